This design comes from an exercise in tuning for a short achievable clock period and few clock cycles on the open sky130 flow, not from production work.
Where RTL was checked, it was by simulation tests only, not by an equivalence proof against the original.
Runs are listed by start time; runs that overlapped did not see each other's results, and the first one shown may already differ from the original design.
Not every run is shown, and edits may drop behaviour that the tests do not exercise.
For runs 4, 5, 7, 8, 10 and 12, only the layout was checked, not whether the RTL still works.
Power figures rest on the tool's default switching activity, not on a simulated workload.

`design/flow/design.v`:
```
module cpu
(
   input  wire       rst,
   input  wire       clk,
   input  wire [7:0] imem_data,
   output wire [7:0] imem_addr,
   output wire       dmem_port_write,
   output wire [7:0] dmem_port_wdata,
   input  wire [7:0] dmem_port_rdata,
   output wire [7:0] dmem_port_addr
);
reg  [7:0] fa;         
reg        ph;         
reg  [7:0] op;         
reg  [7:0] acc;        
reg  [7:0] zr;         
reg        cf;         
reg        pend_ld;    
reg        pend_alu;   
reg  [7:0] daddr;
reg  [7:0] wdata;
reg        we;
assign imem_addr       = fa;
assign dmem_port_addr  = daddr;
assign dmem_port_wdata = wdata;
assign dmem_port_write = we;
wire zf = ~|zr;
wire nf = zr[7];
wire o_ls    = (op[7:2] == 6'b000000);
wire o_alu   = (op[7:6] == 2'b01 || op[7:6] == 2'b10) && (op[5:3] == 3'b000);
wire o_jmp   = (op[7:2] == 6'b110000);
wire o_load  = o_ls & (op[1:0] == 2'd0);
wire o_loadi = o_ls & (op[1:0] == 2'd1);
wire o_store = o_ls & (op[1:0] == 2'd2);
wire o_stori = o_ls & (op[1:0] == 2'd3);
wire o_imm   = op[2];
function cond;
   input [1:0] j;
   input z, c, n;
   begin
      case (j)
      2'd0: cond = 1'b1;
      2'd1: cond = z;
      2'd2: cond = c;
      default: cond = n;
      endcase
   end
endfunction
wire [7:0] bop = ph ? imem_data : dmem_port_rdata;
wire       sub = op[0];
wire       cin = sub ? ~(op[1] & cf) : (op[1] & cf);
wire [8:0] sum = {1'b0, acc} + {1'b0, sub ? ~bop : bop} + {8'd0, cin};
reg  [7:0] lres;
always @(*) begin
   case (op[1:0])
   2'd0: lres = ~(acc & bop);
   2'd1: lres = ~(acc | bop);
   2'd2: lres = acc ^ bop;
   default: lres = ~(acc ^ bop);
   endcase
end
wire [7:0] ares = op[7] ? lres : sum[7:0];
wire       acar = ~op[7] & ~sub & sum[8];
wire [7:0] ni = imem_data;
wire n_used = (ni[7:2] == 6'b000000) ||
              (((ni[7:6] == 2'b01) || (ni[7:6] == 2'b10)) && (ni[5:3] == 3'b000)) ||
              (ni[7:2] == 6'b110000);
wire n_jc   = (ni[7:2] == 6'b110000) && (ni[1:0] != 2'd0);
wire skip   = ~n_used | (n_jc & ~pend_alu & ~cond(ni[1:0], zf, cf, nf));
wire taken  = o_jmp & cond(op[1:0], zf, cf, nf);
always @(posedge clk or posedge rst) begin
   if (rst) begin
      fa       <= 8'd0;
      ph       <= 1'b0;
      op       <= 8'd0;
      acc      <= 8'd0;
      zr       <= 8'd1;
      cf       <= 1'b0;
      pend_ld  <= 1'b0;
      pend_alu <= 1'b0;
      daddr    <= 8'd0;
      wdata    <= 8'd0;
      we       <= 1'b0;
   end
   else if (!ph) begin
      op       <= imem_data;
      pend_ld  <= 1'b0;
      pend_alu <= 1'b0;
      we       <= 1'b0;
      if (pend_ld)
         acc <= dmem_port_rdata;
      if (pend_alu) begin
         acc <= ares;
         zr  <= ares;
         cf  <= acar;
      end
      if (skip) begin
         fa <= fa + 8'd2;
      end
      else begin
         fa <= fa + 8'd1;
         ph <= 1'b1;
      end
   end
   else begin
      ph <= 1'b0;
      fa <= taken ? fa + imem_data : fa + 8'd1;
      if (o_loadi)
         acc <= imem_data;
      if (o_alu & o_imm) begin
         acc <= ares;
         zr  <= ares;
         cf  <= acar;
      end
      if (o_load | (o_alu & ~o_imm)) begin
         daddr    <= imem_data;
         pend_ld  <= o_load;
         pend_alu <= o_alu;
      end
      if (o_store) begin
         daddr <= imem_data;
         wdata <= acc;
         we    <= 1'b1;
      end
      if (o_stori) begin
         daddr <= acc;
         wdata <= imem_data;
         we    <= 1'b1;
      end
   end
end
endmodule
```
`design/flow/run.sh`:
```
#!/bin/bash
# synth_recipe.tcl (not shown) runs the flow's synth.tcl, then flattens the netlist and writes it again
# the make line also repeats each setting of config.mk as NAME=value (left out here)
make -C /OpenROAD-flow-scripts/flow DESIGN_CONFIG=/design/flow/config.mk WORK_HOME=/design/flow/orfs CLKGATE_MAP_FILE= SYNTH_SCRIPT=/design/flow/synth_recipe.tcl finish
```
`design/flow/config.mk`:
```
export PLATFORM = sky130hd
export DESIGN_NAME = cpu
export DESIGN_NICKNAME = cpu
export VERILOG_FILES = /design/flow/design.v
export SDC_FILE = /design/flow/constraint.sdc
export NUM_CORES = 4
export LEC_CHECK = 0
export CAP_MARGIN = 20
export CORE_MARGIN = 2
export CORE_UTILIZATION = 40
export SLEW_MARGIN = 20
```
`design/flow/constraint.sdc`:
```
create_clock -name core_clock -period 7.0 [get_ports {clk}]
set_input_delay 1.4000 -clock core_clock [delete_from_list [all_inputs] [get_ports {clk}]]
set_output_delay 1.4000 -clock core_clock [all_outputs]
set_load 0.01 [all_outputs]
```
==> impl_metrics.csv, run 1 <==
group,metric,value,unit
global_route,grtUsageTotal,20.1,%
drt,firstDrtPassIters,4,
setup_path,cp-startpoint,"imem_data[0]",
job,cap_violations,0,
drt,routed_wl,10.7,mm
setup_path,slowest_delay,570,ps
clock_network,ctsResizeCount,0,
synth,synth.area.top_cells,"dfrtp_1 32%, ha_1 11%, mux2i_1 5.9%, a21oi_1 4.7%, nand2_1 4.3%",
synth,synthDistinctLibCells,60,
setup_path,crit_end,"acc[6]$_DFFE_PP0P_",
clock_network,cts.path.max_buffers,2,
clock_network,clk_latency,320,ps
setup_path,rr_startpoint,"op[0]$_DFFE_PP0N_",
clock_network,path_clk_slew,110,ps
floorplan,boundaryPins,43,
setup_path,crit_chain,"clkdlybuf4s50_1 > mux2i_1 > xnor2_1 > fa_1 > fa_1 > a21o_1 > a21o_1 > a211o_1 > o311a_1 > a21o_1 > a31oi_1",
sta,grt_setup_unrepaired,"false",
worst_hold_path,hold_path_class,"reg2reg",
floorplan,core,9820,sq um
clock_network,numCtsBuffers,5,
setup_path,worstReg2RegEnd,"acc[6]$_DFFE_PP0P_",
cells_and_area,antenna_cells,0,
setup_path,slowest_stage,"clkdlybuf4s50_1",
cells_and_area,final_nets,558,
floorplan,die_w,105,microns
synth,yosysWarnings,1,
setup_path,cp_max_fo,7,
sta,max_slew_margin,44.9,%
cells_and_area,final.fill_count,995,
drt,ant_nets,0,
synth,syn_avg_cell_area,8.66,sq um
setup_path,r2r_slack,3690,ps
sta,setup_tns,0,ps
synth,netlist_area,4070,sq um
setup_path,reg2reg_depth,10,
setup_path,arrival,4460,ps
global_route,grt_pass1_wl,18.0,mm
synth,synth_top_area_share,32.0,%
sta,hold_violations,0,
sta,final.min_clock_period,4210,ps
floorplan,rows,36,
cells_and_area,layout-drive-gt1-share,6.39,%
drt,wl_per_cell,16.8,microns
setup_path,cp-end-kind,"flip-flop",
place,dp_hpwl,7.55,mm
global_route,first_global_vias,3664,
power_and_ir_drop,ir_drop,0.174,mV
clock_network,htreeDepth,2,
sta,drv_slew,0,
synth,synth.largest_area_cell,"dfrtp_1",
cells_and_area,final_cell_mix,"52 x dfrtp_1, 47 x nand2_1, 45 x nor2_1",
drt,drc_errors,0,
outcome,outcome,"timing/DRC/antenna clean",
sta,fin_crit_sh,60.2,%
power_and_ir_drop,power_density,285,nW/um^2
cells_and_area,area_growth,16.3,%
setup_path,critical_path_class,"in2reg",
synth,synthArstFlopShare,100,%
synth,synth_cells,470,
sta,worstMarginPinSlew,827,ps
global_route,antenna_found_initial,0,
place,globalplace.congestion,0.921,
global_route,overflow,0,
clock_network,cts_tree,"done",
place,portBuffers,42,
synth,synth_edf_count,0,
synth,ys_seq_area_share,32.6,%
synth,ys_ff_latch,53,
global_route,grt_max_degree,54,
cells_and_area,register_area,1330,sq um
drt,drt-initial-drc-count,186,
power_and_ir_drop,power.leakage,2.04,nW
clock_network,cts_root_buf,"clkbuf_8",
sta,setup_viol,0,
setup_path,cp.required,7250,ps
cells_and_area,final_core_util,48.2,%
drt,vias,3540,
clock_network,hold_buffers,0,
floorplan,start_util,41.5,%
clock_network,clock-sinks,53,
floorplan,fp.dieH,105,microns
setup_path,worstSetupStartpointType,"input pin",
setup_path,crit_top_cell,"a21o_1",
drt,viasPerCell,5.58,
sta,fin_worst_skew,12.8,ps
synth,syn-num-nets,528,
floorplan,die_area,11000,sq um
cells_and_area,layout_commonest_cell,"dfrtp_1",
clock_network,postCtsSetupRepairBufs,0,
cells_and_area,multiInputGateArea,2530,sq um
synth,yosys_most_used_dff,"dfrtp_1",
sta,max_freq,237,MHz
[flip-flops by register name, indices dropped and copies added, names as in the netlist]
name,flops
pend_alu,1
wdata,8
ph,1
we,1
fa,8
cf,1
acc,8
zr,8
pend_ld,1
daddr,8
op,8
[worst min path at each step]
stage                             end  slack (ps)  cells after the start               from
floorplan           zr[6]$_DFFE_PP0P_         470                      2  zr[6]$_DFFE_PP0P_
global placement      fa[7]$_DFF_PP0_         460                      1    fa[7]$_DFF_PP0_
detailed placement    fa[7]$_DFF_PP0_         470                      1    fa[7]$_DFF_PP0_
CTS                   fa[7]$_DFF_PP0_         480                      1    fa[7]$_DFF_PP0_
global route          fa[7]$_DFF_PP0_         490                      1    fa[7]$_DFF_PP0_
finish                fa[7]$_DFF_PP0_         490                      1    fa[7]$_DFF_PP0_
[cell usage after synthesis, types with 3 or more instances]
library cell,n
xnor2_1,17
a221oi_1,4
nor2b_1,10
nand3_1,8
and2_1,3
nor3_1,10
mux2_2,4
clkbuf_1,20
o22ai_1,8
a31oi_1,6
ha_1,37
o21ai_0,25
a211oi_1,5
a22oi_1,4
xor2_1,8
nor4_2,3
nor2_1,45
o21ai_1,4
o211ai_1,6
nand2_1,47
a21o_1,8
inv_1,29
fa_1,3
a21oi_1,38
dfrtp_1,52
mux2i_1,24
[where the power goes]
part,internal (W),switching [W],leakage [nW]
logic,0.000300,0.000316,1.39
clock network,0.000142,0.000111,0.0681
registers,0.000376,0.000107,0.587
total,0.000818,0.000535,2.04
[layout make-up]
class                   count  area share [%]
clock buffers               5            1.45
clock inverters             3            1.37
inverters                  30            2.38
multi-input cells         362            53.4
flip-flops and latches     53            28.0
well taps                 133            3.51
repair buffers             48            9.83
[cell families (layout without fill, tap and decap cells)]
| logic type | count (synthesis) | count (layout) | synth area share [%] |
|---|---|---|---|
| AO/OA/AOI/OAI | 125 | 125 | 19.8 |
| XOR/XNOR | 25 | 25 | 5.38 |
| adder cells (fa/ha/maj) | 40 | 40 | 12.8 |
| buffers and inverters | 55 | 86 | 5.32 |
| flip-flops | 53 | 53 | 32.6 |
| multiplexers | 30 | 30 | 7.65 |
| AND/OR/NAND/NOR | 142 | 142 | 16.4 |
[through the flow]
| stage | setup slack [ps] | instance area, sq um | hold WS, ps | std cells | power, W |
|---|---|---|---|---|---|
| final | 2790 | 4740 | 485 | 634 | 0.00135 |
| after global routing | 2630 | 4740 | 495 | 634 | 0.00147 |
| after detailed placement | 2500 | 4600 | 468 | 626 | 0.00110 |
| after CTS | 2820 | 4730 | 482 | 634 | 0.00136 |
| after floorplan | 3310 | 4070 | 467 | 470 | 0.000912 |
| after global placement | 2580 | 4600 | 461 | 626 | 0.00108 |
[worst max-delay path, delay by kind of cell]
kind,cells,cell delay (ps)
XOR/XNOR,1,140
multiplexers,1,350
adder cells (fa/ha/maj),2,880
buffers and inverters,1,570
AO/OA/AOI/OAI,6,1120
[routing by layer]
| metal | up-vias | global-route usage [%] | wire [microns] |
|---|---|---|---|
| li1 | 1713 | - | - |
| met1 | 1728 | 26.5 | 4990 |
| met2 | 81 | 33.7 | 5040 |
| met3 | 18 | 3.68 | 427 |
| met4 | 0 | 6.10 | 211 |
| met5 | - | 0 | 0 |
Testbench counts, summed over its fixed seeds: cycles 125,497.
==> run 2: changes to the inputs <==
--- a/design/flow/config.mk
+++ b/design/flow/config.mk
@@ -9,3 +9,4 @@
 export CORE_MARGIN = 2
 export CORE_UTILIZATION = 40
+export SETUP_SLACK_MARGIN = 4.2
 export SLEW_MARGIN = 20
==> run 2 against run 1 <==
  * Critical path depth increased by 4
  * Sequential share of layout area down 3.3 points
  * Clock-buffer cell count stayed put
  * Cell area rose by 14%
  * Fmax is 26% higher
  * Global-route usage is 1.1 points higher
  * Critical path type unchanged
==> impl_metrics.csv, run 2 <==
group,metric,value,unit
floorplan,start_util,41.5,%
sta,setup_viol,0,
cells_and_area,area_growth,32.9,%
setup_path,cp.required,7260,ps
power_and_ir_drop,ir_drop,0.208,mV
job,cap_violations,0,
synth,ys_seq_area_share,32.6,%
synth,synth_common_cells,"52 x dfrtp_1, 47 x nand2_1, 45 x nor2_1",
power_and_ir_drop,p_seq_share,31.8,%
cells_and_area,final.fill_count,936,
floorplan,die_area,11000,sq um
setup_path,critical_path_class,"in2reg",
synth,syn-num-nets,528,
place,place_inst,626,
power_and_ir_drop,power.leakage,2.31,nW
place,dp_hpwl,7.69,mm
drt,wl_per_cell,17.1,microns
global_route,overflow,0,
global_route,antenna_found_initial,0,
sta,hold_violations,0,
power_and_ir_drop,power_switching,0.000631,W
sta,max_slew_margin,48.5,%
drt,vias,3716,
synth,synth.largest_area_cell,"dfrtp_1",
setup_path,crit_top_cell,"buf_6",
sta,fin_worst_skew,8.87,ps
floorplan,fp.dieH,105,microns
drt,firstDrtPassIters,5,
floorplan,boundaryPins,43,
cells_and_area,final_core_util,55.1,%
sta,fin_crit_sh,47.9,%
synth,synth.area.top_cells,"dfrtp_1 32%, ha_1 11%, mux2i_1 5.9%, a21oi_1 4.7%, nand2_1 4.3%",
clock_network,cts_tree,"done",
clock_network,clock-sinks,53,
synth,synth_cells,470,
synth,synthArstFlopShare,100,%
synth,netlist_area,4070,sq um
cells_and_area,layout-drive-gt1-share,25.8,%
floorplan,core,9820,sq um
clock_network,path_clk_slew,110,ps
synth,yosysWarnings,1,
power_and_ir_drop,netSwitchingFraction,41.4,%
global_route,first_global_vias,3811,
synth,syn_avg_cell_area,8.66,sq um
drt,viasPerCell,5.53,
setup_path,cp_max_fo,3,
worst_hold_path,hold_path_class,"reg2reg",
clock_network,cts.path.max_buffers,2,
setup_path,cp-end-kind,"flip-flop",
cells_and_area,layout_commonest_cell,"nand2_1",
clock_network,hold_buffers,0,
clock_network,htreeDepth,2,
power_and_ir_drop,clkPwrFrac,12.5,%
power_and_ir_drop,internal_power,0.000892,W
setup_path,slowest_delay,380,ps
floorplan,rows,36,
sta,worstMarginPinSlew,773,ps
setup_path,crit_chain,"buf_8 > mux2i_4 > xnor2_2 > fa_2 > buf_4 > buf_6 > buf_6 > buf_6 > buf_6 > nand3_4 > a21oi_4 > mux2i_2 > a2111oi_4 > buf_4 > a21o_1",
setup_path,arrival,3620,ps
global_route,grt_pass1_wl,19.0,mm
synth,yosysMostFrequentCell,"dfrtp_1",
global_route,grt_max_degree,54,
sta,drv_slew,0,
clock_network,numCtsBuffers,5,
clock_network,cts_root_buf,"clkbuf_8",
drt,routed_wl,11.5,mm
cells_and_area,final_cells,672,
global_route,grtUsageTotal,21.2,%
cells_and_area,fin_area,5410,sq um
cells_and_area,antenna_cells,0,
sta,max_freq,298,MHz
place,portBuffers,42,
drt,ant_nets,0,
place,placed_area,4710,sq um
sta,grt_setup_unrepaired,"true",
synth,synth_top_area_share,32.0,%
sta,setup_tns,0,ps
clock_network,clk_latency,320,ps
cells_and_area,final_nets,596,
drt,drc_errors,0,
floorplan,die_w,105,microns
setup_path,worstSetupStartpointType,"input pin",
setup_path,slowest_stage,"fa_2",
cells_and_area,final_cell_mix,"45 x nand2_1, 43 x nor2_1, 43 x dfrtp_1",
drt,drt-initial-drc-count,160,
synth,yosys_most_used_dff,"dfrtp_1",
power_and_ir_drop,power_density,282,nW/um^2
power_and_ir_drop,p_comb_share,55.7,%
power_and_ir_drop,p_total,0.00152,W
outcome,outcome,"timing/DRC/antenna clean",
place,globalplace.congestion,0.846,
synth,synthDistinctLibCells,60,
synth,synth_edf_count,0,
synth,ys_ff_latch,53,
sta,final.min_clock_period,3360,ps
==> run 2: critical path: cells and delay by family <==
kind	cells	cell delay, ps
compound gates	3	480
xor+xnor	1	80
fa+ha+maj	1	380
buf+inv	7	840
mux	2	340
simple gates	1	80
==> run 2: power by group through the flow <==
stage / Clock, W / Sequential [W] / Combinational [W]
2_1_floorplan: 0 / 0.000458 / 0.000477
3_3_place_gp: 0 / 0.000489 / 0.000621
3_5_place_dp: 0 / 0.000491 / 0.000634
4_1_cts: 0.000195 / 0.000482 / 0.000750
5_1_grt: 0.000206 / 0.000498 / 0.000938
6_report: 0.000190 / 0.000485 / 0.000849
==> run 2: cells by family (layout without fill, tap and decap cells) <==
logic type,after synthesis,count (layout),synth area share [%]
compound gates,125,125,19.8
simple gates,142,142,16.4
flops,53,53,32.6
xor+xnor,25,25,5.38
mux,30,30,7.65
buf+inv,55,124,5.32
fa+ha+maj,40,40,12.8
==> run 2: metrics by stage <==
stage                     hold slack, ps  worst slack (ps)
final                                472              3640
after global routing                 526              3570
after floorplan                      459              3530
after detailed placement             472              2690
after CTS                            490              3590
after global placement               464              2740
==> run 2: worst paths after layout <==
path | startpoint | endpoint | slack (ps) | depth (start not counted)
setup reg to reg | ph$_DFF_PP0_ | zr[5]$_DFFE_PP0P_ | 3750 | 15
min in group asynchronous | rst | we$_DFFE_PP0P_ | 1610 | 3
max in group asynchronous | rst | op[7]$_DFFE_PP0N_ | 4870 | 3
hold reg to reg | fa[7]$_DFF_PP0_ | fa[7]$_DFF_PP0_ | 470 | 1
setup / recovery | dmem_port_rdata[0] | zr[5]$_DFFE_PP0P_ | 3640 | 15
hold / removal | fa[7]$_DFF_PP0_ | fa[7]$_DFF_PP0_ | 470 | 1
==> run 2: area by class of cell <==
class	instances	area [sq um]	area share, %
multi-input cells	362	2900	53.6
flip-flops and latches	53	1340	24.7
repair buffers	86	797	14.7
well taps	133	166	3.08
inverters	30	113	2.08
clock buffers	5	68.8	1.27
clock inverters	3	26.3	0.486
==> run 2: repair_timing <==
item / CTS / global route
gates resized for setup: 113 / 26
setup endpoints to repair: 30 / 42
buffers inserted: 30 / 8
pin swaps: 34 / 14
==> run 2: metal layers <==
layer  up-vias  wire length, microns  track usage [%]
met5         -                     0                0
met4         0                   111             4.19
met3        15                   440             2.62
met2        80                  5920             37.8
met1      1821                  5000             27.6
li1       1800                     -                -
==> run 3: changes to the inputs <==
--- a/design/flow/config.mk
+++ b/design/flow/config.mk
@@ -6,7 +6,8 @@
 export NUM_CORES = 4
 export LEC_CHECK = 0
+export ABC_CLOCK_PERIOD_IN_PS = 2300
 export CAP_MARGIN = 20
 export CORE_MARGIN = 2
 export CORE_UTILIZATION = 40
-export SETUP_SLACK_MARGIN = 4.2
+export SETUP_SLACK_MARGIN = 4.7
 export SLEW_MARGIN = 20
==> run 3 against run 2 <==
  * Still clean on timing, DRC and antenna
  * Synthesized area is the same
  * Fmax is 0.53% lower
  * Wire length rose by 7.3%
  * Die area stayed put
  * Largest cell class unchanged
==> impl_metrics.csv, run 3 <==
group,metric,value,unit
power_and_ir_drop,power_density,279,nW/um^2
floorplan,core,9820,sq um
cells_and_area,register_area,1350,sq um
synth,yosysMostFrequentCell,"dfrtp_1",
synth,ys_seq_area_share,32.6,%
sta,max_freq,296,MHz
drt,routed_wl,12.3,mm
clock_network,numCtsBuffers,5,
setup_path,crit_top_cell,"a21o_1",
synth,synthArstFlopShare,100,%
cells_and_area,area_growth,39.4,%
floorplan,die_w,105,microns
setup_path,worstReg2RegEnd,"acc[6]$_DFFE_PP0P_",
synth,yosysWarnings,1,
setup_path,slowest_stage,"fa_2",
setup_path,critical_path_class,"in2reg",
drt,ant_nets,0,
place,portBuffers,42,
drt,drc_errors,0,
setup_path,crit_end,"acc[6]$_DFFE_PP0P_",
clock_network,cts_tree,"done",
clock_network,clk_latency,320,ps
sta,fin_worst_skew,16.8,ps
cells_and_area,layout-drive-gt1-share,36.7,%
drt,viasPerCell,5.53,
place,dp_hpwl,7.95,mm
synth,synth_edf_count,0,
drt,wl_per_cell,17.8,microns
setup_path,worstSetupStartpointType,"input pin",
setup_path,rr_startpoint,"ph$_DFF_PP0_",
synth,synthDistinctLibCells,60,
drt,firstDrtPassIters,4,
clock_network,path_clk_slew,120,ps
cells_and_area,final_cell_mix,"52 x buf_4, 44 x nand2_1, 42 x dfrtp_1",
synth,syn-num-nets,528,
clock_network,clock-sinks,53,
clock_network,htreeDepth,2,
synth,synth_common_cells,"52 x dfrtp_1, 47 x nand2_1, 45 x nor2_1",
floorplan,die_area,11000,sq um
job,cap_violations,0,
global_route,overflow,0,
drt,drt-initial-drc-count,173,
floorplan,rows,36,
global_route,first_global_vias,3779,
synth,synth_top_area_share,32.0,%
cells_and_area,layout_commonest_cell,"buf_4",
sta,fin_crit_sh,48.2,%
synth,synth.largest_area_cell,"dfrtp_1",
cells_and_area,final_nets,615,
cells_and_area,antenna_cells,0,
synth,ys_ff_latch,53,
global_route,antenna_found_initial,0,
sta,setup_viol,0,
setup_path,cp-end-kind,"flip-flop",
sta,drv_slew,0,
drt,vias,3822,
synth,synth_cells,470,
global_route,grtUsageTotal,22.5,%
global_route,grt_pass1_wl,19.7,mm
setup_path,cp-startpoint,"dmem_port_rdata[0]",
floorplan,boundaryPins,43,
setup_path,cp_top_family,"compound AO/OA/AOI/OAI gates",
global_route,grt_max_degree,54,
setup_path,slowest_delay,380,ps
synth,synth.area.top_cells,"dfrtp_1 32%, ha_1 11%, mux2i_1 5.9%, a21oi_1 4.7%, nand2_1 4.3%",
synth,syn_avg_cell_area,8.66,sq um
power_and_ir_drop,ir_drop,0.175,mV
cells_and_area,final.fill_count,923,
sta,hold_violations,0,
setup_path,cp.depth,11,
clock_network,cts.path.max_buffers,2,
sta,final.min_clock_period,3370,ps
power_and_ir_drop,power.leakage,2.40,nW
sta,setup_tns,0,ps
sta,whs,490,ps
place,globalplace.congestion,0.828,
floorplan,start_util,41.5,%
setup_path,path_buf_inv,1,
synth,yosys_most_used_dff,"dfrtp_1",
floorplan,fp.dieH,105,microns
sta,grt_setup_unrepaired,"true",
clock_network,cts_root_buf,"clkbuf_8",
setup_path,cp.required,7250,ps
cells_and_area,final_core_util,57.8,%
outcome,outcome,"timing/DRC/antenna clean",
setup_path,r2r_slack,3940,ps
setup_path,crit_chain,"buf_8 > mux2i_4 > xnor2_2 > fa_2 > fa_2 > a21o_1 > a21o_1 > a211o_1 > o311a_1 > a21o_1 > a31oi_1",
setup_path,cp_max_fo,3,
setup_path,reg2reg_depth,11,
cells_and_area,multiInputGateArea,3100,sq um
sta,max_slew_margin,34.8,%
sta,worstMarginPinSlew,974,ps
worst_hold_path,hold_path_class,"reg2reg",
setup_path,arrival,3630,ps
synth,netlist_area,4070,sq um
-- run 3: cells by family after synthesis --
group | after synthesis | share of synthesized area [%]
AOI/OAI and AO/OA | 125 | 19.8
muxes | 30 | 7.65
and+or+nand+nor | 142 | 16.4
adders and majority gates | 40 | 12.8
DFF | 53 | 32.6
buffers and inverters | 55 | 5.32
xor gates and xnor gates | 25 | 5.38
-- run 3: repair_timing --
action / in CTS / in global routing
setup endpoints to repair: 68 / 58
buffers inserted: 44 / 14
resized for setup: 233 / 49
hold buffers: 0 / 0
pin swaps: 42 / 17
-- run 3: per-layer routing --
metal  vias to the layer above  global-route usage (%)  wire length, microns
met2                        95                    38.0                  6030
met1                      1874                    29.8                  5480
met3                        24                    2.81                   465
met5                         -                       0                     0
li1                       1829                       -                     -
met4                         0                    7.24                   328
-- run 3: area by class of cell --
| class | instances | area share (%) |
|---|---|---|
| Clock buffer | 5 | 1.21 |
| Tap cell | 133 | 2.93 |
| Inverter | 30 | 2.14 |
| Timing Repair Buffer | 105 | 15.0 |
| Sequential cell | 53 | 23.7 |
| Clock inverter | 3 | 0.397 |
| Multi-Input combinational cell | 362 | 54.6 |
-- run 3: power breakdown --
part           internal, W  total (W)  switching (W)  leakage (nW)
combinational     0.000464   0.000931       0.000466          1.79
clock            0.0000706   0.000187       0.000116        0.0364
sequential        0.000380   0.000465      0.0000849         0.575
-- run 3: tightest hold or removal path, stage by stage (launching register included) --
cell     delay [ps]
dfrtp_1         360
nand2_1          40
o21ai_0          60
-- run 3: per-stage QoR --
stage	total power (W)	setup slack, ps	cell area, sq um	instances
after detailed placement	0.00117	2710	4780	625
after CTS	0.00147	3580	5310	677
final	0.00158	3630	5670	691
after global placement	0.00115	2750	4780	625
after floorplan	0.000961	3530	4260	470
after global routing	0.00169	3530	5670	691
-- run 3: how the worst min path moves through the flow --
| stage | from | cells past startpoint | end | slack, ps |
|---|---|---|---|---|
| after floorplan | zr[6]$_DFFE_PP0P_ | 2 | zr[6]$_DFFE_PP0P_ | 460 |
| after global placement | fa[7]$_DFF_PP0_ | 1 | fa[7]$_DFF_PP0_ | 460 |
| after detailed placement | fa[7]$_DFF_PP0_ | 1 | fa[7]$_DFF_PP0_ | 460 |
| after CTS | wdata[6]$_DFFE_PP0P_ | 2 | wdata[6]$_DFFE_PP0P_ | 490 |
| after global routing | zr[1]$_DFFE_PP0P_ | 1 | zr[1]$_DFFE_PP0P_ | 530 |
| final | wdata[6]$_DFFE_PP0P_ | 2 | wdata[6]$_DFFE_PP0P_ | 490 |
==> run 4: changes to the inputs <==
==> design/flow/design.v (replaced) <==
module cpu
(
   input  wire       rst,
   input  wire       clk,
   input  wire [7:0] imem_data,
   output wire [7:0] imem_addr,
   output wire       dmem_port_write,
   output wire [7:0] dmem_port_wdata,
   input  wire [7:0] dmem_port_rdata,
   output wire [7:0] dmem_port_addr
);
localparam IB  = 6;                
localparam N   = 1 << IB;          
localparam TB  = 8 - IB;           
localparam WIN = 8'd32;            
reg  [7:0]    fa;                  
reg  [7:0]    pf;                  
reg  [7:0]    pc;                  
reg  [7:0]    pc1, pc2, pc3;       
reg  [7:0]    tg1;                 
reg           q_jmp, q_cj, q_alu, q_ls, q_used;    
reg  [7:0]    ir_op;
reg           ir_opv;
reg  [7:0]    ir_arg;
reg           ir_argv;
reg  [7:0]    tgt;                 
reg  [7:0]    cd [0:N-1];          
reg  [TB-1:0] ct [0:N-1];          
reg  [N-1:0]  cv;                  
reg  [7:0]    acc;
reg  [7:0]    zr;                  
reg           cf;
reg           ex_ld;               
reg           ex_li;               
reg           ex_alu;              
reg           ex_imm;              
reg  [2:0]    ex_op;               
reg  [7:0]    ex_b;
reg  [7:0]    daddr;
reg  [7:0]    wdata;
reg           we;
assign imem_addr       = fa;
assign dmem_port_addr  = daddr;
assign dmem_port_wdata = wdata;
assign dmem_port_write = we;
function [8:0] ks_add;
   input [7:0] a;
   input [7:0] b;
   input       ci;
   reg   [7:0] g, p, g1, p1, g2, p2, g3;
   integer i;
   begin
      g = a & b;
      p = a ^ b;
      g[0] = g[0] | (p[0] & ci);
      for (i = 0; i < 8; i = i + 1) begin
         g1[i] = (i >= 1) ? (g[i] | (p[i] & g[i-1])) : g[i];
         p1[i] = (i >= 1) ? (p[i] & p[i-1]) : p[i];
      end
      for (i = 0; i < 8; i = i + 1) begin
         g2[i] = (i >= 2) ? (g1[i] | (p1[i] & g1[i-2])) : g1[i];
         p2[i] = (i >= 2) ? (p1[i] & p1[i-2]) : p1[i];
      end
      for (i = 0; i < 8; i = i + 1) begin
         g3[i] = (i >= 4) ? (g2[i] | (p2[i] & g2[i-4])) : g2[i];
      end
      ks_add = {g3[7], p ^ {g3[6:0], ci}};
   end
endfunction
function [7:0] ks_tgt;
   input [7:0] a;
   input [7:0] b;
   reg   [8:0] r;
   begin
      r      = ks_add(a, b, 1'b0);
      ks_tgt = r[7:0];
   end
endfunction
wire [7:0] bop = ex_imm ? ex_b : dmem_port_rdata;
wire       sub = ex_op[0];
wire [8:0] sum = ks_add(sub ? ~acc : acc, bop, ex_op[1] & cf);
reg  [7:0] lres;
always @(*) begin
   case (ex_op[1:0])
   2'd0: lres = ~(acc & bop);
   2'd1: lres = ~(acc | bop);
   2'd2: lres = acc ^ bop;
   default: lres = ~(acc ^ bop);
   endcase
end
wire [7:0] ares = ex_op[2] ? lres : sub ? ~sum[7:0] : sum[7:0];
wire       acar = ~ex_op[2] & ~sub & sum[8];
wire [7:0] acc_fwd = ex_alu ? ares : ex_ld ? dmem_port_rdata : ex_li ? ex_b : acc;
wire h2  = cv[pc2[IB-1:0]] && (ct[pc2[IB-1:0]] == pc2[7:IB]);
wire h3  = cv[pc3[IB-1:0]] && (ct[pc3[IB-1:0]] == pc3[7:IB]);
wire ht  = cv[tgt[IB-1:0]] && (ct[tgt[IB-1:0]] == tgt[7:IB]);
wire ht1 = cv[tg1[IB-1:0]] && (ct[tg1[IB-1:0]] == tg1[7:IB]);
wire p0  = (fa == pc);
wire p1  = (fa == pc1);
wire p2  = (fa == pc2);
wire p3  = (fa == pc3);
wire pt  = (fa == tgt);
wire pt1 = (fa == tg1);
wire a2  = h2  | p2;
wire a3  = h3  | p3;
wire at  = ht  | pt;
wire at1 = ht1 | pt1;
wire [7:0] c3  = cd[pc3[IB-1:0]];
wire [7:0] ct1 = cd[tg1[IB-1:0]];
wire [7:0] b2  = p2  ? imem_data : cd[pc2[IB-1:0]];
wire [7:0] b3  = p3  ? imem_data : c3;
wire [7:0] bt  = pt  ? imem_data : cd[tgt[IB-1:0]];
wire [7:0] bt1 = pt1 ? imem_data : ct1;
function [4:0] predecode;             
   input [7:0] o;
   reg ls, alu, jmp;
   begin
      ls  = (o[7:2] == 6'b000000);
      alu = (o[7:6] == 2'b01 || o[7:6] == 2'b10) && (o[5:3] == 3'b000);
      jmp = (o[7:2] == 6'b110000);
      predecode = {jmp, jmp & (o[1:0] != 2'd0), alu, ls, ls | alu | jmp};
   end
endfunction
wire zf = ~|zr;
wire nf = zr[7];
wire d_load  = q_ls & (ir_op[1:0] == 2'd0);
wire d_loadi = q_ls & (ir_op[1:0] == 2'd1);
wire d_store = q_ls & (ir_op[1:0] == 2'd2);
wire d_stori = q_ls & (ir_op[1:0] == 2'd3);
reg cnd;
always @(*) begin
   case (ir_op[1:0])
   2'd0: cnd = 1'b1;
   2'd1: cnd = zf;
   2'd2: cnd = cf;
   default: cnd = nf;
   endcase
end
wire hz      = q_cj & ex_alu;
wire needarg = q_used & ~(q_jmp & ~cnd);
wire issue   = ir_opv & (ir_argv | ~needarg) & ~hz;
wire tk      = q_jmp & cnd;           
wire iseq    = issue & ~tk;
wire itk     = issue & tk;
wire m_op  = ~(ir_opv | p0);
wire m_arg = ~(ir_argv | p1);
function [8:0] pf_at;                 
   input [7:0] p, base, npc;
   reg   [7:0] d, q, w;
   begin
      d = p - base;
      q = d[7] ? base : p;
      w = q - npc;
      pf_at = {(w < WIN), q};
   end
endfunction
wire [8:0] pfs = pf_at(pf, pc3, pc);
wire [8:0] pfq = pf_at(pf, pc + 8'd5, pc2);
wire [8:0] pft = pf_at(pf, tgt + 8'd3, tgt);
wire [8:0] pfx = itk ? pft : iseq ? pfq : pfs;
wire [7:0] pfx1 = itk ? pft[7:0] + 8'd1 : iseq ? pfq[7:0] + 8'd1 : pfs[7:0] + 8'd1;
wire [7:0] npc = itk ? tgt : iseq ? pc2 : pc;
reg  [7:0] dem;
reg        dem_v;
always @(*) begin
   dem_v = 1'b1;
   if (itk) begin
      if (!at)        dem = tgt;
      else if (!at1)  dem = tg1;
      else begin      dem = tgt; dem_v = 1'b0; end
   end
   else if (!issue && m_op)  dem = pc;
   else if (!issue && m_arg) dem = pc1;
   else if (!a2)             dem = pc2;
   else if (!a3)             dem = pc3;
   else begin                dem = pc2; dem_v = 1'b0; end
end
always @(posedge clk) begin
   cd[fa[IB-1:0]] <= imem_data;
   ct[fa[IB-1:0]] <= fa[7:IB];
end
always @(posedge clk or posedge rst) begin
   if (rst) begin
      cv <= {N{1'b0}};
   end
   else begin
      cv[fa[IB-1:0]] <= 1'b1;
   end
end
always @(posedge clk or posedge rst) begin
   if (rst) begin
      fa      <= 8'd0;
      pf      <= 8'd3;
      pc      <= 8'd0;
      pc1     <= 8'd1;
      pc2     <= 8'd2;
      pc3     <= 8'd3;
      ir_op   <= 8'd0;
      ir_opv  <= 1'b0;
      ir_arg  <= 8'd0;
      ir_argv <= 1'b0;
      tgt     <= 8'd0;
      tg1     <= 8'd1;
      q_jmp   <= 1'b0;
      q_cj    <= 1'b0;
      q_alu   <= 1'b0;
      q_ls    <= 1'b0;
      q_used  <= 1'b0;
   end
   else begin
      if (dem_v) begin
         fa <= dem;
         pf <= pfx[7:0];
      end
      else if (pfx[8]) begin
         fa <= pfx[7:0];
         pf <= pfx1;
      end
      else begin
         fa <= npc;
         pf <= pfx[7:0];
      end
      if (itk) begin
         pc      <= tgt;
         pc1     <= tg1;
         pc2     <= tgt + 8'd2;
         pc3     <= tgt + 8'd3;
         ir_opv  <= at;
         ir_op   <= bt;
         {q_jmp, q_cj, q_alu, q_ls, q_used} <= predecode(bt);
         ir_argv <= at1;
         ir_arg  <= bt1;
         tgt     <= pt1 ? ks_tgt(fa, imem_data) : ks_tgt(tg1, ct1);
         tg1     <= pt1 ? ks_tgt(tgt + 8'd2, imem_data) : ks_tgt(tgt + 8'd2, ct1);
      end
      else if (iseq) begin
         pc      <= pc2;
         pc1     <= pc3;
         pc2     <= pc + 8'd4;
         pc3     <= pc + 8'd5;
         ir_opv  <= a2;
         ir_op   <= b2;
         {q_jmp, q_cj, q_alu, q_ls, q_used} <= predecode(b2);
         ir_argv <= a3;
         ir_arg  <= b3;
         tgt     <= p3 ? ks_tgt(fa, imem_data) : ks_tgt(pc3, c3);
         tg1     <= p3 ? ks_tgt(pc + 8'd4, imem_data) : ks_tgt(pc + 8'd4, c3);
      end
      else begin
         if (!ir_opv && p0) begin
            ir_opv <= 1'b1;
            ir_op  <= imem_data;
            {q_jmp, q_cj, q_alu, q_ls, q_used} <= predecode(imem_data);
         end
         if (!ir_argv && p1) begin
            ir_argv <= 1'b1;
            ir_arg  <= imem_data;
            tgt     <= ks_tgt(pc1, imem_data);
            tg1     <= ks_tgt(pc2, imem_data);
         end
      end
   end
end
always @(posedge clk or posedge rst) begin
   if (rst) begin
      acc    <= 8'd0;
      zr     <= 8'd1;
      cf     <= 1'b0;
      ex_ld  <= 1'b0;
      ex_li  <= 1'b0;
      ex_alu <= 1'b0;
      ex_imm <= 1'b0;
      ex_op  <= 3'd0;
      ex_b   <= 8'd0;
      daddr  <= 8'd0;
      wdata  <= 8'd0;
      we     <= 1'b0;
   end
   else begin
      acc <= acc_fwd;
      if (ex_alu) begin
         zr <= ares;
         cf <= acar;
      end
      ex_ld  <= issue & d_load;
      ex_li  <= issue & d_loadi;
      ex_alu <= issue & q_alu;
      we     <= issue & (d_store | d_stori);
      if (issue) begin
         ex_imm <= ir_op[2];
         ex_op  <= {ir_op[7], ir_op[1:0]};
         ex_b   <= ir_arg;
         if (d_load | q_alu | d_store)
            daddr <= ir_arg;
         if (d_stori)
            daddr <= acc_fwd;
         if (d_store)
            wdata <= acc_fwd;
         if (d_stori)
            wdata <= ir_arg;
      end
   end
end
endmodule
--- a/design/flow/config.mk
+++ b/design/flow/config.mk
@@ -6,8 +6,7 @@
 export NUM_CORES = 4
 export LEC_CHECK = 0
-export ABC_CLOCK_PERIOD_IN_PS = 2300
 export CAP_MARGIN = 20
 export CORE_MARGIN = 2
 export CORE_UTILIZATION = 40
-export SETUP_SLACK_MARGIN = 4.7
+export SETUP_SLACK_MARGIN = 4.5
 export SLEW_MARGIN = 20
==> run 4 against run 3 <==
  * Highest routed layer is now met5
  * Still clean on timing, DRC and antenna
  * Critical path type is now reg2reg
  * Sequential share of layout area increased by 10 points
  * Clock skew up 64 ps
  * Sequential cell count grew 783
  * Largest cell class unchanged
  * Setup slack worse by 1600 ps
  * Clock-buffer cell count increased by 119
  * Synthesized area grew to 14 times the previous value
  * Wire length rose to 19 times the previous value
  * Cell area grew to 13 times the previous value
  * Die area grew to 13 times the previous value
  * Global-route usage rose by 8.9 points
  * Core utilization fell by 7.3 points
  * Synthesized cell count rose to 8.8 times the previous value
==> impl_metrics.csv, run 4 <==
group,metric,value,unit
global_route,grtUsageTotal,31.3,%
setup_path,cp_max_fo,6,
synth,synth_common_cells,"702 x mux4_2, 640 x edfxtp_1, 266 x nand2_1",
clock_network,htreeDepth,3,
setup_path,arrival,5650,ps
drt,dr_wl_met2,101,mm
floorplan,boundaryPins,43,
cells_and_area,layout-drive-gt1-share,41.3,%
sta,final.min_clock_period,5000,ps
setup_path,cp-startpoint,"tg1[0]$_DFFE_PP1P_",
synth,yosysWarnings,1,
sta,grt_setup_unrepaired,"true",
setup_path,cp-end-kind,"flip-flop",
floorplan,die_w,380,microns
global_route,antenna_found_initial,12,
setup_path,cp_top_family,"multiplexers",
sta,fin_worst_skew,81.1,ps
sta,hold_violations,0,
global_route,overflow,0,
drt,wl_per_cell,36.1,microns
worst_hold_path,hold_path_class,"reg2reg",
drt,drc_errors,0,
drt,drt-initial-drc-count,7062,
worst_hold_path,hold_start,"ir_op[2]$_DFFE_PP0P_",
setup_path,path_buf_inv,4,
cells_and_area,final_core_util,50.5,%
synth,yosys_most_used_dff,"edfxtp_1",
synth,synth_cells,4136,
synth,synth_top_area_share,33.9,%
clock_network,path_clk_slew,60,ps
floorplan,die_area,145000,sq um
global_route,first_global_vias,43300,
clock_network,numCtsBuffers,96,
drt,ant_nets,0,
synth,synth_edf_count,640,
setup_path,critical_path_class,"reg2reg",
global_route,grt_max_degree,127,
job,cap_violations,0,
cells_and_area,layout_commonest_cell,"mux4_2",
floorplan,core,141000,sq um
clock_network,clk_latency,780,ps
place,globalplace.congestion,0.953,
sta,worstMarginPinSlew,1190,ps
drt,wirelength_met1,80.0,mm
cells_and_area,area_growth,25.8,%
sta,drv_slew,0,
setup_path,worstSetupStartpointType,"flip-flop",
clock_network,clock-sinks,836,
drt,viasPerCell,6.95,
synth,synthDistinctLibCells,95,
synth,ys_ff_latch,836,
drt,routed_wl,234,mm
place,post-place-ws,1100,ps
clock_network,hold_buffers,0,
synth,yosysMostFrequentCell,"mux4_2",
setup_path,cp.required,7650,ps
synth,syn_avg_cell_area,13.7,sq um
sta,fin_crit_sh,71.5,%
floorplan,rows,138,
synth,synth.area.top_cells,"edfxtp_1 34%, mux4_2 28%, dfrtp_1 8.3%, mux2i_1 3.7%, ha_1 3.0%",
sta,max_slew_margin,20.6,%
floorplan,fp.dieH,380,microns
setup_path,rr_startpoint,"tg1[0]$_DFFE_PP1P_",
setup_path,slowest_delay,740,ps
clock_network,cts_root_buf,"clkbuf_16",
sta,whs,463,ps
synth,syn-num-nets,4299,
cells_and_area,final_nets,4674,
drt,vias,45100,
setup_path,slowest_stage,"dfstp_4",
place,portBuffers,42,
sta,setup_tns,0,ps
global_route,grt_pass1_wl,325,mm
cells_and_area,final_cell_mix,"703 x mux4_2, 640 x edfxtp_1, 319 x buf_4",
synth,synth.largest_area_cell,"edfxtp_1",
synth,synthArstFlopShare,23.4,%
clock_network,cts.path.max_buffers,3,
place,dp_hpwl,138,mm
drt,dr.max_layer_used,"met5",
sta,max_freq,200,MHz
drt,wl_met3,35.7,mm
sta,setup_viol,0,
synth,netlist_area,56700,sq um
drt,firstDrtPassIters,8,
outcome,outcome,"timing/DRC/antenna clean",
synth,ys_seq_area_share,42.6,%
setup_path,crit_chain,"buf_12 > buf_12 > buf_12 > mux4_2 > mux4_2 > mux4_2 > ha_1 > inv_1 > o21bai_4 > a21oi_2 > o21bai_1 > a21oi_2 > xnor2_1 > xnor2_1 > a211o_1 > o311ai_1 > a22o_1",
cells_and_area,largest_reg_flops,512,
setup_path,r2r_slack,2000,ps
floorplan,start_util,40.2,%
clock_network,cts_tree,"done",
sta,fin_ws,2000,ps
cells_and_area,final.fill_count,11600,
run 4: changes by cell type after synthesis, sizes merged, moves of 130 or more:
cell    change
a21oi     +167
buf       +149
clkbuf    +153
dfrtp     +136
edfxtp    +640
mux2i     +188
mux4      +706
nand2     +219
nor2      +181
o21ai     +130
run 4: layer usage:
| layer | track usage, % | vias to the layer above |
|---|---|---|
| met5 | 0.529 | - |
| met4 | 18.2 | 12 |
| met3 | 12.0 | 1040 |
| met2 | 46.0 | 3828 |
| met1 | 39.4 | 22700 |
| li1 | - | 17500 |
run 4: cell families (layout without fill, tap and decap cells):
logic type,count (synthesis),after routing,synth area share [%]
mux,947,947,32.4
flops,836,836,42.6
simple gates,782,786,6.23
compound gates,776,778,9.00
buf+inv,466,917,3.51
xor+xnor,183,183,2.91
fa+ha+maj,146,146,3.36
other cells,0,8,0
run 4: what timing repair did:
action | CTS | global route
resized for setup | 606 | 187
pin swaps | 138 | 119
buffers inserted | 274 | 105
endpoints found under the setup margin | 685 | 514
gates cloned | 43 | 12
run 4: cell type report:
| cell class | instances | area, sq um | share of cell area [%] |
|---|---|---|---|
| multi-input combinational | 2840 | 33200 | 46.6 |
| timing repair buffer | 598 | 7610 | 10.7 |
| clock buffer | 124 | 2600 | 3.65 |
| tap | 1890 | 2360 | 3.32 |
| sequential | 836 | 24200 | 34.0 |
| antenna | 8 | 20.0 | 0.0281 |
| inverter | 139 | 566 | 0.793 |
| clock inverter | 56 | 726 | 1.02 |
run 4: tightest hold or removal path: cells and delay by family, from the launching register on:
family	cells	cell delay, ps
flip-flops	1	340
AND/OR/NAND/NOR	2	100
run 4: path summary, 6_finish.rpt:
check                                endpoint  depth (start not counted)
max                        tgt[7]$_DFFE_PP0P_                         17
min                        ex_imm$_DFFE_PP0P_                          2
max reg2reg                tgt[7]$_DFFE_PP0P_                         17
min reg2reg                ex_imm$_DFFE_PP0P_                          2
max in group asynchronous    cv[48]$_DFF_PP0_                          3
min in group asynchronous  pc3[7]$_DFFE_PP0P_                          2
run 4: stage by stage:
step | std cells | instance area (sq um)
after global routing | 6484 | 71300
after global placement | 5869 | 59700
final | 6491 | 71300
after detailed placement | 5869 | 59700
after CTS | 6366 | 69200
after floorplan | 4136 | 57900
Power of run 4 is not shown: the default activity estimate is doubtful for this run.
==> run 5: changes to the inputs <==
==> design/flow/design.v (replaced) <==
module cpu
(
   input  wire       rst,
   input  wire       clk,
   input  wire [7:0] imem_data,
   output wire [7:0] imem_addr,
   output wire       dmem_port_write,
   output wire [7:0] dmem_port_wdata,
   input  wire [7:0] dmem_port_rdata,
   output wire [7:0] dmem_port_addr
);
reg  [7:0] fa;         
reg        ph;         
reg  [7:0] op;         
reg  [7:0] acc;        
reg  [7:0] zr;         
reg        cf;         
reg        pend_ld;    
reg        pend_alu;   
reg  [7:0] daddr;
reg  [7:0] wdata;
reg        we;
assign imem_addr       = fa;
assign dmem_port_addr  = daddr;
assign dmem_port_wdata = wdata;
assign dmem_port_write = we;
wire zf = ~|zr;
wire nf = zr[7];
wire o_ls    = (op[7:2] == 6'b000000);
wire o_alu   = (op[7:6] == 2'b01 || op[7:6] == 2'b10) && (op[5:3] == 3'b000);
wire o_jmp   = (op[7:2] == 6'b110000);
wire o_load  = o_ls & (op[1:0] == 2'd0);
wire o_loadi = o_ls & (op[1:0] == 2'd1);
wire o_store = o_ls & (op[1:0] == 2'd2);
wire o_stori = o_ls & (op[1:0] == 2'd3);
wire o_imm   = op[2];
function cond;
   input [1:0] j;
   input z, c, n;
   begin
      case (j)
      2'd0: cond = 1'b1;
      2'd1: cond = z;
      2'd2: cond = c;
      default: cond = n;
      endcase
   end
endfunction
function [8:0] ks_add;
   input [7:0] a;
   input [7:0] b;
   input       ci;
   reg   [7:0] g, p, g1, p1, g2, p2, g3;
   integer i;
   begin
      g = a & b;
      p = a ^ b;
      g[0] = g[0] | (p[0] & ci);
      for (i = 0; i < 8; i = i + 1) begin
         g1[i] = (i >= 1) ? (g[i] | (p[i] & g[i-1])) : g[i];
         p1[i] = (i >= 1) ? (p[i] & p[i-1]) : p[i];
      end
      for (i = 0; i < 8; i = i + 1) begin
         g2[i] = (i >= 2) ? (g1[i] | (p1[i] & g1[i-2])) : g1[i];
         p2[i] = (i >= 2) ? (p1[i] & p1[i-2]) : p1[i];
      end
      for (i = 0; i < 8; i = i + 1) begin
         g3[i] = (i >= 4) ? (g2[i] | (p2[i] & g2[i-4])) : g2[i];
      end
      ks_add = {g3[7], p ^ {g3[6:0], ci}};
   end
endfunction
function [7:0] ks_tgt;
   input [7:0] a;
   input [7:0] b;
   reg   [8:0] r;
   begin
      r      = ks_add(a, b, 1'b0);
      ks_tgt = r[7:0];
   end
endfunction
wire [7:0] bop = ph ? imem_data : dmem_port_rdata;
wire       sub = op[0];
wire [8:0] sum = ks_add(sub ? ~acc : acc, bop, op[1] & cf);
reg  [7:0] lres;
always @(*) begin
   case (op[1:0])
   2'd0: lres = ~(acc & bop);
   2'd1: lres = ~(acc | bop);
   2'd2: lres = acc ^ bop;
   default: lres = ~(acc ^ bop);
   endcase
end
wire [7:0] ares = op[7] ? lres : sub ? ~sum[7:0] : sum[7:0];
wire       acar = ~op[7] & ~sub & sum[8];
wire [7:0] ni = imem_data;
wire n_used = (ni[7:2] == 6'b000000) ||
              (((ni[7:6] == 2'b01) || (ni[7:6] == 2'b10)) && (ni[5:3] == 3'b000)) ||
              (ni[7:2] == 6'b110000);
wire n_jc   = (ni[7:2] == 6'b110000) && (ni[1:0] != 2'd0);
wire skip   = ~n_used | (n_jc & ~pend_alu & ~cond(ni[1:0], zf, cf, nf));
wire taken  = o_jmp & cond(op[1:0], zf, cf, nf);
always @(posedge clk or posedge rst) begin
   if (rst) begin
      fa       <= 8'd0;
      ph       <= 1'b0;
      op       <= 8'd0;
      acc      <= 8'd0;
      zr       <= 8'd1;
      cf       <= 1'b0;
      pend_ld  <= 1'b0;
      pend_alu <= 1'b0;
      daddr    <= 8'd0;
      wdata    <= 8'd0;
      we       <= 1'b0;
   end
   else if (!ph) begin
      op       <= imem_data;
      pend_ld  <= 1'b0;
      pend_alu <= 1'b0;
      we       <= 1'b0;
      if (pend_ld)
         acc <= dmem_port_rdata;
      if (pend_alu) begin
         acc <= ares;
         zr  <= ares;
         cf  <= acar;
      end
      if (skip) begin
         fa <= fa + 8'd2;
      end
      else begin
         fa <= fa + 8'd1;
         ph <= 1'b1;
      end
   end
   else begin
      ph <= 1'b0;
      fa <= taken ? ks_tgt(fa, imem_data) : fa + 8'd1;
      if (o_loadi)
         acc <= imem_data;
      if (o_alu & o_imm) begin
         acc <= ares;
         zr  <= ares;
         cf  <= acar;
      end
      if (o_load | (o_alu & ~o_imm)) begin
         daddr    <= imem_data;
         pend_ld  <= o_load;
         pend_alu <= o_alu;
      end
      if (o_store) begin
         daddr <= imem_data;
         wdata <= acc;
         we    <= 1'b1;
      end
      if (o_stori) begin
         daddr <= acc;
         wdata <= imem_data;
         we    <= 1'b1;
      end
   end
end
endmodule
==> run 5 against run 4 <==
  * First-iteration DRC count is 97% lower
  * Highest routed layer is now met4
  * Setup slack improved by 1800 ps
  * Global-route usage fell by 9.0 points
  * Sequential cell count down 783
  * Core utilization grew 5.3 points
  * Cell count down 89%
  * Synthesized area down 93%
==> impl_metrics.csv, run 5 <==
group,metric,value,unit
drt,wl_per_cell,17.1,microns
drt,firstDrtPassIters,4,
cells_and_area,final_core_util,55.8,%
setup_path,critical_path_class,"in2reg",
synth,synth_common_cells,"55 x nand2_1, 55 x nor2_1, 52 x dfrtp_1",
synth,synthDistinctLibCells,58,
clock_network,clk_latency,330,ps
synth,ys_ff_latch,53,
setup_path,crit_top_cell,"fa_2",
place,post-place-ws,2620,ps
drt,drc_errors,0,
sta,final.min_clock_period,3230,ps
setup_path,rr_startpoint,"op[0]$_DFFE_PP0N_",
synth,synth.area.top_cells,"dfrtp_1 31%, ha_1 11%, nand2_1 4.9%, nor2_1 4.9%, xor2_1 4.0%",
place,placed_area,4880,sq um
clock_network,path_clk_slew,110,ps
sta,fin_ws,3770,ps
synth,synth_top_area_share,31.1,%
cells_and_area,layout_commonest_cell,"nand2_1",
setup_path,slowest_delay,510,ps
floorplan,die_w,106,microns
worst_hold_path,hold_path_class,"reg2reg",
setup_path,crit_chain,"buf_8 > mux2i_4 > fa_2 > fa_2 > nor2b_2 > o21a_1 > o21ai_2 > mux2i_1 > or4_4 > a31oi_1",
floorplan,boundaryPins,43,
cells_and_area,final_cell_mix,"55 x nand2_1, 53 x nor2_1, 45 x dfrtp_1",
sta,setup_viol,0,
sta,worstMarginPinSlew,954,ps
global_route,grt_max_degree,54,
power_and_ir_drop,ir_drop,0.123,mV
cells_and_area,layout-drive-gt1-share,28.1,%
cells_and_area,final_cells,709,
floorplan,fp.dieH,106,microns
synth,netlist_area,4190,sq um
sta,max_slew_margin,36.2,%
global_route,grt_pass1_wl,19.8,mm
synth,yosysWarnings,1,
setup_path,cp.depth,10,
floorplan,rows,37,
floorplan,die_area,11300,sq um
sta,fin_crit_sh,46.1,%
synth,synthArstFlopShare,100,%
sta,hold_violations,0,
clock_network,hold_buffers,0,
setup_path,cp-end-kind,"flip-flop",
drt,vias,3903,
setup_path,path_buf_inv,1,
power_and_ir_drop,power_density,273,nW/um^2
drt,drt-initial-drc-count,195,
clock_network,htreeDepth,2,
place,dp_hpwl,7.87,mm
setup_path,r2r_slack,3910,ps
clock_network,cts.path.max_buffers,2,
place,place_inst,650,
global_route,antenna_found_initial,0,
synth,synth_edf_count,0,
setup_path,cp_max_fo,2,
cells_and_area,fin_area,5710,sq um
drt,ant_nets,0,
cells_and_area,area_growth,36.4,%
global_route,grtUsageTotal,22.4,%
global_route,overflow,0,
synth,synth_cells,488,
global_route,first_global_vias,3809,
place,globalplace.congestion,0.833,
sta,drv_slew,0,
setup_path,worstReg2RegEnd,"acc[6]$_DFFE_PP0P_",
place,portBuffers,42,
synth,syn-num-nets,545,
floorplan,start_util,40.9,%
clock_network,clock-sinks,53,
sta,fin_worst_skew,9.88,ps
setup_path,slowest_stage,"or4_4",
clock_network,numCtsBuffers,5,
floorplan,core,10200,sq um
outcome,outcome,"timing/DRC/antenna clean",
setup_path,worstSetupStartpointType,"input pin",
job,cap_violations,0,
synth,ys_seq_area_share,31.7,%
sta,grt_setup_unrepaired,"true",
synth,syn_avg_cell_area,8.58,sq um
cells_and_area,final_nets,629,
setup_path,reg2reg_depth,10,
sta,max_freq,310,MHz
clock_network,cts_tree,"done",
drt,routed_wl,12.1,mm
setup_path,cp.required,7260,ps
sta,setup_tns,0,ps
synth,yosys_most_used_dff,"dfrtp_1",
cells_and_area,antenna_cells,0,
setup_path,crit_end,"acc[6]$_DFFE_PP0P_",
synth,synth.largest_area_cell,"dfrtp_1",
setup_path,arrival,3490,ps
setup_path,cp_top_family,"adder cells",
drt,viasPerCell,5.50,
power_and_ir_drop,power.leakage,2.43,nW
clock_network,cts_root_buf,"clkbuf_8",
setup_path,cp-startpoint,"dmem_port_rdata[0]",
==> run 5: cell types whose count changed after synthesis, sizes merged, moves of 87 or more <==
| cell | delta |
|---|---|
| nand2 | -211 |
| buf | -142 |
| nor2 | -172 |
| xnor2 | -98 |
| mux4 | -706 |
| o21ai | -124 |
| mux2i | -196 |
| dfrtp | -136 |
| a21oi | -188 |
| o21bai | -87 |
| inv | -105 |
| edfxtp | -640 |
| clkbuf | -163 |
| ha | -98 |
==> run 5: power breakdown <==
part | total (W) | leakage [nW] | internal, W | switching, W
clock | 0.000231 | 0.0574 | 0.000116 | 0.000115
sequential | 0.000451 | 0.575 | 0.000378 | 0.0000726
combinational | 0.000875 | 1.79 | 0.000434 | 0.000442
total | 0.00156 | 2.43 | 0.000929 | 0.000629
==> run 5: kinds of logic (layout without fill, tap and decap cells) <==
family | Yosys count | count (layout) | share of synthesized area [%]
AND/OR/NAND/NOR | 159 | 159 | 17.8
multiplexers | 21 | 21 | 5.17
flip-flops | 53 | 53 | 31.7
adder cells (fa/ha/maj) | 39 | 39 | 12.2
AO/OA/AOI/OAI | 130 | 130 | 21.2
buffers and inverters | 54 | 139 | 5.26
XOR/XNOR | 32 | 32 | 6.70
==> run 5: layer usage <==
layer,part of all wire (%),up-vias,GRT usage [%]
met5,0,-,0
met4,1.3,0,6.77
met3,3.4,11,2.94
met2,48,77,36.3
met1,47,1919,31.1
li1,-,1896,-
==> run 5: timing repair <==
action	in CTS	in global routing
buffers inserted	41	10
endpoints found under the setup margin	63	38
pin swaps	38	27
gates resized for setup	147	22
==> run 5: metrics by stage <==
stage                     hold slack, ps  power (W)
after floorplan                      440   0.000961
after CTS                            477    0.00152
after global placement               455    0.00114
final                                474    0.00156
after detailed placement             460    0.00116
after global routing                 489    0.00168
==> run 5: worst min-delay path by stage <==
stage | from | end | depth (start not counted)
3_3_place_gp | fa[7]$_DFF_PP0_ | fa[7]$_DFF_PP0_ | 1
4_1_cts | fa[7]$_DFF_PP0_ | fa[7]$_DFF_PP0_ | 1
6_report | fa[7]$_DFF_PP0_ | fa[7]$_DFF_PP0_ | 1
3_5_place_dp | fa[7]$_DFF_PP0_ | fa[7]$_DFF_PP0_ | 1
5_1_grt | fa[7]$_DFF_PP0_ | fa[7]$_DFF_PP0_ | 1
2_1_floorplan | zr[6]$_DFFE_PP0P_ | zr[6]$_DFFE_PP0P_ | 2
==> run 5: worst register-to-register path, delay by kind of cell, from the launching register on <==
| kind | cells | cell delay (ps) |
|---|---|---|
| adders and majority gates | 2 | 850 |
| and+or+nand+nor | 2 | 630 |
| buffers and inverters | 1 | 460 |
| AOI/OAI and AO/OA | 3 | 400 |
| DFF | 1 | 340 |
| xor gates and xnor gates | 1 | 220 |
| muxes | 1 | 120 |
==> run 5: area by class of cell <==
cell class	instances	area, sq um
clock inverters	2	37.5
fillers	913	4520
inverters	32	144
multi-input cells	381	3040
well taps	136	170
clock buffers	6	82.6
repair buffers	99	902
flip-flops and latches	53	1340
==> run 6: changes to the inputs <==
==> design/flow/design.v (replaced) <==
module cpu
(
   input  wire       rst,
   input  wire       clk,
   input  wire [7:0] imem_data,
   output wire [7:0] imem_addr,
   output wire       dmem_port_write,
   output wire [7:0] dmem_port_wdata,
   input  wire [7:0] dmem_port_rdata,
   output wire [7:0] dmem_port_addr
);
reg  [7:0] fa;         
reg        ph;         
reg  [7:0] op;         
reg  [7:0] acc;
reg  [7:0] zr;         
reg        cf;
reg        m_ld, m_li, m_alu, m_imm;
reg  [2:0] m_op;       
reg  [7:0] m_b;
reg  [7:0] daddr;
reg  [7:0] wdata;
reg        we;
reg        e_ld, e_li, e_alu;
reg  [2:0] e_op;
reg  [7:0] e_b;
assign imem_addr       = fa;
assign dmem_port_addr  = daddr;
assign dmem_port_wdata = wdata;
assign dmem_port_write = we;
function [8:0] ks_add;
   input [7:0] a;
   input [7:0] b;
   input       ci;
   reg   [7:0] g, p, g1, p1, g2, p2, g3;
   integer i;
   begin
      g = a & b;
      p = a ^ b;
      g[0] = g[0] | (p[0] & ci);
      for (i = 0; i < 8; i = i + 1) begin
         g1[i] = (i >= 1) ? (g[i] | (p[i] & g[i-1])) : g[i];
         p1[i] = (i >= 1) ? (p[i] & p[i-1]) : p[i];
      end
      for (i = 0; i < 8; i = i + 1) begin
         g2[i] = (i >= 2) ? (g1[i] | (p1[i] & g1[i-2])) : g1[i];
         p2[i] = (i >= 2) ? (p1[i] & p1[i-2]) : p1[i];
      end
      for (i = 0; i < 8; i = i + 1) begin
         g3[i] = (i >= 4) ? (g2[i] | (p2[i] & g2[i-4])) : g2[i];
      end
      ks_add = {g3[7], p ^ {g3[6:0], ci}};
   end
endfunction
function [7:0] ks_tgt;
   input [7:0] a;
   input [7:0] b;
   reg   [8:0] r;
   begin
      r      = ks_add(a, b, 1'b0);
      ks_tgt = r[7:0];
   end
endfunction
wire       sub = e_op[0];
wire [8:0] sum = ks_add(sub ? ~acc : acc, e_b, e_op[1] & cf);
reg  [7:0] lres;
always @(*) begin
   case (e_op[1:0])
   2'd0: lres = ~(acc & e_b);
   2'd1: lres = ~(acc | e_b);
   2'd2: lres = acc ^ e_b;
   default: lres = ~(acc ^ e_b);
   endcase
end
wire [7:0] ares    = e_op[2] ? lres : sub ? ~sum[7:0] : sum[7:0];
wire       acar    = ~e_op[2] & ~sub & sum[8];
wire [7:0] acc_fwd = e_alu ? ares : (e_ld | e_li) ? e_b : acc;
wire zf = ~|zr;
wire nf = zr[7];
function cond;
   input [1:0] j;
   input z, c, n;
   begin
      case (j)
      2'd0: cond = 1'b1;
      2'd1: cond = z;
      2'd2: cond = c;
      default: cond = n;
      endcase
   end
endfunction
wire [7:0] ni     = imem_data;
wire       n_used = (ni[7:2] == 6'b000000) ||
                    (((ni[7:6] == 2'b01) || (ni[7:6] == 2'b10)) && (ni[5:3] == 3'b000)) ||
                    (ni[7:2] == 6'b110000);
wire       n_jc   = (ni[7:2] == 6'b110000) && (ni[1:0] != 2'd0);
wire       fbusy  = m_alu | e_alu;
wire       skip   = ~n_used | (n_jc & ~fbusy & ~cond(ni[1:0], zf, cf, nf));
wire o_ls    = (op[7:2] == 6'b000000);
wire o_alu   = (op[7:6] == 2'b01 || op[7:6] == 2'b10) && (op[5:3] == 3'b000);
wire o_jmp   = (op[7:2] == 6'b110000);
wire o_load  = o_ls & (op[1:0] == 2'd0);
wire o_loadi = o_ls & (op[1:0] == 2'd1);
wire o_store = o_ls & (op[1:0] == 2'd2);
wire o_stori = o_ls & (op[1:0] == 2'd3);
wire o_wait  = o_jmp & (op[1:0] != 2'd0) & e_alu;
wire taken   = o_jmp & cond(op[1:0], zf, cf, nf);
always @(posedge clk or posedge rst) begin
   if (rst) begin
      fa    <= 8'd0;
      ph    <= 1'b0;
      op    <= 8'd0;
      acc   <= 8'd0;
      zr    <= 8'd1;
      cf    <= 1'b0;
      m_ld  <= 1'b0;
      m_li  <= 1'b0;
      m_alu <= 1'b0;
      m_imm <= 1'b0;
      m_op  <= 3'd0;
      m_b   <= 8'd0;
      daddr <= 8'd0;
      wdata <= 8'd0;
      we    <= 1'b0;
      e_ld  <= 1'b0;
      e_li  <= 1'b0;
      e_alu <= 1'b0;
      e_op  <= 3'd0;
      e_b   <= 8'd0;
   end
   else begin
      acc <= acc_fwd;
      if (e_alu) begin
         zr <= ares;
         cf <= acar;
      end
      e_ld  <= m_ld;
      e_li  <= m_li;
      e_alu <= m_alu;
      e_op  <= m_op;
      e_b   <= (m_imm | m_li) ? m_b : dmem_port_rdata;
      m_ld  <= 1'b0;
      m_li  <= 1'b0;
      m_alu <= 1'b0;
      we    <= 1'b0;
      if (!ph) begin
         op <= imem_data;
         if (skip) begin
            fa <= fa + 8'd2;
         end
         else begin
            fa <= fa + 8'd1;
            ph <= 1'b1;
         end
      end
      else if (!o_wait) begin
         ph    <= 1'b0;
         fa    <= taken ? ks_tgt(fa, imem_data) : fa + 8'd1;
         m_ld  <= o_load;
         m_li  <= o_loadi;
         m_alu <= o_alu;
         m_imm <= op[2];
         m_op  <= {op[7], op[1:0]};
         m_b   <= imem_data;
         we    <= o_store | o_stori;
         if (o_load | o_store | (o_alu & ~op[2]))
            daddr <= imem_data;
         if (o_stori)
            daddr <= acc_fwd;
         if (o_store)
            wdata <= acc_fwd;
         if (o_stori)
            wdata <= imem_data;
      end
   end
end
endmodule
==> run 6 against run 5 <==
  * Still clean on timing, DRC and antenna
  * Cell area is 21% higher
  * Sequential share of layout area increased by 5.9 points
  * Worst hold slack lost 130 ps
  * Register-to-register slack improved by 490 ps
  * Non-clock buffer count fell by 19
  * Critical endpoint is now fa[6]$_DFFE_PP0P_
  * Largest power group unchanged
==> impl_metrics.csv, run 6 <==
group,metric,value,unit
clock_network,path_clk_slew,60,ps
power_and_ir_drop,ir_drop,0.182,mV
cells_and_area,fin_area,6890,sq um
cells_and_area,layout_commonest_cell,"dfrtp_1",
drt,viasPerCell,5.50,
floorplan,die_w,118,microns
cells_and_area,antenna_cells,0,
floorplan,rows,41,
clock_network,cts.path.max_buffers,2,
job,cap_violations,0,
drt,drc_errors,0,
global_route,grt_max_degree,61,
sta,max_slew_margin,43.0,%
sta,setup_tns,0,ps
global_route,antenna_found_initial,0,
setup_path,slowest_delay,400,ps
worst_hold_path,min_path_cells,0,
setup_path,cp.depth,9,
clock_network,cts_tree,"done",
cells_and_area,final.fill_count,1150,
drt,ant_nets,0,
place,placed_area,5900,sq um
drt,drt-initial-drc-count,261,
setup_path,cp.required,7260,ps
synth,synth_cells,553,
synth,netlist_area,5180,sq um
synth,synth_top_area_share,38.1,%
global_route,grtUsageTotal,21.4,%
synth,synth_common_cells,"79 x dfrtp_1, 44 x inv_1, 44 x nand2_1",
synth,synthArstFlopShare,100,%
setup_path,cp-end-kind,"flip-flop",
sta,setup_viol,0,
setup_path,reg2reg_depth,10,
global_route,overflow,0,
setup_path,cp_top_family,"simple AND/OR/NAND/NOR gates",
sta,grt_setup_unrepaired,"true",
synth,syn-num-nets,610,
clock_network,numCtsBuffers,9,
sta,drv_slew,0,
sta,fin_worst_skew,6.49,ps
drt,routed_wl,14.7,mm
place,globalplace.congestion,0.848,
synth,synth_edf_count,0,
sta,hold_violations,0,
setup_path,arrival,2940,ps
power_and_ir_drop,power.leakage,2.94,nW
setup_path,slowest_stage,"a2111oi_4",
cells_and_area,final_core_util,54.6,%
place,post-place-ws,3210,ps
floorplan,boundaryPins,43,
global_route,first_global_vias,4407,
cells_and_area,area_growth,32.8,%
cells_and_area,final_nets,677,
outcome,outcome,"timing/DRC/antenna clean",
power_and_ir_drop,power_density,350,nW/um^2
place,portBuffers,42,
synth,yosys_most_used_dff,"dfrtp_1",
floorplan,start_util,41.1,%
synth,synth.largest_area_cell,"dfrtp_1",
sta,fin_crit_sh,38.3,%
sta,final.min_clock_period,2680,ps
synth,synthDistinctLibCells,66,
synth,ys_seq_area_share,38.6,%
worst_hold_path,hold_path_class,"reg2reg",
synth,ys_ff_latch,80,
setup_path,path_buf_inv,2,
place,dp_hpwl,9.58,mm
floorplan,fp.dieH,118,microns
setup_path,cp_max_fo,6,
synth,yosysMostFrequentCell,"dfrtp_1",
clock_network,hold_buffers,0,
drt,firstDrtPassIters,4,
drt,wl_per_cell,18.5,microns
synth,synth.area.top_cells,"dfrtp_1 38%, ha_1 8.7%, xnor2_1 3.2%, a21oi_1 3.2%, inv_1 3.2%",
clock_network,cts_root_buf,"clkbuf_16",
sta,worstMarginPinSlew,853,ps
floorplan,core,12600,sq um
synth,yosysWarnings,1,
sta,max_freq,373,MHz
clock_network,clock-sinks,80,
cells_and_area,final_cell_mix,"69 x dfrtp_1, 41 x nand2_1, 38 x inv_1",
clock_network,clk_latency,350,ps
clock_network,htreeDepth,3,
cells_and_area,layout-drive-gt1-share,26.9,%
drt,vias,4379,
setup_path,critical_path_class,"in2reg",
global_route,grt_pass1_wl,23.4,mm
setup_path,crit_chain,"buf_12 > inv_12 > ha_4 > o21bai_4 > a2111oi_4 > nand3_4 > mux2i_2 > and3b_1 > nor3_2",
floorplan,die_area,13900,sq um
synth,syn_avg_cell_area,9.38,sq um
sta,fin_ws,4320,ps
setup_path,worstSetupStartpointType,"input pin",
## run 6: changes by cell type in the layout (fill, tap and decap cells not counted), moves of 7 or more
cell             delta
a21oi_2             +8
a31oi_1             -8
and3_1              +7
buf_4              -10
buf_6              -12
clkbuf_16          +10
clkdlybuf4s50_1     +7
dfrtp_1            +24
inv_1              +14
mux2_2              +8
nand2_1            -14
nor2_1             -31
nor2b_1            +10
o21ai_1            +20
## run 6: final timing paths
kind	startpoint	slack, ps	to
worst min-delay path	m_ld$_DFF_PP0_	350	e_ld$_DFF_PP0_
worst max-delay path	imem_data[6]	4320	fa[6]$_DFFE_PP0P_
min in group asynchronous	rst	1450	zr[3]$_DFFE_PP0P_
worst max register to register	e_op[0]$_DFF_PP0_	4400	daddr[1]$_DFFE_PP0P_
worst min register to register	m_ld$_DFF_PP0_	350	e_ld$_DFF_PP0_
max in group asynchronous	rst	4720	fa[3]$_DFFE_PP0P_
## run 6: kinds of logic after synthesis
logic type,Yosys count,synth area share [%]
mux,32,6.64
compound gates,148,18.5
fa+ha+maj,39,9.85
simple gates,151,15.3
buf+inv,70,5.48
xor+xnor,33,5.57
flops,80,38.6
## run 6: layout make-up
type                            instances  area [sq um]  area share (%)
Tap cell                              172           215            3.12
Clock buffer                           10           239            3.47
Multi-Input combinational cell        403          3350            48.6
Timing Repair Buffer                   80           803            11.7
Inverter                               46           204            2.96
Clock inverter                          5          57.6           0.836
Sequential cell                        80          2020            29.3
## run 6: report_power, final
part	switching (W)	internal, W
sequential	0.0000952	0.000566
combinational	0.000661	0.000609
clock	0.000196	0.000283
total	0.000952	0.00146
## run 6: repair_timing
action | 4_1_cts | 5_1_grt
pin swaps | 23 | 33
buffers inserted | 20 | 11
endpoints found under the setup margin | 136 | 91
resized for setup | 122 | 50
cloned | 1 | 1
## run 6: metal layers
metal / wire, microns / track usage, % / vias up
met2: 7290 / 35.8 / 79
li1: - / - / 2093
met5: 0 / 0 / -
met3: 611 / 4.31 / 17
met4: 244 / 6.33 / 0
met1: 6560 / 28.0 / 2190
## run 6: per-stage QoR
step / hold WS (ps) / total power (W) / std cells
CTS: 352 / 0.00227 / 784
detailed placement: 343 / 0.00165 / 748
finish: 349 / 0.00241 / 796
global route: 365 / 0.00257 / 796
global placement: 335 / 0.00163 / 748
floorplan: 331 / 0.00141 / 553
Testbench counts for the RTL of run 6, summed over its fixed seeds: cycles 128,148.
==> run 7: changes to the inputs <==
--- a/design/flow/design.v
+++ b/design/flow/design.v
@@ -17,4 +17,5 @@
 reg        cf;
 reg        m_ld, m_li, m_alu, m_imm;
+reg        m_st, m_sti;    
 reg  [2:0] m_op;       
 reg  [7:0] m_b;
@@ -75,5 +76,5 @@
 wire [7:0] ares    = e_op[2] ? lres : sub ? ~sum[7:0] : sum[7:0];
 wire       acar    = ~e_op[2] & ~sub & sum[8];
-wire [7:0] acc_fwd = e_alu ? ares : (e_ld | e_li) ? e_b : acc;
+wire [7:0] acc_nxt = e_alu ? ares : (e_ld | e_li) ? e_b : acc;
 wire zf = ~|zr;
 wire nf = zr[7];
@@ -118,4 +119,6 @@
       m_alu <= 1'b0;
       m_imm <= 1'b0;
+      m_st  <= 1'b0;
+      m_sti <= 1'b0;
       m_op  <= 3'd0;
       m_b   <= 8'd0;
@@ -130,5 +133,5 @@
    end
    else begin
-      acc <= acc_fwd;
+      acc <= acc_nxt;
       if (e_alu) begin
          zr <= ares;
@@ -143,5 +146,15 @@
       m_li  <= 1'b0;
       m_alu <= 1'b0;
-      we    <= 1'b0;
+      m_st  <= 1'b0;
+      m_sti <= 1'b0;
+      we    <= m_st | m_sti;
+      if (m_st) begin
+         daddr <= m_b;
+         wdata <= acc;
+      end
+      if (m_sti) begin
+         daddr <= acc;
+         wdata <= m_b;
+      end
       if (!ph) begin
          op <= imem_data;
@@ -163,13 +176,8 @@
          m_op  <= {op[7], op[1:0]};
          m_b   <= imem_data;
-         we    <= o_store | o_stori;
-         if (o_load | o_store | (o_alu & ~op[2]))
+         m_st  <= o_store;
+         m_sti <= o_stori;
+         if (o_load | (o_alu & ~op[2]))
             daddr <= imem_data;
-         if (o_stori)
-            daddr <= acc_fwd;
-         if (o_store)
-            wdata <= acc_fwd;
-         if (o_stori)
-            wdata <= imem_data;
       end
    end
--- a/design/flow/config.mk
+++ b/design/flow/config.mk
@@ -9,4 +9,4 @@
 export CORE_MARGIN = 2
 export CORE_UTILIZATION = 40
-export SETUP_SLACK_MARGIN = 4.5
+export SETUP_SLACK_MARGIN = 4.8
 export SLEW_MARGIN = 20
==> run 7 against run 6 <==
  * Synthesized area increased by 0.14%
  * Worst hold slack worse by 0.82 ps
  * Register-to-register slack improved by 190 ps
  * Wire length decreased by 9.1%
==> impl_metrics.csv, run 7 <==
group,metric,value,unit
outcome,outcome,"timing/DRC/antenna clean",
clock_network,clock-sinks,82,
synth,synth_edf_count,0,
place,post-place-ws,3230,ps
synth,synth_top_area_share,39.0,%
drt,ant_nets,0,
place,portBuffers,42,
synth,synth_cells,555,
power_and_ir_drop,power_density,336,nW/um^2
sta,worstMarginPinSlew,906,ps
sta,max_freq,362,MHz
setup_path,critical_path_class,"in2reg",
drt,drt-initial-drc-count,314,
synth,ys_ff_latch,82,
drt,vias,4219,
sta,whs,348,ps
cells_and_area,antenna_cells,0,
drt,drc_errors,0,
power_and_ir_drop,ir_drop,0.143,mV
clock_network,clk_latency,340,ps
job,cap_violations,0,
clock_network,htreeDepth,3,
floorplan,rows,41,
global_route,antenna_found_initial,0,
global_route,grt_pass1_wl,21.7,mm
synth,yosysWarnings,1,
synth,synth_common_cells,"81 x dfrtp_1, 66 x nand2_1, 46 x o21ai_0",
clock_network,cts_tree,"done",
power_and_ir_drop,power.leakage,2.97,nW
setup_path,cp-end-kind,"flip-flop",
synth,ys_seq_area_share,39.5,%
synth,syn-num-nets,612,
sta,grt_setup_unrepaired,"true",
synth,yosys_most_used_dff,"dfrtp_1",
synth,synthArstFlopShare,100,%
setup_path,worstSetupStartpointType,"input pin",
sta,hold_violations,0,
clock_network,numCtsBuffers,9,
cells_and_area,layout-drive-gt1-share,26.8,%
drt,wl_per_cell,16.7,microns
global_route,overflow,0,
sta,setup_tns,0,ps
global_route,first_global_vias,4122,
synth,synthDistinctLibCells,62,
place,globalplace.congestion,0.852,
sta,fin_ws,4230,ps
synth,syn_avg_cell_area,9.36,sq um
global_route,grt_max_degree,83,
cells_and_area,final_nets,682,
global_route,grtUsageTotal,19.8,%
sta,drv_slew,0,
place,dp_hpwl,8.92,mm
sta,final.min_clock_period,2770,ps
synth,synth.largest_area_cell,"dfrtp_1",
setup_path,cp.required,7200,ps
setup_path,cp_max_fo,5,
sta,max_slew_margin,39.6,%
floorplan,fp.dieH,118,microns
synth,yosysMostFrequentCell,"dfrtp_1",
drt,routed_wl,13.4,mm
drt,firstDrtPassIters,5,
synth,synth.area.top_cells,"dfrtp_1 39%, ha_1 8.7%, mux2i_1 5.8%, nand2_1 4.8%, o21ai_0 4.4%",
floorplan,boundaryPins,43,
floorplan,die_area,13900,sq um
clock_network,path_clk_slew,70,ps
drt,viasPerCell,5.26,
floorplan,start_util,41.0,%
cells_and_area,layout_commonest_cell,"dfrtp_1",
clock_network,cts_root_buf,"clkbuf_16",
clock_network,cts.path.max_buffers,2,
sta,fin_crit_sh,39.5,%
synth,netlist_area,5190,sq um
sta,fin_worst_skew,9.97,ps
floorplan,core,12700,sq um
sta,setup_viol,0,
cells_and_area,area_growth,27.2,%
cells_and_area,final_cell_mix,"70 x dfrtp_1, 64 x nand2_1, 39 x buf_4",
floorplan,die_w,118,microns
worst_hold_path,hold_path_class,"reg2reg",
clock_network,hold_buffers,0,
setup_path,arrival,2970,ps
-- run 7: report_power, final --
part | leakage (nW) | internal [W] | switching [W]
clock | 0.158 | 0.000316 | 0.000202
sequential | 1.03 | 0.000568 | 0.000111
combinational | 1.79 | 0.000507 | 0.000517
-- run 7: cell families (layout without fill, tap and decap cells) --
group | Yosys count | after routing | synth area share, %
buf+inv | 70 | 145 | 5.45
compound gates | 127 | 127 | 15.9
simple gates | 157 | 157 | 14.1
flops | 82 | 82 | 39.5
mux | 49 | 49 | 9.90
xor+xnor | 31 | 31 | 5.23
fa+ha+maj | 39 | 39 | 9.83
-- run 7: repair_timing --
item	4_1_cts	5_1_grt
pin swaps	27	16
buffers inserted	29	9
gates cloned	2	0
setup endpoints to repair	141	57
gates resized for setup	187	21
-- run 7: through the flow --
stage | std cells | total power (W) | utilization (%) | area (sq um)
CTS | 793 | 0.00217 | 50.8 | 6440
finish | 802 | 0.00222 | 52.1 | 6600
floorplan | 555 | 0.00127 | - | 5250
detailed placement | 746 | 0.00149 | 45.6 | 5770
global route | 802 | 0.00237 | 52.1 | 6600
global placement | 746 | 0.00147 | 45.6 | 5770
-- run 7: worst max-delay path, stage by stage --
cell,delay [ps]
buf_8,80
ha_4,120
or4b_4,470
a221oi_4,200
a21o_4,190
mux2i_2,230
xnor2_1,150
o221ai_1,130
-- run 7: layout make-up --
type | count | area (sq um)
Fill cell | 1169 | 6070
Multi-Input combinational cell | 403 | 3060
Sequential cell | 82 | 2070
Timing Repair Buffer | 88 | 778
Clock buffer | 9 | 225
Tap cell | 172 | 215
Inverter | 41 | 161
Clock inverter | 7 | 101
-- run 7: routing by layer --
layer | vias up | track usage (%) | routed length, microns
li1 | 2065 | - | -
met2 | 102 | 31.9 | 6550
met4 | 0 | 6.78 | 194
met3 | 16 | 2.52 | 485
met1 | 2036 | 27.6 | 6140
met5 | - | 0 | 0
-- run 7: path summary, 6_finish.rpt --
path / start / to / slack, ps / cells past startpoint
min: m_ld$_DFF_PP0_ / e_ld$_DFF_PP0_ / 350 / 0
max in group asynchronous: rst / zr[0]$_DFFE_PP1P_ / 5090 / 3
max reg2reg: e_op[0]$_DFF_PP0_ / acc[4]$_DFFE_PP0P_ / 4590 / 10
min reg2reg: m_ld$_DFF_PP0_ / e_ld$_DFF_PP0_ / 350 / 0
max: imem_data[7] / fa[4]$_DFFE_PP0P_ / 4230 / 8
min in group asynchronous: rst / daddr[5]$_DFF_PP0_ / 1520 / 3
==> run 8: changes to the inputs <==
--- a/design/flow/design.v
+++ b/design/flow/design.v
@@ -11,4 +11,5 @@
 );
 reg  [7:0] fa;         
+reg  [7:0] fa1, fa2, fa3;    
 reg        ph;         
 reg  [7:0] op;         
@@ -110,4 +111,7 @@
    if (rst) begin
       fa    <= 8'd0;
+      fa1   <= 8'd1;
+      fa2   <= 8'd2;
+      fa3   <= 8'd3;
       ph    <= 1'b0;
       op    <= 8'd0;
@@ -160,14 +164,31 @@
          op <= imem_data;
          if (skip) begin
-            fa <= fa + 8'd2;
+            fa  <= fa2;
+            fa1 <= fa3;
+            fa2 <= fa2 + 8'd2;
+            fa3 <= fa3 + 8'd2;
          end
          else begin
-            fa <= fa + 8'd1;
-            ph <= 1'b1;
+            fa  <= fa1;
+            fa1 <= fa2;
+            fa2 <= fa3;
+            fa3 <= fa3 + 8'd1;
+            ph  <= 1'b1;
          end
       end
       else if (!o_wait) begin
          ph    <= 1'b0;
-         fa    <= taken ? ks_tgt(fa, imem_data) : fa + 8'd1;
+         if (taken) begin
+            fa  <= ks_tgt(fa, imem_data);
+            fa1 <= ks_tgt(fa1, imem_data);
+            fa2 <= ks_tgt(fa2, imem_data);
+            fa3 <= ks_tgt(fa3, imem_data);
+         end
+         else begin
+            fa  <= fa1;
+            fa1 <= fa2;
+            fa2 <= fa3;
+            fa3 <= fa3 + 8'd1;
+         end
          m_ld  <= o_load;
          m_li  <= o_loadi;
--- a/design/flow/config.mk
+++ b/design/flow/config.mk
@@ -9,4 +9,4 @@
 export CORE_MARGIN = 2
 export CORE_UTILIZATION = 40
-export SETUP_SLACK_MARGIN = 4.8
+export SETUP_SLACK_MARGIN = 4.5
 export SLEW_MARGIN = 20
==> run 8 against run 7 <==
  * Critical path type unchanged
  * Combinational power rose to 2.5 times the previous value
  * Global-route usage up 2.5 points
  * Die area up 45%
  * Critical path depth up 1
  * Worst hold slack better by 29 ps
  * Largest cell class unchanged
  * Highest routed layer unchanged
==> impl_metrics.csv, run 8 <==
group,metric,value,unit
outcome,outcome,"timing/DRC/antenna clean",
global_route,first_global_vias,6162,
cells_and_area,final_nets,974,
cells_and_area,antenna_cells,0,
global_route,overflow,0,
global_route,grt_pass1_wl,34.7,mm
setup_path,cp-end-kind,"flip-flop",
clock_network,clk_latency,360,ps
setup_path,cp_max_fo,7,
synth,synthArstFlopShare,100,%
global_route,grtUsageTotal,22.3,%
setup_path,crit_chain,"buf_12 > ha_4 > nor4b_4 > and3_4 > a211o_4 > buf_12 > or4b_4 > and4_1 > nand2_1",
sta,grt_setup_unrepaired,"true",
worst_hold_path,hold_path_class,"reg2reg",
place,dp_hpwl,13.8,mm
clock_network,numCtsBuffers,9,
place,portBuffers,42,
setup_path,worstSetupStartpointType,"input pin",
synth,synth_common_cells,"101 x dfrtp_1, 80 x nand2_1, 66 x o21ai_0",
synth,synth_edf_count,0,
drt,viasPerCell,5.69,
job,cap_violations,0,
global_route,antenna_found_initial,0,
drt,vias,6441,
floorplan,core,18600,sq um
drt,firstDrtPassIters,7,
setup_path,slowest_stage,"or4b_4",
synth,syn_avg_cell_area,9.15,sq um
place,globalplace.congestion,0.780,
drt,routed_wl,22.3,mm
global_route,grt_max_degree,69,
setup_path,r2r_slack,4170,ps
floorplan,die_w,142,microns
floorplan,die_area,20100,sq um
synth,synth.area.top_cells,"dfrtp_1 33%, ha_1 9.6%, mux2i_1 6.5%, o21ai_0 4.3%, nand2_1 4.0%",
cells_and_area,area_growth,26.6,%
power_and_ir_drop,power.leakage,4.13,nW
synth,yosys_most_used_dff,"dfrtp_1",
sta,worstMarginPinSlew,933,ps
synth,synth_top_area_share,33.3,%
cells_and_area,layout_commonest_cell,"dfrtp_1",
synth,ys_seq_area_share,35.0,%
drt,wl_per_cell,19.7,microns
synth,syn-num-nets,912,
setup_path,slowest_delay,460,ps
power_and_ir_drop,p_total,0.00432,W
setup_path,cp.required,7300,ps
power_and_ir_drop,power_density,449,nW/um^2
sta,final.min_clock_period,2900,ps
cells_and_area,layout-drive-gt1-share,22.7,%
drt,drc_errors,0,
sta,setup_tns,0,ps
setup_path,crit_top_cell,"buf_12",
sta,setup_viol,0,
floorplan,rows,50,
power_and_ir_drop,ir_drop,0.232,mV
synth,synth.largest_area_cell,"dfrtp_1",
setup_path,path_buf_inv,2,
clock_network,cts.path.max_buffers,2,
synth,netlist_area,7590,sq um
clock_network,htreeDepth,3,
sta,fin_crit_sh,41.5,%
sta,max_slew_margin,37.8,%
synth,yosysWarnings,1,
synth,synthDistinctLibCells,66,
cells_and_area,final_cell_mix,"98 x dfrtp_1, 75 x nand2_1, 58 x o21ai_0",
floorplan,fp.dieH,142,microns
clock_network,cts_root_buf,"clkbuf_16",
sta,max_freq,344,MHz
synth,synth_cells,830,
synth,yosysMostFrequentCell,"dfrtp_1",
sta,hold_violations,0,
sta,drv_slew,0,
setup_path,cp_top_family,"simple AND/OR/NAND/NOR gates",
clock_network,clock-sinks,106,
setup_path,critical_path_class,"in2reg",
setup_path,arrival,3200,ps
drt,drt-initial-drc-count,540,
drt,ant_nets,0,
sta,fin_worst_skew,13.7,ps
clock_network,path_clk_slew,80,ps
floorplan,start_util,40.7,%
floorplan,boundaryPins,43,
clock_network,cts_tree,"done",
synth,ys_ff_latch,106,
==> run 8: worst reg2reg max path, delay by kind of cell (launching register included) <==
kind	cells	cell delay [ps]
AO/OA/AOI/OAI	4	930
buffers and inverters	1	130
adder cells (fa/ha/maj)	2	760
AND/OR/NAND/NOR	1	50
flip-flops	1	430
XOR/XNOR	1	140
multiplexers	1	280
==> run 8: final timing paths <==
check / from / endpoint / depth (start not counted)
max: imem_data[7] / fa3[7]$_DFFE_PP0P_ / 9
min: m_ld$_DFF_PP0_ / e_ld$_DFF_PP0_ / 0
max reg2reg: e_op[0]$_DFF_PP0_ / cf$_DFFE_PP0P_ / 10
min reg2reg: m_ld$_DFF_PP0_ / e_ld$_DFF_PP0_ / 0
max in group asynchronous: rst / fa3[1]$_DFFE_PP1P_ / 3
min in group asynchronous: rst / fa[5]$_DFFE_PP0P_ / 2
==> run 8: cell type report <==
class                      count  area, sq um
timing repair buffer          99         1090
timing repair inverter         1         7.51
clock buffer                  10          229
inverter                      44          183
fill                        1711         9030
multi-input combinational    631         5090
tap                          234          293
sequential                   106         2670
clock inverter                 6         57.6
==> run 8: cell families (layout without fill, tap and decap cells) <==
group,after synthesis,after routing,synth area share [%]
buffers and inverters,93,160,5.01
XOR/XNOR,46,46,5.31
flip-flops,106,106,35.0
AO/OA/AOI/OAI,216,216,18.8
AND/OR/NAND/NOR,233,233,14.9
adder cells (fa/ha/maj),64,64,11.1
multiplexers,72,72,9.87
==> run 8: repair_timing <==
action	CTS	global route
hold buffers	0	0
setup buffers	24	16
setup endpoints to repair	147	49
gates resized for setup	149	54
pin swaps	21	32
cloned	7	0
==> run 8: power by group <==
part / switching, W / total (W) / internal (W)
combinational: 0.00128 / 0.00256 / 0.00128
clock: 0.000260 / 0.000511 / 0.000251
sequential: 0.000380 / 0.00125 / 0.000867
total: 0.00192 / 0.00432 / 0.00240
==> run 8: through the flow <==
step | cell area, sq um | cells | hold WS [ps] | setup slack, ps | util (%)
CTS | 9240 | 1115 | 381 | 4090 | 49.6
finish | 9610 | 1131 | 377 | 4100 | 51.6
floorplan | 7790 | 830 | 331 | 3980 | -
global route | 9610 | 1131 | 399 | 4040 | 51.6
detailed placement | 8320 | 1068 | 359 | 2690 | 44.6
global placement | 8320 | 1068 | 359 | 2720 | 44.6
==> run 8: layer usage <==
layer	vias up	part of all wire (%)	GRT usage, %
met5	-	0	0
met4	0	1.9	6.21
met3	25	3.1	3.07
met2	125	47	35.6
met1	3181	48	31.7
li1	3110	-	-
==> run 9: changes to the inputs <==
==> design/flow/design.v (replaced) <==
module cpu
(
   input  wire       rst,
   input  wire       clk,
   input  wire [7:0] imem_data,
   output wire [7:0] imem_addr,
   output wire       dmem_port_write,
   output wire [7:0] dmem_port_wdata,
   input  wire [7:0] dmem_port_rdata,
   output wire [7:0] dmem_port_addr
);
localparam LB  = 5;                
localparam NL  = 1 << LB;          
localparam TB  = 7 - LB;           
localparam WIN = 8'd32;            
reg  [7:0]    fa;                  
reg  [7:0]    pf;                  
reg  [7:0]    pc;                  
reg  [7:0]    pc2;                 
reg  [7:0]    pd;                  
reg  [LB-1:0] i2d, itd;            
reg  [LB-1:0] i2hn, ithn;          
reg  [7:0]    ir_op;
reg           ir_opv;
reg  [7:0]    ir_arg;
reg           ir_argv;
reg  [7:0]    tgt;                 
reg           q_jmp, q_cj, q_alu, q_ls, q_used;    
reg  [7:0]    lop [0:NL-1];        
reg  [7:0]    larg[0:NL-1];        
reg  [7:0]    ltg [0:NL-1];        
reg  [4:0]    lpd [0:NL-1];        
reg  [TB-1:0] ltag[0:NL-1];
reg  [NL-1:0] vlo, vhi;            
reg  [7:0]    acc;
reg  [7:0]    zr;                  
reg           cf;
reg           ex_ld;               
reg           ex_li;               
reg           ex_alu;              
reg           ex_imm;              
reg  [2:0]    ex_op;               
reg  [7:0]    ex_b;
reg  [7:0]    daddr;
reg  [7:0]    wdata;
reg           we;
assign imem_addr       = fa;
assign dmem_port_addr  = daddr;
assign dmem_port_wdata = wdata;
assign dmem_port_write = we;
function [8:0] ks_add;
   input [7:0] a;
   input [7:0] b;
   input       ci;
   reg   [7:0] g, p, g1, p1, g2, p2, g3;
   integer i;
   begin
      g = a & b;
      p = a ^ b;
      g[0] = g[0] | (p[0] & ci);
      for (i = 0; i < 8; i = i + 1) begin
         g1[i] = (i >= 1) ? (g[i] | (p[i] & g[i-1])) : g[i];
         p1[i] = (i >= 1) ? (p[i] & p[i-1]) : p[i];
      end
      for (i = 0; i < 8; i = i + 1) begin
         g2[i] = (i >= 2) ? (g1[i] | (p1[i] & g1[i-2])) : g1[i];
         p2[i] = (i >= 2) ? (p1[i] & p1[i-2]) : p1[i];
      end
      for (i = 0; i < 8; i = i + 1) begin
         g3[i] = (i >= 4) ? (g2[i] | (p2[i] & g2[i-4])) : g2[i];
      end
      ks_add = {g3[7], p ^ {g3[6:0], ci}};
   end
endfunction
function [7:0] ks_tgt;
   input [7:0] a;
   input [7:0] b;
   reg   [8:0] r;
   begin
      r      = ks_add(a, b, 1'b0);
      ks_tgt = r[7:0];
   end
endfunction
wire [7:0] bop = ex_imm ? ex_b : dmem_port_rdata;
wire       sub = ex_op[0];
wire [8:0] sum = ks_add(sub ? ~acc : acc, bop, ex_op[1] & cf);
reg  [7:0] lres;
always @(*) begin
   case (ex_op[1:0])
   2'd0: lres = ~(acc & bop);
   2'd1: lres = ~(acc | bop);
   2'd2: lres = acc ^ bop;
   default: lres = ~(acc ^ bop);
   endcase
end
wire [7:0] ares = ex_op[2] ? lres : sub ? ~sum[7:0] : sum[7:0];
wire       acar = ~ex_op[2] & ~sub & sum[8];
wire [7:0] acc_fwd = ex_alu ? ares : ex_ld ? dmem_port_rdata : ex_li ? ex_b : acc;
function [4:0] predecode;             
   input [7:0] o;
   reg ls, alu, jmp;
   begin
      ls  = (o[7:2] == 6'b000000);
      alu = (o[7:6] == 2'b01 || o[7:6] == 2'b10) && (o[5:3] == 3'b000);
      jmp = (o[7:2] == 6'b110000);
      predecode = {jmp, jmp & (o[1:0] != 2'd0), alu, ls, ls | alu | jmp};
   end
endfunction
wire [7:0]    pc1 = pc + 8'd1;
wire [7:0]    pc3 = pc2 + 8'd1;
wire [7:0]    tg1 = tgt + 8'd1;
wire [LB-1:0] i2h = ~i2hn;
wire [LB-1:0] ith = ~ithn;
wire m2  = ~pc2[0] && (ltag[i2h] == pc2[7:LB+1]);
wire mt  = ~tgt[0] && (ltag[ith] == tgt[7:LB+1]);
wire p0  = (fa == pc);
wire p1  = (fa == pc1);
wire p2  = (fa == pc2);
wire p3  = (fa == pc3);
wire pt  = (fa == tgt);
wire pt1 = (fa == tg1);
wire a2  = (m2 & vlo[i2h]) | p2;
wire a3  = (m2 & vhi[i2h]) | p3;
wire at  = (mt & vlo[ith]) | pt;
wire at1 = (mt & vhi[ith]) | pt1;
wire [7:0] fsum = ks_tgt(fa, imem_data);    
wire [4:0] fpd  = predecode(imem_data);
wire [7:0] b2  = p2  ? imem_data : lop[i2d];
wire [4:0] e2  = p2  ? fpd       : lpd[i2d];
wire [7:0] b3  = p3  ? imem_data : larg[i2d];
wire [7:0] g3  = p3  ? fsum      : ltg[i2d];
wire [7:0] bt  = pt  ? imem_data : lop[itd];
wire [4:0] et  = pt  ? fpd       : lpd[itd];
wire [7:0] bt1 = pt1 ? imem_data : larg[itd];
wire [7:0] gt1 = pt1 ? fsum      : ltg[itd];
wire zf = ~|zr;
wire nf = zr[7];
wire d_load  = q_ls & (ir_op[1:0] == 2'd0);
wire d_loadi = q_ls & (ir_op[1:0] == 2'd1);
wire d_store = q_ls & (ir_op[1:0] == 2'd2);
wire d_stori = q_ls & (ir_op[1:0] == 2'd3);
reg cnd;
always @(*) begin
   case (ir_op[1:0])
   2'd0: cnd = 1'b1;
   2'd1: cnd = zf;
   2'd2: cnd = cf;
   default: cnd = nf;
   endcase
end
wire hz      = q_cj & ex_alu;
wire needarg = q_used & ~(q_jmp & ~cnd);
wire issue   = ir_opv & (ir_argv | ~needarg) & ~hz;
wire tk      = q_jmp & cnd;           
wire iseq    = issue & ~tk;
wire itk     = issue & tk;
wire m_op  = ~(ir_opv | p0);
wire m_arg = ~(ir_argv | p1);
wire [7:0] pd_s = pd;
wire [7:0] pd_q = pd - 8'd2;
wire [7:0] pd_t = pf - tgt;
wire       cl_s = pd_s[7] | (pd_s < 8'd3);
wire       cl_q = pd_q[7] | (pd_q < 8'd3);
wire       cl_t = pd_t[7] | (pd_t < 8'd3);
wire [7:0] pf_s = cl_s ? pc + 8'd3  : pf;
wire [7:0] pf_q = cl_q ? pc2 + 8'd3 : pf;
wire [7:0] pf_t = cl_t ? tgt + 8'd3 : pf;
wire [7:0] pe_s = cl_s ? 8'd3 : pd_s;
wire [7:0] pe_q = cl_q ? 8'd3 : pd_q;
wire [7:0] pe_t = cl_t ? 8'd3 : pd_t;
wire [7:0] pfx  = itk ? pf_t : iseq ? pf_q : pf_s;
wire [7:0] pex  = itk ? pe_t : iseq ? pe_q : pe_s;
wire       pok  = itk ? (pe_t < WIN) : iseq ? (pe_q < WIN) : (pe_s < WIN);
wire [7:0] pfx1 = itk ? pf_t + 8'd1 : iseq ? pf_q + 8'd1 : pf_s + 8'd1;
wire [7:0] pex1 = itk ? pe_t + 8'd1 : iseq ? pe_q + 8'd1 : pe_s + 8'd1;
wire [7:0] npc  = itk ? tgt : iseq ? pc2 : pc;
function [8:0] first_missing;         
   input       v0, v1, v2, v3;
   input [7:0] a0, a1, a2, a3;
   begin
      if (!v0)      first_missing = {1'b1, a0};
      else if (!v1) first_missing = {1'b1, a1};
      else if (!v2) first_missing = {1'b1, a2};
      else if (!v3) first_missing = {1'b1, a3};
      else          first_missing = {1'b0, a0};
   end
endfunction
wire [8:0] dm_s = first_missing(ir_opv | p0, ir_argv | p1, a2, a3, pc, pc1, pc2, pc3);
wire [8:0] dm_q = first_missing(a2, a3, 1'b1, 1'b1, pc2, pc3, pc2, pc3);
wire [8:0] dm_t = first_missing(at, at1, 1'b1, 1'b1, tgt, tg1, tgt, tg1);
wire [8:0] dem  = itk ? dm_t : iseq ? dm_q : dm_s;
wire [LB-1:0] wi    = fa[LB:1];
wire          wsame = (ltag[wi] == fa[7:LB+1]);
always @(posedge clk) begin
   ltag[wi] <= fa[7:LB+1];
   if (!fa[0]) begin
      lop[wi]  <= imem_data;
      lpd[wi]  <= fpd;
   end
   else begin
      larg[wi] <= imem_data;
      ltg[wi]  <= fsum;
   end
end
always @(posedge clk or posedge rst) begin
   if (rst) begin
      vlo <= {NL{1'b0}};
      vhi <= {NL{1'b0}};
   end
   else if (!fa[0]) begin
      vlo[wi] <= 1'b1;
      if (!wsame)
         vhi[wi] <= 1'b0;
   end
   else begin
      vhi[wi] <= 1'b1;
      if (!wsame)
         vlo[wi] <= 1'b0;
   end
end
always @(posedge clk or posedge rst) begin
   if (rst) begin
      fa      <= 8'd0;
      pf      <= 8'd3;
      pd      <= 8'd3;
      i2d     <= 5'd1;
      i2hn    <= ~5'd1;
      itd     <= 5'd0;
      ithn    <= ~5'd0;
      pc      <= 8'd0;
      pc2     <= 8'd2;
      ir_op   <= 8'd0;
      ir_opv  <= 1'b0;
      ir_arg  <= 8'd0;
      ir_argv <= 1'b0;
      tgt     <= 8'd0;
      q_jmp   <= 1'b0;
      q_cj    <= 1'b0;
      q_alu   <= 1'b0;
      q_ls    <= 1'b0;
      q_used  <= 1'b0;
   end
   else begin
      if (dem[8]) begin
         fa <= dem[7:0];
         pf <= pfx;
         pd <= pex;
      end
      else if (pok) begin
         fa <= pfx;
         pf <= pfx1;
         pd <= pex1;
      end
      else begin
         fa <= npc;
         pf <= pfx;
         pd <= pex;
      end
      if (itk) begin
         pc      <= tgt;
         pc2     <= tgt + 8'd2;
         i2d     <= itd + 1'b1;
         i2hn    <= ~(itd + 1'b1);
         ir_opv  <= at;
         ir_op   <= bt;
         {q_jmp, q_cj, q_alu, q_ls, q_used} <= et;
         ir_argv <= at1;
         ir_arg  <= bt1;
         tgt     <= gt1;
         itd     <= gt1[LB:1];
         ithn    <= ~gt1[LB:1];
      end
      else if (iseq) begin
         pc      <= pc2;
         pc2     <= pc2 + 8'd2;
         i2d     <= i2d + 1'b1;
         i2hn    <= ~(i2d + 1'b1);
         ir_opv  <= a2;
         ir_op   <= b2;
         {q_jmp, q_cj, q_alu, q_ls, q_used} <= e2;
         ir_argv <= a3;
         ir_arg  <= b3;
         tgt     <= g3;
         itd     <= g3[LB:1];
         ithn    <= ~g3[LB:1];
      end
      else begin
         if (!ir_opv && p0) begin
            ir_opv <= 1'b1;
            ir_op  <= imem_data;
            {q_jmp, q_cj, q_alu, q_ls, q_used} <= predecode(imem_data);
         end
         if (!ir_argv && p1) begin
            ir_argv <= 1'b1;
            ir_arg  <= imem_data;
            tgt     <= fsum;
            itd     <= fsum[LB:1];
            ithn    <= ~fsum[LB:1];
         end
      end
   end
end
always @(posedge clk or posedge rst) begin
   if (rst) begin
      acc    <= 8'd0;
      zr     <= 8'd1;
      cf     <= 1'b0;
      ex_ld  <= 1'b0;
      ex_li  <= 1'b0;
      ex_alu <= 1'b0;
      ex_imm <= 1'b0;
      ex_op  <= 3'd0;
      ex_b   <= 8'd0;
      daddr  <= 8'd0;
      wdata  <= 8'd0;
      we     <= 1'b0;
   end
   else begin
      acc <= acc_fwd;
      if (ex_alu) begin
         zr <= ares;
         cf <= acar;
      end
      ex_ld  <= issue & d_load;
      ex_li  <= issue & d_loadi;
      ex_alu <= issue & q_alu;
      we     <= issue & (d_store | d_stori);
      if (issue) begin
         ex_imm <= ir_op[2];
         ex_op  <= {ir_op[7], ir_op[1:0]};
         ex_b   <= ir_arg;
         if (d_load | q_alu | d_store)
            daddr <= ir_arg;
         if (d_stori)
            daddr <= acc_fwd;
         if (d_store)
            wdata <= acc_fwd;
         if (d_stori)
            wdata <= ir_arg;
      end
   end
end
endmodule
==> run 9 against run 8 <==
  * Synthesized area grew to 7.3 times the previous value
  * Register-to-register slack got worse by 840 ps
  * Wire length grew to 9.0 times the previous value
  * Core utilization fell by 0.32 points
  * Cell area rose to 7.3 times the previous value
  * Critical path type is now reg2reg
  * Largest cell class is now flip-flops and latches
  * Clock-buffer cell count up 139
==> impl_metrics.csv, run 9 <==
group,metric,value,unit
clock_network,htreeDepth,3,
floorplan,rows,136,
sta,max_slew_margin,33.1,%
place,portBuffers,42,
drt,vias,39700,
global_route,grtUsageTotal,27.6,%
setup_path,path_buf_inv,1,
setup_path,cp_top_family,"multiplexers",
cells_and_area,final_cell_mix,"864 x edfxtp_1, 458 x mux4_2, 249 x nand2_1",
floorplan,boundaryPins,43,
synth,syn-num-nets,3907,
synth,ys_seq_area_share,55.9,%
cells_and_area,layout_commonest_cell,"edfxtp_1",
global_route,antenna_found_initial,3,
place,dp_hpwl,103,mm
sta,fin_crit_sh,52.5,%
place,post-place-ws,2340,ps
drt,wl_per_cell,32.8,microns
synth,synth_edf_count,864,
global_route,overflow,0,
sta,fin_ws,3330,ps
floorplan,core,137000,sq um
setup_path,slowest_delay,720,ps
drt,viasPerCell,6.48,
global_route,grt_pass1_wl,279,mm
synth,synth_cells,3827,
setup_path,arrival,4290,ps
floorplan,fp.dieH,376,microns
drt,routed_wl,201,mm
worst_hold_path,hold_path_class,"reg2reg",
place,place_inst,5485,
setup_path,worstSetupStartpointType,"flip-flop",
synth,yosysWarnings,1,
clock_network,cts_root_buf,"clkbuf_16",
sta,setup_viol,0,
power_and_ir_drop,ir_drop,0.322,mV
clock_network,clock-sinks,1059,
clock_network,clk_latency,800,ps
synth,netlist_area,55200,sq um
synth,syn_avg_cell_area,14.4,sq um
drt,drc_errors,0,
floorplan,start_util,40.2,%
synth,synth_common_cells,"864 x edfxtp_1, 458 x mux4_2, 273 x nand2_1",
place,globalplace.congestion,0.886,
synth,synthDistinctLibCells,89,
sta,drv_slew,0,
synth,synth.area.top_cells,"edfxtp_1 47%, mux4_2 19%, dfrtp_1 8.1%, mux2i_1 4.4%, o21ai_0 2.0%",
power_and_ir_drop,power_density,489,nW/um^2
drt,ant_nets,0,
cells_and_area,final_cells,6124,
drt,firstDrtPassIters,6,
synth,synth_top_area_share,47.0,%
floorplan,die_area,141000,sq um
synth,yosysMostFrequentCell,"edfxtp_1",
sta,worstMarginPinSlew,1000,ps
sta,max_freq,272,MHz
setup_path,cp.required,7610,ps
setup_path,critical_path_class,"reg2reg",
cells_and_area,antenna_cells,0,
setup_path,slowest_stage,"dfstp_4",
setup_path,cp_max_fo,7,
cells_and_area,area_growth,27.5,%
outcome,outcome,"timing/DRC/antenna clean",
sta,grt_setup_unrepaired,"true",
sta,fin_worst_skew,67.2,ps
setup_path,crit_top_cell,"mux4_2",
clock_network,path_clk_slew,70,ps
global_route,first_global_vias,38200,
synth,yosys_most_used_dff,"edfxtp_1",
sta,hold_violations,0,
job,cap_violations,0,
setup_path,cp-end-kind,"flip-flop",
drt,drt-initial-drc-count,5230,
sta,final.min_clock_period,3670,ps
cells_and_area,final_nets,4313,
synth,synth.largest_area_cell,"edfxtp_1",
synth,ys_ff_latch,1059,
cells_and_area,layout-drive-gt1-share,39.7,%
power_and_ir_drop,power.leakage,25.0,nW
clock_network,numCtsBuffers,113,
global_route,grt_max_degree,137,
clock_network,cts_tree,"done",
setup_path,crit_chain,"buf_12 > mux4_2 > mux4_2 > mux2i_4 > or3b_1 > mux2_4 > o31a_1 > nor3_2 > mux2_2 > a31oi_1",
synth,synthArstFlopShare,18.4,%
sta,whs,484,ps
clock_network,cts.path.max_buffers,3,
sta,setup_tns,0,ps
floorplan,die_w,376,microns
[run 9: routing by layer]
| layer | GRT usage, % | vias to the layer above | wire length (microns) |
|---|---|---|---|
| li1 | - | 16100 | - |
| met1 | 37.1 | 20500 | 74800 |
| met2 | 43.4 | 2532 | 92600 |
| met3 | 5.86 | 595 | 22500 |
| met4 | 11.9 | 6 | 10600 |
| met5 | 0 | - | 46 |
[run 9: final timing paths]
check / start / endpoint / slack [ps] / depth (start not counted)
worst max-delay path: ithn[0]$_DFFE_PP1P_ / fa[7]$_DFF_PP0_ / 3330 / 10
worst min register to register: zr[0]$_DFFE_PP1P_ / zr[0]$_DFFE_PP1P_ / 480 / 2
max in group asynchronous: rst / ex_alu$_DFF_PP0_ / 4880 / 3
worst max register to register: ithn[0]$_DFFE_PP1P_ / fa[7]$_DFF_PP0_ / 3330 / 10
worst min-delay path: zr[0]$_DFFE_PP1P_ / zr[0]$_DFFE_PP1P_ / 480 / 2
min in group asynchronous: rst / async pin / 1210 / 3
[run 9: worst register-to-register path, cell delays in order, from the launching register on]
cell and delay (ps):
dfstp_4 720, buf_12 170, mux4_2 550, mux4_2 510, mux2i_4 240, or3b_1 370, mux2_4 330, o31a_1 260
nor3_2 160, mux2_2 190, a31oi_1 40
[run 9: repair_timing]
action | 4_1_cts | 5_1_grt
resized for setup | 714 | 309
pin swaps | 147 | 127
endpoints found under the setup margin | 1375 | 931
cloned | 58 | 13
hold buffers | 0 | 0
buffers inserted | 246 | 110
[run 9: report_power, final]
part / total [W] / leakage [nW] / switching (W) / internal (W)
clock network: 0.00614 / 1.81 / 0.00267 / 0.00347
registers: 0.00915 / 10.2 / 0.00106 / 0.00809
logic: 0.0192 / 13.0 / 0.0101 / 0.00901
[run 9: cell type report]
cell class | count | area, sq um
timing repair inverter | 3 | 22.5
sequential | 1059 | 30900
clock buffer | 149 | 3080
fill | 11000 | 66900
tap | 1794 | 2240
inverter | 116 | 483
clock inverter | 63 | 661
multi-input combinational | 2378 | 25800
timing repair buffer | 562 | 7110
[run 9: stage by stage]
| step | instance area [sq um] | util [%] | power (W) |
|---|---|---|---|
| floorplan | 55900 | - | 0.0184 |
| global placement | 58400 | 42.5 | 0.0223 |
| detailed placement | 58400 | 42.5 | 0.0224 |
| CTS | 67900 | 49.5 | 0.0325 |
| global route | 70400 | 51.3 | 0.0356 |
| finish | 70400 | 51.3 | 0.0344 |
[run 9: logic make-up (layout without fill, tap and decap cells)]
logic type | after synthesis | in the layout | synth area share (%)
compound gates | 685 | 686 | 8.02
xor+xnor | 123 | 133 | 1.98
fa+ha+maj | 62 | 62 | 1.46
buf+inv | 405 | 893 | 2.96
flops | 1059 | 1059 | 55.9
mux | 714 | 714 | 23.4
other cells | 1 | 1 | 0.00679
simple gates | 778 | 782 | 6.35
Testbench counts for the RTL of run 9, summed over its fixed seeds: cycles 86,042.
==> run 10: changes to the inputs <==
--- a/design/flow/design.v
+++ b/design/flow/design.v
@@ -19,6 +19,9 @@
 reg  [7:0]    pc2;                 
 reg  [7:0]    pd;                  
-reg  [LB-1:0] i2d, itd;            
-reg  [LB-1:0] i2hn, ithn;          
+reg           pfsel;               
+reg  [7:0]    pf1, pd1;            
+reg  [NL-1:0] oh2;                 
+reg  [3:0]    tha;                 
+reg  [7:0]    thb;                 
 reg  [7:0]    ir_op;
 reg           ir_opv;
@@ -40,4 +43,5 @@
 reg           ex_alu;              
 reg           ex_imm;              
+reg           ex_st, ex_sti;       
 reg  [2:0]    ex_op;               
 reg  [7:0]    ex_b;
@@ -107,11 +111,60 @@
    end
 endfunction
+function [NL-1:0] onehot;
+   input [LB-1:0] i;
+   begin
+      onehot    = {NL{1'b0}};
+      onehot[i] = 1'b1;
+   end
+endfunction
+function [3:0] onehot2;
+   input [1:0] i;
+   begin
+      onehot2    = 4'd0;
+      onehot2[i] = 1'b1;
+   end
+endfunction
+function [7:0] onehot3;
+   input [2:0] i;
+   begin
+      onehot3    = 8'd0;
+      onehot3[i] = 1'b1;
+   end
+endfunction
+reg [NL-1:0] oht;                  
+integer      j;
+always @(*) begin
+   for (j = 0; j < NL; j = j + 1)
+      oht[j] = tha[j / 8] & thb[j % 8];
+end
+reg [7:0]    r2_op, r2_arg, r2_tg, rt_op, rt_arg, rt_tg;
+reg [4:0]    r2_pd, rt_pd;
+reg [TB-1:0] r2_tag, rt_tag;
+integer      k;
+always @(*) begin
+   r2_op = 8'd0; r2_arg = 8'd0; r2_tg = 8'd0; r2_pd = 5'd0; r2_tag = {TB{1'b0}};
+   rt_op = 8'd0; rt_arg = 8'd0; rt_tg = 8'd0; rt_pd = 5'd0; rt_tag = {TB{1'b0}};
+   for (k = 0; k < NL; k = k + 1) begin
+      r2_op  = r2_op  | (lop[k]  & {8{oh2[k]}});
+      r2_arg = r2_arg | (larg[k] & {8{oh2[k]}});
+      r2_tg  = r2_tg  | (ltg[k]  & {8{oh2[k]}});
+      r2_pd  = r2_pd  | (lpd[k]  & {5{oh2[k]}});
+      r2_tag = r2_tag | (ltag[k] & {TB{oh2[k]}});
+      rt_op  = rt_op  | (lop[k]  & {8{oht[k]}});
+      rt_arg = rt_arg | (larg[k] & {8{oht[k]}});
+      rt_tg  = rt_tg  | (ltg[k]  & {8{oht[k]}});
+      rt_pd  = rt_pd  | (lpd[k]  & {5{oht[k]}});
+      rt_tag = rt_tag | (ltag[k] & {TB{oht[k]}});
+   end
+end
+wire r2_lo = |(vlo & oh2);
+wire r2_hi = |(vhi & oh2);
+wire rt_lo = |(vlo & oht);
+wire rt_hi = |(vhi & oht);
 wire [7:0]    pc1 = pc + 8'd1;
 wire [7:0]    pc3 = pc2 + 8'd1;
 wire [7:0]    tg1 = tgt + 8'd1;
-wire [LB-1:0] i2h = ~i2hn;
-wire [LB-1:0] ith = ~ithn;
-wire m2  = ~pc2[0] && (ltag[i2h] == pc2[7:LB+1]);
-wire mt  = ~tgt[0] && (ltag[ith] == tgt[7:LB+1]);
+wire m2  = ~pc2[0] && (r2_tag == pc2[7:LB+1]);
+wire mt  = ~tgt[0] && (rt_tag == tgt[7:LB+1]);
 wire p0  = (fa == pc);
 wire p1  = (fa == pc1);
@@ -120,18 +173,18 @@
 wire pt  = (fa == tgt);
 wire pt1 = (fa == tg1);
-wire a2  = (m2 & vlo[i2h]) | p2;
-wire a3  = (m2 & vhi[i2h]) | p3;
-wire at  = (mt & vlo[ith]) | pt;
-wire at1 = (mt & vhi[ith]) | pt1;
+wire a2  = (m2 & r2_lo) | p2;
+wire a3  = (m2 & r2_hi) | p3;
+wire at  = (mt & rt_lo) | pt;
+wire at1 = (mt & rt_hi) | pt1;
 wire [7:0] fsum = ks_tgt(fa, imem_data);    
 wire [4:0] fpd  = predecode(imem_data);
-wire [7:0] b2  = p2  ? imem_data : lop[i2d];
-wire [4:0] e2  = p2  ? fpd       : lpd[i2d];
-wire [7:0] b3  = p3  ? imem_data : larg[i2d];
-wire [7:0] g3  = p3  ? fsum      : ltg[i2d];
-wire [7:0] bt  = pt  ? imem_data : lop[itd];
-wire [4:0] et  = pt  ? fpd       : lpd[itd];
-wire [7:0] bt1 = pt1 ? imem_data : larg[itd];
-wire [7:0] gt1 = pt1 ? fsum      : ltg[itd];
+wire [7:0] b2  = p2  ? imem_data : r2_op;
+wire [4:0] e2  = p2  ? fpd       : r2_pd;
+wire [7:0] b3  = p3  ? imem_data : r2_arg;
+wire [7:0] g3  = p3  ? fsum      : r2_tg;
+wire [7:0] bt  = pt  ? imem_data : rt_op;
+wire [4:0] et  = pt  ? fpd       : rt_pd;
+wire [7:0] bt1 = pt1 ? imem_data : rt_arg;
+wire [7:0] gt1 = pt1 ? fsum      : rt_tg;
 wire zf = ~|zr;
 wire nf = zr[7];
@@ -149,5 +202,5 @@
    endcase
 end
-wire hz      = q_cj & ex_alu;
+wire hz      = (q_cj & ex_alu) | ((ex_st | ex_sti) & ((q_ls & (ir_op[1:0] == 2'd0)) | (q_alu & ~ir_op[2])));
 wire needarg = q_used & ~(q_jmp & ~cnd);
 wire issue   = ir_opv & (ir_argv | ~needarg) & ~hz;
@@ -157,13 +210,15 @@
 wire m_op  = ~(ir_opv | p0);
 wire m_arg = ~(ir_argv | p1);
-wire [7:0] pd_s = pd;
-wire [7:0] pd_q = pd - 8'd2;
-wire [7:0] pd_t = pf - tgt;
+wire [7:0] pfe  = pfsel ? pf1 : pf;
+wire [7:0] pde  = pfsel ? pd1 : pd;
+wire [7:0] pd_s = pde;
+wire [7:0] pd_q = pde - 8'd2;
+wire [7:0] pd_t = pfe - tgt;
 wire       cl_s = pd_s[7] | (pd_s < 8'd3);
 wire       cl_q = pd_q[7] | (pd_q < 8'd3);
 wire       cl_t = pd_t[7] | (pd_t < 8'd3);
-wire [7:0] pf_s = cl_s ? pc + 8'd3  : pf;
-wire [7:0] pf_q = cl_q ? pc2 + 8'd3 : pf;
-wire [7:0] pf_t = cl_t ? tgt + 8'd3 : pf;
+wire [7:0] pf_s = cl_s ? pc + 8'd3  : pfe;
+wire [7:0] pf_q = cl_q ? pc2 + 8'd3 : pfe;
+wire [7:0] pf_t = cl_t ? tgt + 8'd3 : pfe;
 wire [7:0] pe_s = cl_s ? 8'd3 : pd_s;
 wire [7:0] pe_q = cl_q ? 8'd3 : pd_q;
@@ -172,6 +227,4 @@
 wire [7:0] pex  = itk ? pe_t : iseq ? pe_q : pe_s;
 wire       pok  = itk ? (pe_t < WIN) : iseq ? (pe_q < WIN) : (pe_s < WIN);
-wire [7:0] pfx1 = itk ? pf_t + 8'd1 : iseq ? pf_q + 8'd1 : pf_s + 8'd1;
-wire [7:0] pex1 = itk ? pe_t + 8'd1 : iseq ? pe_q + 8'd1 : pe_s + 8'd1;
 wire [7:0] npc  = itk ? tgt : iseq ? pc2 : pc;
 function [8:0] first_missing;         
@@ -224,8 +277,10 @@
       pf      <= 8'd3;
       pd      <= 8'd3;
-      i2d     <= 5'd1;
-      i2hn    <= ~5'd1;
-      itd     <= 5'd0;
-      ithn    <= ~5'd0;
+      pfsel   <= 1'b0;
+      pf1     <= 8'd4;
+      pd1     <= 8'd4;
+      oh2     <= {{(NL-2){1'b0}}, 2'b10};
+      tha     <= 4'd1;
+      thb     <= 8'd1;
       pc      <= 8'd0;
       pc2     <= 8'd2;
@@ -242,24 +297,24 @@
    end
    else begin
+      pf  <= pfx;
+      pd  <= pex;
+      pf1 <= pfx + 8'd1;
+      pd1 <= pex + 8'd1;
       if (dem[8]) begin
-         fa <= dem[7:0];
-         pf <= pfx;
-         pd <= pex;
+         fa    <= dem[7:0];
+         pfsel <= 1'b0;
       end
       else if (pok) begin
-         fa <= pfx;
-         pf <= pfx1;
-         pd <= pex1;
+         fa    <= pfx;
+         pfsel <= 1'b1;
       end
       else begin
-         fa <= npc;
-         pf <= pfx;
-         pd <= pex;
+         fa    <= npc;
+         pfsel <= 1'b0;
       end
       if (itk) begin
          pc      <= tgt;
          pc2     <= tgt + 8'd2;
-         i2d     <= itd + 1'b1;
-         i2hn    <= ~(itd + 1'b1);
+         oh2     <= {oht[NL-2:0], oht[NL-1]};
          ir_opv  <= at;
          ir_op   <= bt;
@@ -268,12 +323,11 @@
          ir_arg  <= bt1;
          tgt     <= gt1;
-         itd     <= gt1[LB:1];
-         ithn    <= ~gt1[LB:1];
+         tha     <= onehot2(gt1[5:4]);
+         thb     <= onehot3(gt1[3:1]);
       end
       else if (iseq) begin
          pc      <= pc2;
          pc2     <= pc2 + 8'd2;
-         i2d     <= i2d + 1'b1;
-         i2hn    <= ~(i2d + 1'b1);
+         oh2     <= {oh2[NL-2:0], oh2[NL-1]};
          ir_opv  <= a2;
          ir_op   <= b2;
@@ -282,6 +336,6 @@
          ir_arg  <= b3;
          tgt     <= g3;
-         itd     <= g3[LB:1];
-         ithn    <= ~g3[LB:1];
+         tha     <= onehot2(g3[5:4]);
+         thb     <= onehot3(g3[3:1]);
       end
       else begin
@@ -295,6 +349,6 @@
             ir_arg  <= imem_data;
             tgt     <= fsum;
-            itd     <= fsum[LB:1];
-            ithn    <= ~fsum[LB:1];
+            tha     <= onehot2(fsum[5:4]);
+         thb     <= onehot3(fsum[3:1]);
          end
       end
@@ -310,4 +364,6 @@
       ex_alu <= 1'b0;
       ex_imm <= 1'b0;
+      ex_st  <= 1'b0;
+      ex_sti <= 1'b0;
       ex_op  <= 3'd0;
       ex_b   <= 8'd0;
@@ -325,17 +381,21 @@
       ex_li  <= issue & d_loadi;
       ex_alu <= issue & q_alu;
-      we     <= issue & (d_store | d_stori);
+      ex_st  <= issue & d_store;
+      ex_sti <= issue & d_stori;
+      we     <= ex_st | ex_sti;
+      if (ex_st) begin
+         daddr <= ex_b;
+         wdata <= acc;
+      end
+      if (ex_sti) begin
+         daddr <= acc;
+         wdata <= ex_b;
+      end
       if (issue) begin
          ex_imm <= ir_op[2];
          ex_op  <= {ir_op[7], ir_op[1:0]};
          ex_b   <= ir_arg;
-         if (d_load | q_alu | d_store)
+         if (d_load | (q_alu & ~ir_op[2]))
             daddr <= ir_arg;
-         if (d_stori)
-            daddr <= acc_fwd;
-         if (d_store)
-            wdata <= acc_fwd;
-         if (d_stori)
-            wdata <= ir_arg;
       end
    end
==> run 10 against run 9 <==
  * Setup slack got worse by 120 ps
  * Critical path depth increased by 5
  * Non-clock buffer count increased by 120
  * Wire length increased by 39%
  * First-iteration DRC count increased by 97%
  * Clock power increased by 9.8%
  * Sequential cell count increased by 48
  * Fmax decreased by 3.2%
  * Critical path type unchanged
  * Largest power group unchanged
  * Highest routed layer unchanged
==> impl_metrics.csv, run 10 <==
group,metric,value,unit
synth,synthArstFlopShare,22.0,%
synth,yosysWarnings,1,
synth,synth.area.top_cells,"edfxtp_1 49%, dfrtp_1 11%, a22oi_1 7.4%, a22o_1 4.5%, a221oi_1 3.2%",
setup_path,reg2reg_depth,15,
cells_and_area,layout_commonest_cell,"edfxtp_1",
synth,synth_top_area_share,48.9,%
power_and_ir_drop,ir_drop,0.351,mV
synth,synth_cells,4351,
sta,grt_setup_unrepaired,"true",
setup_path,worstSetupStartpointType,"flip-flop",
cells_and_area,layout-drive-gt1-share,30.5,%
setup_path,slowest_delay,490,ps
floorplan,start_util,40.3,%
global_route,grt_pass1_wl,372,mm
place,globalplace.congestion,0.988,
synth,yosysMostFrequentCell,"edfxtp_1",
floorplan,die_area,136000,sq um
sta,final.min_clock_period,3800,ps
sta,fin_crit_sh,54.2,%
cells_and_area,final_cell_mix,"864 x edfxtp_1, 521 x a22oi_1, 362 x buf_4",
sta,max_freq,263,MHz
clock_network,cts_root_buf,"clkbuf_16",
place,placed_area,56600,sq um
synth,synth_edf_count,864,
drt,drt-initial-drc-count,10300,
drt,ant_nets,0,
global_route,grt_max_degree,76,
cells_and_area,fin_area,69400,sq um
sta,hold_violations,0,
drt,drc_errors,0,
clock_network,clock-sinks,1107,
global_route,antenna_found_initial,16,
setup_path,slowest_stage,"or4b_4",
synth,synthDistinctLibCells,90,
drt,wl_per_cell,41.8,microns
power_and_ir_drop,internal_power,0.0190,W
floorplan,die_w,368,microns
drt,viasPerCell,7.55,
floorplan,fp.dieH,368,microns
sta,setup_viol,0,
sta,setup_tns,0,ps
drt,vias,50300,
clock_network,clk_latency,800,ps
setup_path,crit_top_cell,"buf_12",
place,dp_hpwl,149,mm
power_and_ir_drop,power_density,491,nW/um^2
global_route,grtUsageMet1,47.0,%
floorplan,core,132000,sq um
floorplan,rows,133,
setup_path,arrival,4450,ps
global_route,met3_usage,20.4,%
power_and_ir_drop,power.leakage,25.0,nW
worst_hold_path,min_path_cells,2,
setup_path,cp.required,7660,ps
global_route,busiest_layer,"met2",
synth,yosys_most_used_dff,"edfxtp_1",
drt,routed_wl,279,mm
global_route,use_met2,54.1,%
setup_path,cp-end-kind,"flip-flop",
cells_and_area,final.fill_count,10900,
place,portBuffers,42,
synth,syn-num-nets,4433,
clock_network,numCtsBuffers,117,
synth,synth_common_cells,"864 x edfxtp_1, 525 x a22oi_1, 302 x clkbuf_1",
synth,ys_seq_area_share,60.4,%
floorplan,boundaryPins,43,
clock_network,cts_tree,"done",
power_and_ir_drop,power_switching,0.0150,W
sta,fin_worst_skew,74.6,ps
synth,synth.largest_area_cell,"edfxtp_1",
setup_path,critical_path_class,"reg2reg",
global_route,first_global_vias,46100,
cells_and_area,final_nets,4871,
clock_network,path_clk_slew,60,ps
sta,worstMarginPinSlew,985,ps
power_and_ir_drop,netSwitchingFraction,44.1,%
outcome,outcome,"timing/DRC/antenna clean",
synth,netlist_area,53100,sq um
setup_path,cp_max_fo,4,
job,cap_violations,0,
synth,ys_ff_latch,1107,
global_route,grtUsageTotal,39.4,%
power_and_ir_drop,p_seq_share,30.2,%
power_and_ir_drop,clkPwrFrac,19.8,%
drt,firstDrtPassIters,13,
clock_network,htreeDepth,3,
sta,max_slew_margin,34.3,%
sta,drv_slew,0,
synth,syn_avg_cell_area,12.2,sq um
global_route,overflow,0,
power_and_ir_drop,p_comb_share,50.0,%
setup_path,crit_chain,"buf_12 > mux2i_4 > ha_2 > or4b_4 > and2_4 > or4_4 > a32oi_4 > buf_12 > buf_16 > mux2i_1 > nor2_1 > o2bb2ai_4 > nor4b_4 > nand3_1 > xnor2_1",
clock_network,cts.path.max_buffers,3,
worst_hold_path,hold_path_class,"reg2reg",
cells_and_area,area_growth,30.7,%
[run 10: path summary, 6_finish.rpt]
check,start,to,slack (ps)
worst max-delay path,pfsel$_DFF_PP0_,pf1[7]$_DFF_PP0_,3200
min in group asynchronous,rst,tgt[4]$_DFFE_PP0P_,1420
worst min-delay path,zr[0]$_DFFE_PP1P_,zr[0]$_DFFE_PP1P_,490
max in group asynchronous,rst,zr[5]$_DFFE_PP0P_,4740
worst max register to register,pfsel$_DFF_PP0_,pf1[7]$_DFF_PP0_,3200
worst min register to register,zr[0]$_DFFE_PP1P_,zr[0]$_DFFE_PP1P_,490
[run 10: final cells by class]
type / count / area (sq um) / area share [%]
well taps: 1755 / 2200 / 3.17
inverters: 97 / 438 / 0.631
multi-input cells: 2781 / 22700 / 32.7
flip-flops and latches: 1107 / 32200 / 46.4
clock buffers: 148 / 3190 / 4.60
repair inverters: 3 / 21.3 / 0.0307
clock inverters: 71 / 902 / 1.30
diodes: 16 / 40.0 / 0.0577
repair buffers: 682 / 7680 / 11.1
[run 10: power by group through the flow]
stage               logic, W  registers (W)  clock network, W
finish                0.0170         0.0103           0.00674
global route          0.0172         0.0102           0.00695
CTS                   0.0145         0.0102           0.00669
detailed placement    0.0109         0.0105                 0
global placement      0.0108         0.0105                 0
floorplan            0.00709        0.00923                 0
[run 10: through the flow]
step / util [%] / std cells / total power [W] / hold WS (ps) / setup slack [ps]
finish: 52.7 / 6660 / 0.0341 / 490 / 3200
global route: 52.7 / 6645 / 0.0344 / 532 / 3090
CTS: 50.8 / 6511 / 0.0313 / 488 / 3260
detailed placement: 43.0 / 5948 / 0.0214 / 475 / 1920
global placement: 43.0 / 5948 / 0.0214 / 479 / 1940
floorplan: - / 4351 / 0.0163 / 439 / 2420
[run 10: kinds of logic after synthesis]
logic type                 share of synthesized area (%)
DFF                                                 60.4
other                                            0.00707
buffers and inverters                               3.41
adders and majority gates                           1.57
AOI/OAI and AO/OA                                   20.7
and+or+nand+nor                                     9.22
muxes                                               2.71
xor gates and xnor gates                            2.01
[run 10: what timing repair did]
action | 4_1_cts | 5_1_grt
setup endpoints to repair | 1689 | 1034
hold buffers | 0 | 0
buffers inserted | 311 | 119
gates cloned | 33 | 14
pin swaps | 167 | 134
gates resized for setup | 796 | 292
endpoints found under the hold margin | 0 | 0
[run 10: worst max-delay path: cells and delay by family (launching register included)]
kind | cells | cell delay, ps
muxes | 2 | 300
DFF | 1 | 450
AOI/OAI and AO/OA | 2 | 380
and+or+nand+nor | 6 | 1780
adders and majority gates | 1 | 210
buffers and inverters | 3 | 410
xor gates and xnor gates | 1 | 150
[run 10: metal layers]
metal / up-vias / part of all wire [%] / wire length (microns)
li1: 18300 / - / -
met1: 24200 / 32 / 88800
met2: 5755 / 39 / 110000
met3: 1963 / 18 / 51200
met4: 28 / 10 / 28500
met5: - / 0.21 / 580
==> run 11: changes to the inputs <==
==> design/flow/design.v: back to that of run 9 <==
--- a/design/flow/config.mk
+++ b/design/flow/config.mk
@@ -6,7 +6,8 @@
 export NUM_CORES = 4
 export LEC_CHECK = 0
+export ABC_CLOCK_PERIOD_IN_PS = 3000
 export CAP_MARGIN = 20
 export CORE_MARGIN = 2
-export CORE_UTILIZATION = 40
+export CORE_UTILIZATION = 60
 export SETUP_SLACK_MARGIN = 4.5
 export SLEW_MARGIN = 20
==> run 11 against run 10 <==
  * Clock power shrank 12%
  * First-iteration DRC count down 32%
  * Register-to-register slack better by 150 ps
  * Largest cell class unchanged
  * Largest power group unchanged
==> impl_metrics.csv, run 11 <==
group,metric,value,unit
clock_network,htreeDepth,3,
drt,wl_per_cell,37.4,microns
synth,ys_ff_latch,1059,
cells_and_area,layout_commonest_cell,"edfxtp_1",
floorplan,rows,111,
worst_hold_path,hold_start,"zr[0]$_DFFE_PP1P_",
sta,fin_worst_skew,61.5,ps
floorplan,die_area,94500,sq um
job,cap_violations,0,
synth,yosysWarnings,1,
place,post-place-ws,2070,ps
worst_hold_path,hold-path-endpoint,"zr[0]$_DFFE_PP1P_",
global_route,grtUsageTotal,43.5,%
setup_path,arrival,4230,ps
clock_network,numCtsBuffers,109,
setup_path,worstReg2RegEnd,"fa[7]$_DFF_PP0_",
synth,syn-num-nets,3907,
cells_and_area,final.fill_count,5388,
synth,synth_cells,3827,
setup_path,cp-startpoint,"tgt[5]$_DFFE_PP0P_",
place,globalplace.congestion,0.967,
synth,syn_avg_cell_area,14.4,sq um
sta,max_freq,274,MHz
sta,grt_setup_unrepaired,"true",
drt,drt-initial-drc-count,6987,
global_route,busiest_layer,"met2",
synth,synth_common_cells,"864 x edfxtp_1, 458 x mux4_2, 273 x nand2_1",
sta,fin_ws,3350,ps
floorplan,die_w,307,microns
worst_hold_path,min_path_cells,2,
sta,fin_crit_sh,52.1,%
synth,synth_top_area_share,47.0,%
power_and_ir_drop,ir_drop,0.313,mV
clock_network,clk_latency,770,ps
place,portBuffers,42,
power_and_ir_drop,power_density,497,nW/um^2
synth,synthArstFlopShare,18.4,%
clock_network,cts.path.max_buffers,3,
floorplan,start_util,60.4,%
sta,hold_violations,0,
cells_and_area,layout-drive-gt1-share,39.1,%
clock_network,cts_root_buf,"clkbuf_16",
sta,setup_tns,0,ps
synth,synthDistinctLibCells,89,
setup_path,worstSetupStartpointType,"flip-flop",
setup_path,r2r_slack,3350,ps
global_route,use_met2,64.2,%
sta,final.min_clock_period,3650,ps
synth,synth.area.top_cells,"edfxtp_1 47%, mux4_2 19%, dfrtp_1 8.1%, mux2i_1 4.4%, o21ai_0 2.0%",
global_route,grtUsageMet1,57.9,%
cells_and_area,final_core_util,76.0,%
synth,synth.largest_area_cell,"edfxtp_1",
floorplan,boundaryPins,43,
setup_path,reg2reg_depth,12,
synth,ys_seq_area_share,55.9,%
setup_path,critical_path_class,"reg2reg",
global_route,grt_pass1_wl,289,mm
power_and_ir_drop,power.leakage,25.0,nW
drt,drc_errors,0,
synth,netlist_area,55200,sq um
global_route,grt_max_degree,123,
synth,synth_edf_count,864,
sta,setup_viol,0,
worst_hold_path,hold_path_class,"reg2reg",
floorplan,fp.dieH,307,microns
power_and_ir_drop,p_total,0.0345,W
sta,worstMarginPinSlew,970,ps
sta,drv_slew,0,
cells_and_area,final_cell_mix,"864 x edfxtp_1, 458 x mux4_2, 246 x buf_4",
setup_path,cp.required,7580,ps
cells_and_area,final_nets,4300,
synth,yosys_most_used_dff,"edfxtp_1",
sta,max_slew_margin,35.3,%
drt,firstDrtPassIters,6,
clock_network,path_clk_slew,60,ps
drt,vias,41400,
global_route,antenna_found_initial,1,
clock_network,cts_tree,"done",
global_route,met3_usage,14.5,%
place,dp_hpwl,109,mm
drt,ant_nets,0,
synth,yosysMostFrequentCell,"edfxtp_1",
clock_network,clock-sinks,1059,
floorplan,core,91400,sq um
cells_and_area,area_growth,25.7,%
drt,viasPerCell,7.52,
setup_path,cp-end-kind,"flip-flop",
global_route,overflow,0,
setup_path,cp_max_fo,21,
drt,routed_wl,206,mm
global_route,first_global_vias,40300,
outcome,outcome,"timing/DRC/antenna clean",
setup_path,rr_startpoint,"tgt[5]$_DFFE_PP0P_",
## run 11: worst max path at each step
stage / end / slack [ps]
floorplan: async pin / 3090
global placement: pf[7]$_DFF_PP0_ / 2070
detailed placement: pf[7]$_DFF_PP0_ / 2070
CTS: fa[7]$_DFF_PP0_ / 3370
global route: pd[2]$_DFF_PP0_ / 3270
finish: fa[7]$_DFF_PP0_ / 3350
## run 11: kinds of logic (layout without fill, tap and decap cells)
| family | count (synthesis) | in the layout | share of synthesized area, % |
|---|---|---|---|
| other | 1 | 2 | 0.00679 |
| flip-flops | 1059 | 1059 | 55.9 |
| AO/OA/AOI/OAI | 685 | 686 | 8.02 |
| XOR/XNOR | 123 | 129 | 1.98 |
| AND/OR/NAND/NOR | 778 | 784 | 6.35 |
| buffers and inverters | 405 | 882 | 2.96 |
| adder cells (fa/ha/maj) | 62 | 62 | 1.46 |
| multiplexers | 714 | 714 | 23.4 |
## run 11: where the power goes
part | total [W] | switching, W | internal (W)
sequential | 0.00917 | 0.00108 | 0.00809
clock | 0.00592 | 0.00259 | 0.00333
combinational | 0.0194 | 0.0105 | 0.00891
## run 11: layer usage
metal / vias to the layer above / wire [microns] / share of wire, %
met5: - / 10 / 0.0049
met4: 2 / 13800 / 6.7
met1: 21000 / 70100 / 34
li1: 16000 / - / -
met3: 825 / 30900 / 15
met2: 3575 / 91100 / 44
## run 11: timing repair
action | 4_1_cts | 5_1_grt
setup endpoints to repair | 1420 | 673
setup buffers | 282 | 80
resized for setup | 695 | 273
gates cloned | 54 | 9
hold endpoints to repair | 0 | 0
pin swaps | 141 | 125
hold buffers | 0 | 0
## run 11: worst max-delay path: stages (launching register included)
cell and delay (ps):
dfrtp_4 550, buf_4 200, xnor2_1 310, nand4_1 130, or4_1 430, buf_6 220, and4b_2 350, or3b_1 370
mux2_4 330, o31a_1 260, nor3_2 140, mux2_2 180, a31oi_1 40
## run 11: final cells by class
cell class	count	area [sq um]	area share (%)
flip-flops and latches	1059	30900	44.6
multi-input cells	2376	25700	37.1
repair buffers	555	7180	10.3
clock buffers	159	3010	4.33
well taps	1186	1480	2.14
clock inverters	49	587	0.845
inverters	116	468	0.674
repair inverters	3	22.5	0.0324
diodes	1	2.50	0.00361
## run 11: stage by stage
step                hold slack, ps  instances  area [sq um]
finish                         480       5504         69400
detailed placement             464       4870         57600
CTS                            473       5414         67400
floorplan                      439       3827         55900
global placement               463       4870         57600
global route                   482       5503         69400
Testbench counts for the RTL of run 11, summed over its fixed seeds: cycles 86,042.
==> run 12: changes to the inputs <==
--- a/design/flow/design.v
+++ b/design/flow/design.v
@@ -19,4 +19,7 @@
 reg  [7:0]    pc2;                 
 reg  [7:0]    pd;                  
+reg           pfsel;               
+reg  [7:0]    pf1, pd1;            
+reg           ok0, ok1;            
 reg  [LB-1:0] i2d, itd;            
 reg  [LB-1:0] i2hn, ithn;          
@@ -40,4 +43,5 @@
 reg           ex_alu;              
 reg           ex_imm;              
+reg           ex_st, ex_sti;       
 reg  [2:0]    ex_op;               
 reg  [7:0]    ex_b;
@@ -149,5 +153,5 @@
    endcase
 end
-wire hz      = q_cj & ex_alu;
+wire hz      = (q_cj & ex_alu) | ((ex_st | ex_sti) & ((q_ls & (ir_op[1:0] == 2'd0)) | (q_alu & ~ir_op[2])));
 wire needarg = q_used & ~(q_jmp & ~cnd);
 wire issue   = ir_opv & (ir_argv | ~needarg) & ~hz;
@@ -157,13 +161,15 @@
 wire m_op  = ~(ir_opv | p0);
 wire m_arg = ~(ir_argv | p1);
-wire [7:0] pd_s = pd;
-wire [7:0] pd_q = pd - 8'd2;
-wire [7:0] pd_t = pf - tgt;
+wire [7:0] pfe  = pfsel ? pf1 : pf;
+wire [7:0] pde  = pfsel ? pd1 : pd;
+wire [7:0] pd_s = pde;
+wire [7:0] pd_q = pde - 8'd2;
+wire [7:0] pd_t = pfe - tgt;
 wire       cl_s = pd_s[7] | (pd_s < 8'd3);
 wire       cl_q = pd_q[7] | (pd_q < 8'd3);
 wire       cl_t = pd_t[7] | (pd_t < 8'd3);
-wire [7:0] pf_s = cl_s ? pc + 8'd3  : pf;
-wire [7:0] pf_q = cl_q ? pc2 + 8'd3 : pf;
-wire [7:0] pf_t = cl_t ? tgt + 8'd3 : pf;
+wire [7:0] pf_s = cl_s ? pc + 8'd3  : pfe;
+wire [7:0] pf_q = cl_q ? pc2 + 8'd3 : pfe;
+wire [7:0] pf_t = cl_t ? tgt + 8'd3 : pfe;
 wire [7:0] pe_s = cl_s ? 8'd3 : pd_s;
 wire [7:0] pe_q = cl_q ? 8'd3 : pd_q;
@@ -171,7 +177,5 @@
 wire [7:0] pfx  = itk ? pf_t : iseq ? pf_q : pf_s;
 wire [7:0] pex  = itk ? pe_t : iseq ? pe_q : pe_s;
-wire       pok  = itk ? (pe_t < WIN) : iseq ? (pe_q < WIN) : (pe_s < WIN);
-wire [7:0] pfx1 = itk ? pf_t + 8'd1 : iseq ? pf_q + 8'd1 : pf_s + 8'd1;
-wire [7:0] pex1 = itk ? pe_t + 8'd1 : iseq ? pe_q + 8'd1 : pe_s + 8'd1;
+wire       pok  = pfsel ? ok1 : ok0;      
 wire [7:0] npc  = itk ? tgt : iseq ? pc2 : pc;
 function [8:0] first_missing;         
@@ -224,4 +228,9 @@
       pf      <= 8'd3;
       pd      <= 8'd3;
+      pfsel   <= 1'b0;
+      pf1     <= 8'd4;
+      pd1     <= 8'd4;
+      ok0     <= 1'b1;
+      ok1     <= 1'b1;
       i2d     <= 5'd1;
       i2hn    <= ~5'd1;
@@ -242,18 +251,21 @@
    end
    else begin
+      pf  <= pfx;
+      pd  <= pex;
+      pf1 <= pfx + 8'd1;
+      pd1 <= pex + 8'd1;
+      ok0 <= itk ? (pe_t < WIN) : iseq ? (pe_q < WIN) : (pe_s < WIN);
+      ok1 <= itk ? (pe_t < WIN - 8'd1) : iseq ? (pe_q < WIN - 8'd1) : (pe_s < WIN - 8'd1);
       if (dem[8]) begin
-         fa <= dem[7:0];
-         pf <= pfx;
-         pd <= pex;
+         fa    <= dem[7:0];
+         pfsel <= 1'b0;
       end
       else if (pok) begin
-         fa <= pfx;
-         pf <= pfx1;
-         pd <= pex1;
+         fa    <= pfe;
+         pfsel <= 1'b1;
       end
       else begin
-         fa <= npc;
-         pf <= pfx;
-         pd <= pex;
+         fa    <= npc;
+         pfsel <= 1'b0;
       end
       if (itk) begin
@@ -310,4 +322,6 @@
       ex_alu <= 1'b0;
       ex_imm <= 1'b0;
+      ex_st  <= 1'b0;
+      ex_sti <= 1'b0;
       ex_op  <= 3'd0;
       ex_b   <= 8'd0;
@@ -325,17 +339,21 @@
       ex_li  <= issue & d_loadi;
       ex_alu <= issue & q_alu;
-      we     <= issue & (d_store | d_stori);
+      ex_st  <= issue & d_store;
+      ex_sti <= issue & d_stori;
+      we     <= ex_st | ex_sti;
+      if (ex_st) begin
+         daddr <= ex_b;
+         wdata <= acc;
+      end
+      if (ex_sti) begin
+         daddr <= acc;
+         wdata <= ex_b;
+      end
       if (issue) begin
          ex_imm <= ir_op[2];
          ex_op  <= {ir_op[7], ir_op[1:0]};
          ex_b   <= ir_arg;
-         if (d_load | q_alu | d_store)
+         if (d_load | (q_alu & ~ir_op[2]))
             daddr <= ir_arg;
-         if (d_stori)
-            daddr <= acc_fwd;
-         if (d_store)
-            wdata <= acc_fwd;
-         if (d_stori)
-            wdata <= ir_arg;
       end
    end
--- a/design/flow/config.mk
+++ b/design/flow/config.mk
@@ -6,8 +6,7 @@
 export NUM_CORES = 4
 export LEC_CHECK = 0
-export ABC_CLOCK_PERIOD_IN_PS = 3000
 export CAP_MARGIN = 20
 export CORE_MARGIN = 2
-export CORE_UTILIZATION = 60
+export CORE_UTILIZATION = 40
 export SETUP_SLACK_MARGIN = 4.5
 export SLEW_MARGIN = 20
==> run 12 against run 11 <==
  * Cell area up 5.0%
  * Fmax down 2.7%
  * Sequential cell count up 21
  * Critical path depth up 5
  * Clock-buffer cell count down 17
  * Non-clock buffer count up 43
  * Worst hold slack better by 23 ps
  * Cell count up 9.7%
  * Critical endpoint is now pf1[4]$_DFF_PP0_
==> impl_metrics.csv, run 12 <==
group,metric,value,unit
outcome,outcome,"timing/DRC/antenna clean",
synth,synthDistinctLibCells,90,
floorplan,die_w,378,microns
sta,setup_tns,0,ps
synth,synth_top_family_by_area,"multiplexers",
sta,worstMarginPinSlew,904,ps
sta,grt_setup_unrepaired,"true",
place,globalplace.congestion,0.901,
cells_and_area,layout-drive-gt1-share,44.9,%
place,portBuffers,42,
synth,synth_edf_count,864,
clock_network,cts.path.max_buffers,3,
cells_and_area,final_nets,4146,
synth,synth_xor_area_share,1.94,%
synth,synthAdderAreaFrac,1.48,%
clock_network,clk_latency,770,ps
worst_hold_path,hold_path_class,"reg2reg",
global_route,antenna_found_initial,8,
synth,synth_compound_area_share,6.25,%
floorplan,start_util,40.2,%
cells_and_area,multiInputGateArea,26600,sq um
floorplan,fp.dieH,378,microns
synth,synth.area.top_cells,"edfxtp_1 46%, mux4_2 22%, dfrtp_1 8.8%, mux2i_1 2.6%, nand2_1 2.0%",
global_route,grt_max_degree,120,
sta,drv_slew,0,
sta,fin_ws,3250,ps
floorplan,die_area,143000,sq um
clock_network,cts_root_buf,"clkbuf_16",
place,post-place-ws,2170,ps
synth,yosys.area_share.simple,6.27,%
drt,wl_per_cell,32.9,microns
synth,yosysWarnings,1,
setup_path,cp_max_fo,7,
drt,ant_nets,0,
place,placed_area,59100,sq um
synth,synthMuxAreaShare,25.5,%
setup_path,slowest_stage,"or4_4",
clock_network,path_clk_slew,60,ps
place,dp_hpwl,102,mm
setup_path,slowest_delay,450,ps
drt,routed_wl,199,mm
clock_network,hold_buffers,0,
setup_path,crit_top_cell,"a21oi_4",
global_route,busiest_layer,"met2",
synth,ys_ff_latch,1080,
synth,yosysMostFrequentCell,"edfxtp_1",
synth,syn_avg_cell_area,15.5,sq um
synth,synthArstFlopShare,20.0,%
global_route,grtUsageTotal,27.0,%
synth,yosys_most_used_dff,"edfxtp_1",
drt,vias,38700,
drt,firstDrtPassIters,6,
sta,hold_violations,0,
floorplan,boundaryPins,43,
setup_path,worstSetupStartpointType,"flip-flop",
setup_path,r2r_slack,3250,ps
sta,final.min_clock_period,3750,ps
sta,fin_crit_sh,53.6,%
global_route,grtUsageMet1,35.8,%
global_route,met3_usage,6.05,%
drt,drt-initial-drc-count,5333,
cells_and_area,fin_area,72900,sq um
cells_and_area,area_growth,30.2,%
setup_path,cp.required,7660,ps
clock_network,numCtsBuffers,113,
sta,max_slew_margin,39.7,%
setup_path,critical_path_class,"reg2reg",
setup_path,crit_chain,"buf_12 > mux2i_4 > ha_2 > inv_2 > fa_2 > a21o_1 > a21oi_4 > xnor2_2 > or4_4 > o31ai_4 > buf_6 > mux2_4 > a21oi_4 > ha_4 > buf_4 > nand3_2 > xnor2_1",
setup_path,arrival,4410,ps
synth,ys_seq_area_share,56.0,%
job,cap_violations,0,
synth,synth_common_cells,"864 x edfxtp_1, 558 x mux4_2, 300 x nand2_1",
clock_network,htreeDepth,3,
sta,setup_viol,0,
global_route,grt_pass1_wl,277,mm
sta,max_freq,267,MHz
clock_network,clock-sinks,1080,
floorplan,core,139000,sq um
synth,netlist_area,56000,sq um
synth,syn-num-nets,3703,
sta,fin_worst_skew,52.2,ps
synth,synth_top_area_share,46.3,%
clock_network,cts_tree,"done",
cells_and_area,final_cell_mix,"864 x edfxtp_1, 558 x mux4_2, 241 x buf_4",
cells_and_area,final.fill_count,11000,
floorplan,rows,137,
synth,synth_cells,3621,
setup_path,cp-end-kind,"flip-flop",
cells_and_area,layout_commonest_cell,"edfxtp_1",
synth,synth.largest_area_cell,"edfxtp_1",
global_route,first_global_vias,38100,
drt,drc_errors,0,
cells_and_area,register_area,31500,sq um
global_route,use_met2,42.8,%
drt,viasPerCell,6.40,
global_route,overflow,0,
[run 12: final cells by class]
class	instances	share of cell area [%]
Antenna cell	2	0.00687
Clock buffer	142	4.13
Clock inverter	69	1.12
Inverter	79	0.455
Multi-Input combinational cell	2191	36.5
Sequential cell	1080	43.2
Tap cell	1876	3.22
Timing Repair Buffer	598	11.4
Timing Repair inverter	1	0.00687
[run 12: layer usage]
layer | share of wire (%) | wire, microns
met3 | 11 | 21900
met5 | 0.026 | 52
met1 | 37 | 74000
met2 | 47 | 92900
met4 | 4.9 | 9820
[run 12: timing repair]
item / CTS / global route
endpoints found under the setup margin: 1384 / 876
pin swaps: 125 / 95
setup buffers: 277 / 105
gates resized for setup: 768 / 401
gates cloned: 56 / 25
hold endpoints to repair: 0 / 0
[run 12: metrics by stage]
step / hold WS [ps] / cells / util, %
after floorplan: 439 / 3621 / -
after global placement: 472 / 5361 / 42.5
after detailed placement: 484 / 5362 / 42.5
after CTS: 497 / 5906 / 50.1
after global routing: 533 / 6037 / 52.4
final: 503 / 6038 / 52.4
[run 12: worst paths after layout]
path,endpoint,startpoint,depth (start not counted)
setup / recovery,pf1[4]$_DFF_PP0_,pfsel$_DFF_PP0_,17
hold / removal,flip-flop,flip-flop,2
setup reg to reg,pf1[4]$_DFF_PP0_,pfsel$_DFF_PP0_,17
hold reg to reg,flip-flop,flip-flop,2
max in group asynchronous,ex_sti$_DFF_PP0_,rst,3
min in group asynchronous,async pin,rst,2
[run 12: worst max-delay path, delay by kind of cell, from the launching register on]
family                     cells  cell delay, ps
AOI/OAI and AO/OA              4             860
and+or+nand+nor                2             510
xor gates and xnor gates       2             200
muxes                          2             550
adders and majority gates      3             700
buffers and inverters          4             430
DFF                            1             380
[run 12: logic make-up after synthesis]
logic type | after synthesis
flops | 1080
simple gates | 750
mux | 722
compound gates | 521
buf+inv | 360
xor+xnor | 123
fa+ha+maj | 64
other cells | 1
Power of run 12 is not shown: the default activity estimate is doubtful for this run.
==> run 13: changes to the inputs <==
--- a/design/flow/design.v
+++ b/design/flow/design.v
@@ -175,4 +175,11 @@
 wire [7:0] pe_q = cl_q ? 8'd3 : pd_q;
 wire [7:0] pe_t = cl_t ? 8'd3 : pd_t;
+wire [7:0] pfe1  = pfsel ? pf1 + 8'd1 : pf1;
+wire [7:0] pf1_s = cl_s ? pc + 8'd4  : pfe1;
+wire [7:0] pf1_q = cl_q ? pc2 + 8'd4 : pfe1;
+wire [7:0] pf1_t = cl_t ? tgt + 8'd4 : pfe1;
+wire [7:0] pd1_s = cl_s ? 8'd4 : pde + 8'd1;
+wire [7:0] pd1_q = cl_q ? 8'd4 : pde - 8'd1;
+wire [7:0] pd1_t = cl_t ? 8'd4 : pfe1 - tgt;
 wire [7:0] pfx  = itk ? pf_t : iseq ? pf_q : pf_s;
 wire [7:0] pex  = itk ? pe_t : iseq ? pe_q : pe_s;
@@ -253,6 +260,6 @@
       pf  <= pfx;
       pd  <= pex;
-      pf1 <= pfx + 8'd1;
-      pd1 <= pex + 8'd1;
+      pf1 <= itk ? pf1_t : iseq ? pf1_q : pf1_s;
+      pd1 <= itk ? pd1_t : iseq ? pd1_q : pd1_s;
       ok0 <= itk ? (pe_t < WIN) : iseq ? (pe_q < WIN) : (pe_s < WIN);
       ok1 <= itk ? (pe_t < WIN - 8'd1) : iseq ? (pe_q < WIN - 8'd1) : (pe_s < WIN - 8'd1);
==> run 13 against run 12 <==
  * Cell count rose by 7.7%
  * Synthesized cell count rose by 10%
  * Via count rose by 10%
  * Clock-buffer cell count rose by 4
  * Core utilization rose by 0.24 points
  * Fmax rose by 7.7%
  * First-iteration DRC count rose by 10%
  * Largest cell class unchanged
==> impl_metrics.csv, run 13 <==
group,metric,value,unit
outcome,outcome,"timing/DRC/antenna clean",
setup_path,path_buf_inv,7,
setup_path,slowest_stage,"dfrtp_2",
sta,max_freq,287,MHz
synth,ys_seq_area_share,55.0,%
synth,synth_common_cells,"864 x edfxtp_1, 462 x mux4_2, 353 x nand2_1",
job,cap_violations,0,
clock_network,cts.path.max_buffers,3,
cells_and_area,fin_area,74500,sq um
sta,hold_violations,0,
drt,wl_per_cell,33.1,microns
drt,viasPerCell,6.55,
synth,synthArstFlopShare,20.0,%
clock_network,clk_latency,790,ps
drt,firstDrtPassIters,9,
clock_network,numCtsBuffers,115,
synth,synth_top_area_share,45.5,%
sta,drv_slew,0,
setup_path,crit_top_cell,"buf_6",
floorplan,core,142000,sq um
worst_hold_path,hold_path_class,"reg2reg",
cells_and_area,final_cell_mix,"864 x edfxtp_1, 462 x mux4_2, 320 x buf_4",
sta,max_slew_margin,25.6,%
drt,drc_errors,0,
floorplan,boundaryPins,43,
sta,worstMarginPinSlew,1110,ps
global_route,grt_pass1_wl,297,mm
setup_path,cp_top_family,"buffers and inverters",
cells_and_area,final_nets,4603,
place,dp_hpwl,111,mm
global_route,antenna_found_initial,7,
synth,synth.area.top_cells,"edfxtp_1 45%, mux4_2 18%, dfrtp_1 8.6%, mux2i_1 4.9%, nand2_1 2.3%",
drt,vias,42600,
cells_and_area,layout_commonest_cell,"edfxtp_1",
synth,yosysMostFrequentCell,"edfxtp_1",
drt,ant_nets,0,
synth,ys_ff_latch,1080,
synth,yosysWarnings,1,
global_route,overflow,0,
cells_and_area,layout-drive-gt1-share,40.8,%
setup_path,cp-end-kind,"flip-flop",
synth,synth_cells,3989,
setup_path,critical_path_class,"reg2reg",
setup_path,slowest_delay,420,ps
floorplan,rows,138,
global_route,grt_max_degree,104,
drt,drt-initial-drc-count,5873,
sta,setup_tns,0,ps
synth,syn_avg_cell_area,14.3,sq um
drt,routed_wl,215,mm
setup_path,r2r_slack,3520,ps
synth,syn-num-nets,4086,
setup_path,crit_chain,"buf_12 > mux2_4 > fa_2 > a21o_1 > a21oi_2 > buf_4 > buf_6 > buf_6 > buf_6 > xnor2_4 > nand2_2 > nor4_4 > nor3_4 > buf_6 > buf_6 > mux2i_1 > a221o_1",
setup_path,cp.required,7630,ps
synth,yosys_most_used_dff,"edfxtp_1",
clock_network,htreeDepth,3,
floorplan,die_area,146000,sq um
place,globalplace.congestion,0.917,
global_route,grtUsageTotal,28.3,%
synth,synthDistinctLibCells,89,
setup_path,cp_max_fo,5,
sta,fin_worst_skew,58.4,ps
floorplan,die_w,382,microns
setup_path,worstSetupStartpointType,"flip-flop",
synth,netlist_area,57100,sq um
place,placed_area,60400,sq um
setup_path,arrival,4110,ps
synth,synth.largest_area_cell,"edfxtp_1",
sta,fin_crit_sh,49.7,%
floorplan,start_util,40.3,%
clock_network,cts_tree,"done",
synth,synth_edf_count,864,
cells_and_area,area_growth,30.5,%
sta,final.min_clock_period,3480,ps
sta,grt_setup_unrepaired,"true",
clock_network,cts_root_buf,"clkbuf_16",
sta,setup_viol,0,
floorplan,fp.dieH,382,microns
clock_network,path_clk_slew,60,ps
global_route,first_global_vias,40700,
place,portBuffers,42,
clock_network,clock-sinks,1080,
## run 13: changes by cell type in the layout (fill, tap and decap cells not counted), moves of 30 or more
cell     before  now
mux2i_1     111  256
mux4_2      558  462
nand2_1     228  289
nor2_1      132  164
inv_1        57   88
a22o_1       35   69
nor2_2       10   40
nor2_4       16   49
buf_4       241  320
o21ai_0      60   92
## run 13: worst paths after layout
kind | startpoint | depth (start not counted) | to
max | pfsel$_DFF_PP0_ | 17 | pf1[0]$_DFF_PP0_
min | zr[6]$_DFFE_PP0P_ | 2 | zr[6]$_DFFE_PP0P_
max reg2reg | pfsel$_DFF_PP0_ | 17 | pf1[0]$_DFF_PP0_
min reg2reg | zr[6]$_DFFE_PP0P_ | 2 | zr[6]$_DFFE_PP0P_
max in group asynchronous | rst | 3 | ex_st$_DFF_PP0_
min in group asynchronous | rst | 2 | async pin
## run 13: what timing repair did
item,CTS,global route
resized for setup,799,327
setup buffers,328,130
hold buffers,0,0
setup endpoints to repair,1295,840
pin swaps,148,130
gates cloned,55,16
hold endpoints to repair,0,0
## run 13: routing by layer
| metal | wire length, microns | global-route usage, % | vias up |
|---|---|---|---|
| met4 | 14100 | 14.0 | 6 |
| met3 | 25500 | 6.79 | 797 |
| met2 | 97300 | 43.6 | 3131 |
| met5 | 41 | 0 | - |
| li1 | - | - | 16900 |
| met1 | 78200 | 37.4 | 21800 |
## run 13: cell type report
cell class,count,area (sq um)
Fill cell,11300,67100
Sequential cell,1080,31500
Multi-Input combinational cell,2508,27300
Timing Repair Buffer,683,8720
Clock buffer,146,3170
Tap cell,1890,2360
Clock inverter,73,901
Inverter,116,498
Timing Repair inverter,2,10.0
Antenna cell,3,7.51
## run 13: metrics by stage
step	utilization, %	instances	hold WS [ps]	setup slack, ps
floorplan	-	3989	439	2800
global placement	42.6	5749	482	2480
detailed placement	42.6	5750	488	2460
CTS	50.6	6352	509	3580
global route	52.6	6498	511	3400
finish	52.6	6501	501	3520
## run 13: logic make-up after synthesis
kind of cell | count (synthesis) | share of synthesized area, %
other cells | 1 | 0.00657
compound gates | 704 | 8.48
simple gates | 814 | 6.20
buf+inv | 412 | 2.88
xor+xnor | 137 | 2.10
mux | 762 | 23.5
fa+ha+maj | 79 | 1.80
flops | 1080 | 55.0
## run 13: worst min-delay path, delay by kind of cell (launching register included)
| family | cells | cell delay (ps) |
|---|---|---|
| buffers and inverters | 1 | 60 |
| DFF | 1 | 320 |
| AOI/OAI and AO/OA | 1 | 100 |
Testbench counts for the RTL of run 13, summed over its fixed seeds: cycles 88,033.
Power of run 13 is not shown: the default activity estimate is doubtful for this run.

-- separate check: timing with driven ports --
Ports are ideal in the flow. The routed layouts listed here were re-timed in OpenROAD. Step 1, drivers: a clkbuf_16 drives clk and a buf_2 each remaining input, both assumed. Step 2, shift: input delay + t, output delay - t, t = (earliest + latest rising clock arrival at the registers) / 2. This alone moves slack from input paths to output paths. a / b / c = no drivers / after step 1 / after step 2; a / b = the first two.
| run | shift t [ns] | setup WS [ns] | worst hold slack (ns) | worst register clock-pin slew, ns |
|---|---|---|---|---|
| run 1 | 0.346 | 2.786 / 2.796 / 2.451 | 0.485 / 0.485 / 0.485 | 0.11 / 0.11 |
| run 2 | 0.339 | 3.645 / 3.623 / 3.284 | 0.472 / 0.472 / 0.472 | 0.11 / 0.11 |
| run 3 | 0.348 | 3.627 / 3.615 / 3.267 | 0.490 / 0.490 / 0.490 | 0.12 / 0.12 |
| run 4 | 0.819 | 1.997 / 1.997 / 1.997 | 0.463 / 0.463 / 0.463 | 0.07 / 0.07 |
| run 5 | 0.361 | 3.770 / 3.744 / 3.383 | 0.474 / 0.474 / 0.474 | 0.11 / 0.11 |
| run 6 | 0.379 | 4.319 / 4.303 / 3.925 | 0.349 / 0.349 / 0.349 | 0.06 / 0.06 |
| run 7 | 0.377 | 4.234 / 4.224 / 3.847 | 0.348 / 0.348 / 0.348 | 0.07 / 0.07 |
| run 8 | 0.402 | 4.096 / 4.089 / 3.687 | 0.377 / 0.377 / 0.377 | 0.09 / 0.09 |
| run 9 | 0.845 | 3.325 / 3.325 / 3.056 | 0.484 / 0.484 / 0.484 | 0.07 / 0.07 |
| run 10 | 0.848 | 3.204 / 3.204 / 2.817 | 0.490 / 0.490 / 0.490 | 0.07 / 0.07 |
| run 11 | 0.813 | 3.352 / 3.352 / 2.989 | 0.480 / 0.480 / 0.480 | 0.07 / 0.07 |
| run 12 | 0.833 | 3.251 / 3.251 / 3.139 | 0.503 / 0.503 / 0.503 | 0.07 / 0.07 |
| run 13 | 0.834 | 3.520 / 3.520 / 3.216 | 0.501 / 0.501 / 0.501 | 0.07 / 0.07 |
After both steps every run listed still meets setup and hold. The setup slack of run 8, which loses most, moves by -0.007 ns with the drivers and by -0.409 ns with both steps.
